Background: an optimization exercise with open tools, aiming at small area. Do not read the settings as production practice.
Function was checked by simulation only, so behaviour that the tests miss may differ from the original.
Runs are listed by start time; runs that overlapped did not see each other's results, and the first one shown may already differ from the original design.
The series may have gaps, and a smaller design here may also do less where the tests do not look.
Power and IR drop assume default switching activity.

[flow/constraint.sdc]
create_clock -name core_clock -period 10.0 [get_ports {clk}]
set_input_delay 2.0000 -clock core_clock [delete_from_list [all_inputs] [get_ports {clk}]]
set_output_delay 2.0000 -clock core_clock [all_outputs]
set_load 0.01 [all_outputs]
[flow/run.sh]
#!/bin/bash
# synth_recipe.tcl (not shown) runs the flow's synth.tcl, then flattens the netlist and writes it again
# the make line also repeats each setting of config.mk as NAME=value (left out here)
make -C /OpenROAD-flow-scripts/flow DESIGN_CONFIG=/design/flow/config.mk WORK_HOME=/design/flow/orfs CLKGATE_MAP_FILE= SYNTH_SCRIPT=/design/flow/synth_recipe.tcl finish
[flow/config.mk]
export PLATFORM = sky130hd
export DESIGN_NAME = top_flyinglogo
export DESIGN_NICKNAME = top_flyinglogo
export VERILOG_FILES = /design/flow/design.v
export SDC_FILE = /design/flow/constraint.sdc
export NUM_CORES = 4
export LEC_CHECK = 0
export CAP_MARGIN = 20
export CORE_MARGIN = 2
export CORE_UTILIZATION = 40
export SLEW_MARGIN = 20
export SYNTH_MEMORY_MAX_BITS = 65536
[flow/design.v]
`timescale 1ns / 1ps
module buzzer(
input clk,
input rst,
input up,
input down,
output buzzer_out
    );
    parameter [31:0] period = 32'd500;
    parameter [31:0] length = 32'd2048;
    reg [1:0] crtSong;
    reg [31:0] crtTune;
    reg clk_1000;
    reg [2:0]buzzer_state;
    reg [31:0]cnt;
    reg [31:0]MODE;
    reg [31:0] clkCounter;
    function [8:0] tune_rom;
        input [1:0] song;
        input [31:0] idx;
        begin
            tune_rom = 9'h000;
            if (idx < 32'd512) begin
                case ({song, idx[8:0]})
                11'd512: tune_rom = 9'h008;
                11'd513: tune_rom = 9'h108;
                11'd514: tune_rom = 9'h108;
                11'd515: tune_rom = 9'h108;
                11'd516: tune_rom = 9'h008;
                11'd517: tune_rom = 9'h108;
                11'd518: tune_rom = 9'h108;
                11'd519: tune_rom = 9'h108;
                11'd520: tune_rom = 9'h00c;
                11'd521: tune_rom = 9'h10c;
                11'd522: tune_rom = 9'h10c;
                11'd523: tune_rom = 9'h10c;
                11'd524: tune_rom = 9'h00c;
                11'd525: tune_rom = 9'h10c;
                11'd526: tune_rom = 9'h10c;
                11'd527: tune_rom = 9'h10c;
                11'd528: tune_rom = 9'h00d;
                11'd529: tune_rom = 9'h10d;
                11'd530: tune_rom = 9'h10d;
                11'd531: tune_rom = 9'h10d;
                11'd532: tune_rom = 9'h00d;
                11'd533: tune_rom = 9'h10d;
                11'd534: tune_rom = 9'h10d;
                11'd535: tune_rom = 9'h10d;
                11'd536: tune_rom = 9'h00c;
                11'd537: tune_rom = 9'h10c;
                11'd538: tune_rom = 9'h10c;
                11'd539: tune_rom = 9'h10c;
                11'd540: tune_rom = 9'h10c;
                11'd541: tune_rom = 9'h10c;
                11'd542: tune_rom = 9'h10c;
                11'd543: tune_rom = 9'h10c;
                11'd544: tune_rom = 9'h00b;
                11'd545: tune_rom = 9'h10b;
                11'd546: tune_rom = 9'h10b;
                11'd547: tune_rom = 9'h10b;
                11'd548: tune_rom = 9'h00b;
                11'd549: tune_rom = 9'h10b;
                11'd550: tune_rom = 9'h10b;
                11'd551: tune_rom = 9'h10b;
                11'd552: tune_rom = 9'h00a;
                11'd553: tune_rom = 9'h10a;
                11'd554: tune_rom = 9'h10a;
                11'd555: tune_rom = 9'h10a;
                11'd556: tune_rom = 9'h00a;
                11'd557: tune_rom = 9'h10a;
                11'd558: tune_rom = 9'h10a;
                11'd559: tune_rom = 9'h10a;
                11'd560: tune_rom = 9'h009;
                11'd561: tune_rom = 9'h109;
                11'd562: tune_rom = 9'h109;
                11'd563: tune_rom = 9'h109;
                11'd564: tune_rom = 9'h009;
                11'd565: tune_rom = 9'h109;
                11'd566: tune_rom = 9'h109;
                11'd567: tune_rom = 9'h109;
                11'd568: tune_rom = 9'h008;
                11'd569: tune_rom = 9'h108;
                11'd570: tune_rom = 9'h108;
                11'd571: tune_rom = 9'h108;
                11'd572: tune_rom = 9'h108;
                11'd573: tune_rom = 9'h108;
                11'd574: tune_rom = 9'h108;
                11'd575: tune_rom = 9'h108;
                11'd576: tune_rom = 9'h00c;
                11'd577: tune_rom = 9'h10c;
                11'd578: tune_rom = 9'h10c;
                11'd579: tune_rom = 9'h10c;
                11'd580: tune_rom = 9'h00c;
                11'd581: tune_rom = 9'h10c;
                11'd582: tune_rom = 9'h10c;
                11'd583: tune_rom = 9'h10c;
                11'd584: tune_rom = 9'h00b;
                11'd585: tune_rom = 9'h10b;
                11'd586: tune_rom = 9'h10b;
                11'd587: tune_rom = 9'h10b;
                11'd588: tune_rom = 9'h00b;
                11'd589: tune_rom = 9'h10b;
                11'd590: tune_rom = 9'h10b;
                11'd591: tune_rom = 9'h10b;
                11'd592: tune_rom = 9'h00a;
                11'd593: tune_rom = 9'h10a;
                11'd594: tune_rom = 9'h10a;
                11'd595: tune_rom = 9'h10a;
                11'd596: tune_rom = 9'h00a;
                11'd597: tune_rom = 9'h10a;
                11'd598: tune_rom = 9'h10a;
                11'd599: tune_rom = 9'h10a;
                11'd600: tune_rom = 9'h009;
                11'd601: tune_rom = 9'h109;
                11'd602: tune_rom = 9'h109;
                11'd603: tune_rom = 9'h109;
                11'd604: tune_rom = 9'h109;
                11'd605: tune_rom = 9'h109;
                11'd606: tune_rom = 9'h109;
                11'd607: tune_rom = 9'h109;
                11'd608: tune_rom = 9'h00c;
                11'd609: tune_rom = 9'h10c;
                11'd610: tune_rom = 9'h10c;
                11'd611: tune_rom = 9'h10c;
                11'd612: tune_rom = 9'h00c;
                11'd613: tune_rom = 9'h10c;
                11'd614: tune_rom = 9'h10c;
                11'd615: tune_rom = 9'h10c;
                11'd616: tune_rom = 9'h00b;
                11'd617: tune_rom = 9'h10b;
                11'd618: tune_rom = 9'h10b;
                11'd619: tune_rom = 9'h10b;
                11'd620: tune_rom = 9'h00b;
                11'd621: tune_rom = 9'h10b;
                11'd622: tune_rom = 9'h10b;
                11'd623: tune_rom = 9'h10b;
                11'd624: tune_rom = 9'h00a;
                11'd625: tune_rom = 9'h10a;
                11'd626: tune_rom = 9'h10a;
                11'd627: tune_rom = 9'h10a;
                11'd628: tune_rom = 9'h00a;
                11'd629: tune_rom = 9'h10a;
                11'd630: tune_rom = 9'h10a;
                11'd631: tune_rom = 9'h10a;
                11'd632: tune_rom = 9'h009;
                11'd633: tune_rom = 9'h109;
                11'd634: tune_rom = 9'h109;
                11'd635: tune_rom = 9'h109;
                11'd636: tune_rom = 9'h109;
                11'd637: tune_rom = 9'h109;
                11'd638: tune_rom = 9'h109;
                11'd639: tune_rom = 9'h109;
                11'd1025: tune_rom = 9'h100;
                11'd1026: tune_rom = 9'h00a;
                11'd1027: tune_rom = 9'h10a;
                11'd1028: tune_rom = 9'h00a;
                11'd1029: tune_rom = 9'h10a;
                11'd1030: tune_rom = 9'h00c;
                11'd1031: tune_rom = 9'h10c;
                11'd1032: tune_rom = 9'h00d;
                11'd1033: tune_rom = 9'h10d;
                11'd1034: tune_rom = 9'h10d;
                11'd1035: tune_rom = 9'h10d;
                11'd1036: tune_rom = 9'h10d;
                11'd1037: tune_rom = 9'h10d;
                11'd1038: tune_rom = 9'h00c;
                11'd1039: tune_rom = 9'h00d;
                11'd1040: tune_rom = 9'h00c;
                11'd1041: tune_rom = 9'h10c;
                11'd1042: tune_rom = 9'h00a;
                11'd1043: tune_rom = 9'h10a;
                11'd1044: tune_rom = 9'h009;
                11'd1045: tune_rom = 9'h109;
                11'd1046: tune_rom = 9'h00c;
                11'd1047: tune_rom = 9'h10c;
                11'd1048: tune_rom = 9'h00a;
                11'd1049: tune_rom = 9'h10a;
                11'd1050: tune_rom = 9'h10a;
                11'd1051: tune_rom = 9'h10a;
                11'd1052: tune_rom = 9'h10a;
                11'd1053: tune_rom = 9'h10a;
                11'd1054: tune_rom = 9'h10a;
                11'd1055: tune_rom = 9'h10a;
                11'd1056: tune_rom = 9'h10a;
                11'd1057: tune_rom = 9'h10a;
                11'd1058: tune_rom = 9'h10a;
                11'd1059: tune_rom = 9'h10a;
                11'd1060: tune_rom = 9'h00a;
                11'd1061: tune_rom = 9'h10a;
                11'd1062: tune_rom = 9'h00c;
                11'd1063: tune_rom = 9'h10c;
                11'd1064: tune_rom = 9'h00d;
                11'd1065: tune_rom = 9'h10d;
                11'd1066: tune_rom = 9'h10d;
                11'd1067: tune_rom = 9'h10d;
                11'd1068: tune_rom = 9'h10d;
                11'd1069: tune_rom = 9'h10d;
                11'd1070: tune_rom = 9'h00c;
                11'd1071: tune_rom = 9'h00d;
                11'd1072: tune_rom = 9'h00f;
                11'd1073: tune_rom = 9'h10f;
                11'd1074: tune_rom = 9'h00e;
                11'd1075: tune_rom = 9'h10e;
                11'd1076: tune_rom = 9'h00d;
                11'd1077: tune_rom = 9'h10d;
                11'd1078: tune_rom = 9'h00c;
                11'd1079: tune_rom = 9'h10c;
                11'd1080: tune_rom = 9'h00d;
                11'd1081: tune_rom = 9'h10d;
                11'd1082: tune_rom = 9'h10d;
                11'd1083: tune_rom = 9'h10d;
                11'd1084: tune_rom = 9'h10d;
                11'd1085: tune_rom = 9'h10d;
                11'd1086: tune_rom = 9'h10d;
                11'd1087: tune_rom = 9'h10d;
                11'd1089: tune_rom = 9'h100;
                11'd1090: tune_rom = 9'h00c;
                11'd1091: tune_rom = 9'h00d;
                11'd1092: tune_rom = 9'h00c;
                11'd1093: tune_rom = 9'h10c;
                11'd1094: tune_rom = 9'h00a;
                11'd1095: tune_rom = 9'h10a;
                11'd1096: tune_rom = 9'h009;
                11'd1097: tune_rom = 9'h109;
                11'd1098: tune_rom = 9'h109;
                11'd1099: tune_rom = 9'h109;
                11'd1100: tune_rom = 9'h109;
                11'd1101: tune_rom = 9'h109;
                11'd1102: tune_rom = 9'h109;
                11'd1103: tune_rom = 9'h109;
                11'd1105: tune_rom = 9'h100;
                11'd1106: tune_rom = 9'h00c;
                11'd1107: tune_rom = 9'h00d;
                11'd1108: tune_rom = 9'h00c;
                11'd1109: tune_rom = 9'h10c;
                11'd1110: tune_rom = 9'h009;
                11'd1111: tune_rom = 9'h109;
                11'd1112: tune_rom = 9'h008;
                11'd1113: tune_rom = 9'h108;
                11'd1114: tune_rom = 9'h108;
                11'd1115: tune_rom = 9'h108;
                11'd1116: tune_rom = 9'h108;
                11'd1117: tune_rom = 9'h108;
                11'd1118: tune_rom = 9'h108;
                11'd1119: tune_rom = 9'h108;
                11'd1121: tune_rom = 9'h100;
                11'd1122: tune_rom = 9'h100;
                11'd1123: tune_rom = 9'h100;
                11'd1124: tune_rom = 9'h006;
                11'd1125: tune_rom = 9'h106;
                11'd1126: tune_rom = 9'h007;
                11'd1127: tune_rom = 9'h107;
                11'd1128: tune_rom = 9'h008;
                11'd1129: tune_rom = 9'h108;
                11'd1130: tune_rom = 9'h108;
                11'd1131: tune_rom = 9'h108;
                11'd1132: tune_rom = 9'h108;
                11'd1133: tune_rom = 9'h108;
                11'd1134: tune_rom = 9'h009;
                11'd1135: tune_rom = 9'h109;
                11'd1136: tune_rom = 9'h007;
                11'd1137: tune_rom = 9'h107;
                11'd1138: tune_rom = 9'h107;
                11'd1139: tune_rom = 9'h107;
                11'd1140: tune_rom = 9'h107;
                11'd1141: tune_rom = 9'h107;
                11'd1142: tune_rom = 9'h006;
                11'd1143: tune_rom = 9'h106;
                11'd1144: tune_rom = 9'h006;
                11'd1145: tune_rom = 9'h106;
                11'd1146: tune_rom = 9'h106;
                11'd1147: tune_rom = 9'h106;
                11'd1148: tune_rom = 9'h106;
                11'd1149: tune_rom = 9'h106;
                11'd1150: tune_rom = 9'h106;
                11'd1151: tune_rom = 9'h106;
                11'd1152: tune_rom = 9'h106;
                11'd1153: tune_rom = 9'h106;
                11'd1154: tune_rom = 9'h106;
                11'd1155: tune_rom = 9'h106;
                11'd1157: tune_rom = 9'h100;
                11'd1158: tune_rom = 9'h100;
                11'd1159: tune_rom = 9'h100;
                11'd1161: tune_rom = 9'h100;
                11'd1162: tune_rom = 9'h100;
                11'd1163: tune_rom = 9'h100;
                11'd1164: tune_rom = 9'h009;
                11'd1165: tune_rom = 9'h109;
                11'd1166: tune_rom = 9'h109;
                11'd1167: tune_rom = 9'h109;
                11'd1168: tune_rom = 9'h109;
                11'd1169: tune_rom = 9'h109;
                11'd1170: tune_rom = 9'h109;
                11'd1171: tune_rom = 9'h109;
                11'd1172: tune_rom = 9'h109;
                11'd1173: tune_rom = 9'h109;
                11'd1174: tune_rom = 9'h109;
                11'd1175: tune_rom = 9'h109;
                11'd1176: tune_rom = 9'h109;
                11'd1177: tune_rom = 9'h109;
                11'd1178: tune_rom = 9'h109;
                11'd1179: tune_rom = 9'h109;
                11'd1180: tune_rom = 9'h009;
                11'd1181: tune_rom = 9'h109;
                11'd1182: tune_rom = 9'h109;
                11'd1183: tune_rom = 9'h109;
                11'd1184: tune_rom = 9'h109;
                11'd1185: tune_rom = 9'h109;
                11'd1186: tune_rom = 9'h109;
                11'd1187: tune_rom = 9'h109;
                11'd1188: tune_rom = 9'h008;
                11'd1189: tune_rom = 9'h108;
                11'd1190: tune_rom = 9'h108;
                11'd1191: tune_rom = 9'h108;
                11'd1192: tune_rom = 9'h108;
                11'd1193: tune_rom = 9'h108;
                11'd1194: tune_rom = 9'h108;
                11'd1195: tune_rom = 9'h108;
                11'd1196: tune_rom = 9'h009;
                11'd1197: tune_rom = 9'h109;
                11'd1198: tune_rom = 9'h109;
                11'd1199: tune_rom = 9'h109;
                11'd1200: tune_rom = 9'h109;
                11'd1201: tune_rom = 9'h109;
                11'd1202: tune_rom = 9'h109;
                11'd1203: tune_rom = 9'h109;
                11'd1204: tune_rom = 9'h109;
                11'd1205: tune_rom = 9'h109;
                11'd1206: tune_rom = 9'h109;
                11'd1207: tune_rom = 9'h109;
                11'd1208: tune_rom = 9'h00b;
                11'd1209: tune_rom = 9'h10b;
                11'd1210: tune_rom = 9'h10b;
                11'd1211: tune_rom = 9'h10b;
                11'd1212: tune_rom = 9'h00a;
                11'd1213: tune_rom = 9'h10a;
                11'd1214: tune_rom = 9'h10a;
                11'd1215: tune_rom = 9'h10a;
                11'd1216: tune_rom = 9'h10a;
                11'd1217: tune_rom = 9'h10a;
                11'd1218: tune_rom = 9'h009;
                11'd1219: tune_rom = 9'h109;
                11'd1220: tune_rom = 9'h108;
                11'd1221: tune_rom = 9'h108;
                11'd1222: tune_rom = 9'h108;
                11'd1223: tune_rom = 9'h108;
                11'd1224: tune_rom = 9'h108;
                11'd1225: tune_rom = 9'h108;
                11'd1226: tune_rom = 9'h108;
                11'd1227: tune_rom = 9'h108;
                11'd1228: tune_rom = 9'h009;
                11'd1229: tune_rom = 9'h109;
                11'd1230: tune_rom = 9'h109;
                11'd1231: tune_rom = 9'h109;
                11'd1232: tune_rom = 9'h109;
                11'd1233: tune_rom = 9'h109;
                11'd1234: tune_rom = 9'h109;
                11'd1235: tune_rom = 9'h109;
                11'd1236: tune_rom = 9'h00c;
                11'd1237: tune_rom = 9'h10c;
                11'd1238: tune_rom = 9'h10c;
                11'd1239: tune_rom = 9'h10c;
                11'd1240: tune_rom = 9'h10c;
                11'd1241: tune_rom = 9'h10c;
                11'd1242: tune_rom = 9'h10c;
                11'd1243: tune_rom = 9'h10c;
                11'd1244: tune_rom = 9'h00b;
                11'd1245: tune_rom = 9'h10b;
                11'd1246: tune_rom = 9'h10b;
                11'd1247: tune_rom = 9'h10b;
                11'd1248: tune_rom = 9'h00a;
                11'd1249: tune_rom = 9'h10a;
                11'd1250: tune_rom = 9'h10a;
                11'd1251: tune_rom = 9'h10a;
                11'd1252: tune_rom = 9'h009;
                11'd1253: tune_rom = 9'h109;
                11'd1254: tune_rom = 9'h109;
                11'd1255: tune_rom = 9'h109;
                11'd1256: tune_rom = 9'h00a;
                11'd1257: tune_rom = 9'h10a;
                11'd1258: tune_rom = 9'h10a;
                11'd1259: tune_rom = 9'h10a;
                11'd1260: tune_rom = 9'h00b;
                11'd1261: tune_rom = 9'h10b;
                11'd1262: tune_rom = 9'h10b;
                11'd1263: tune_rom = 9'h10b;
                11'd1264: tune_rom = 9'h10b;
                11'd1265: tune_rom = 9'h10b;
                11'd1266: tune_rom = 9'h00c;
                11'd1267: tune_rom = 9'h10c;
                11'd1268: tune_rom = 9'h10c;
                11'd1269: tune_rom = 9'h10c;
                11'd1270: tune_rom = 9'h10c;
                11'd1271: tune_rom = 9'h10c;
                11'd1272: tune_rom = 9'h00d;
                11'd1273: tune_rom = 9'h10d;
                11'd1274: tune_rom = 9'h10d;
                11'd1275: tune_rom = 9'h10d;
                11'd1276: tune_rom = 9'h10d;
                11'd1277: tune_rom = 9'h10d;
                11'd1278: tune_rom = 9'h10d;
                11'd1279: tune_rom = 9'h10d;
                11'd1280: tune_rom = 9'h00c;
                11'd1281: tune_rom = 9'h10c;
                11'd1282: tune_rom = 9'h10c;
                11'd1283: tune_rom = 9'h10c;
                11'd1284: tune_rom = 9'h00b;
                11'd1285: tune_rom = 9'h10b;
                11'd1286: tune_rom = 9'h10b;
                11'd1287: tune_rom = 9'h10b;
                11'd1288: tune_rom = 9'h00a;
                11'd1289: tune_rom = 9'h10a;
                11'd1290: tune_rom = 9'h10a;
                11'd1291: tune_rom = 9'h10a;
                11'd1292: tune_rom = 9'h009;
                11'd1293: tune_rom = 9'h109;
                11'd1294: tune_rom = 9'h109;
                11'd1295: tune_rom = 9'h109;
                11'd1296: tune_rom = 9'h109;
                11'd1297: tune_rom = 9'h109;
                11'd1298: tune_rom = 9'h109;
                11'd1299: tune_rom = 9'h109;
                11'd1300: tune_rom = 9'h109;
                11'd1301: tune_rom = 9'h109;
                11'd1302: tune_rom = 9'h109;
                11'd1303: tune_rom = 9'h109;
                11'd1304: tune_rom = 9'h109;
                11'd1305: tune_rom = 9'h109;
                11'd1306: tune_rom = 9'h109;
                11'd1307: tune_rom = 9'h109;
                11'd1308: tune_rom = 9'h009;
                11'd1309: tune_rom = 9'h109;
                11'd1310: tune_rom = 9'h109;
                11'd1311: tune_rom = 9'h109;
                11'd1312: tune_rom = 9'h109;
                11'd1313: tune_rom = 9'h109;
                11'd1314: tune_rom = 9'h109;
                11'd1315: tune_rom = 9'h109;
                11'd1316: tune_rom = 9'h008;
                11'd1317: tune_rom = 9'h108;
                11'd1318: tune_rom = 9'h108;
                11'd1319: tune_rom = 9'h108;
                11'd1320: tune_rom = 9'h108;
                11'd1321: tune_rom = 9'h108;
                11'd1322: tune_rom = 9'h108;
                11'd1323: tune_rom = 9'h108;
                11'd1324: tune_rom = 9'h009;
                11'd1325: tune_rom = 9'h109;
                11'd1326: tune_rom = 9'h109;
                11'd1327: tune_rom = 9'h109;
                11'd1328: tune_rom = 9'h109;
                11'd1329: tune_rom = 9'h109;
                11'd1330: tune_rom = 9'h109;
                11'd1331: tune_rom = 9'h109;
                11'd1332: tune_rom = 9'h109;
                11'd1333: tune_rom = 9'h109;
                11'd1334: tune_rom = 9'h109;
                11'd1335: tune_rom = 9'h109;
                11'd1336: tune_rom = 9'h00b;
                11'd1337: tune_rom = 9'h10b;
                11'd1338: tune_rom = 9'h10b;
                11'd1339: tune_rom = 9'h10b;
                11'd1340: tune_rom = 9'h00a;
                11'd1341: tune_rom = 9'h10a;
                11'd1342: tune_rom = 9'h10a;
                11'd1343: tune_rom = 9'h10a;
                11'd1344: tune_rom = 9'h10a;
                11'd1345: tune_rom = 9'h10a;
                11'd1346: tune_rom = 9'h009;
                11'd1347: tune_rom = 9'h109;
                11'd1348: tune_rom = 9'h108;
                11'd1349: tune_rom = 9'h108;
                11'd1350: tune_rom = 9'h108;
                11'd1351: tune_rom = 9'h108;
                11'd1352: tune_rom = 9'h108;
                11'd1353: tune_rom = 9'h108;
                11'd1354: tune_rom = 9'h108;
                11'd1355: tune_rom = 9'h108;
                11'd1356: tune_rom = 9'h009;
                11'd1357: tune_rom = 9'h109;
                11'd1358: tune_rom = 9'h109;
                11'd1359: tune_rom = 9'h109;
                11'd1360: tune_rom = 9'h006;
                11'd1361: tune_rom = 9'h106;
                11'd1362: tune_rom = 9'h008;
                11'd1363: tune_rom = 9'h108;
                11'd1364: tune_rom = 9'h108;
                11'd1365: tune_rom = 9'h108;
                11'd1366: tune_rom = 9'h009;
                11'd1367: tune_rom = 9'h109;
                11'd1368: tune_rom = 9'h006;
                11'd1369: tune_rom = 9'h106;
                11'd1370: tune_rom = 9'h106;
                11'd1371: tune_rom = 9'h106;
                11'd1372: tune_rom = 9'h005;
                11'd1373: tune_rom = 9'h105;
                11'd1374: tune_rom = 9'h105;
                11'd1375: tune_rom = 9'h105;
                11'd1376: tune_rom = 9'h105;
                11'd1377: tune_rom = 9'h105;
                11'd1378: tune_rom = 9'h105;
                11'd1379: tune_rom = 9'h105;
                11'd1380: tune_rom = 9'h006;
                11'd1381: tune_rom = 9'h106;
                11'd1382: tune_rom = 9'h106;
                11'd1383: tune_rom = 9'h106;
                11'd1384: tune_rom = 9'h008;
                11'd1385: tune_rom = 9'h108;
                11'd1386: tune_rom = 9'h108;
                11'd1387: tune_rom = 9'h108;
                11'd1388: tune_rom = 9'h009;
                11'd1389: tune_rom = 9'h109;
                11'd1390: tune_rom = 9'h109;
                11'd1391: tune_rom = 9'h109;
                11'd1392: tune_rom = 9'h109;
                11'd1393: tune_rom = 9'h109;
                11'd1394: tune_rom = 9'h109;
                11'd1395: tune_rom = 9'h109;
                11'd1396: tune_rom = 9'h109;
                11'd1397: tune_rom = 9'h109;
                11'd1398: tune_rom = 9'h109;
                11'd1399: tune_rom = 9'h109;
                11'd1400: tune_rom = 9'h109;
                11'd1401: tune_rom = 9'h109;
                11'd1402: tune_rom = 9'h109;
                11'd1403: tune_rom = 9'h109;
                11'd1404: tune_rom = 9'h109;
                11'd1405: tune_rom = 9'h109;
                11'd1406: tune_rom = 9'h109;
                11'd1407: tune_rom = 9'h109;
                11'd1408: tune_rom = 9'h109;
                11'd1409: tune_rom = 9'h109;
                11'd1410: tune_rom = 9'h109;
                11'd1411: tune_rom = 9'h109;
                11'd1412: tune_rom = 9'h109;
                11'd1413: tune_rom = 9'h109;
                11'd1414: tune_rom = 9'h109;
                11'd1415: tune_rom = 9'h109;
                11'd1416: tune_rom = 9'h109;
                11'd1417: tune_rom = 9'h109;
                11'd1418: tune_rom = 9'h109;
                11'd1419: tune_rom = 9'h109;
                11'd1536: tune_rom = 9'h00a;
                11'd1537: tune_rom = 9'h10a;
                11'd1538: tune_rom = 9'h00a;
                11'd1539: tune_rom = 9'h10a;
                11'd1540: tune_rom = 9'h00a;
                11'd1541: tune_rom = 9'h10a;
                11'd1542: tune_rom = 9'h008;
                11'd1543: tune_rom = 9'h00a;
                11'd1545: tune_rom = 9'h00c;
                11'd1546: tune_rom = 9'h10c;
                11'd1548: tune_rom = 9'h005;
                11'd1549: tune_rom = 9'h105;
                11'd1551: tune_rom = 9'h008;
                11'd1552: tune_rom = 9'h108;
                11'd1554: tune_rom = 9'h005;
                11'd1556: tune_rom = 9'h003;
                11'd1557: tune_rom = 9'h103;
                11'd1559: tune_rom = 9'h006;
                11'd1560: tune_rom = 9'h106;
                11'd1561: tune_rom = 9'h007;
                11'd1562: tune_rom = 9'h107;
                11'd1563: tune_rom = 9'h007;
                11'd1564: tune_rom = 9'h006;
                11'd1565: tune_rom = 9'h106;
                11'd1566: tune_rom = 9'h005;
                11'd1567: tune_rom = 9'h105;
                11'd1568: tune_rom = 9'h00a;
                11'd1569: tune_rom = 9'h10a;
                11'd1570: tune_rom = 9'h00c;
                11'd1571: tune_rom = 9'h00d;
                11'd1573: tune_rom = 9'h00b;
                11'd1574: tune_rom = 9'h00c;
                11'd1576: tune_rom = 9'h00a;
                11'd1578: tune_rom = 9'h008;
                11'd1579: tune_rom = 9'h009;
                11'd1580: tune_rom = 9'h007;
                11'd1581: tune_rom = 9'h107;
                11'd1583: tune_rom = 9'h008;
                11'd1584: tune_rom = 9'h108;
                11'd1586: tune_rom = 9'h005;
                11'd1589: tune_rom = 9'h003;
                11'd1591: tune_rom = 9'h006;
                11'd1592: tune_rom = 9'h106;
                11'd1593: tune_rom = 9'h007;
                11'd1595: tune_rom = 9'h007;
                11'd1596: tune_rom = 9'h006;
                11'd1597: tune_rom = 9'h106;
                11'd1599: tune_rom = 9'h005;
                11'd1600: tune_rom = 9'h00a;
                11'd1601: tune_rom = 9'h10a;
                11'd1602: tune_rom = 9'h00c;
                11'd1603: tune_rom = 9'h10c;
                11'd1604: tune_rom = 9'h00d;
                11'd1605: tune_rom = 9'h10d;
                11'd1606: tune_rom = 9'h00b;
                11'd1607: tune_rom = 9'h10b;
                11'd1608: tune_rom = 9'h00c;
                11'd1609: tune_rom = 9'h10c;
                11'd1611: tune_rom = 9'h00a;
                11'd1612: tune_rom = 9'h10a;
                11'd1613: tune_rom = 9'h009;
                11'd1614: tune_rom = 9'h008;
                11'd1615: tune_rom = 9'h007;
                11'd1616: tune_rom = 9'h107;
                11'd1617: tune_rom = 9'h107;
                11'd1618: tune_rom = 9'h107;
                11'd1620: tune_rom = 9'h00c;
                11'd1621: tune_rom = 9'h10c;
                11'd1622: tune_rom = 9'h00b;
                11'd1623: tune_rom = 9'h00b;
                11'd1624: tune_rom = 9'h00a;
                11'd1625: tune_rom = 9'h10a;
                11'd1626: tune_rom = 9'h00a;
                11'd1627: tune_rom = 9'h10a;
                11'd1628: tune_rom = 9'h005;
                11'd1629: tune_rom = 9'h006;
                11'd1630: tune_rom = 9'h106;
                11'd1631: tune_rom = 9'h008;
                11'd1632: tune_rom = 9'h108;
                11'd1634: tune_rom = 9'h006;
                11'd1635: tune_rom = 9'h008;
                11'd1636: tune_rom = 9'h009;
                11'd1637: tune_rom = 9'h109;
                11'd1639: tune_rom = 9'h00c;
                11'd1640: tune_rom = 9'h00b;
                11'd1641: tune_rom = 9'h00b;
                11'd1642: tune_rom = 9'h10b;
                11'd1643: tune_rom = 9'h00a;
                11'd1644: tune_rom = 9'h10a;
                11'd1646: tune_rom = 9'h00a;
                11'd1647: tune_rom = 9'h10a;
                11'd1648: tune_rom = 9'h001;
                11'd1649: tune_rom = 9'h101;
                11'd1650: tune_rom = 9'h001;
                11'd1651: tune_rom = 9'h101;
                11'd1652: tune_rom = 9'h001;
                11'd1653: tune_rom = 9'h101;
                11'd1655: tune_rom = 9'h00c;
                11'd1656: tune_rom = 9'h00b;
                11'd1657: tune_rom = 9'h00b;
                11'd1658: tune_rom = 9'h00a;
                11'd1659: tune_rom = 9'h10a;
                11'd1660: tune_rom = 9'h00a;
                11'd1662: tune_rom = 9'h005;
                11'd1664: tune_rom = 9'h006;
                11'd1665: tune_rom = 9'h008;
                11'd1666: tune_rom = 9'h108;
                11'd1667: tune_rom = 9'h006;
                11'd1668: tune_rom = 9'h008;
                11'd1670: tune_rom = 9'h009;
                11'd1671: tune_rom = 9'h109;
                11'd1673: tune_rom = 9'h00a;
                11'd1674: tune_rom = 9'h10a;
                11'd1676: tune_rom = 9'h009;
                11'd1677: tune_rom = 9'h109;
                11'd1679: tune_rom = 9'h100;
                11'd1680: tune_rom = 9'h100;
                11'd1681: tune_rom = 9'h100;
                11'd1682: tune_rom = 9'h008;
                11'd1684: tune_rom = 9'h100;
                11'd1685: tune_rom = 9'h100;
                11'd1686: tune_rom = 9'h100;
                11'd1688: tune_rom = 9'h100;
                11'd1689: tune_rom = 9'h100;
                11'd1690: tune_rom = 9'h100;
                11'd1692: tune_rom = 9'h100;
                11'd1693: tune_rom = 9'h100;
                11'd1694: tune_rom = 9'h100;
                11'd1695: tune_rom = 9'h00c;
                default: tune_rom = 9'h000;
                endcase
            end
        end
    endfunction
    wire [8:0] crt_entry  = tune_rom(crtSong, crtTune);
    wire [8:0] next_entry = tune_rom(crtSong, crtTune + 32'd1);
    wire [7:0] crt_note   = crt_entry[7:0];
    wire       next_cont  = next_entry[8];
    always@(posedge clk or negedge rst)
    begin
        if (~rst )
        begin
            crtSong <= 2'd0;
            buzzer_state<=0;
            crtTune <= 0;
            clkCounter <= 32'd0;
        end
        else
        begin
            if (up) begin
               case(crtSong)
                2'b00:begin crtSong <= 2'b11;end
                2'b01:begin crtSong <= 2'b00;end
                2'b10:begin crtSong <= 2'b01;end
                2'b11:begin crtSong <= 2'b10;end
                endcase
                crtTune <= 0;
                clkCounter <= 0;
            end
            else if (down)
            begin
                case(crtSong)
                    2'b00:begin crtSong <= 2'b01;end
                    2'b01:begin crtSong <= 2'b10;end
                    2'b10:begin crtSong <= 2'b11;end
                    2'b11:begin crtSong <= 2'b00;end
                endcase
                crtTune <= 0;
                clkCounter <= 0;
            end
            else
            begin
                crtSong <= crtSong;
                if (crtTune < length && clkCounter == period)
                begin
                        crtTune <= crtTune + 1;
                        clkCounter <= 0;
                end
                else
                begin
                        crtTune <= crtTune;
                        clkCounter <= clkCounter + 1;
                end
            end
            case (crt_note)
                8'd0: begin buzzer_state <= 1; MODE <= 32'd200000; end
                8'd1: begin buzzer_state <= 1; MODE <= 32'd382; end
                8'd2: begin buzzer_state <= 1; MODE <= 32'd340; end
                8'd3: begin buzzer_state <= 1; MODE <= 32'd303; end
                8'd4: begin buzzer_state <= 1; MODE <= 32'd286; end
                8'd5: begin buzzer_state <= 1; MODE <= 32'd255; end
                8'd6: begin buzzer_state <= 1; MODE <= 32'd227; end
                8'd7: begin buzzer_state <= 1; MODE <= 32'd202; end
                8'd8: begin buzzer_state <= 1; MODE <= 32'd191; end
                8'd9: begin buzzer_state <= 1; MODE <= 32'd170; end
                8'd10: begin buzzer_state <= 1; MODE <= 32'd152; end
                8'd11: begin buzzer_state <= 1; MODE <= 32'd143; end
                8'd12: begin buzzer_state <= 1; MODE <= 32'd128; end
                8'd13: begin buzzer_state <= 1; MODE <= 32'd114; end
                8'd14: begin buzzer_state <= 1; MODE <= 32'd101; end
                8'd15: begin buzzer_state <= 1; MODE <= 32'd96; end
                8'd16: begin buzzer_state <= 1; MODE <= 32'd85; end
                8'd17: begin buzzer_state <= 1; MODE <= 32'd76; end
                8'd18: begin buzzer_state <= 1; MODE <= 32'd72; end
                8'd19: begin buzzer_state <= 1; MODE <= 32'd64; end
                8'd20: begin buzzer_state <= 1; MODE <= 32'd57; end
                8'd21: begin buzzer_state <= 1; MODE <= 32'd51; end
               default :buzzer_state<=0;
            endcase
        end
    end
    always@(posedge clk or negedge rst)
    begin
        if (~rst )
        begin
            clk_1000 <= 0;
            cnt <= 0;
        end
        else if(buzzer_state)
        begin
            if (cnt == MODE || (!next_cont && clkCounter == period))
            begin
                clk_1000 <= ~clk_1000;
                cnt <= 0;
            end
            else
            begin
                cnt<=cnt+32'b1;
            end
         end
     end
   assign  buzzer_out = clk_1000;
endmodule
`timescale 1ns / 1ps
module toPosedge(
    input clk,
    input rst_n,
    input  sig_in,
    output sig_out
    );
    reg prevSign;
	reg [99:0] cnt;
	reg [1:0] debounced, debounced_prev;
	always @(posedge clk) begin
	   if (rst_n) begin
	       cnt <= 0;
	       debounced <= 0; 
	       debounced_prev <= 0;
	       prevSign <= 0;
	   end
	   else 
	   begin 
	       prevSign <= sig_in;
           if (sig_in == prevSign) begin
               cnt <= cnt + 1;
            end 
            else 
            begin
               cnt <= 0;
            end
            if (cnt >= 100'd1024) begin
               debounced <= {1'b0, sig_in};
            end
            else begin
               debounced <= 2'b10;
            end
            debounced_prev <= debounced;
	    end
	 end
	assign sig_out = debounced == 2'b0 & debounced_prev == 2'b01;
endmodule
`timescale 1 ns / 1 ns
module vga_640x480(pclk, reset, hsync, vsync, valid, h_cnt, v_cnt);
   input        pclk;
   input        reset;
   output       hsync;
   output       vsync;
   output       valid;
   output [16:0] h_cnt;
   output [16:0] v_cnt;
   parameter    h_frontporch = 95;
   parameter    h_active = 143;
   parameter    h_backporch = 783;
   parameter    h_total = 800;
   parameter    v_frontporch = 2;
   parameter    v_active = 35;
   parameter    v_backporch = 515;
   parameter    v_total = 525;
   reg [16:0]    x_cnt;
   reg [16:0]    y_cnt;
   wire         h_valid;
   wire         v_valid;
   always @(posedge reset or posedge pclk)
      if (reset == 1'b1) begin
         x_cnt <= 0;
      end
      else 
      begin
         if (x_cnt == h_total - 1)
            x_cnt <= 0;
         else
            x_cnt <= x_cnt + 1;
      end
   always @(posedge pclk)
      if (reset == 1'b1)
         y_cnt <= 0;
      else 
      begin
         if (y_cnt == (v_total - 1) & x_cnt == (h_total - 1))
            y_cnt <= 0;
         else if (x_cnt == (h_total - 1))
            y_cnt <= y_cnt + 1;
      end
   assign hsync = ((x_cnt >= h_frontporch)) ? 1'b1 : 
                  1'b0;
   assign vsync = ((y_cnt >= v_frontporch)) ? 1'b1 : 
                  1'b0;
   assign h_valid = ((x_cnt >= h_active) & (x_cnt < h_backporch)) ? 1'b1 : 
                    1'b0;
   assign v_valid = ((y_cnt >= v_active) & (y_cnt < v_backporch)) ? 1'b1 : 
                    1'b0;
   assign valid = ((h_valid == 1'b1) & (v_valid == 1'b1)) ? 1'b1 : 
                  1'b0;
   assign h_cnt = ((h_valid == 1'b1)) ? x_cnt - 17'd143 : 
                  {17'b1111_1111_1111_1111_1};
   assign v_cnt = ((v_valid == 1'b1)) ? y_cnt - 17'd36 : 
                  {17'b1111_1111_1111_1111_1};
endmodule
`timescale 1 ns / 1 ns
module logo_rom(clka, addra, douta, rom_addr, rom_data);
   input         clka;
   input  [16:0] addra;
   output [11:0] douta;
   output [16:0] rom_addr;
   input  [11:0] rom_data;
   reg [11:0] mem_q;
   reg [11:0] out_q;
   assign rom_addr = addra;
   always @(posedge clka) begin
      mem_q <= rom_data;
      out_q <= mem_q;
   end
   assign douta = out_q;
endmodule
`timescale 1 ns / 1 ns
module top_flyinglogo(clk, rst, hsync, vsync, vga_r, vga_g, vga_b, buzzer_out, button, rom_addr, rom_data);
   input           clk;
   input           rst;
   input [1:0]     button;
   output          hsync;
   output          vsync;
   output [3:0]    vga_r;
   output [3:0]    vga_g;
   output [3:0]    vga_b;
   output [16:0]   rom_addr;
   input  [11:0]   rom_data;
   wire            pclk;
   wire            valid;
   wire [16:0]      h_cnt;
   wire [16:0]      v_cnt;
   reg [11:0]       vga_data;
   wire [11:0]      douta;
   wire            inArea;
   reg [9:0]       logo_x;
   reg [9:0]       logo_y;
   parameter [16:0] WIDTH = 17'd320;
   wire [16:0] addr;
   wire             go_up, go_down;
   reg  [1:0]       focus;
   reg [11:0]       color;
   reg [19:0]       cnt;
   reg              darking;
   assign addr = {1'b0, v_cnt[16:1]} * WIDTH + {1'b0, h_cnt[16:1]};
   reg [7:0]       speed_cnt;
   wire            speed_ctrl;
   output buzzer_out;
   buzzer Buzzer(
    clk, rst, go_up, go_down, buzzer_out);
   reg [3:0]       flag_edge;
   reg rst_n;
   toPosedge btnUp(clk, rst_n, button[1], go_up);
   toPosedge btnDown(clk, rst_n ,button[0], go_down);
   always @(posedge clk)
   begin
        if (rst_n) begin
            focus <= 2'b00;
        end
        else begin
            if (go_up == 1'b1) begin
            case(focus)
                2'b00:begin focus <= 2'b11;end
                2'b01:begin focus <= 2'b00;end
                2'b10:begin focus <= 2'b01;end
                2'b11:begin focus <= 2'b10;end
            endcase
          end
          else if (go_down == 1'b1) begin
            case(focus)
                2'b00:begin focus <= 2'b01;end
                2'b01:begin focus <= 2'b10;end
                2'b10:begin focus <= 2'b11;end
                2'b11:begin focus <= 2'b00;end
            endcase
          end
          else begin
            focus <= focus;
          end
        end
        rst_n <= ~rst;
   end 
   assign pclk = clk;
	logo_rom u1 (
          .clka(pclk),     
          .addra(addr),   
          .douta(douta),   
          .rom_addr(rom_addr),
          .rom_data(rom_data)
        );
	vga_640x480 u2 (
		.pclk(pclk), 
		.reset(rst_n), 
		.hsync(hsync), 
		.vsync(vsync), 
		.valid(valid), 
		.h_cnt(h_cnt), 
		.v_cnt(v_cnt)
		);
   always @(posedge pclk)
   begin: logo_display
      if (rst_n == 1'b1) begin
            darking <= 1'b1;
            color <= 12'hfff;
            vga_data <= 12'b0;
            cnt <= 20'b0;
      end
      else 
      begin
          if(cnt < (20'd25000 - 20'd1)) begin
            cnt <= cnt + 20'b1;
            color <= color;
            darking <= darking;
          end
          else begin
            cnt <= 20'b0;
             if(darking) begin
                color <= color - 12'h111;
             end
             else begin 
                color <= color + 12'h111;
             end
             if ((darking && color == 12'h111) || (!darking && color == 12'heee)) begin
                darking <= ~darking;
             end
             else begin
                darking <= darking;
             end
          end
          if (!(hsync && vsync) ) begin
               vga_data <= 12'd0;
          end
          else if (valid == 1'b1) begin
            if(douta != 12'h0)begin
                if(v_cnt >= 0 && v_cnt < 160 && focus == 2'b01)begin
                    vga_data <= color;
                end
                else if (v_cnt >= 160 && v_cnt < 320 && focus == 2'b10) begin
                    vga_data <= color;
                end
                else if (v_cnt >= 320 && v_cnt < 480 && focus == 2'b11) begin
                    vga_data <= color;
                end
                else begin
                    vga_data <= douta;
                end
            end
            else begin
               vga_data <= douta;
            end
         end
         else
         begin
            vga_data <= 12'h0;
         end
      end
   end
   assign vga_r = vga_data[11:8];
   assign vga_g = vga_data[7:4];
   assign vga_b = vga_data[3:0];
endmodule
==> impl_metrics.tcl, run 1 <==
set metrics [dict create \
    area_delta_synth_final_pct 11.64 \
    synth-seq-area-share_pct 39.52 \
    synth.avg_cell_area_um2 8.431 \
    min_path_type "register to register" \
    worst_pin_slew_ps 1019 \
    drive_gt1_share_pct 5.442 \
    diodes 0 \
    synthArstFlopShare_pct 27.46 \
    clk-insertion-delay-late_ps 620 \
    skew_ps 41.07 \
    place_congestion 0.9119 \
    critPathMaxFanout 18 \
    crit_path_end_kind "output pin" \
    clk_pin_slew_ps 70 \
    finalSetupViolations 0 \
    initial_utilization_pct 40.41 \
    yosys-top-cells-area "dfxtp_1 (26%), dfrtp_1 (13%), xor2_1 (7.8%), nor2_1 (6.8%), xnor2_1 (5.0%)" \
    core_area_um2 57700 \
    synthCells 2765 \
    htreeDepth 2 \
    finalPower_mw 3.638 \
    postRouteAntennaNets 0 \
    path_cells "or4_1, nor4_1, o21ai_0, a21oi_1, o21a_1, nand3_1, ha_1, ha_1, inv_1, fa_1, inv_1, a21oi_1, o21bai_1, a21o_1, a21oi_1, xnor2_1, ha_1, nand2_1, o21ai_0, xnor2_1, clkdlybuf4s50_1" \
    period_minus_slack_ps 7772 \
    synth.distinct_cells 90 \
    dp.final_hpwl_um 37190 \
    root_buffer "clkbuf_16" \
    crit_arrival_ps 5770 \
    grt-ovfl-total 0 \
    grt_usage_pct 17.85 \
    p_leak_nw 9.949 \
    finalHoldViolCount 0 \
    drt_iter0_drc 1542 \
    synth-seq-cells 426 \
    fin_hold_ws_ps 321.8 \
    num_vias 19260 \
    postCtsSetupRepairBufs 0 \
    rows 88 \
    dieArea_um2 60230 \
    max_freq_mhz 128.7 \
    synth_edf_count 10 \
    worst_slack_ps 2228 \
    cts_sinks 426 \
    fin_area_um2 26030 \
    numCtsBuffers 47 \
    io_pins 48 \
    synthTopCellsByCount "nor2_1 (420), dfxtp_1 (299), nand2_1 (231)" \
    layout.nets 2850 \
    drv_cap 0 \
    wire_per_inst_um 15.35 \
    max_stage_delay_ps 650 \
    synth_top_area_cell "dfxtp_1" \
    start_kind "register" \
    antenna_found_initial 0 \
    relSlewSlack_pct 32.04 \
    dp.cells 3470 \
    die_y_um 245.4 \
    grt_first_pass_wirelength_um 91330 \
    firstDrtPassIters 7 \
    crit_path_top_delay_cell "or4_1" \
    io_buffers 47 \
    crit_type "register to output pin" \
    place_area_um2 24390 \
    grt_pass1_vias 18390 \
    crit_required_ps 8000 \
    syn_area_um2 23310 \
    ff2ff_path_depth 13 \
    hold_depth 0 \
    cts_tree "built" \
    crit_buf_inv 3 \
    status "finished clean" \
    critPathTopFamily "compound AO/OA/AOI/OAI gates" \
    cts_resized 0 \
    utilization_pct 45.11 \
    tns_ps 0 \
    synth_top_cell_area_share_pct 25.68 \
    pre_cts_slack_ps 2853 \
    ys_warn_count 5 \
    stdcell_count 3558 \
    vias_per_cell 5.413 \
    cts_buffer_depth 3 \
    die_w_um 245.4 \
    hold_buffers 0 \
    slew_viol_final 0 \
    rsz0062_at_grt "no" \
    crit_cells 21 \
    yosysMostFrequentCell "nor2_1" \
    drc 0 \
    wl_um 54610 \
    fin_crit_sh_pct 77.72 \
    grt_start_max_net_pins 100 \
    irDropWorstVdd_mv 0.1372 \
    synthFlopType "dfxtp_1" \
    power_density_nw_per_um2 139.8 \
]
layer usage:
metal / vias to the layer above / GRT usage (%) / part of all wire [%]
met5: - / 0 / 0
met1: 9195 / 24.34 / 48
met3: 74 / 2.499 / 4.0
met2: 355 / 29.40 / 46
li1: 9636 / - / -
met4: 0 / 5.152 / 1.8
cell families after synthesis:
group / synth area share (%)
compound gates: 9.661
xor+xnor: 12.85
fa+ha+maj: 4.304
buf+inv: 3.607
flops: 39.52
mux: 1.803
other cells: 0.03221
simple gates: 28.22
registers in the layout, indices dropped and copies added, names as in the netlist, 10 cells and up:
signal             flops
Buzzer.crtTune        32
Buzzer.clkCounter     32
Buzzer.MODE           10
Buzzer.cnt            32
color                 12
u1.mem_q              12
cnt                   20
u2.x_cnt              17
btnDown.cnt          100
u2.y_cnt              17
vga_data              12
u1.out_q              12
btnUp.cnt            100
cells in the final DEF, fill, tap and decap left out, drive strengths merged, types with 37 or more instances in the layout:
cell type,instances
nand3,136
nand2,231
nor3,63
nor4,84
or3,53
dfrtp,117
and3,67
inv,82
xnor2,134
clkbuf,68
xor2,208
clkdlybuf4s50,46
ha,77
o21ai,101
dfxtp,299
a21oi,85
nor2,421
nand4,97
and2,37
where the power goes:
| group | internal (mW) | switching (mW) | leakage, nW |
|---|---|---|---|
| sequential | 1.74 | 0.0296 | 4.12 |
| combinational | 0.0360 | 0.0581 | 5.04 |
| clock | 1.04 | 0.739 | 0.787 |
| total | 2.81 | 0.827 | 9.95 |
final timing paths:
check                           slack [ps]                end              start
max in group asynchronous             7560  Buzzer.crtTune[3]                rst
worst min-delay path                   320        u1.out_q[4]        u1.mem_q[4]
worst max-delay path                  2230       rom_addr[16]        u2.y_cnt[7]
min in group asynchronous              650        u2.x_cnt[5]              rst_n
worst max register to register        5400    Buzzer.clk_1000  Buzzer.crtTune[2]
worst min register to register         320        u1.out_q[4]        u1.mem_q[4]
final cells by class:
| type | count | area [um2] |
|---|---|---|
| fillers | 5634 | 31670 |
| multi-input cells | 2132 | 13310 |
| flip-flops and latches | 426 | 9215 |
| clock buffers | 68 | 1366 |
| well taps | 765 | 957.2 |
| repair buffers | 67 | 638.1 |
| inverters | 81 | 304.0 |
| clock inverters | 19 | 237.7 |
worst register-to-register path: cells and delay by family (launching register included):
kind	cells	cell delay, ps
fa+ha+maj	1	900
flops	1	590
buf+inv	4	1440
xor+xnor	1	180
simple gates	4	740
compound gates	3	630
==> run 2, diff against run 1 <==
==> flow/design.v (replaced) <==
`timescale 1ns / 1ps
module buzzer(
input clk,
input rst,
input up,
input down,
output buzzer_out
    );
    reg [1:0]  song;
    reg [11:0] tune;       
    reg [8:0]  slot_cnt;   
    reg        run;        
    reg [3:0]  note_q;     
    reg [17:0] cnt;        
    reg        wave;
    function [4:0] song_rom;
        input [10:0] a;
        begin
            song_rom = 5'h00;
            case (a)
            11'd512: song_rom = 5'h18;
            11'd513: song_rom = 5'h18;
            11'd514: song_rom = 5'h18;
            11'd515: song_rom = 5'h08;
            11'd516: song_rom = 5'h18;
            11'd517: song_rom = 5'h18;
            11'd518: song_rom = 5'h18;
            11'd519: song_rom = 5'h08;
            11'd520: song_rom = 5'h1c;
            11'd521: song_rom = 5'h1c;
            11'd522: song_rom = 5'h1c;
            11'd523: song_rom = 5'h0c;
            11'd524: song_rom = 5'h1c;
            11'd525: song_rom = 5'h1c;
            11'd526: song_rom = 5'h1c;
            11'd527: song_rom = 5'h0c;
            11'd528: song_rom = 5'h1d;
            11'd529: song_rom = 5'h1d;
            11'd530: song_rom = 5'h1d;
            11'd531: song_rom = 5'h0d;
            11'd532: song_rom = 5'h1d;
            11'd533: song_rom = 5'h1d;
            11'd534: song_rom = 5'h1d;
            11'd535: song_rom = 5'h0d;
            11'd536: song_rom = 5'h1c;
            11'd537: song_rom = 5'h1c;
            11'd538: song_rom = 5'h1c;
            11'd539: song_rom = 5'h1c;
            11'd540: song_rom = 5'h1c;
            11'd541: song_rom = 5'h1c;
            11'd542: song_rom = 5'h1c;
            11'd543: song_rom = 5'h0c;
            11'd544: song_rom = 5'h1b;
            11'd545: song_rom = 5'h1b;
            11'd546: song_rom = 5'h1b;
            11'd547: song_rom = 5'h0b;
            11'd548: song_rom = 5'h1b;
            11'd549: song_rom = 5'h1b;
            11'd550: song_rom = 5'h1b;
            11'd551: song_rom = 5'h0b;
            11'd552: song_rom = 5'h1a;
            11'd553: song_rom = 5'h1a;
            11'd554: song_rom = 5'h1a;
            11'd555: song_rom = 5'h0a;
            11'd556: song_rom = 5'h1a;
            11'd557: song_rom = 5'h1a;
            11'd558: song_rom = 5'h1a;
            11'd559: song_rom = 5'h0a;
            11'd560: song_rom = 5'h19;
            11'd561: song_rom = 5'h19;
            11'd562: song_rom = 5'h19;
            11'd563: song_rom = 5'h09;
            11'd564: song_rom = 5'h19;
            11'd565: song_rom = 5'h19;
            11'd566: song_rom = 5'h19;
            11'd567: song_rom = 5'h09;
            11'd568: song_rom = 5'h18;
            11'd569: song_rom = 5'h18;
            11'd570: song_rom = 5'h18;
            11'd571: song_rom = 5'h18;
            11'd572: song_rom = 5'h18;
            11'd573: song_rom = 5'h18;
            11'd574: song_rom = 5'h18;
            11'd575: song_rom = 5'h08;
            11'd576: song_rom = 5'h1c;
            11'd577: song_rom = 5'h1c;
            11'd578: song_rom = 5'h1c;
            11'd579: song_rom = 5'h0c;
            11'd580: song_rom = 5'h1c;
            11'd581: song_rom = 5'h1c;
            11'd582: song_rom = 5'h1c;
            11'd583: song_rom = 5'h0c;
            11'd584: song_rom = 5'h1b;
            11'd585: song_rom = 5'h1b;
            11'd586: song_rom = 5'h1b;
            11'd587: song_rom = 5'h0b;
            11'd588: song_rom = 5'h1b;
            11'd589: song_rom = 5'h1b;
            11'd590: song_rom = 5'h1b;
            11'd591: song_rom = 5'h0b;
            11'd592: song_rom = 5'h1a;
            11'd593: song_rom = 5'h1a;
            11'd594: song_rom = 5'h1a;
            11'd595: song_rom = 5'h0a;
            11'd596: song_rom = 5'h1a;
            11'd597: song_rom = 5'h1a;
            11'd598: song_rom = 5'h1a;
            11'd599: song_rom = 5'h0a;
            11'd600: song_rom = 5'h19;
            11'd601: song_rom = 5'h19;
            11'd602: song_rom = 5'h19;
            11'd603: song_rom = 5'h19;
            11'd604: song_rom = 5'h19;
            11'd605: song_rom = 5'h19;
            11'd606: song_rom = 5'h19;
            11'd607: song_rom = 5'h09;
            11'd608: song_rom = 5'h1c;
            11'd609: song_rom = 5'h1c;
            11'd610: song_rom = 5'h1c;
            11'd611: song_rom = 5'h0c;
            11'd612: song_rom = 5'h1c;
            11'd613: song_rom = 5'h1c;
            11'd614: song_rom = 5'h1c;
            11'd615: song_rom = 5'h0c;
            11'd616: song_rom = 5'h1b;
            11'd617: song_rom = 5'h1b;
            11'd618: song_rom = 5'h1b;
            11'd619: song_rom = 5'h0b;
            11'd620: song_rom = 5'h1b;
            11'd621: song_rom = 5'h1b;
            11'd622: song_rom = 5'h1b;
            11'd623: song_rom = 5'h0b;
            11'd624: song_rom = 5'h1a;
            11'd625: song_rom = 5'h1a;
            11'd626: song_rom = 5'h1a;
            11'd627: song_rom = 5'h0a;
            11'd628: song_rom = 5'h1a;
            11'd629: song_rom = 5'h1a;
            11'd630: song_rom = 5'h1a;
            11'd631: song_rom = 5'h0a;
            11'd632: song_rom = 5'h19;
            11'd633: song_rom = 5'h19;
            11'd634: song_rom = 5'h19;
            11'd635: song_rom = 5'h19;
            11'd636: song_rom = 5'h19;
            11'd637: song_rom = 5'h19;
            11'd638: song_rom = 5'h19;
            11'd639: song_rom = 5'h09;
            11'd1024: song_rom = 5'h10;
            11'd1026: song_rom = 5'h1a;
            11'd1027: song_rom = 5'h0a;
            11'd1028: song_rom = 5'h1a;
            11'd1029: song_rom = 5'h0a;
            11'd1030: song_rom = 5'h1c;
            11'd1031: song_rom = 5'h0c;
            11'd1032: song_rom = 5'h1d;
            11'd1033: song_rom = 5'h1d;
            11'd1034: song_rom = 5'h1d;
            11'd1035: song_rom = 5'h1d;
            11'd1036: song_rom = 5'h1d;
            11'd1037: song_rom = 5'h0d;
            11'd1038: song_rom = 5'h0c;
            11'd1039: song_rom = 5'h0d;
            11'd1040: song_rom = 5'h1c;
            11'd1041: song_rom = 5'h0c;
            11'd1042: song_rom = 5'h1a;
            11'd1043: song_rom = 5'h0a;
            11'd1044: song_rom = 5'h19;
            11'd1045: song_rom = 5'h09;
            11'd1046: song_rom = 5'h1c;
            11'd1047: song_rom = 5'h0c;
            11'd1048: song_rom = 5'h1a;
            11'd1049: song_rom = 5'h1a;
            11'd1050: song_rom = 5'h1a;
            11'd1051: song_rom = 5'h1a;
            11'd1052: song_rom = 5'h1a;
            11'd1053: song_rom = 5'h1a;
            11'd1054: song_rom = 5'h1a;
            11'd1055: song_rom = 5'h1a;
            11'd1056: song_rom = 5'h1a;
            11'd1057: song_rom = 5'h1a;
            11'd1058: song_rom = 5'h1a;
            11'd1059: song_rom = 5'h0a;
            11'd1060: song_rom = 5'h1a;
            11'd1061: song_rom = 5'h0a;
            11'd1062: song_rom = 5'h1c;
            11'd1063: song_rom = 5'h0c;
            11'd1064: song_rom = 5'h1d;
            11'd1065: song_rom = 5'h1d;
            11'd1066: song_rom = 5'h1d;
            11'd1067: song_rom = 5'h1d;
            11'd1068: song_rom = 5'h1d;
            11'd1069: song_rom = 5'h0d;
            11'd1070: song_rom = 5'h0c;
            11'd1071: song_rom = 5'h0d;
            11'd1072: song_rom = 5'h1f;
            11'd1073: song_rom = 5'h0f;
            11'd1074: song_rom = 5'h1e;
            11'd1075: song_rom = 5'h0e;
            11'd1076: song_rom = 5'h1d;
            11'd1077: song_rom = 5'h0d;
            11'd1078: song_rom = 5'h1c;
            11'd1079: song_rom = 5'h0c;
            11'd1080: song_rom = 5'h1d;
            11'd1081: song_rom = 5'h1d;
            11'd1082: song_rom = 5'h1d;
            11'd1083: song_rom = 5'h1d;
            11'd1084: song_rom = 5'h1d;
            11'd1085: song_rom = 5'h1d;
            11'd1086: song_rom = 5'h1d;
            11'd1087: song_rom = 5'h0d;
            11'd1088: song_rom = 5'h10;
            11'd1090: song_rom = 5'h0c;
            11'd1091: song_rom = 5'h0d;
            11'd1092: song_rom = 5'h1c;
            11'd1093: song_rom = 5'h0c;
            11'd1094: song_rom = 5'h1a;
            11'd1095: song_rom = 5'h0a;
            11'd1096: song_rom = 5'h19;
            11'd1097: song_rom = 5'h19;
            11'd1098: song_rom = 5'h19;
            11'd1099: song_rom = 5'h19;
            11'd1100: song_rom = 5'h19;
            11'd1101: song_rom = 5'h19;
            11'd1102: song_rom = 5'h19;
            11'd1103: song_rom = 5'h09;
            11'd1104: song_rom = 5'h10;
            11'd1106: song_rom = 5'h0c;
            11'd1107: song_rom = 5'h0d;
            11'd1108: song_rom = 5'h1c;
            11'd1109: song_rom = 5'h0c;
            11'd1110: song_rom = 5'h19;
            11'd1111: song_rom = 5'h09;
            11'd1112: song_rom = 5'h18;
            11'd1113: song_rom = 5'h18;
            11'd1114: song_rom = 5'h18;
            11'd1115: song_rom = 5'h18;
            11'd1116: song_rom = 5'h18;
            11'd1117: song_rom = 5'h18;
            11'd1118: song_rom = 5'h18;
            11'd1119: song_rom = 5'h08;
            11'd1120: song_rom = 5'h10;
            11'd1121: song_rom = 5'h10;
            11'd1122: song_rom = 5'h10;
            11'd1124: song_rom = 5'h16;
            11'd1125: song_rom = 5'h06;
            11'd1126: song_rom = 5'h17;
            11'd1127: song_rom = 5'h07;
            11'd1128: song_rom = 5'h18;
            11'd1129: song_rom = 5'h18;
            11'd1130: song_rom = 5'h18;
            11'd1131: song_rom = 5'h18;
            11'd1132: song_rom = 5'h18;
            11'd1133: song_rom = 5'h08;
            11'd1134: song_rom = 5'h19;
            11'd1135: song_rom = 5'h09;
            11'd1136: song_rom = 5'h17;
            11'd1137: song_rom = 5'h17;
            11'd1138: song_rom = 5'h17;
            11'd1139: song_rom = 5'h17;
            11'd1140: song_rom = 5'h17;
            11'd1141: song_rom = 5'h07;
            11'd1142: song_rom = 5'h16;
            11'd1143: song_rom = 5'h06;
            11'd1144: song_rom = 5'h16;
            11'd1145: song_rom = 5'h16;
            11'd1146: song_rom = 5'h16;
            11'd1147: song_rom = 5'h16;
            11'd1148: song_rom = 5'h16;
            11'd1149: song_rom = 5'h16;
            11'd1150: song_rom = 5'h16;
            11'd1151: song_rom = 5'h16;
            11'd1152: song_rom = 5'h16;
            11'd1153: song_rom = 5'h16;
            11'd1154: song_rom = 5'h16;
            11'd1155: song_rom = 5'h06;
            11'd1156: song_rom = 5'h10;
            11'd1157: song_rom = 5'h10;
            11'd1158: song_rom = 5'h10;
            11'd1160: song_rom = 5'h10;
            11'd1161: song_rom = 5'h10;
            11'd1162: song_rom = 5'h10;
            11'd1164: song_rom = 5'h19;
            11'd1165: song_rom = 5'h19;
            11'd1166: song_rom = 5'h19;
            11'd1167: song_rom = 5'h19;
            11'd1168: song_rom = 5'h19;
            11'd1169: song_rom = 5'h19;
            11'd1170: song_rom = 5'h19;
            11'd1171: song_rom = 5'h19;
            11'd1172: song_rom = 5'h19;
            11'd1173: song_rom = 5'h19;
            11'd1174: song_rom = 5'h19;
            11'd1175: song_rom = 5'h19;
            11'd1176: song_rom = 5'h19;
            11'd1177: song_rom = 5'h19;
            11'd1178: song_rom = 5'h19;
            11'd1179: song_rom = 5'h09;
            11'd1180: song_rom = 5'h19;
            11'd1181: song_rom = 5'h19;
            11'd1182: song_rom = 5'h19;
            11'd1183: song_rom = 5'h19;
            11'd1184: song_rom = 5'h19;
            11'd1185: song_rom = 5'h19;
            11'd1186: song_rom = 5'h19;
            11'd1187: song_rom = 5'h09;
            11'd1188: song_rom = 5'h18;
            11'd1189: song_rom = 5'h18;
            11'd1190: song_rom = 5'h18;
            11'd1191: song_rom = 5'h18;
            11'd1192: song_rom = 5'h18;
            11'd1193: song_rom = 5'h18;
            11'd1194: song_rom = 5'h18;
            11'd1195: song_rom = 5'h08;
            11'd1196: song_rom = 5'h19;
            11'd1197: song_rom = 5'h19;
            11'd1198: song_rom = 5'h19;
            11'd1199: song_rom = 5'h19;
            11'd1200: song_rom = 5'h19;
            11'd1201: song_rom = 5'h19;
            11'd1202: song_rom = 5'h19;
            11'd1203: song_rom = 5'h19;
            11'd1204: song_rom = 5'h19;
            11'd1205: song_rom = 5'h19;
            11'd1206: song_rom = 5'h19;
            11'd1207: song_rom = 5'h09;
            11'd1208: song_rom = 5'h1b;
            11'd1209: song_rom = 5'h1b;
            11'd1210: song_rom = 5'h1b;
            11'd1211: song_rom = 5'h0b;
            11'd1212: song_rom = 5'h1a;
            11'd1213: song_rom = 5'h1a;
            11'd1214: song_rom = 5'h1a;
            11'd1215: song_rom = 5'h1a;
            11'd1216: song_rom = 5'h1a;
            11'd1217: song_rom = 5'h0a;
            11'd1218: song_rom = 5'h19;
            11'd1219: song_rom = 5'h19;
            11'd1220: song_rom = 5'h18;
            11'd1221: song_rom = 5'h18;
            11'd1222: song_rom = 5'h18;
            11'd1223: song_rom = 5'h18;
            11'd1224: song_rom = 5'h18;
            11'd1225: song_rom = 5'h18;
            11'd1226: song_rom = 5'h18;
            11'd1227: song_rom = 5'h08;
            11'd1228: song_rom = 5'h19;
            11'd1229: song_rom = 5'h19;
            11'd1230: song_rom = 5'h19;
            11'd1231: song_rom = 5'h19;
            11'd1232: song_rom = 5'h19;
            11'd1233: song_rom = 5'h19;
            11'd1234: song_rom = 5'h19;
            11'd1235: song_rom = 5'h09;
            11'd1236: song_rom = 5'h1c;
            11'd1237: song_rom = 5'h1c;
            11'd1238: song_rom = 5'h1c;
            11'd1239: song_rom = 5'h1c;
            11'd1240: song_rom = 5'h1c;
            11'd1241: song_rom = 5'h1c;
            11'd1242: song_rom = 5'h1c;
            11'd1243: song_rom = 5'h0c;
            11'd1244: song_rom = 5'h1b;
            11'd1245: song_rom = 5'h1b;
            11'd1246: song_rom = 5'h1b;
            11'd1247: song_rom = 5'h0b;
            11'd1248: song_rom = 5'h1a;
            11'd1249: song_rom = 5'h1a;
            11'd1250: song_rom = 5'h1a;
            11'd1251: song_rom = 5'h0a;
            11'd1252: song_rom = 5'h19;
            11'd1253: song_rom = 5'h19;
            11'd1254: song_rom = 5'h19;
            11'd1255: song_rom = 5'h09;
            11'd1256: song_rom = 5'h1a;
            11'd1257: song_rom = 5'h1a;
            11'd1258: song_rom = 5'h1a;
            11'd1259: song_rom = 5'h0a;
            11'd1260: song_rom = 5'h1b;
            11'd1261: song_rom = 5'h1b;
            11'd1262: song_rom = 5'h1b;
            11'd1263: song_rom = 5'h1b;
            11'd1264: song_rom = 5'h1b;
            11'd1265: song_rom = 5'h0b;
            11'd1266: song_rom = 5'h1c;
            11'd1267: song_rom = 5'h1c;
            11'd1268: song_rom = 5'h1c;
            11'd1269: song_rom = 5'h1c;
            11'd1270: song_rom = 5'h1c;
            11'd1271: song_rom = 5'h0c;
            11'd1272: song_rom = 5'h1d;
            11'd1273: song_rom = 5'h1d;
            11'd1274: song_rom = 5'h1d;
            11'd1275: song_rom = 5'h1d;
            11'd1276: song_rom = 5'h1d;
            11'd1277: song_rom = 5'h1d;
            11'd1278: song_rom = 5'h1d;
            11'd1279: song_rom = 5'h0d;
            11'd1280: song_rom = 5'h1c;
            11'd1281: song_rom = 5'h1c;
            11'd1282: song_rom = 5'h1c;
            11'd1283: song_rom = 5'h0c;
            11'd1284: song_rom = 5'h1b;
            11'd1285: song_rom = 5'h1b;
            11'd1286: song_rom = 5'h1b;
            11'd1287: song_rom = 5'h0b;
            11'd1288: song_rom = 5'h1a;
            11'd1289: song_rom = 5'h1a;
            11'd1290: song_rom = 5'h1a;
            11'd1291: song_rom = 5'h0a;
            11'd1292: song_rom = 5'h19;
            11'd1293: song_rom = 5'h19;
            11'd1294: song_rom = 5'h19;
            11'd1295: song_rom = 5'h19;
            11'd1296: song_rom = 5'h19;
            11'd1297: song_rom = 5'h19;
            11'd1298: song_rom = 5'h19;
            11'd1299: song_rom = 5'h19;
            11'd1300: song_rom = 5'h19;
            11'd1301: song_rom = 5'h19;
            11'd1302: song_rom = 5'h19;
            11'd1303: song_rom = 5'h19;
            11'd1304: song_rom = 5'h19;
            11'd1305: song_rom = 5'h19;
            11'd1306: song_rom = 5'h19;
            11'd1307: song_rom = 5'h09;
            11'd1308: song_rom = 5'h19;
            11'd1309: song_rom = 5'h19;
            11'd1310: song_rom = 5'h19;
            11'd1311: song_rom = 5'h19;
            11'd1312: song_rom = 5'h19;
            11'd1313: song_rom = 5'h19;
            11'd1314: song_rom = 5'h19;
            11'd1315: song_rom = 5'h09;
            11'd1316: song_rom = 5'h18;
            11'd1317: song_rom = 5'h18;
            11'd1318: song_rom = 5'h18;
            11'd1319: song_rom = 5'h18;
            11'd1320: song_rom = 5'h18;
            11'd1321: song_rom = 5'h18;
            11'd1322: song_rom = 5'h18;
            11'd1323: song_rom = 5'h08;
            11'd1324: song_rom = 5'h19;
            11'd1325: song_rom = 5'h19;
            11'd1326: song_rom = 5'h19;
            11'd1327: song_rom = 5'h19;
            11'd1328: song_rom = 5'h19;
            11'd1329: song_rom = 5'h19;
            11'd1330: song_rom = 5'h19;
            11'd1331: song_rom = 5'h19;
            11'd1332: song_rom = 5'h19;
            11'd1333: song_rom = 5'h19;
            11'd1334: song_rom = 5'h19;
            11'd1335: song_rom = 5'h09;
            11'd1336: song_rom = 5'h1b;
            11'd1337: song_rom = 5'h1b;
            11'd1338: song_rom = 5'h1b;
            11'd1339: song_rom = 5'h0b;
            11'd1340: song_rom = 5'h1a;
            11'd1341: song_rom = 5'h1a;
            11'd1342: song_rom = 5'h1a;
            11'd1343: song_rom = 5'h1a;
            11'd1344: song_rom = 5'h1a;
            11'd1345: song_rom = 5'h0a;
            11'd1346: song_rom = 5'h19;
            11'd1347: song_rom = 5'h19;
            11'd1348: song_rom = 5'h18;
            11'd1349: song_rom = 5'h18;
            11'd1350: song_rom = 5'h18;
            11'd1351: song_rom = 5'h18;
            11'd1352: song_rom = 5'h18;
            11'd1353: song_rom = 5'h18;
            11'd1354: song_rom = 5'h18;
            11'd1355: song_rom = 5'h08;
            11'd1356: song_rom = 5'h19;
            11'd1357: song_rom = 5'h19;
            11'd1358: song_rom = 5'h19;
            11'd1359: song_rom = 5'h09;
            11'd1360: song_rom = 5'h16;
            11'd1361: song_rom = 5'h06;
            11'd1362: song_rom = 5'h18;
            11'd1363: song_rom = 5'h18;
            11'd1364: song_rom = 5'h18;
            11'd1365: song_rom = 5'h08;
            11'd1366: song_rom = 5'h19;
            11'd1367: song_rom = 5'h09;
            11'd1368: song_rom = 5'h16;
            11'd1369: song_rom = 5'h16;
            11'd1370: song_rom = 5'h16;
            11'd1371: song_rom = 5'h06;
            11'd1372: song_rom = 5'h15;
            11'd1373: song_rom = 5'h15;
            11'd1374: song_rom = 5'h15;
            11'd1375: song_rom = 5'h15;
            11'd1376: song_rom = 5'h15;
            11'd1377: song_rom = 5'h15;
            11'd1378: song_rom = 5'h15;
            11'd1379: song_rom = 5'h05;
            11'd1380: song_rom = 5'h16;
            11'd1381: song_rom = 5'h16;
            11'd1382: song_rom = 5'h16;
            11'd1383: song_rom = 5'h06;
            11'd1384: song_rom = 5'h18;
            11'd1385: song_rom = 5'h18;
            11'd1386: song_rom = 5'h18;
            11'd1387: song_rom = 5'h08;
            11'd1388: song_rom = 5'h19;
            11'd1389: song_rom = 5'h19;
            11'd1390: song_rom = 5'h19;
            11'd1391: song_rom = 5'h19;
            11'd1392: song_rom = 5'h19;
            11'd1393: song_rom = 5'h19;
            11'd1394: song_rom = 5'h19;
            11'd1395: song_rom = 5'h19;
            11'd1396: song_rom = 5'h19;
            11'd1397: song_rom = 5'h19;
            11'd1398: song_rom = 5'h19;
            11'd1399: song_rom = 5'h19;
            11'd1400: song_rom = 5'h19;
            11'd1401: song_rom = 5'h19;
            11'd1402: song_rom = 5'h19;
            11'd1403: song_rom = 5'h19;
            11'd1404: song_rom = 5'h19;
            11'd1405: song_rom = 5'h19;
            11'd1406: song_rom = 5'h19;
            11'd1407: song_rom = 5'h19;
            11'd1408: song_rom = 5'h19;
            11'd1409: song_rom = 5'h19;
            11'd1410: song_rom = 5'h19;
            11'd1411: song_rom = 5'h19;
            11'd1412: song_rom = 5'h19;
            11'd1413: song_rom = 5'h19;
            11'd1414: song_rom = 5'h19;
            11'd1415: song_rom = 5'h19;
            11'd1416: song_rom = 5'h19;
            11'd1417: song_rom = 5'h19;
            11'd1418: song_rom = 5'h19;
            11'd1419: song_rom = 5'h09;
            11'd1536: song_rom = 5'h1a;
            11'd1537: song_rom = 5'h0a;
            11'd1538: song_rom = 5'h1a;
            11'd1539: song_rom = 5'h0a;
            11'd1540: song_rom = 5'h1a;
            11'd1541: song_rom = 5'h0a;
            11'd1542: song_rom = 5'h08;
            11'd1543: song_rom = 5'h0a;
            11'd1545: song_rom = 5'h1c;
            11'd1546: song_rom = 5'h0c;
            11'd1548: song_rom = 5'h15;
            11'd1549: song_rom = 5'h05;
            11'd1551: song_rom = 5'h18;
            11'd1552: song_rom = 5'h08;
            11'd1554: song_rom = 5'h05;
            11'd1556: song_rom = 5'h13;
            11'd1557: song_rom = 5'h03;
            11'd1559: song_rom = 5'h16;
            11'd1560: song_rom = 5'h06;
            11'd1561: song_rom = 5'h17;
            11'd1562: song_rom = 5'h07;
            11'd1563: song_rom = 5'h07;
            11'd1564: song_rom = 5'h16;
            11'd1565: song_rom = 5'h06;
            11'd1566: song_rom = 5'h15;
            11'd1567: song_rom = 5'h05;
            11'd1568: song_rom = 5'h1a;
            11'd1569: song_rom = 5'h0a;
            11'd1570: song_rom = 5'h0c;
            11'd1571: song_rom = 5'h0d;
            11'd1573: song_rom = 5'h0b;
            11'd1574: song_rom = 5'h0c;
            11'd1576: song_rom = 5'h0a;
            11'd1578: song_rom = 5'h08;
            11'd1579: song_rom = 5'h09;
            11'd1580: song_rom = 5'h17;
            11'd1581: song_rom = 5'h07;
            11'd1583: song_rom = 5'h18;
            11'd1584: song_rom = 5'h08;
            11'd1586: song_rom = 5'h05;
            11'd1589: song_rom = 5'h03;
            11'd1591: song_rom = 5'h16;
            11'd1592: song_rom = 5'h06;
            11'd1593: song_rom = 5'h07;
            11'd1595: song_rom = 5'h07;
            11'd1596: song_rom = 5'h16;
            11'd1597: song_rom = 5'h06;
            11'd1599: song_rom = 5'h05;
            11'd1600: song_rom = 5'h1a;
            11'd1601: song_rom = 5'h0a;
            11'd1602: song_rom = 5'h1c;
            11'd1603: song_rom = 5'h0c;
            11'd1604: song_rom = 5'h1d;
            11'd1605: song_rom = 5'h0d;
            11'd1606: song_rom = 5'h1b;
            11'd1607: song_rom = 5'h0b;
            11'd1608: song_rom = 5'h1c;
            11'd1609: song_rom = 5'h0c;
            11'd1611: song_rom = 5'h1a;
            11'd1612: song_rom = 5'h0a;
            11'd1613: song_rom = 5'h09;
            11'd1614: song_rom = 5'h08;
            11'd1615: song_rom = 5'h17;
            11'd1616: song_rom = 5'h17;
            11'd1617: song_rom = 5'h17;
            11'd1618: song_rom = 5'h07;
            11'd1620: song_rom = 5'h1c;
            11'd1621: song_rom = 5'h0c;
            11'd1622: song_rom = 5'h0b;
            11'd1623: song_rom = 5'h0b;
            11'd1624: song_rom = 5'h1a;
            11'd1625: song_rom = 5'h0a;
            11'd1626: song_rom = 5'h1a;
            11'd1627: song_rom = 5'h0a;
            11'd1628: song_rom = 5'h05;
            11'd1629: song_rom = 5'h16;
            11'd1630: song_rom = 5'h06;
            11'd1631: song_rom = 5'h18;
            11'd1632: song_rom = 5'h08;
            11'd1634: song_rom = 5'h06;
            11'd1635: song_rom = 5'h08;
            11'd1636: song_rom = 5'h19;
            11'd1637: song_rom = 5'h09;
            11'd1639: song_rom = 5'h0c;
            11'd1640: song_rom = 5'h0b;
            11'd1641: song_rom = 5'h1b;
            11'd1642: song_rom = 5'h0b;
            11'd1643: song_rom = 5'h1a;
            11'd1644: song_rom = 5'h0a;
            11'd1646: song_rom = 5'h1a;
            11'd1647: song_rom = 5'h0a;
            11'd1648: song_rom = 5'h11;
            11'd1649: song_rom = 5'h01;
            11'd1650: song_rom = 5'h11;
            11'd1651: song_rom = 5'h01;
            11'd1652: song_rom = 5'h11;
            11'd1653: song_rom = 5'h01;
            11'd1655: song_rom = 5'h0c;
            11'd1656: song_rom = 5'h0b;
            11'd1657: song_rom = 5'h0b;
            11'd1658: song_rom = 5'h1a;
            11'd1659: song_rom = 5'h0a;
            11'd1660: song_rom = 5'h0a;
            11'd1662: song_rom = 5'h05;
            11'd1664: song_rom = 5'h06;
            11'd1665: song_rom = 5'h18;
            11'd1666: song_rom = 5'h08;
            11'd1667: song_rom = 5'h06;
            11'd1668: song_rom = 5'h08;
            11'd1670: song_rom = 5'h19;
            11'd1671: song_rom = 5'h09;
            11'd1673: song_rom = 5'h1a;
            11'd1674: song_rom = 5'h0a;
            11'd1676: song_rom = 5'h19;
            11'd1677: song_rom = 5'h09;
            11'd1678: song_rom = 5'h10;
            11'd1679: song_rom = 5'h10;
            11'd1680: song_rom = 5'h10;
            11'd1682: song_rom = 5'h08;
            11'd1683: song_rom = 5'h10;
            11'd1684: song_rom = 5'h10;
            11'd1685: song_rom = 5'h10;
            11'd1687: song_rom = 5'h10;
            11'd1688: song_rom = 5'h10;
            11'd1689: song_rom = 5'h10;
            11'd1691: song_rom = 5'h10;
            11'd1692: song_rom = 5'h10;
            11'd1693: song_rom = 5'h10;
            11'd1695: song_rom = 5'h0c;
            default: song_rom = 5'h00;
            endcase
        end
    endfunction
    function [17:0] half_period;
        input [3:0] n;
        begin
            case (n)
            4'd0:  half_period = 18'd200000;
            4'd1:  half_period = 18'd382;
            4'd2:  half_period = 18'd340;
            4'd3:  half_period = 18'd303;
            4'd4:  half_period = 18'd286;
            4'd5:  half_period = 18'd255;
            4'd6:  half_period = 18'd227;
            4'd7:  half_period = 18'd202;
            4'd8:  half_period = 18'd191;
            4'd9:  half_period = 18'd170;
            4'd10: half_period = 18'd152;
            4'd11: half_period = 18'd143;
            4'd12: half_period = 18'd128;
            4'd13: half_period = 18'd114;
            4'd14: half_period = 18'd101;
            default: half_period = 18'd96;
            endcase
        end
    endfunction
    wire [4:0] entry     = (tune[11:9] == 3'd0) ? song_rom({song, tune[8:0]}) : 5'h00;
    wire       next_cont = entry[4];
    wire       slot_end  = (slot_cnt == 9'd500);
    wire       finished  = tune[11] & tune[0];
    always @(posedge clk or negedge rst)
    begin
        if (~rst) begin
            song     <= 2'd0;
            tune     <= 12'd0;
            slot_cnt <= 9'd0;
            run      <= 1'b0;
        end
        else begin
            run <= 1'b1;
            if (up) begin
                song     <= song - 2'd1;
                tune     <= 12'd0;
                slot_cnt <= 9'd0;
            end
            else if (down) begin
                song     <= song + 2'd1;
                tune     <= 12'd0;
                slot_cnt <= 9'd0;
            end
            else if (slot_end) begin
                tune     <= tune + 12'd1;
                slot_cnt <= 9'd0;
            end
            else if (!finished)
                slot_cnt <= slot_cnt + 9'd1;
        end
    end
    always @(posedge clk)
        note_q <= entry[3:0];
    always @(posedge clk or negedge rst)
    begin
        if (~rst) begin
            wave <= 1'b0;
            cnt  <= 18'd0;
        end
        else if (run) begin
            if (cnt == half_period(note_q) || (!next_cont && slot_end)) begin
                wave <= ~wave;
                cnt  <= 18'd0;
            end
            else
                cnt <= cnt + 18'd1;
        end
    end
    assign buzzer_out = wave;
endmodule
`timescale 1ns / 1ps
module toPosedge(
    input clk,
    input rst_n,
    input  sig_in,
    output sig_out
    );
    reg        prev;      
    reg        armed;     
    reg [10:0] cnt;       
    wire       sat = cnt[10] & cnt[0];
    always @(posedge clk) begin
        if (rst_n) begin
            prev  <= 1'b0;
            armed <= 1'b0;
            cnt   <= 11'd0;
        end
        else begin
            prev  <= sig_in;
            armed <= sat & prev;
            if (sig_in != prev)
                cnt <= 11'd0;
            else if (!sat)
                cnt <= cnt + 11'd1;
        end
    end
    assign sig_out = armed & ~prev;
endmodule
`timescale 1 ns / 1 ns
module vga_640x480(pclk, reset, hsync, vsync, x_cnt, y_cnt);
   input        pclk;
   input        reset;
   output       hsync;
   output       vsync;
   output reg [9:0] x_cnt;
   output reg [9:0] y_cnt;
   always @(posedge pclk)
      if (reset) begin
         x_cnt <= 10'd0;
         y_cnt <= 10'd0;
      end
      else if (x_cnt == 10'd799) begin
         x_cnt <= 10'd0;
         y_cnt <= (y_cnt == 10'd524) ? 10'd0 : y_cnt + 10'd1;
      end
      else
         x_cnt <= x_cnt + 10'd1;
   assign hsync = (x_cnt >= 10'd95);
   assign vsync = (y_cnt >= 10'd2);
endmodule
`timescale 1 ns / 1 ns
module logo_rom(x_cnt, y_cnt, rom_addr);
   input  [9:0]  x_cnt;
   input  [9:0]  y_cnt;
   output [16:0] rom_addr;
   wire [9:0]  hx = x_cnt - 10'd146;
   wire [9:0]  vy = y_cnt - 10'd36;
   wire [16:0] h  = (x_cnt >= 10'd146) ? {8'd0, hx[9:1]} : 17'h0ffff;
   wire [16:0] v  = (y_cnt >= 10'd36)  ? {8'd0, vy[9:1]} : 17'h0ffff;
   assign rom_addr = v * 17'd320 + h;
endmodule
`timescale 1 ns / 1 ns
module top_flyinglogo(clk, rst, hsync, vsync, vga_r, vga_g, vga_b, buzzer_out, button, rom_addr, rom_data);
   input           clk;
   input           rst;
   input [1:0]     button;
   output          hsync;
   output          vsync;
   output [3:0]    vga_r;
   output [3:0]    vga_g;
   output [3:0]    vga_b;
   output [16:0]   rom_addr;
   input  [11:0]   rom_data;
   output          buzzer_out;
   reg             rst_n;      
   reg             rst_n2;     
   wire            go_up, go_down;
   wire [9:0]      x_cnt, y_cnt;
   always @(posedge clk) begin
      rst_n  <= ~rst;
      rst_n2 <= rst_n;
   end
   toPosedge btnUp(clk, rst_n, button[1], go_up);
   toPosedge btnDown(clk, rst_n, button[0], go_down);
   buzzer Buzzer(clk, rst, go_up, go_down, buzzer_out);
   vga_640x480 u2(.pclk(clk), .reset(rst_n), .hsync(hsync), .vsync(vsync),
                  .x_cnt(x_cnt), .y_cnt(y_cnt));
   logo_rom u1(.x_cnt(x_cnt), .y_cnt(y_cnt), .rom_addr(rom_addr));
   reg             up_d, down_d;
   reg  [1:0]      focus_d;    
   reg  [14:0]     fade_cnt;   
   reg  [3:0]      grey;       
   reg             darking;
   always @(posedge clk) begin
      up_d   <= go_up;
      down_d <= go_down;
      if (rst_n2)
         focus_d <= 2'd0;
      else if (up_d)
         focus_d <= focus_d - 2'd1;
      else if (down_d)
         focus_d <= focus_d + 2'd1;
      if (rst_n2) begin
         fade_cnt <= 15'd0;
         grey     <= 4'hf;
         darking  <= 1'b1;
      end
      else if (fade_cnt == 15'd24999) begin
         fade_cnt <= 15'd0;
         grey     <= darking ? grey - 4'd1 : grey + 4'd1;
         if ((darking && grey == 4'd1) || (!darking && grey == 4'd14))
            darking <= ~darking;
      end
      else
         fade_cnt <= fade_cnt + 15'd1;
   end
   wire visible = (x_cnt >= 10'd144) && (x_cnt < 10'd784) &&
                  (y_cnt >= 10'd35) && (y_cnt < 10'd515);
   wire in_band = ((y_cnt >= 10'd36)  && (y_cnt < 10'd196) && focus_d == 2'd1) ||
                  ((y_cnt >= 10'd196) && (y_cnt < 10'd356) && focus_d == 2'd2) ||
                  ((y_cnt >= 10'd356) && focus_d == 2'd3);
   wire grey_on = in_band && (rom_data != 12'd0);
   wire [11:0] pix = grey_on ? {grey, grey, grey} : rom_data;
   wire [11:0] vga_data = visible ? pix : 12'd0;
   assign vga_r = vga_data[11:8];
   assign vga_g = vga_data[7:4];
   assign vga_b = vga_data[3:0];
endmodule
==> run 2 against run 1 <==
Still clean; via count is 56% lower; count of clock-buffer cells in the layout is 46 lower; critical path depth stayed put; total power is 64% lower; area after synthesis is 58% lower; register-to-register slack better by 170 ps; synthesized cell count is 56% lower; critical endpoint is now rom_addr[15]; largest power group unchanged.
==> impl_metrics.tcl, run 2 <==
set metrics [dict create \
    hold_buffers 0 \
    rsz0062_at_grt "no" \
    clk_pin_slew_ps 60 \
    yosys.area_share.simple_pct 24.25 \
    largestRegisters "Buzzer.cnt: 18 flops, fade_cnt: 15 flops, Buzzer.tune: 12 flops" \
    synth-seq-area-share_pct 27.67 \
    cts_resized 0 \
    place_area_um2 10370 \
    core_area_um2 24180 \
    tns_ps 0 \
    p_leak_nw 4.375 \
    synth_edf_count 0 \
    max_stage_delay_ps 600 \
    synth.avg_cell_area_um2 8.017 \
    synth_xor_area_share_pct 10.35 \
    dp.final_hpwl_um 15590 \
    ys_warn_count 4 \
    synthCells 1225 \
    yosys-top-cells-area "dfxtp_1 (17%), dfrtp_1 (11%), ha_1 (10%), nor2_1 (5.7%), xor2_1 (5.5%)" \
    min_from "Buzzer.wave" \
    area_delta_synth_final_pct 12.07 \
    postCtsSetupRepairBufs 0 \
    grt-ovfl-total 0 \
    critPathMaxFanout 10 \
    synth_top_cell_area_share_pct 16.72 \
    grt_pass1_vias 7807 \
    postRouteAntennaNets 0 \
    relSlewSlack_pct 45.60 \
    min_path_type "register to register" \
    layout.nets 1324 \
    root_buffer "clkbuf_16" \
    synth-compound-area-share_pct 17.42 \
    start_kind "register" \
    wl_um 22840 \
    firstDrtPassIters 5 \
    io_pins 48 \
    crit_required_ps 8000 \
    yosysMostFrequentCell "nor2_1" \
    synthArstFlopShare_pct 34.40 \
    drv_cap 0 \
    hold_depth 1 \
    path_cells "inv_1, ha_1, nand2b_1, o21a_1, or3_1, o21ai_0, ha_1, fa_1, a21oi_1, nor2_1, nor2_1, o21bai_1, a21oi_1, xnor2_1, ha_1, inv_1, nor4_1, a21oi_1, o311a_1, o311ai_0, clkdlybuf4s50_1" \
    power_density_nw_per_um2 118.9 \
    hold_end "Buzzer.wave" \
    numCtsBuffers 17 \
    syn_area_um2 9821 \
    synth_top_area_cell "dfxtp_1" \
    fin_hold_ws_ps 462.7 \
    rows 57 \
    wire_per_inst_um 14.63 \
    synth-seq-cells 125 \
    regMostFlops "Buzzer.cnt" \
    status "finished clean" \
    worst_pin_slew_ps 816.0 \
    drive_gt1_share_pct 6.225 \
    drc 0 \
    period_minus_slack_ps 7238 \
    synthAdderAreaFrac_pct 10.73 \
    largest_reg_flops 18 \
    final_common_cell "nor2_1" \
    die_y_um 160.7 \
    max_freq_mhz 138.2 \
    vias_per_cell 5.430 \
    die_w_um 160.7 \
    synthMuxAreaShare_pct 3.198 \
    htreeDepth 4 \
    cts_tree "built" \
    diodes 0 \
    stdcell_count 1561 \
    grt_usage_pct 17.91 \
    initial_utilization_pct 40.62 \
    synth.distinct_cells 87 \
    fin_crit_sh_pct 72.38 \
    grt_first_pass_wirelength_um 38750 \
    place_congestion 0.8490 \
    finalHoldViolCount 0 \
    grt_start_max_net_pins 83 \
    crit_arrival_ps 5240 \
    r2r-start "Buzzer.tune[2]" \
    crit_path_top_delay_cell "clkdlybuf4s50_1" \
    fin_area_um2 11010 \
    irDropWorstVdd_mv 0.1186 \
    synth_top_family_by_area "simple AND/OR/NAND/NOR gates" \
    crit_path_end_kind "output pin" \
    synthFlopType "dfxtp_1" \
    io_buffers 47 \
    ff2ff_path_depth 13 \
    num_vias 8476 \
    crit_type "register to output pin" \
    synthTopCellsByCount "nor2_1 (148), nand2_1 (117), dfxtp_1 (82)" \
    slew_viol_final 0 \
    rrSetupSlack_ps 5570 \
    drt_iter0_drc 691 \
    cts_buffer_depth 2 \
    utilization_pct 45.52 \
    dieArea_um2 25820 \
    layout_common_cells "nor2_1 (148), nand2_1 (117), dfxtp_1 (82)" \
    finalSetupViolations 0 \
    skew_ps 6.893 \
    clk-insertion-delay-late_ps 420 \
    dp.cells 1530 \
    antenna_found_initial 0 \
    cts_sinks 125 \
]
## run 2: through the flow
stage | power, mW | setup slack [ps]
detailed placement | 0.6639 | 3197
global placement | 0.6613 | 3316
global route | 1.364 | 2201
CTS | 1.324 | 2736
finish | 1.308 | 2762
floorplan | 0.6352 | 4046
## run 2: final cells by class
class	instances	area, um2
Clock inverter	9	126.4
Timing Repair Buffer	56	533.0
Tap cell	324	405.4
Multi-Input combinational cell	964	6485
Clock buffer	22	506.7
Fill cell	2380	13170
Sequential cell	125	2720
Inverter	61	229.0
## run 2: worst max-delay path by stage
| stage | from | to | slack (ps) | cells after the start |
|---|---|---|---|---|
| 2_1_floorplan | u2.y_cnt[2] | rom_addr[15] | 4050 | 21 |
| 3_3_place_gp | u2.y_cnt[2] | rom_addr[15] | 3320 | 21 |
| 3_5_place_dp | u2.y_cnt[2] | rom_addr[15] | 3200 | 21 |
| 4_1_cts | u2.y_cnt[2] | rom_addr[15] | 2740 | 21 |
| 5_1_grt | u2.y_cnt[2] | rom_addr[15] | 2200 | 21 |
| 6_report | u2.y_cnt[2] | rom_addr[15] | 2760 | 21 |
## run 2: critical path, delay by kind of cell, from the launching register on
kind                     cells  cell delay (ps)
XOR/XNOR                     1               90
adder cells (fa/ha/maj)      4             1390
flip-flops                   1              390
AO/OA/AOI/OAI                8             1090
buffers and inverters        3              860
AND/OR/NAND/NOR              5             1000
## run 2: kinds of logic (layout without fill, tap and decap cells)
| logic type | count (synthesis) | in the layout |
|---|---|---|
| flops | 125 | 125 |
| mux | 27 | 27 |
| simple gates | 487 | 487 |
| fa+ha+maj | 83 | 83 |
| xor+xnor | 116 | 116 |
| buf+inv | 136 | 148 |
| other cells | 1 | 1 |
| compound gates | 250 | 250 |
## run 2: report_power, final
group / total (mW) / switching, mW / internal [mW]
logic: 0.0888 / 0.0447 / 0.0442
registers: 0.565 / 0.0350 / 0.530
clock network: 0.654 / 0.221 / 0.433
total: 1.31 / 0.301 / 1.01
## run 2: metal layers
metal	track usage (%)	part of all wire [%]
met1	25.73	49
met2	27.31	44
met3	3.022	5.3
met4	5.925	1.6
met5	0	0
==> run 3, diff against run 2 <==
--- a/flow/design.v
+++ b/flow/design.v
@@ -10,6 +10,7 @@
     reg [11:0] tune;       
-    reg [8:0]  slot_cnt;   
+    reg        fin;        
+    reg [8:0]  slot;       
     reg        run;        
-    reg [3:0]  note_q;     
-    reg [17:0] cnt;        
+    reg        match;      
+    reg [8:0]  cnt;        
     reg        wave;
@@ -18,3 +19,2 @@
         begin
-            song_rom = 5'h00;
             case (a)
@@ -671,3 +671,3 @@
     endfunction
-    function [17:0] half_period;
+    function [8:0] pre_match;
         input [3:0] n;
@@ -675,18 +675,17 @@
             case (n)
-            4'd0:  half_period = 18'd200000;
-            4'd1:  half_period = 18'd382;
-            4'd2:  half_period = 18'd340;
-            4'd3:  half_period = 18'd303;
-            4'd4:  half_period = 18'd286;
-            4'd5:  half_period = 18'd255;
-            4'd6:  half_period = 18'd227;
-            4'd7:  half_period = 18'd202;
-            4'd8:  half_period = 18'd191;
-            4'd9:  half_period = 18'd170;
-            4'd10: half_period = 18'd152;
-            4'd11: half_period = 18'd143;
-            4'd12: half_period = 18'd128;
-            4'd13: half_period = 18'd114;
-            4'd14: half_period = 18'd101;
-            default: half_period = 18'd96;
+            4'd0: pre_match = 9'h001;   
+            4'd1: pre_match = 9'h1c4;   
+            4'd3: pre_match = 9'h064;   
+            4'd5: pre_match = 9'h01d;   
+            4'd6: pre_match = 9'h138;   
+            4'd7: pre_match = 9'h1d7;   
+            4'd8: pre_match = 9'h1d2;   
+            4'd9: pre_match = 9'h0bb;   
+            4'd10: pre_match = 9'h014;   
+            4'd11: pre_match = 9'h154;   
+            4'd12: pre_match = 9'h05a;   
+            4'd13: pre_match = 9'h16e;   
+            4'd14: pre_match = 9'h083;   
+            4'd15: pre_match = 9'h174;   
+            default: pre_match = 9'bx;
             endcase
@@ -694,6 +693,9 @@
     endfunction
-    wire [4:0] entry     = (tune[11:9] == 3'd0) ? song_rom({song, tune[8:0]}) : 5'h00;
-    wire       next_cont = entry[4];
-    wire       slot_end  = (slot_cnt == 9'd500);
-    wire       finished  = tune[11] & tune[0];
+    wire [4:0] raw       = song_rom({song, tune[8:0]});
+    wire       in_song   = (tune[11:9] == 3'd0) & ~fin;
+    wire [3:0] note      = in_song ? raw[3:0] : 4'd0;
+    wire       next_cont = in_song & raw[4];
+    wire       slot_end  = (slot == 9'h0c4);
+    wire       fin_flip  = fin & (tune[8:0] == 9'd399) & (slot == 9'h0df);
+    wire       flip      = match | (slot_end & ~fin & ~next_cont) | fin_flip;
     always @(posedge clk or negedge rst)
@@ -701,6 +703,7 @@
         if (~rst) begin
-            song     <= 2'd0;
-            tune     <= 12'd0;
-            slot_cnt <= 9'd0;
-            run      <= 1'b0;
+            song <= 2'd0;
+            tune <= 12'd0;
+            fin  <= 1'b0;
+            slot <= 9'h001;
+            run  <= 1'b0;
         end
@@ -708,18 +711,23 @@
             run <= 1'b1;
-            if (up) begin
-                song     <= song - 2'd1;
-                tune     <= 12'd0;
-                slot_cnt <= 9'd0;
+            if (up | down) begin
+                song <= up ? song - 2'd1 : song + 2'd1;
+                tune <= 12'd0;
+                fin  <= 1'b0;
+                slot <= 9'h001;
             end
-            else if (down) begin
-                song     <= song + 2'd1;
-                tune     <= 12'd0;
-                slot_cnt <= 9'd0;
+            else if (fin_flip) begin
+                tune <= 12'd0;
+                slot <= 9'h001;
             end
             else if (slot_end) begin
-                tune     <= tune + 12'd1;
-                slot_cnt <= 9'd0;
+                slot <= 9'h001;
+                if (tune[11]) begin
+                    fin  <= 1'b1;
+                    tune <= 12'd0;
+                end
+                else
+                    tune <= tune + 12'd1;
             end
-            else if (!finished)
-                slot_cnt <= slot_cnt + 9'd1;
+            else
+                slot <= {slot[7:0], slot[8] ^ slot[4]};
         end
@@ -727,3 +735,3 @@
     always @(posedge clk)
-        note_q <= entry[3:0];
+        match <= run & ~flip & (cnt == pre_match(note));
     always @(posedge clk or negedge rst)
@@ -732,11 +740,11 @@
             wave <= 1'b0;
-            cnt  <= 18'd0;
+            cnt  <= 9'h04d;
         end
         else if (run) begin
-            if (cnt == half_period(note_q) || (!next_cont && slot_end)) begin
+            if (flip) begin
                 wave <= ~wave;
-                cnt  <= 18'd0;
+                cnt  <= 9'h04d;
             end
             else
-                cnt <= cnt + 18'd1;
+                cnt <= {cnt[7:0], cnt[8] ^ cnt[4] ^ ((cnt[7:0] == 8'd0) & cnt[8])};
         end
@@ -754,4 +762,6 @@
     reg        armed;     
-    reg [10:0] cnt;       
-    wire       sat = cnt[10] & cnt[0];
+    reg [10:0] cnt;
+    wire       low_zero = (cnt[9:0] == 10'd0);
+    wire       sat      = low_zero & ~cnt[10];
+    wire       fb       = cnt[10] ^ cnt[8] ^ (low_zero & cnt[10]);
     always @(posedge clk) begin
@@ -760,3 +770,3 @@
             armed <= 1'b0;
-            cnt   <= 11'd0;
+            cnt   <= 11'h7f0;
         end
@@ -766,5 +776,5 @@
             if (sig_in != prev)
-                cnt <= 11'd0;
-            else if (!sat)
-                cnt <= cnt + 11'd1;
+                cnt <= 11'h7f0;
+            else
+                cnt <= {cnt[9:0], fb};
         end
@@ -774,33 +784,43 @@
 `timescale 1 ns / 1 ns
-module vga_640x480(pclk, reset, hsync, vsync, x_cnt, y_cnt);
-   input        pclk;
-   input        reset;
-   output       hsync;
-   output       vsync;
-   output reg [9:0] x_cnt;
-   output reg [9:0] y_cnt;
+module vga_640x480(pclk, reset, hsync, vsync, h_cnt, line_base, line_odd);
+   input             pclk;
+   input             reset;
+   output            hsync;
+   output            vsync;
+   output reg [9:0]  h_cnt;
+   output reg [10:0] line_base;
+   output reg        line_odd;
+   wire line_end  = (h_cnt == 10'd781);
+   wire frame_end = (line_base == 11'd1219) & ~line_odd;
    always @(posedge pclk)
       if (reset) begin
-         x_cnt <= 10'd0;
-         y_cnt <= 10'd0;
+         h_cnt     <= 10'd1006;
+         line_base <= 11'd1957;
+         line_odd  <= 1'b0;
       end
-      else if (x_cnt == 10'd799) begin
-         x_cnt <= 10'd0;
-         y_cnt <= (y_cnt == 10'd524) ? 10'd0 : y_cnt + 10'd1;
+      else if (line_end) begin
+         h_cnt <= 10'd1006;
+         if (frame_end) begin
+            line_base <= 11'd1957;
+            line_odd  <= 1'b0;
+         end
+         else begin
+            if (line_odd)
+               line_base <= line_base + 11'd5;
+            line_odd <= ~line_odd;
+         end
       end
       else
-         x_cnt <= x_cnt + 10'd1;
-   assign hsync = (x_cnt >= 10'd95);
-   assign vsync = (y_cnt >= 10'd2);
+         h_cnt <= h_cnt + 10'd1;
+   assign hsync = (h_cnt >= 10'd77) && (h_cnt < 10'd1006);
+   assign vsync = (line_base != 11'd1957);
 endmodule
 `timescale 1 ns / 1 ns
-module logo_rom(x_cnt, y_cnt, rom_addr);
-   input  [9:0]  x_cnt;
-   input  [9:0]  y_cnt;
+module logo_rom(h_cnt, line_base, rom_addr);
+   input  [9:0]  h_cnt;
+   input  [10:0] line_base;
    output [16:0] rom_addr;
-   wire [9:0]  hx = x_cnt - 10'd146;
-   wire [9:0]  vy = y_cnt - 10'd36;
-   wire [16:0] h  = (x_cnt >= 10'd146) ? {8'd0, hx[9:1]} : 17'h0ffff;
-   wire [16:0] v  = (y_cnt >= 10'd36)  ? {8'd0, vy[9:1]} : 17'h0ffff;
-   assign rom_addr = v * 17'd320 + h;
+   wire [10:0] hi   = line_base + {8'd0, h_cnt[9:7]};
+   wire        at_edge = (h_cnt[9:7] == 3'd0);
+   assign rom_addr = {hi[10] ^ at_edge, hi[9:0], h_cnt[6:1]};
 endmodule
@@ -820,9 +840,8 @@
    reg             rst_n;      
-   reg             rst_n2;     
    wire            go_up, go_down;
-   wire [9:0]      x_cnt, y_cnt;
-   always @(posedge clk) begin
-      rst_n  <= ~rst;
-      rst_n2 <= rst_n;
-   end
+   wire [9:0]      h_cnt;
+   wire [10:0]     line_base;
+   wire            line_odd;
+   always @(posedge clk)
+      rst_n <= ~rst;
    toPosedge btnUp(clk, rst_n, button[1], go_up);
@@ -831,13 +850,14 @@
    vga_640x480 u2(.pclk(clk), .reset(rst_n), .hsync(hsync), .vsync(vsync),
-                  .x_cnt(x_cnt), .y_cnt(y_cnt));
-   logo_rom u1(.x_cnt(x_cnt), .y_cnt(y_cnt), .rom_addr(rom_addr));
+                  .h_cnt(h_cnt), .line_base(line_base), .line_odd(line_odd));
+   logo_rom u1(.h_cnt(h_cnt), .line_base(line_base), .rom_addr(rom_addr));
    reg             up_d, down_d;
    reg  [1:0]      focus_d;    
-   reg  [14:0]     fade_cnt;   
+   reg  [14:0]     fade;       
    reg  [3:0]      grey;       
    reg             darking;
+   wire            fade_end = (fade == 15'h1b5d);
    always @(posedge clk) begin
-      up_d   <= go_up;
-      down_d <= go_down;
-      if (rst_n2)
+      up_d   <= go_up & ~rst_n;
+      down_d <= go_down & ~rst_n;
+      if (rst_n)
          focus_d <= 2'd0;
@@ -847,10 +867,10 @@
          focus_d <= focus_d + 2'd1;
-      if (rst_n2) begin
-         fade_cnt <= 15'd0;
-         grey     <= 4'hf;
-         darking  <= 1'b1;
+      if (rst_n) begin
+         fade    <= 15'h1b5d;
+         grey    <= 4'd14;
+         darking <= 1'b0;
       end
-      else if (fade_cnt == 15'd24999) begin
-         fade_cnt <= 15'd0;
-         grey     <= darking ? grey - 4'd1 : grey + 4'd1;
+      else if (fade_end) begin
+         fade    <= 15'h1b5f;
+         grey    <= darking ? grey - 4'd1 : grey + 4'd1;
          if ((darking && grey == 4'd1) || (!darking && grey == 4'd14))
@@ -859,9 +879,12 @@
       else
-         fade_cnt <= fade_cnt + 15'd1;
+         fade <= {fade[13:0], fade[14] ^ fade[13]};
    end
-   wire visible = (x_cnt >= 10'd144) && (x_cnt < 10'd784) &&
-                  (y_cnt >= 10'd35) && (y_cnt < 10'd515);
-   wire in_band = ((y_cnt >= 10'd36)  && (y_cnt < 10'd196) && focus_d == 2'd1) ||
-                  ((y_cnt >= 10'd196) && (y_cnt < 10'd356) && focus_d == 2'd2) ||
-                  ((y_cnt >= 10'd356) && focus_d == 2'd3);
+   wire row_vis = (line_base == 11'd2042 && line_odd) || (line_base == 11'd2047) ||
+                  (line_base < 11'd1194) || (line_base == 11'd1194 && !line_odd);
+   wire visible = (h_cnt >= 10'd126) && (h_cnt < 10'd766) && row_vis;
+   wire band1   = (line_base == 11'd2047) || (line_base < 11'd399);
+   wire band2   = (line_base >= 11'd399) && (line_base < 11'd799);
+   wire band3   = (line_base >= 11'd799) && (line_base < 11'd1957);
+   wire in_band = (band1 && focus_d == 2'd1) || (band2 && focus_d == 2'd2) ||
+                  (band3 && focus_d == 2'd3);
    wire grey_on = in_band && (rom_data != 12'd0);
==> run 3 against run 2 <==
Clock skew is 2.9 ps higher; sequential share of layout area is 1.8 points higher; die area is 16% lower; fmax is 24% higher; critical path depth is 14 lower; hold slack worse by 16 ps; register-to-register slack worse by 680 ps; total power is 29% lower; synthesized cell count is 15% lower; still clean; final cell count is 17% lower; combinational power is 1% lower.
==> impl_metrics.tcl, run 3 <==
set metrics [dict create \
    status "finished clean" \
    hold_depth 1 \
    rsz0062_at_grt "no" \
    num_vias 7575 \
    ff2ff_path_depth 14 \
    htreeDepth 3 \
    cts_resized 0 \
    crit_buf_inv 3 \
    postRouteAntennaNets 0 \
    path_cells "clkdlybuf4s50_1, nor4_1, a31o_2, inv_1, nand2_1, a21oi_1, clkdlybuf4s50_1" \
    multi_input_area_um2 5244 \
    yosys-top-cells-area "dfxtp_1 (18%), dfrtp_1 (9.2%), ha_1 (7.5%), nand2_1 (5.7%), nor2_1 (3.7%)" \
    vias_per_cell 5.827 \
    firstDrtPassIters 5 \
    synth.avg_cell_area_um2 7.889 \
    r2r-end "Buzzer.match" \
    layout.nets 1091 \
    dp.final_hpwl_um 14680 \
    grt_pass1_vias 6977 \
    grt_usage_pct 20.19 \
    synth-seq-cells 109 \
    io_buffers 47 \
    finalSetupViolations 0 \
    io_pins 48 \
    root_buffer "clkbuf_16" \
    drc 0 \
    drv_cap 0 \
    slew_viol_final 0 \
    synth-seq-area-share_pct 28.84 \
    regMostFlops "fade" \
    initial_utilization_pct 40.64 \
    crit_path_top_delay_cell "clkdlybuf4s50_1" \
    postCtsSetupRepairBufs 0 \
    final_common_cell "nand2_1" \
    grt-ovfl-total 0 \
    clk-insertion-delay-late_ps 350 \
    wl_um 21520 \
    grt_first_pass_wirelength_um 36430 \
    final.fill_count 2066 \
    max_stage_delay_ps 500 \
    start_kind "primary input" \
    irDropWorstVdd_mv 0.09113 \
    synth_top_cell_area_share_pct 18.07 \
    synthTopCellsByCount "nand2_1 (124), nor2_1 (80), dfxtp_1 (74)" \
    place_congestion 0.8921 \
    synth_edf_count 0 \
    diodes 0 \
    max_freq_mhz 171.0 \
    area_delta_synth_final_pct 9.067 \
    layout_common_cells "nand2_1 (124), nor2_1 (80), dfxtp_1 (74)" \
    critPathMaxFanout 7 \
    synthCells 1039 \
    crit_path_end_kind "output pin" \
    worst_pin_slew_ps 994.3 \
    cpMostUsedCell "clkdlybuf4s50_1" \
    drive_gt1_share_pct 5.922 \
    skew_ps 9.798 \
    synth.distinct_cells 86 \
    min_from "btnDown.cnt[10]" \
    synth_top_area_cell "dfxtp_1" \
    yosysMostFrequentCell "nand2_1" \
    numCtsBuffers 9 \
    period_minus_slack_ps 5848 \
    hold_buffers 0 \
    synthArstFlopShare_pct 32.11 \
    wire_per_inst_um 16.56 \
    die_y_um 147.2 \
    min_path_type "register to register" \
    die_w_um 147.2 \
    drt_iter0_drc 696 \
    synthFlopType "dfxtp_1" \
    rows 52 \
    relSlewSlack_pct 33.42 \
    antenna_found_initial 0 \
    finalHoldViolCount 0 \
    cts_sinks 109 \
    largest_reg_flops 15 \
    p_leak_nw 3.394 \
    crit_required_ps 8000 \
    cts_tree "built" \
    hold_end "btnDown.armed" \
    tns_ps 0 \
    crit_type "primary input to output pin" \
    syn_area_um2 8197 \
    regArea_um2 2369 \
    r2r-start "Buzzer.tune[1]" \
    utilization_pct 44.32 \
    largestRegisters "fade: 15 flops, Buzzer.tune: 12 flops" \
    dieArea_um2 21650 \
    crit_arrival_ps 3850 \
    grt_start_max_net_pins 82 \
    critPathTopFamily "buffers and inverters" \
    cts_buffer_depth 2 \
    clk_pin_slew_ps 80 \
    fin_crit_sh_pct 58.48 \
    crit_start "rom_data[7]" \
    rrSetupSlack_ps 4890 \
    ys_warn_count 4 \
    core_area_um2 20170 \
    power_density_nw_per_um2 104.3 \
]
-- run 3: cell types whose count changed in the layout (fill, tap and decap cells not counted), sizes merged, moves of 8 or more --
cell,delta
a21oi,-11
and2,+17
clkbuf,-13
dfrtp,-13
dfxtp,-8
ha,-32
inv,-21
mux2i,-10
nand4,-17
nor2,-75
or3,+14
xnor2,-32
xor2,-37
-- run 3: cell families after synthesis --
logic type                 share of synthesized area, %
muxes                                             1.786
xor gates and xnor gates                          5.022
other                                           0.04575
adders and majority gates                         7.724
buffers and inverters                             7.190
DFF                                               28.84
AOI/OAI and AO/OA                                 22.56
and+or+nand+nor                                   26.84
-- run 3: power breakdown --
part	leakage, nW	switching, mW	internal, mW
Sequential	1.06	0.0233	0.456
Combinational	2.18	0.0432	0.0445
Clock	0.152	0.184	0.181
-- run 3: routing by layer --
| layer | vias up | share of wire [%] | wire, um | global-route usage (%) |
|---|---|---|---|---|
| met5 | - | 0 | 0 | 0 |
| met4 | 0 | 1.9 | 416 | 6.635 |
| met3 | 37 | 5.7 | 1223 | 3.137 |
| met2 | 253 | 45 | 9585 | 30.19 |
| met1 | 3573 | 48 | 10300 | 29.67 |
| li1 | 3712 | - | - | - |
-- run 3: area by class of cell --
type | instances | area share, %
multi-input cells | 811 | 58.66
clock inverters | 7 | 0.9937
inverters | 38 | 1.596
flip-flops and latches | 109 | 26.49
well taps | 270 | 3.779
repair buffers | 56 | 5.962
clock buffers | 9 | 2.519
-- run 3: stage by stage --
stage          total power [mW]  std cells  hold slack [ps]  area (um2)  setup WS, ps
2_1_floorplan            0.5430       1039            405.8        8197          5204
4_1_cts                  0.9480       1300            451.9        8940          4146
3_3_place_gp             0.5768       1284            426.0        8626          4150
6_report                 0.9324       1300            447.1        8940          4152
3_5_place_dp             0.5766       1284            423.3        8626          4148
5_1_grt                  0.9795       1300            461.8        8940          4039
-- run 3: how the worst max path moves through the flow --
stage	endpoint	slack, ps	cells after the start
after global placement	vga_b[1]	4150	7
after floorplan	vga_b[2]	5200	5
after global routing	vga_b[1]	4040	7
after detailed placement	vga_b[1]	4150	7
final	vga_b[1]	4150	7
after CTS	vga_b[1]	4150	7
==> run 4, diff against run 3 <==
==> flow/design.v (replaced) <==
`timescale 1ns / 1ps
module buzzer(
input clk,
input rst,
input up,
input down,
output buzzer_out
    );
    reg [1:0]  song;
    reg [11:0] tune;       
    reg        fin;        
    reg [8:0]  slot;       
    reg        run;        
    reg        match;      
    reg [8:0]  cnt;        
    reg        wave;
    function [8:0] pre_match;
        input [3:0] n;
        begin
            case (n)
            4'd0: pre_match = 9'h001;   
            4'd1: pre_match = 9'h1c4;   
            4'd3: pre_match = 9'h064;   
            4'd5: pre_match = 9'h01d;   
            4'd6: pre_match = 9'h138;   
            4'd7: pre_match = 9'h1d7;   
            4'd8: pre_match = 9'h1d2;   
            4'd9: pre_match = 9'h0bb;   
            4'd10: pre_match = 9'h014;   
            4'd11: pre_match = 9'h154;   
            4'd12: pre_match = 9'h05a;   
            4'd13: pre_match = 9'h16e;   
            4'd14: pre_match = 9'h083;   
            4'd15: pre_match = 9'h174;   
            default: pre_match = 9'bx;
            endcase
        end
    endfunction
    wire [4:0] raw;
    song_table table0(.a({song, tune[8:0]}), .q(raw));
    wire       in_song   = (tune[11:9] == 3'd0) & ~fin;
    wire [3:0] note      = in_song ? raw[3:0] : 4'd0;
    wire       next_cont = in_song & raw[4];
    wire       slot_end  = (slot == 9'h0c4);
    wire       fin_flip  = fin & (tune[8:0] == 9'd399) & (slot == 9'h0df);
    wire       flip      = match | (slot_end & ~fin & ~next_cont) | fin_flip;
    always @(posedge clk or negedge rst)
    begin
        if (~rst) begin
            song <= 2'd0;
            tune <= 12'd0;
            fin  <= 1'b0;
            slot <= 9'h001;
            run  <= 1'b0;
        end
        else begin
            run <= 1'b1;
            if (up | down) begin
                song <= up ? song - 2'd1 : song + 2'd1;
                tune <= 12'd0;
                fin  <= 1'b0;
                slot <= 9'h001;
            end
            else if (fin_flip) begin
                tune <= 12'd0;
                slot <= 9'h001;
            end
            else if (slot_end) begin
                slot <= 9'h001;
                if (tune[11]) begin
                    fin  <= 1'b1;
                    tune <= 12'd0;
                end
                else
                    tune <= tune + 12'd1;
            end
            else
                slot <= {slot[7:0], slot[8] ^ slot[4]};
        end
    end
    always @(posedge clk)
        match <= run & ~flip & (cnt == pre_match(note));
    always @(posedge clk or negedge rst)
    begin
        if (~rst) begin
            wave <= 1'b0;
            cnt  <= 9'h04d;
        end
        else if (run) begin
            if (flip) begin
                wave <= ~wave;
                cnt  <= 9'h04d;
            end
            else
                cnt <= {cnt[7:0], cnt[8] ^ cnt[4] ^ ((cnt[7:0] == 8'd0) & cnt[8])};
        end
    end
    assign buzzer_out = wave;
endmodule
module song_table(a, q);
  input [10:0] a;
  wire [10:0] a;
  output [4:0] q;
  wire [4:0] q;
  wire _000_;
  wire _001_;
  wire _002_;
  wire _003_;
  wire _004_;
  wire _005_;
  wire _006_;
  wire _007_;
  wire _008_;
  wire _009_;
  wire _010_;
  wire _011_;
  wire _012_;
  wire _013_;
  wire _014_;
  wire _015_;
  wire _016_;
  wire _017_;
  wire _018_;
  wire _019_;
  wire _020_;
  wire _021_;
  wire _022_;
  wire _023_;
  wire _024_;
  wire _025_;
  wire _026_;
  wire _027_;
  wire _028_;
  wire _029_;
  wire _030_;
  wire _031_;
  wire _032_;
  wire _033_;
  wire _034_;
  wire _035_;
  wire _036_;
  wire _037_;
  wire _038_;
  wire _039_;
  wire _040_;
  wire _041_;
  wire _042_;
  wire _043_;
  wire _044_;
  wire _045_;
  wire _046_;
  wire _047_;
  wire _048_;
  wire _049_;
  wire _050_;
  wire _051_;
  wire _052_;
  wire _053_;
  wire _054_;
  wire _055_;
  wire _056_;
  wire _057_;
  wire _058_;
  wire _059_;
  wire _060_;
  wire _061_;
  wire _062_;
  wire _063_;
  wire _064_;
  wire _065_;
  wire _066_;
  wire _067_;
  wire _068_;
  wire _069_;
  wire _070_;
  wire _071_;
  wire _072_;
  wire _073_;
  wire _074_;
  wire _075_;
  wire _076_;
  wire _077_;
  wire _078_;
  wire _079_;
  wire _080_;
  wire _081_;
  wire _082_;
  wire _083_;
  wire _084_;
  wire _085_;
  wire _086_;
  wire _087_;
  wire _088_;
  wire _089_;
  wire _090_;
  wire _091_;
  wire _092_;
  wire _093_;
  wire _094_;
  wire _095_;
  wire _096_;
  wire _097_;
  wire _098_;
  wire _099_;
  wire _100_;
  wire _101_;
  wire _102_;
  wire _103_;
  wire _104_;
  wire _105_;
  wire _106_;
  wire _107_;
  wire _108_;
  wire _109_;
  wire _110_;
  wire _111_;
  wire _112_;
  wire _113_;
  wire _114_;
  wire _115_;
  wire _116_;
  wire _117_;
  wire _118_;
  wire _119_;
  wire _120_;
  wire _121_;
  wire _122_;
  wire _123_;
  wire _124_;
  wire _125_;
  wire _126_;
  wire _127_;
  wire _128_;
  wire _129_;
  wire _130_;
  wire _131_;
  wire _132_;
  wire _133_;
  wire _134_;
  wire _135_;
  wire _136_;
  wire _137_;
  wire _138_;
  wire _139_;
  wire _140_;
  wire _141_;
  wire _142_;
  wire _143_;
  wire _144_;
  wire _145_;
  wire _146_;
  wire _147_;
  wire _148_;
  wire _149_;
  wire _150_;
  wire _151_;
  wire _152_;
  wire _153_;
  wire _154_;
  wire _155_;
  wire _156_;
  wire _157_;
  wire _158_;
  wire _159_;
  wire _160_;
  wire _161_;
  wire _162_;
  wire _163_;
  wire _164_;
  wire _165_;
  wire _166_;
  wire _167_;
  wire _168_;
  wire _169_;
  wire _170_;
  wire _171_;
  wire _172_;
  wire _173_;
  wire _174_;
  wire _175_;
  wire _176_;
  wire _177_;
  wire _178_;
  wire _179_;
  wire _180_;
  wire _181_;
  wire _182_;
  wire _183_;
  wire _184_;
  wire _185_;
  wire _186_;
  wire _187_;
  wire _188_;
  wire _189_;
  wire _190_;
  wire _191_;
  wire _192_;
  wire _193_;
  wire _194_;
  wire _195_;
  wire _196_;
  wire _197_;
  wire _198_;
  wire _199_;
  wire _200_;
  wire _201_;
  wire _202_;
  wire _203_;
  wire _204_;
  wire _205_;
  wire _206_;
  wire _207_;
  wire _208_;
  wire _209_;
  wire _210_;
  wire _211_;
  wire _212_;
  wire _213_;
  wire _214_;
  wire _215_;
  wire _216_;
  wire _217_;
  wire _218_;
  wire _219_;
  wire _220_;
  wire _221_;
  wire _222_;
  wire _223_;
  wire _224_;
  wire _225_;
  wire _226_;
  wire _227_;
  wire _228_;
  wire _229_;
  wire _230_;
  wire _231_;
  wire _232_;
  wire _233_;
  wire _234_;
  wire _235_;
  wire _236_;
  wire _237_;
  wire _238_;
  wire _239_;
  wire _240_;
  wire _241_;
  wire _242_;
  wire _243_;
  wire _244_;
  wire _245_;
  wire _246_;
  wire _247_;
  wire _248_;
  wire _249_;
  wire _250_;
  wire _251_;
  wire _252_;
  wire _253_;
  wire _254_;
  wire _255_;
  wire _256_;
  wire _257_;
  wire _258_;
  wire _259_;
  wire _260_;
  wire _261_;
  wire _262_;
  wire _263_;
  wire _264_;
  wire _265_;
  wire _266_;
  wire _267_;
  wire _268_;
  wire _269_;
  wire _270_;
  wire _271_;
  wire _272_;
  wire _273_;
  wire _274_;
  wire _275_;
  wire _276_;
  wire _277_;
  wire _278_;
  wire _279_;
  wire _280_;
  wire _281_;
  wire _282_;
  wire _283_;
  wire _284_;
  wire _285_;
  wire _286_;
  wire _287_;
  wire _288_;
  wire _289_;
  wire _290_;
  wire _291_;
  wire _292_;
  wire _293_;
  wire _294_;
  wire _295_;
  wire _296_;
  wire _297_;
  wire _298_;
  wire _299_;
  wire _300_;
  wire _301_;
  wire _302_;
  wire _303_;
  wire _304_;
  wire _305_;
  wire _306_;
  wire _307_;
  wire _308_;
  wire _309_;
  wire _310_;
  wire _311_;
  wire _312_;
  wire _313_;
  wire _314_;
  wire _315_;
  wire _316_;
  wire _317_;
  wire _318_;
  wire _319_;
  wire _320_;
  wire _321_;
  wire _322_;
  wire _323_;
  wire _324_;
  wire _325_;
  wire _326_;
  wire _327_;
  wire _328_;
  wire _329_;
  wire _330_;
  wire _331_;
  wire _332_;
  wire _333_;
  wire _334_;
  wire _335_;
  wire _336_;
  wire _337_;
  wire _338_;
  wire _339_;
  wire _340_;
  wire _341_;
  wire _342_;
  wire _343_;
  wire _344_;
  wire _345_;
  wire _346_;
  wire _347_;
  wire _348_;
  wire _349_;
  wire _350_;
  wire _351_;
  wire _352_;
  wire _353_;
  wire _354_;
  wire _355_;
  wire _356_;
  wire _357_;
  wire _358_;
  wire _359_;
  wire _360_;
  wire _361_;
  wire _362_;
  wire _363_;
  wire _364_;
  wire _365_;
  wire _366_;
  wire _367_;
  wire _368_;
  wire _369_;
  wire _370_;
  wire _371_;
  wire _372_;
  wire _373_;
  wire _374_;
  wire _375_;
  wire _376_;
  wire _377_;
  wire _378_;
  wire _379_;
  wire _380_;
  wire _381_;
  wire _382_;
  wire _383_;
  wire _384_;
  wire _385_;
  wire _386_;
  wire _387_;
  wire _388_;
  wire _389_;
  wire _390_;
  wire _391_;
  wire _392_;
  wire _393_;
  wire _394_;
  wire _395_;
  wire _396_;
  wire _397_;
  wire _398_;
  wire _399_;
  wire _400_;
  wire _401_;
  wire _402_;
  wire _403_;
  wire _404_;
  wire _405_;
  wire _406_;
  wire _407_;
  wire _408_;
  wire _409_;
  wire _410_;
  wire _411_;
  wire _412_;
  wire _413_;
  wire _414_;
  wire _415_;
  wire _416_;
  wire _417_;
  wire _418_;
  wire _419_;
  wire _420_;
  wire _421_;
  wire _422_;
  wire _423_;
  wire _424_;
  wire _425_;
  wire _426_;
  wire _427_;
  wire _428_;
  wire _429_;
  wire _430_;
  wire _431_;
  wire _432_;
  wire _433_;
  wire _434_;
  wire _435_;
  wire _436_;
  wire _437_;
  wire _438_;
  wire _439_;
  wire _440_;
  wire _441_;
  wire _442_;
  wire _443_;
  wire _444_;
  wire _445_;
  wire _446_;
  wire _447_;
  wire _448_;
  wire _449_;
  wire _450_;
  assign _069_ = ~a[9];
  assign _080_ = a[8] | a[7];
  assign _091_ = _080_ | _069_;
  assign _102_ = ~_091_;
  assign _113_ = a[4] & ~(a[3]);
  assign _124_ = ~(a[2] & a[1]);
  assign _135_ = _124_ & _113_;
  assign _145_ = a[2] & ~(a[5]);
  assign _156_ = _135_ & ~(_145_);
  assign _167_ = ~a[1];
  assign _178_ = a[2] & ~(a[4]);
  assign _189_ = _178_ ? a[3] : _167_;
  assign _200_ = ~a[0];
  assign _211_ = ~(a[5] | a[1]);
  assign _221_ = _211_ | _200_;
  assign _232_ = _189_ & ~(_221_);
  assign _243_ = _232_ | _156_;
  assign _254_ = a[0] | ~(a[2]);
  assign _265_ = ~(a[6] | a[3]);
  assign _276_ = _265_ | _254_;
  assign _287_ = a[6] | ~(a[2]);
  assign _298_ = a[3] & ~(a[2]);
  assign _308_ = _287_ & ~(_298_);
  assign _319_ = a[0] & ~(_308_);
  assign _330_ = _276_ & ~(_319_);
  assign _341_ = _330_ | _167_;
  assign _352_ = ~(a[2] | a[1]);
  assign _363_ = a[0] | a[6];
  assign _374_ = _352_ & ~(_363_);
  assign _385_ = _341_ & ~(_374_);
  assign _396_ = _385_ & _243_;
  assign _399_ = ~a[6];
  assign _400_ = _399_ & ~(_243_);
  assign _401_ = ~(a[3] & a[4]);
  assign _402_ = a[1] & ~(a[0]);
  assign _403_ = _401_ & ~(_402_);
  assign _404_ = a[5] & ~(_403_);
  assign _405_ = _167_ ? a[4] : _200_;
  assign _406_ = ~a[3];
  assign _407_ = _178_ | _406_;
  assign _408_ = _405_ & ~(_407_);
  assign _409_ = _408_ | _404_;
  assign _410_ = _409_ | _400_;
  assign _411_ = _410_ | _396_;
  assign _412_ = ~a[10];
  assign _413_ = a[1] | ~(a[2]);
  assign _414_ = a[4] & ~(a[5]);
  assign _415_ = ~(_414_ | _413_);
  assign _416_ = a[5] | a[4];
  assign _417_ = a[2] & a[4];
  assign _418_ = _416_ & ~(_417_);
  assign _419_ = _418_ | _415_;
  assign _420_ = a[0] & ~(_413_);
  assign _421_ = ~(a[6] & a[3]);
  assign _422_ = _421_ | _420_;
  assign _423_ = _419_ & ~(_422_);
  assign _424_ = _423_ | _412_;
  assign _425_ = ~a[2];
  assign _426_ = a[0] & ~(a[1]);
  assign _427_ = _425_ & ~(_426_);
  assign _428_ = a[5] | a[2];
  assign _429_ = ~(_428_ & a[3]);
  assign _430_ = _429_ | _427_;
  assign _431_ = a[0] | ~(a[1]);
  assign _432_ = _431_ & ~(_426_);
  assign _433_ = a[5] & a[2];
  assign _434_ = a[3] & ~(a[5]);
  assign _435_ = ~(_434_ | _433_);
  assign _436_ = _432_ & ~(_435_);
  assign _437_ = a[6] | a[4];
  assign _438_ = _437_ | _436_;
  assign _439_ = _430_ & ~(_438_);
  assign _440_ = _439_ | _424_;
  assign _441_ = _411_ & ~(_440_);
  assign _442_ = _102_ & ~(_441_);
  assign _443_ = a[6] | a[5];
  assign _444_ = a[8] | ~(a[7]);
  assign _445_ = _444_ | _069_;
  assign _446_ = _445_ | _443_;
  assign _447_ = a[3] & ~(a[4]);
  assign _448_ = _413_ | ~(_447_);
  assign _449_ = a[8] & ~(a[9]);
  assign _450_ = _449_ & _448_;
  assign _000_ = _450_ | ~(_446_);
  assign _001_ = a[2] & a[3];
  assign _002_ = ~_001_;
  assign _003_ = a[4] | ~(a[7]);
  assign _004_ = _003_ | _443_;
  assign _005_ = _002_ & ~(_004_);
  assign _006_ = _124_ & ~(_352_);
  assign _007_ = _006_ | a[3];
  assign _008_ = a[6] | ~(a[1]);
  assign _009_ = a[4] & ~(a[6]);
  assign _010_ = _009_ | _433_;
  assign _011_ = _008_ & ~(_010_);
  assign _012_ = _011_ | _007_;
  assign _013_ = _012_ & ~(_449_);
  assign _014_ = _005_ & ~(_013_);
  assign _015_ = _448_ & ~(_014_);
  assign _016_ = _000_ & ~(_015_);
  assign _017_ = a[1] & ~(a[3]);
  assign _018_ = ~a[4];
  assign _019_ = a[0] & a[2];
  assign _020_ = _019_ | _018_;
  assign _021_ = a[0] & ~(a[2]);
  assign _022_ = _021_ | ~(_254_);
  assign _023_ = _167_ & ~(_022_);
  assign _024_ = _020_ & ~(_023_);
  assign _025_ = _024_ | _017_;
  assign _026_ = a[0] & a[1];
  assign _027_ = _124_ & ~(_026_);
  assign _028_ = _027_ | ~(_401_);
  assign _029_ = _446_ | ~(_028_);
  assign _030_ = _025_ & ~(_029_);
  assign _031_ = _449_ & ~(a[7]);
  assign _032_ = _031_ | _030_;
  assign _033_ = _414_ & ~(_017_);
  assign _034_ = a[2] & ~(a[3]);
  assign _035_ = _034_ | _399_;
  assign _036_ = _035_ | ~(_033_);
  assign _037_ = a[3] | a[4];
  assign _038_ = _037_ | _399_;
  assign _039_ = a[5] & ~(_038_);
  assign _040_ = _036_ & ~(_039_);
  assign _041_ = _040_ & _032_;
  assign _042_ = ~_444_;
  assign _043_ = _009_ | a[2];
  assign _044_ = a[5] & ~(a[6]);
  assign _045_ = ~(a[1] | a[3]);
  assign _046_ = _044_ | ~(_045_);
  assign _047_ = _046_ | _043_;
  assign _048_ = ~(a[6] & a[5]);
  assign _049_ = ~(_048_ | _447_);
  assign _050_ = _049_ | a[8];
  assign _051_ = _047_ & ~(_050_);
  assign _052_ = _051_ | _042_;
  assign _053_ = _005_ | a[9];
  assign _054_ = _052_ & ~(_053_);
  assign _055_ = ~(_054_ | _041_);
  assign _056_ = _055_ & ~(_016_);
  assign _057_ = a[10] & ~(_056_);
  assign q[3] = _057_ | _442_;
  assign _058_ = ~(a[5] | a[3]);
  assign _059_ = _058_ & ~(a[2]);
  assign _060_ = _437_ | ~(_059_);
  assign _061_ = _060_ & _040_;
  assign _062_ = _069_ & ~(_061_);
  assign _063_ = a[8] & ~(_062_);
  assign _064_ = a[3] | ~(a[6]);
  assign _065_ = a[5] & ~(a[2]);
  assign _066_ = _065_ | _064_;
  assign _067_ = _006_ & ~(_066_);
  assign _068_ = ~(a[8] ^ a[7]);
  assign _070_ = a[3] & ~(a[6]);
  assign _071_ = a[4] ? a[5] : _070_;
  assign _072_ = _071_ | ~(_068_);
  assign _073_ = _072_ | _067_;
  assign _074_ = _012_ & ~(_073_);
  assign _075_ = _074_ | _063_;
  assign _076_ = a[6] & a[4];
  assign _077_ = a[5] & ~(_045_);
  assign _078_ = a[2] | ~(a[3]);
  assign _079_ = _078_ & ~(_034_);
  assign _081_ = _079_ & ~(_077_);
  assign _082_ = _076_ & ~(_081_);
  assign _083_ = a[7] & ~(_082_);
  assign _084_ = _069_ & ~(_083_);
  assign _085_ = _060_ & ~(_084_);
  assign _086_ = _085_ | _030_;
  assign _087_ = _086_ | _075_;
  assign _088_ = _029_ | ~(_025_);
  assign _089_ = _088_ | _385_;
  assign _090_ = _352_ & ~(_434_);
  assign _092_ = _385_ & ~(_090_);
  assign _093_ = _092_ | a[4];
  assign _094_ = a[0] | ~(a[5]);
  assign _095_ = _167_ & ~(_034_);
  assign _096_ = _095_ | _094_;
  assign _097_ = a[2] & ~(_431_);
  assign _098_ = a[6] & ~(_097_);
  assign _099_ = _037_ | a[2];
  assign _100_ = ~(a[6] & a[4]);
  assign _101_ = _001_ & ~(_100_);
  assign _103_ = _099_ & ~(_101_);
  assign _104_ = _096_ ? _098_ : _103_;
  assign _105_ = _417_ | _406_;
  assign _106_ = _428_ & ~(_211_);
  assign _107_ = _105_ & ~(_106_);
  assign _108_ = a[6] & ~(a[2]);
  assign _109_ = _413_ & ~(_108_);
  assign _110_ = a[6] & ~(a[5]);
  assign _111_ = _110_ | a[3];
  assign _112_ = _109_ & ~(_111_);
  assign _114_ = a[3] | ~(a[1]);
  assign _115_ = _114_ & ~(_416_);
  assign _116_ = _115_ & ~(_006_);
  assign _117_ = _116_ | _112_;
  assign _118_ = _117_ | _107_;
  assign _119_ = _104_ & ~(_118_);
  assign _120_ = a[4] & ~(_114_);
  assign _121_ = _120_ & _022_;
  assign _122_ = _058_ & ~(_437_);
  assign _123_ = _045_ & ~(a[6]);
  assign _125_ = _123_ | _091_;
  assign _126_ = _125_ | _122_;
  assign _127_ = _126_ | _121_;
  assign _128_ = _127_ | _119_;
  assign _129_ = _128_ | ~(_093_);
  assign _130_ = ~(_129_ & _089_);
  assign _131_ = _087_ & ~(_130_);
  assign _132_ = a[10] & ~(_131_);
  assign _133_ = _412_ & ~(_091_);
  assign _134_ = _037_ ? _443_ : _399_;
  assign _136_ = _133_ & ~(_134_);
  assign q[2] = _136_ | _132_;
  assign _137_ = _399_ ? a[5] : _037_;
  assign _138_ = _064_ & ~(_018_);
  assign _139_ = _137_ & ~(_138_);
  assign _140_ = _139_ | a[10];
  assign _141_ = a[5] | ~(a[6]);
  assign _142_ = _402_ | a[3];
  assign _143_ = _432_ | _018_;
  assign _144_ = _142_ & ~(_143_);
  assign _146_ = _007_ & ~(_144_);
  assign _147_ = _146_ | _141_;
  assign _148_ = a[2] | ~(a[4]);
  assign _149_ = _402_ | a[6];
  assign _150_ = _149_ | ~(_148_);
  assign _151_ = _070_ | ~(_150_);
  assign _152_ = _433_ | ~(_447_);
  assign _153_ = _094_ & ~(_152_);
  assign _154_ = a[5] & ~(a[4]);
  assign _155_ = ~(_154_ | _001_);
  assign _157_ = a[1] & ~(_155_);
  assign _158_ = _157_ | _153_;
  assign _159_ = _151_ & ~(_158_);
  assign _160_ = _159_ | ~(_147_);
  assign _161_ = ~(_160_ & _096_);
  assign _162_ = ~(a[6] & a[1]);
  assign _163_ = _018_ & ~(_034_);
  assign _164_ = _163_ & ~(_162_);
  assign _165_ = _037_ & ~(_200_);
  assign _166_ = _094_ & ~(_165_);
  assign _168_ = _164_ & ~(_166_);
  assign _169_ = _168_ | _424_;
  assign _170_ = _161_ & ~(_169_);
  assign _171_ = _170_ | _091_;
  assign _172_ = _088_ & ~(_060_);
  assign _173_ = _113_ & ~(_065_);
  assign _174_ = ~(_154_ | _045_);
  assign _175_ = _174_ | _035_;
  assign _176_ = _175_ | _173_;
  assign _177_ = _141_ & ~(_044_);
  assign _179_ = _108_ | _401_;
  assign _180_ = _179_ | _177_;
  assign _181_ = ~(_180_ & a[7]);
  assign _182_ = _176_ & ~(_181_);
  assign _183_ = _069_ & ~(_182_);
  assign _184_ = _183_ | _172_;
  assign _185_ = ~a[8];
  assign _186_ = _124_ | a[6];
  assign _187_ = a[5] | a[1];
  assign _188_ = _287_ & ~(_187_);
  assign _190_ = a[2] ? a[4] : a[6];
  assign _191_ = _190_ | _188_;
  assign _192_ = _186_ & ~(_191_);
  assign _193_ = _185_ & ~(_192_);
  assign _194_ = _193_ | a[3];
  assign _195_ = _265_ | _018_;
  assign _196_ = _177_ & ~(_195_);
  assign _197_ = _196_ | _042_;
  assign _198_ = _194_ & ~(_197_);
  assign _199_ = a[2] | a[1];
  assign _201_ = _141_ | a[7];
  assign _202_ = _201_ | _199_;
  assign _203_ = ~_178_;
  assign _204_ = _177_ & ~(_203_);
  assign _205_ = _204_ | _185_;
  assign _206_ = _202_ & ~(_205_);
  assign _207_ = _206_ | _412_;
  assign _208_ = _207_ | _198_;
  assign _209_ = _184_ & ~(_208_);
  assign _210_ = _437_ & ~(_076_);
  assign _212_ = _210_ | _428_;
  assign _213_ = ~a[5];
  assign _214_ = _009_ & ~(_213_);
  assign _215_ = _212_ & ~(_214_);
  assign _216_ = a[3] & ~(_215_);
  assign _217_ = _216_ & _032_;
  assign _218_ = _217_ | _209_;
  assign _219_ = _171_ & ~(_218_);
  assign q[1] = _140_ & ~(_219_);
  assign _220_ = _421_ & ~(_265_);
  assign _222_ = _220_ | _122_;
  assign _223_ = _133_ & ~(_222_);
  assign _224_ = _078_ & ~(_216_);
  assign _225_ = _148_ & ~(_224_);
  assign _226_ = _048_ | a[8];
  assign _227_ = a[2] & ~(a[8]);
  assign _228_ = _211_ | _178_;
  assign _229_ = ~(_228_ | _227_);
  assign _230_ = ~(_229_ & _226_);
  assign _231_ = _199_ & ~(_064_);
  assign _233_ = _037_ & ~(_231_);
  assign _234_ = a[8] & ~(_443_);
  assign _235_ = _178_ & ~(_226_);
  assign _236_ = _235_ | _234_;
  assign _237_ = _236_ | _233_;
  assign _238_ = _230_ & ~(_237_);
  assign _239_ = _100_ | a[7];
  assign _240_ = ~(_437_ & _421_);
  assign _241_ = _240_ | ~(_239_);
  assign _242_ = _241_ & ~(_428_);
  assign _244_ = _242_ | _068_;
  assign _245_ = _244_ | _238_;
  assign _246_ = _245_ | _225_;
  assign _247_ = _113_ & ~(_150_);
  assign _248_ = _028_ & ~(_247_);
  assign _249_ = _203_ & ~(_248_);
  assign _250_ = _447_ | a[5];
  assign _251_ = _250_ | _249_;
  assign _252_ = ~(_178_ & a[1]);
  assign _253_ = _070_ | _213_;
  assign _255_ = _253_ | _135_;
  assign _256_ = _252_ & ~(_255_);
  assign _257_ = ~(a[0] & a[3]);
  assign _258_ = _008_ | ~(_257_);
  assign _259_ = _407_ & ~(_258_);
  assign _260_ = _259_ | _080_;
  assign _261_ = _260_ | _256_;
  assign _262_ = _251_ & ~(_261_);
  assign _263_ = _246_ & ~(_262_);
  assign _264_ = _263_ | a[9];
  assign _266_ = ~(a[2] | a[4]);
  assign _267_ = _417_ & ~(_187_);
  assign _268_ = ~(_267_ | _266_);
  assign _269_ = _268_ | _064_;
  assign _270_ = _010_ | ~(_428_);
  assign _271_ = _270_ & ~(_028_);
  assign _272_ = _271_ | _091_;
  assign _273_ = _269_ & ~(_272_);
  assign _274_ = a[0] | a[5];
  assign _275_ = _274_ | ~(_417_);
  assign _277_ = _275_ & ~(_065_);
  assign _278_ = _277_ | a[1];
  assign _279_ = _148_ & ~(_178_);
  assign _280_ = _094_ | ~(_413_);
  assign _281_ = _279_ & ~(_280_);
  assign _282_ = a[5] | ~(a[0]);
  assign _283_ = _178_ & ~(_282_);
  assign _284_ = _283_ | _421_;
  assign _285_ = _284_ | _281_;
  assign _286_ = _278_ & ~(_285_);
  assign _288_ = ~(_094_ & _416_);
  assign _289_ = _288_ | _095_;
  assign _290_ = ~(_257_ | _148_);
  assign _291_ = _289_ & ~(_290_);
  assign _292_ = ~(_448_ & _399_);
  assign _293_ = _292_ | _120_;
  assign _294_ = _291_ & ~(_293_);
  assign _295_ = _294_ | _286_;
  assign _296_ = _273_ & ~(_295_);
  assign _297_ = _296_ | _016_;
  assign _299_ = _264_ & ~(_297_);
  assign _300_ = a[10] & ~(_299_);
  assign q[0] = _300_ | _223_;
  assign _301_ = a[3] & ~(_148_);
  assign _302_ = _026_ & ~(_301_);
  assign _303_ = _102_ & ~(_302_);
  assign _304_ = _303_ | a[10];
  assign _305_ = a[5] & ~(_008_);
  assign _306_ = _201_ & ~(_305_);
  assign _307_ = _306_ | _425_;
  assign _309_ = _018_ & ~(_110_);
  assign _310_ = ~(_309_ & _017_);
  assign _311_ = a[4] ? a[3] : _421_;
  assign _312_ = _307_ ? _310_ : _311_;
  assign _313_ = a[8] | ~(a[4]);
  assign _314_ = _199_ | _399_;
  assign _315_ = _313_ & ~(_314_);
  assign _316_ = ~(_315_ | _068_);
  assign _317_ = ~(_316_ & _312_);
  assign _318_ = _186_ | ~(_447_);
  assign _320_ = _177_ | _167_;
  assign _321_ = _309_ | _406_;
  assign _322_ = _320_ & ~(_321_);
  assign _323_ = _018_ ? a[1] : _399_;
  assign _324_ = _065_ & ~(_323_);
  assign _325_ = _298_ | _200_;
  assign _326_ = _325_ | _324_;
  assign _327_ = _326_ | _322_;
  assign _328_ = a[8] & a[7];
  assign _329_ = _059_ & ~(_162_);
  assign _331_ = _329_ | _328_;
  assign _332_ = _331_ | ~(_327_);
  assign _333_ = _332_ & ~(_005_);
  assign _334_ = _318_ & ~(_333_);
  assign _335_ = _317_ & ~(_334_);
  assign _336_ = _100_ & ~(_122_);
  assign _337_ = _185_ & ~(_336_);
  assign _338_ = _078_ & ~(_337_);
  assign _339_ = ~(_080_ & a[0]);
  assign _340_ = _100_ | a[2];
  assign _342_ = _340_ ? _167_ : _077_;
  assign _343_ = _342_ | _339_;
  assign _344_ = _343_ | _338_;
  assign _345_ = _147_ & ~(_344_);
  assign _346_ = _345_ | a[9];
  assign _347_ = _346_ | _335_;
  assign _348_ = a[3] & ~(a[1]);
  assign _349_ = _348_ | _018_;
  assign _350_ = _200_ & ~(_058_);
  assign _351_ = _187_ & ~(_350_);
  assign _353_ = _351_ | _349_;
  assign _354_ = _167_ & ~(_274_);
  assign _355_ = _257_ | ~(_154_);
  assign _356_ = ~(_355_ & _108_);
  assign _357_ = _356_ | _354_;
  assign _358_ = _353_ & ~(_357_);
  assign _359_ = _220_ | _266_;
  assign _360_ = a[0] | a[1];
  assign _361_ = _360_ | _298_;
  assign _362_ = _361_ | ~(_359_);
  assign _364_ = _076_ | _352_;
  assign _365_ = _282_ | _406_;
  assign _366_ = _364_ & ~(_365_);
  assign _367_ = _366_ | _108_;
  assign _368_ = _362_ & ~(_367_);
  assign _369_ = _368_ | _358_;
  assign _370_ = _028_ | _287_;
  assign _371_ = _165_ & ~(_370_);
  assign _372_ = _037_ & _287_;
  assign _373_ = _372_ | _274_;
  assign _375_ = _370_ & ~(_373_);
  assign _376_ = _094_ | ~(_178_);
  assign _377_ = _037_ & ~(_282_);
  assign _378_ = _376_ & ~(_377_);
  assign _379_ = _164_ & ~(_378_);
  assign _380_ = _379_ | _375_;
  assign _381_ = _380_ | _371_;
  assign _382_ = _369_ & ~(_381_);
  assign _383_ = _102_ & ~(_382_);
  assign _384_ = _427_ | _420_;
  assign _386_ = _384_ & ~(a[4]);
  assign _387_ = _045_ & _021_;
  assign _388_ = _431_ & ~(_387_);
  assign _389_ = a[4] & ~(_388_);
  assign _390_ = _178_ & ~(_142_);
  assign _391_ = _390_ | _446_;
  assign _392_ = _391_ | _389_;
  assign _393_ = _392_ | _386_;
  assign _394_ = _089_ & ~(_393_);
  assign _395_ = _394_ | _412_;
  assign _397_ = _395_ | _383_;
  assign _398_ = _347_ & ~(_397_);
  assign q[4] = _304_ & ~(_398_);
endmodule
`timescale 1ns / 1ps
module toPosedge(
    input clk,
    input rst_n,
    input  sig_in,
    output sig_out
    );
    reg        prev;      
    reg        armed;     
    reg [10:0] cnt;
    wire       low_zero = (cnt[9:0] == 10'd0);
    wire       sat      = low_zero & ~cnt[10];
    wire       fb       = cnt[10] ^ cnt[8] ^ (low_zero & cnt[10]);
    always @(posedge clk) begin
        if (rst_n) begin
            prev  <= 1'b0;
            armed <= 1'b0;
            cnt   <= 11'h7f0;
        end
        else begin
            prev  <= sig_in;
            armed <= sat & prev;
            if (sig_in != prev)
                cnt <= 11'h7f0;
            else
                cnt <= {cnt[9:0], fb};
        end
    end
    assign sig_out = armed & ~prev;
endmodule
`timescale 1 ns / 1 ns
module vga_640x480(pclk, reset, hsync, vsync, h_cnt, line_base, line_odd);
   input             pclk;
   input             reset;
   output            hsync;
   output            vsync;
   output reg [9:0]  h_cnt;
   output reg [10:0] line_base;
   output reg        line_odd;
   wire line_end  = (h_cnt == 10'd781);
   wire frame_end = (line_base == 11'd1219) & ~line_odd;
   always @(posedge pclk)
      if (reset) begin
         h_cnt     <= 10'd1006;
         line_base <= 11'd1957;
         line_odd  <= 1'b0;
      end
      else if (line_end) begin
         h_cnt <= 10'd1006;
         if (frame_end) begin
            line_base <= 11'd1957;
            line_odd  <= 1'b0;
         end
         else begin
            if (line_odd)
               line_base <= line_base + 11'd5;
            line_odd <= ~line_odd;
         end
      end
      else
         h_cnt <= h_cnt + 10'd1;
   assign hsync = (h_cnt >= 10'd77) && (h_cnt < 10'd1006);
   assign vsync = (line_base != 11'd1957);
endmodule
`timescale 1 ns / 1 ns
module logo_rom(h_cnt, line_base, rom_addr);
   input  [9:0]  h_cnt;
   input  [10:0] line_base;
   output [16:0] rom_addr;
   wire [10:0] hi   = line_base + {8'd0, h_cnt[9:7]};
   wire        at_edge = (h_cnt[9:7] == 3'd0);
   assign rom_addr = {hi[10] ^ at_edge, hi[9:0], h_cnt[6:1]};
endmodule
`timescale 1 ns / 1 ns
module top_flyinglogo(clk, rst, hsync, vsync, vga_r, vga_g, vga_b, buzzer_out, button, rom_addr, rom_data);
   input           clk;
   input           rst;
   input [1:0]     button;
   output          hsync;
   output          vsync;
   output [3:0]    vga_r;
   output [3:0]    vga_g;
   output [3:0]    vga_b;
   output [16:0]   rom_addr;
   input  [11:0]   rom_data;
   output          buzzer_out;
   reg             rst_n;      
   wire            go_up, go_down;
   wire [9:0]      h_cnt;
   wire [10:0]     line_base;
   wire            line_odd;
   always @(posedge clk)
      rst_n <= ~rst;
   toPosedge btnUp(clk, rst_n, button[1], go_up);
   toPosedge btnDown(clk, rst_n, button[0], go_down);
   buzzer Buzzer(clk, rst, go_up, go_down, buzzer_out);
   vga_640x480 u2(.pclk(clk), .reset(rst_n), .hsync(hsync), .vsync(vsync),
                  .h_cnt(h_cnt), .line_base(line_base), .line_odd(line_odd));
   logo_rom u1(.h_cnt(h_cnt), .line_base(line_base), .rom_addr(rom_addr));
   reg             up_d, down_d;
   reg  [1:0]      focus_d;    
   reg  [14:0]     fade;       
   reg  [3:0]      grey;       
   reg             darking;
   wire            fade_end = (fade == 15'h1b5d);
   always @(posedge clk) begin
      up_d   <= go_up & ~rst_n;
      down_d <= go_down & ~rst_n;
      if (rst_n)
         focus_d <= 2'd0;
      else if (up_d)
         focus_d <= focus_d - 2'd1;
      else if (down_d)
         focus_d <= focus_d + 2'd1;
      if (rst_n) begin
         fade    <= 15'h1b5d;
         grey    <= 4'd14;
         darking <= 1'b0;
      end
      else if (fade_end) begin
         fade    <= 15'h1b5f;
         grey    <= darking ? grey - 4'd1 : grey + 4'd1;
         if ((darking && grey == 4'd1) || (!darking && grey == 4'd14))
            darking <= ~darking;
      end
      else
         fade <= {fade[13:0], fade[14] ^ fade[13]};
   end
   wire row_vis = (line_base == 11'd2042 && line_odd) || (line_base == 11'd2047) ||
                  (line_base < 11'd1194) || (line_base == 11'd1194 && !line_odd);
   wire visible = (h_cnt >= 10'd126) && (h_cnt < 10'd766) && row_vis;
   wire band1   = (line_base == 11'd2047) || (line_base < 11'd399);
   wire band2   = (line_base >= 11'd399) && (line_base < 11'd799);
   wire band3   = (line_base >= 11'd799) && (line_base < 11'd1957);
   wire in_band = (band1 && focus_d == 2'd1) || (band2 && focus_d == 2'd2) ||
                  (band3 && focus_d == 2'd3);
   wire grey_on = in_band && (rom_data != 12'd0);
   wire [11:0] pix = grey_on ? {grey, grey, grey} : rom_data;
   wire [11:0] vga_data = visible ? pix : 12'd0;
   assign vga_r = vga_data[11:8];
   assign vga_g = vga_data[7:4];
   assign vga_b = vga_data[3:0];
endmodule
==> flow/flow/run.sh (new file) <==
#!/bin/bash
# Own layout flow: the standard ORFS flow, with two changes:
#  * synthesis maps logic with an area-oriented ABC script (area.abc) in place
#    of ORFS's speed script; everything else in synthesis is the standard flow's own
#    (synth_recipe.tcl is sourced unchanged, only the abc call is redirected);
#  * ports are buffered with sky130_fd_sc_hd__buf_1.
# Each tool's output goes to a log file in the work folder.
set -euo pipefail
W=$(pwd)
export AREA_ABC_SCRIPT="$W/flow/area.abc"
# synthesis script: redirect the abc call, then the standard flow's own script
{
  echo 'proc abc {args} {'
  echo '  set i [lsearch -exact $args -script]'
  echo '  if {$i >= 0} { lset args [expr {$i + 1}] $::env(AREA_ABC_SCRIPT) }'
  echo '  yosys abc {*}$args'
  echo '}'
  cat "$W/synth_recipe.tcl"
} > "$W/area_synth.tcl"
sed -e "s#SYNTH_SCRIPT=[^ ]*#SYNTH_SCRIPT=$W/area_synth.tcl BUFFER_PORTS_ARGS='-buffer_cell sky130_fd_sc_hd__buf_1'#" \
  "$W/standard.sh" > "$W/area_standard.sh"
bash "$W/area_standard.sh" > "$W/flow_make.log" 2>&1
test -f "$W/out/final.def"
==> flow/flow/area.abc (new file) <==
strash
dc2
dch -f
if -K 6 -a
mfs2
strash
dc2
dch -f
map -a
mfs2
strash
dch -f
map -a
topo
==> flow/standard.sh (new file) <==
#!/bin/bash
# synth_recipe.tcl (not shown) runs the flow's synth.tcl, then flattens the netlist and writes it again
# the make line also repeats each setting of config.mk as NAME=value (left out here)
make -C /OpenROAD-flow-scripts/flow DESIGN_CONFIG=/design/flow/config.mk WORK_HOME=/design/flow/orfs CLKGATE_MAP_FILE= SYNTH_SCRIPT=/design/flow/synth_recipe.tcl "${@:-finish}"
--- a/flow/config.mk
+++ b/flow/config.mk
@@ -10,2 +10,3 @@
 export CORE_UTILIZATION = 40
+export CTS_BUF_LIST = sky130_fd_sc_hd__clkbuf_8
 export SLEW_MARGIN = 20
removed: flow/run.sh
==> run 4 against run 3 <==
Still clean; register-to-register slack improved by 190 ps; sequential power decreased by 3%; clock skew is 11 ps higher; via count decreased by 7.7%; synthesized cell count down 5.3%; global-route usage up 1.1 points; die area shrank 14%; utilization increased by 0.22 points; first-iteration DRC count down 6.0%; non-clock buffer count decreased by 4; critical path type unchanged; largest power group unchanged.
==> impl_metrics.tcl, run 4 <==
set metrics [dict create \
    rsz0062_at_grt "no" \
    ys_warn_count 4 \
    grt_first_pass_wirelength_um 31710 \
    area_delta_synth_final_pct 9.238 \
    crit_path_end_kind "output pin" \
    synth-seq-cells 109 \
    layout.nets 1114 \
    slew_viol_final 0 \
    period_minus_slack_ps 5341 \
    ff2ff_path_depth 22 \
    drv_cap 0 \
    hold_buffers 0 \
    worst_slack_ps 4659 \
    place_congestion 0.9835 \
    synth_top_area_cell "dfxtp_1" \
    place_area_um2 7481 \
    final.fill_count 1805 \
    wl_um 19210 \
    syn_area_um2 7029 \
    clk-insertion-delay-late_ps 390 \
    grt_start_max_net_pins 37 \
    pre_cts_slack_ps 4677 \
    start_kind "primary input" \
    core_area_um2 17240 \
    dieArea_um2 18650 \
    synth_top_cell_area_share_pct 21.08 \
    hold_depth 2 \
    largestRegisters "fade: 15 flops, Buzzer.tune: 12 flops" \
    finalSetupViolations 0 \
    fin_crit_sh_pct 53.41 \
    vias_per_cell 5.496 \
    regArea_um2 2364 \
    drc 0 \
    regMostFlops "fade" \
    cts_resized 0 \
    synth-seq-area-share_pct 33.62 \
    relSlewSlack_pct 35.86 \
    cts_sinks 109 \
    synthFlopType "dfxtp_1" \
    yosysMostFrequentCell "clkinv_1" \
    io_pins 48 \
    synthArstFlopShare_pct 32.11 \
    dp.final_hpwl_um 14520 \
    cts_buffer_depth 2 \
    min_path_type "register to register" \
    clk_pin_slew_ps 110 \
    firstDrtPassIters 5 \
    fin_area_um2 7679 \
    finalHoldViolCount 0 \
    numCtsBuffers 9 \
    postCtsSetupRepairBufs 0 \
    num_vias 6991 \
    postRouteAntennaNets 0 \
    max_freq_mhz 187.2 \
    cts_tree "built" \
    grt-ovfl-total 0 \
    irDropWorstVdd_mv 0.08717 \
    p_leak_nw 2.912 \
    power_density_nw_per_um2 103.0 \
    die_w_um 136.6 \
    synth_edf_count 0 \
    antenna_found_initial 1 \
    crit_arrival_ps 3340 \
    synthCells 984 \
    skew_ps 20.60 \
    final_common_cell "clkinv_1" \
    initial_utilization_pct 40.78 \
    status "finished clean" \
    drt_iter0_drc 654 \
    synth.avg_cell_area_um2 7.144 \
    grt_pass1_vias 6389 \
    synth.distinct_cells 40 \
    yosys-top-cells-area "dfxtp_1 (21%), dfrtp_1 (11%), ha_1 (10%), clkinv_1 (9.2%), nor2_1 (7.9%)" \
    rows 48 \
    synthTopCellsByCount "clkinv_1 (172), nor2_1 (148), nand2_1 (101)" \
    fin_hold_ws_ps 426.2 \
    wire_per_inst_um 15.11 \
    tns_ps 0 \
    grt_usage_pct 21.34 \
    largest_reg_flops 15 \
    htreeDepth 3 \
    multi_input_area_um2 3975 \
    root_buffer "clkbuf_8" \
    critPathMaxFanout 12 \
    crit_required_ps 8000 \
    io_buffers 47 \
    crit_type "primary input to output pin" \
    layout_common_cells "clkinv_1 (172), nor2_1 (148), nand2_1 (101)" \
    worst_pin_slew_ps 953.3 \
    die_y_um 136.6 \
    drive_gt1_share_pct 4.302 \
]
run 4: cell count changes after synthesis, sizes merged, moves of 32 or more:
cell	before	now
nor2	83	148
o21ai	51	87
clkinv	0	172
clkbuf	32	0
inv	38	0
buf	49	6
run 4: kinds of logic after synthesis:
group	synth area share (%)
xor gates and xnor gates	2.866
DFF	33.62
and+or+nand+nor	22.93
AOI/OAI and AO/OA	20.45
other	0.05335
adders and majority gates	10.25
buffers and inverters	9.826
run 4: power breakdown:
| part | total [mW] | switching, mW | leakage [nW] | internal (mW) |
|---|---|---|---|---|
| sequential | 0.467 | 0.0129 | 1.06 | 0.454 |
| clock | 0.261 | 0.164 | 0.102 | 0.0972 |
| combinational | 0.0626 | 0.0394 | 1.75 | 0.0232 |
| total | 0.791 | 0.216 | 2.91 | 0.574 |
run 4: critical path, cell delays in order:
cell      delay [ps]
buf_1             90
nor4_1           280
nand3_1          100
nand2_1          290
clkinv_1         200
nand2_1          140
a21oi_1           70
buf_1            160
run 4: layout make-up:
| cell class | instances | share of cell area (%) |
|---|---|---|
| multi-input cells | 697 | 51.77 |
| clock buffers | 9 | 1.613 |
| clock inverters | 7 | 0.9288 |
| well taps | 225 | 3.666 |
| flip-flops and latches | 109 | 30.78 |
| inverters | 172 | 8.408 |
| repair buffers | 52 | 2.803 |
| diodes | 1 | 0.03259 |
run 4: layer usage:
metal,vias up,wire length (um),GRT usage [%]
met5,-,0,0
met1,3202,8857,29.00
met4,0,539,8.333
met3,48,1412,4.296
li1,3472,-,-
met2,269,8405,33.28
run 4: metrics by stage:
step	power, mW	utilization [%]	cells
2_1_floorplan	0.5206	-	984
3_3_place_gp	0.5399	43.40	1255
3_5_place_dp	0.5401	43.40	1255
4_1_cts	0.8005	44.53	1271
5_1_grt	0.8301	44.53	1271
6_report	0.7908	44.55	1272
run 4: final timing paths:
check	startpoint	to	slack [ps]
min in group asynchronous	rst	Buzzer.cnt[5]	1620
hold reg to reg	fade[0]	fade[1]	430
max in group asynchronous	rst	Buzzer.slot[0]	8020
setup / recovery	rom_data[0]	vga_b[2]	4660
setup reg to reg	Buzzer.tune[3]	Buzzer.match	5080
hold / removal	fade[0]	fade[1]	430
==> run 5, diff against run 4 <==
--- a/flow/design.v
+++ b/flow/design.v
@@ -12,3 +12,2 @@
     reg [8:0]  slot;       
-    reg        run;        
     reg        match;      
@@ -46,3 +45,3 @@
     wire       flip      = match | (slot_end & ~fin & ~next_cont) | fin_flip;
-    always @(posedge clk or negedge rst)
+    always @(posedge clk)
     begin
@@ -53,6 +52,4 @@
             slot <= 9'h001;
-            run  <= 1'b0;
         end
         else begin
-            run <= 1'b1;
             if (up | down) begin
@@ -81,4 +78,4 @@
     always @(posedge clk)
-        match <= run & ~flip & (cnt == pre_match(note));
-    always @(posedge clk or negedge rst)
+        match <= ~flip & (cnt == pre_match(note));
+    always @(posedge clk)
     begin
@@ -86,5 +83,5 @@
             wave <= 1'b0;
-            cnt  <= 9'h04d;
+            cnt  <= 9'h126;
         end
-        else if (run) begin
+        else begin
             if (flip) begin
@@ -1051,8 +1048,8 @@
    output reg        line_odd;
-   wire line_end  = (h_cnt == 10'd781);
-   wire frame_end = (line_base == 11'd1219) & ~line_odd;
+   wire line_end  = (h_cnt == 10'd909);
+   wire frame_end = (line_base == 11'd1218) & ~line_odd;
    always @(posedge pclk)
       if (reset) begin
-         h_cnt     <= 10'd1006;
-         line_base <= 11'd1957;
+         h_cnt     <= 10'd110;
+         line_base <= 11'd1956;
          line_odd  <= 1'b0;
@@ -1060,5 +1057,5 @@
       else if (line_end) begin
-         h_cnt <= 10'd1006;
+         h_cnt <= 10'd110;
          if (frame_end) begin
-            line_base <= 11'd1957;
+            line_base <= 11'd1956;
             line_odd  <= 1'b0;
@@ -1073,4 +1070,4 @@
          h_cnt <= h_cnt + 10'd1;
-   assign hsync = (h_cnt >= 10'd77) && (h_cnt < 10'd1006);
-   assign vsync = (line_base != 11'd1957);
+   assign hsync = (h_cnt >= 10'd205);
+   assign vsync = (line_base != 11'd1956);
 endmodule
@@ -1081,4 +1078,4 @@
    output [16:0] rom_addr;
-   wire [10:0] hi   = line_base + {8'd0, h_cnt[9:7]};
-   wire        at_edge = (h_cnt[9:7] == 3'd0);
+   wire [10:0] hi      = line_base + {8'd0, h_cnt[9:7]};
+   wire        at_edge = ~h_cnt[9] & ~h_cnt[8];
    assign rom_addr = {hi[10] ^ at_edge, hi[9:0], h_cnt[6:1]};
@@ -1140,8 +1137,8 @@
    end
-   wire row_vis = (line_base == 11'd2042 && line_odd) || (line_base == 11'd2047) ||
-                  (line_base < 11'd1194) || (line_base == 11'd1194 && !line_odd);
-   wire visible = (h_cnt >= 10'd126) && (h_cnt < 10'd766) && row_vis;
-   wire band1   = (line_base == 11'd2047) || (line_base < 11'd399);
-   wire band2   = (line_base >= 11'd399) && (line_base < 11'd799);
-   wire band3   = (line_base >= 11'd799) && (line_base < 11'd1957);
+   wire row_vis = (line_base == 11'd2041 && line_odd) || (line_base == 11'd2046) ||
+                  (line_base < 11'd1192) || (line_base == 11'd1193 && !line_odd);
+   wire visible = (h_cnt >= 10'd254) && (h_cnt < 10'd894) && row_vis;
+   wire band1   = (line_base == 11'd2046) || (line_base < 11'd396);
+   wire band2   = (line_base >= 11'd396) && (line_base < 11'd796);
+   wire band3   = (line_base >= 11'd796) && (line_base < 11'd1956);
    wire in_band = (band1 && focus_d == 2'd1) || (band2 && focus_d == 2'd2) ||
--- a/flow/flow/run.sh
+++ b/flow/flow/run.sh
@@ -5,3 +5,4 @@
 #    (synth_recipe.tcl is sourced unchanged, only the abc call is redirected);
-#  * ports are buffered with sky130_fd_sc_hd__buf_1.
+#  * ports are buffered with sky130_fd_sc_hd__buf_1;
+#  * clock tree synthesis uses clkbuf_8 and inserts no dummy loads.
 # Each tool's output goes to a log file in the work folder.
@@ -19,3 +20,3 @@
 } > "$W/area_synth.tcl"
-sed -e "s#SYNTH_SCRIPT=[^ ]*#SYNTH_SCRIPT=$W/area_synth.tcl BUFFER_PORTS_ARGS='-buffer_cell sky130_fd_sc_hd__buf_1'#" \
+sed -e "s#SYNTH_SCRIPT=[^ ]*#SYNTH_SCRIPT=$W/area_synth.tcl BUFFER_PORTS_ARGS='-buffer_cell sky130_fd_sc_hd__buf_1' CTS_ARGS='-sink_clustering_enable -repair_clock_nets -buf_list sky130_fd_sc_hd__clkbuf_8 -dont_use_dummy_load'#" \
   "$W/standard.sh" > "$W/area_standard.sh"
==> run 5 against run 4 <==
Still clean; fmax down 1.0%; clock power down 19%; synthesized cell count grew 0.10%; total power shrank 11%; sequential cell count fell by 1; sequential power shrank 3%; sequential share of layout area fell by 1.4 points; utilization down 0.26 points; cell area shrank 4.0%; largest power group unchanged; highest routed layer unchanged.
==> impl_metrics.tcl, run 5 <==
set metrics [dict create \
    dp.final_hpwl_um 14160 \
    start_kind "primary input" \
    grt-ovfl-total 0 \
    slew_viol_final 0 \
    htreeDepth 3 \
    period_minus_slack_ps 5396 \
    wire_per_inst_um 14.74 \
    r2r-start "Buzzer.tune[4]" \
    fin_hold_ws_ps 403.4 \
    max_freq_mhz 185.3 \
    dieArea_um2 18110 \
    numCtsBuffers 9 \
    p_seq_share_pct 64.0 \
    yosys-top-cells-area "dfxtp_1 (32%), ha_1 (10%), clkinv_1 (9.4%), nor2_1 (8.6%), nand2_1 (6.1%)" \
    multi_input_area_um2 3973 \
    tns_ps 0 \
    p_leak_nw 2.672 \
    crit_buf_inv 3 \
    synth_edf_count 0 \
    io_buffers 47 \
    die_w_um 134.6 \
    layout_common_cells "clkinv_1 (170), nor2_1 (156), nand2_1 (111)" \
    cts_sinks 108 \
    regMostFlops "fade" \
    largest_reg_flops 15 \
    fin_crit_sh_pct 53.96 \
    synth_top_area_cell "dfxtp_1" \
    place_congestion 0.9850 \
    skew_ps 37.02 \
    synth-seq-cells 108 \
    grt_usage_pct 20.83 \
    combPwrFrac_pct 6.1 \
    synthFlopType "dfxtp_1" \
    synthTopCellsByCount "clkinv_1 (170), nor2_1 (156), nand2_1 (111)" \
    dp.cells 1249 \
    crit_type "primary input to output pin" \
    grt_start_max_net_pins 24 \
    crit_path_top_delay_cell "nor4_1" \
    final_common_cell "clkinv_1" \
    crit_path_end_kind "output pin" \
    core_area_um2 16640 \
    final.fill_count 1735 \
    synth.avg_cell_area_um2 6.922 \
    cts_buffer_depth 2 \
    min_path_type "register to register" \
    synth-seq-area-share_pct 31.71 \
    hold_buffers 0 \
    finalHoldViolCount 0 \
    ys_warn_count 4 \
    io_pins 48 \
    finalPower_uw 704.5 \
    drc 0 \
    worst_pin_slew_ps 885.2 \
    finalSetupViolations 0 \
    area_delta_synth_final_pct 8.112 \
    synth.distinct_cells 43 \
    relSlewSlack_pct 40.90 \
    crit_required_ps 8000 \
    clk_pin_slew_ps 100 \
    postCtsSetupRepairBufs 0 \
    root_buffer "clkbuf_8" \
    status "finished clean" \
    antenna_found_initial 0 \
    path_cells "buf_1, nor4_1, nand3_1, nand2_1, clkinv_1, nand2_1, a21oi_1, buf_1" \
    synthCells 985 \
    diodes 0 \
    rsz0062_at_grt "no" \
    cts_resized 0 \
    clk-insertion-delay-late_ps 390 \
    layout.nets 1114 \
    crit_start "rom_data[4]" \
    regArea_um2 2162 \
    num_vias 6795 \
    p_clk_share_pct 29.9 \
    max_stage_delay_ps 320 \
    cts_tree "built" \
    largestRegisters "fade: 15 flops, Buzzer.tune: 12 flops" \
    synth_top_cell_area_share_pct 31.71 \
    wl_um 18540 \
    drv_cap 0 \
    grt_pass1_vias 6366 \
    initial_utilization_pct 40.97 \
    synthArstFlopShare_pct 0 \
    min_from "fade[9]" \
    power_density_nw_per_um2 95.58 \
    die_y_um 134.6 \
    firstDrtPassIters 6 \
    vias_per_cell 5.401 \
    crit_arrival_ps 3400 \
    drive_gt1_share_pct 3.179 \
    sw_frac_of_total_pct 23.66 \
    yosysMostFrequentCell "clkinv_1" \
    grt_first_pass_wirelength_um 31000 \
    stdcell_count 1258 \
    critPathMaxFanout 12 \
    p_sw_uw 166.7 \
    rows 47 \
    critPathTopFamily "simple AND/OR/NAND/NOR gates" \
    power.internal_uw 537.9 \
    postRouteAntennaNets 0 \
    irDropWorstVdd_mv 0.06449 \
    drt_iter0_drc 771 \
    syn_area_um2 6818 \
]
==> run 5: cells by family after synthesis <==
kind of cell	share of synthesized area (%)
and+or+nand+nor	25.34
AOI/OAI and AO/OA	19.73
buffers and inverters	10.02
DFF	31.71
adders and majority gates	10.75
xor gates and xnor gates	2.441
==> run 5: layer usage <==
metal	GRT usage (%)	share of wire [%]	routed length, um	vias to the layer above
met2	33.33	44	8166	268
met1	27.92	46	8503	3028
met3	4.429	7.2	1341	58
met4	7.076	2.9	530	0
met5	0	0	0	-
li1	-	-	-	3441
==> run 5: tightest hold or removal path, cell delays in order, from the launching register on <==
cell and delay [ps]:
dfxtp_1 300, clkinv_1 50, nor2_1 40
==> run 5: power by group through the flow <==
stage	combinational [mW]	clock (mW)	sequential, mW
final	0.0427	0.211	0.451
after floorplan	0.0337	0	0.459
after CTS	0.0432	0.220	0.451
after detailed placement	0.0431	0	0.461
after global placement	0.0426	0	0.461
after global routing	0.0502	0.237	0.453
==> run 5: area by class of cell <==
class,instances,area share [%]
Clock buffer,9,1.681
Multi-Input combinational cell,701,53.90
Tap cell,220,3.735
Sequential cell,108,29.33
Inverter,170,8.657
Timing Repair Buffer,50,2.699
==> run 5: stage by stage <==
step | util, % | setup slack, ps | cell area (um2)
floorplan | - | 5043 | 6818
global placement | 43.55 | 4622 | 7247
detailed placement | 43.55 | 4630 | 7247
CTS | 44.29 | 4561 | 7371
global route | 44.29 | 4069 | 7371
finish | 44.29 | 4604 | 7371
==> run 5: final timing paths <==
path / endpoint / slack, ps / cells after the start
setup reg to reg: Buzzer.match / 4960 / 18
hold / removal: fade[10] / 400 / 2
setup / recovery: vga_r[0] / 4600 / 8
hold reg to reg: fade[10] / 400 / 2
==> run 6, diff against run 5 <==
==> flow/flow/run.sh (replaced) <==
#!/bin/bash
# Own layout flow: the standard ORFS flow (standard.sh), with these changes:
#  * synthesis maps logic with an area-oriented ABC script (flow/area.abc) in
#    place of ORFS's speed script, and leaves adders to ABC instead of mapping
#    them to half/full-adder cells (ADDER_MAP_FILE empty). Everything else in
#    synthesis is the standard flow's own: synth_recipe.tcl is sourced unchanged and only
#    the abc call's -script argument is redirected;
#  * ports are buffered with sky130_fd_sc_hd__buf_1;
#  * clock tree synthesis uses clkbuf_8 and inserts no dummy loads.
# The make output (all tools) goes to flow_make.log in the work folder; ORFS
# keeps each step's log under orfs/logs/.
set -euo pipefail
W=$(pwd)
export AREA_ABC_SCRIPT="$W/flow/area.abc"
{
  echo 'proc abc {args} {'
  echo '  set i [lsearch -exact $args -script]'
  echo '  if {$i >= 0} { lset args [expr {$i + 1}] $::env(AREA_ABC_SCRIPT) }'
  echo '  yosys abc {*}$args'
  echo '}'
  cat "$W/synth_recipe.tcl"
} > "$W/area_synth.tcl"
EXTRA="SYNTH_SCRIPT=$W/area_synth.tcl ADDER_MAP_FILE= BUFFER_PORTS_ARGS='-buffer_cell sky130_fd_sc_hd__buf_1'"
EXTRA="$EXTRA CTS_ARGS='-sink_clustering_enable -repair_clock_nets -buf_list sky130_fd_sc_hd__clkbuf_8 -dont_use_dummy_load'"
sed -e "s#SYNTH_SCRIPT=[^ ]*#$EXTRA#" "$W/standard.sh" > "$W/area_standard.sh"
bash "$W/area_standard.sh" > "$W/flow_make.log" 2>&1
test -f "$W/out/final.def"
==> flow/flow/area.abc (replaced) <==
strash
dc2
dch -f
if -K 4 -a
mfs2
strash
dc2
dch -f
map -a
mfs2
strash
dch -f
map -a
topo
==> run 6 against run 5 <==
Global-route usage rose by 0.11 points; total power fell by 1.2%; setup slack got worse by 110 ps; clock power barely moved; final cell count fell by 7.0%; register-to-register slack improved by 260 ps; utilization rose by 0.53 points; combinational power fell by 11%.
==> impl_metrics.tcl, run 6 <==
set metrics [dict create \
    status "finished clean" \
    grt_pass1_vias 5877 \
    synth.distinct_cells 35 \
    htreeDepth 3 \
    path_cells "buf_1, nor4_1, a31oi_1, nand3_1, clkinv_1, nand2_1, a21oi_1, buf_1" \
    rrSetupSlack_ps 5220 \
    rows 44 \
    yosys.area_share.simple_pct 28.71 \
    p_clk_share_pct 29.8 \
    p_seq_share_pct 64.7 \
    max_freq_mhz 181.7 \
    firstDrtPassIters 5 \
    period_minus_slack_ps 5505 \
    p_leak_nw 2.314 \
    wire_per_inst_um 14.30 \
    syn_area_um2 6048 \
    crit_path_end_kind "output pin" \
    synth-compound-area-share_pct 22.47 \
    grt_start_max_net_pins 24 \
    grt_first_pass_wirelength_um 27760 \
    drc 0 \
    worst_pin_slew_ps 715.7 \
    die_w_um 127.0 \
    place_congestion 1.023 \
    skew_ps 39.84 \
    postRouteAntennaNets 0 \
    dp.final_hpwl_um 12700 \
    synth-seq-cells 108 \
    layout.nets 1004 \
    crit_arrival_ps 3500 \
    synthTopCellsByCount "nor2_1 (185), clkinv_1 (159), nand2_1 (112)" \
    rsz0062_at_grt "no" \
    drv_cap 0 \
    drt_iter0_drc 750 \
    final_common_cell "nor2_1" \
    sw_frac_of_total_pct 22.90 \
    power.internal_uw 536.7 \
    yosysMostFrequentCell "nor2_1" \
    crit_type "primary input to output pin" \
    max_stage_delay_ps 340 \
    irDropWorstVdd_mv 0.06556 \
    regMostFlops "fade" \
    root_buffer "clkbuf_8" \
    tns_ps 0 \
    crit_cells 8 \
    synth_top_family_by_area "simple AND/OR/NAND/NOR gates" \
    final.fill_count 1544 \
    cts_resized 0 \
    synth_top_area_cell "dfxtp_1" \
    die_y_um 127.0 \
    synthCells 932 \
    cts_sinks 108 \
    p_sw_uw 159.4 \
    finalHoldViolCount 0 \
    numCtsBuffers 9 \
    largest_reg_flops 15 \
    combPwrFrac_pct 5.5 \
    cts_tree "built" \
    largestRegisters "fade: 15 flops, Buzzer.tune: 12 flops" \
    clk_pin_slew_ps 80 \
    start_kind "primary input" \
    stdcell_count 1170 \
    io_buffers 47 \
    synthMuxAreaShare_pct 0 \
    synth-seq-area-share_pct 35.75 \
    hold_buffers 0 \
    crit_path_top_delay_cell "nor4_1" \
    num_vias 6447 \
    place_area_um2 6440 \
    grt_usage_pct 20.94 \
    synth_top_cell_area_share_pct 35.75 \
    crit_start "rom_data[4]" \
    fin_area_um2 6564 \
    drive_gt1_share_pct 3.448 \
    crit_required_ps 8000 \
    min_path_type "register to register" \
    io_pins 48 \
    r2r-start "Buzzer.tune[1]" \
    ff2ff_path_depth 18 \
    layout_common_cells "nor2_1 (185), clkinv_1 (159), nand2_1 (112)" \
    synth_edf_count 0 \
    critPathTopFamily "simple AND/OR/NAND/NOR gates" \
    clk-insertion-delay-late_ps 380 \
    diodes 0 \
    antenna_found_initial 0 \
    initial_utilization_pct 41.30 \
    postCtsSetupRepairBufs 0 \
    yosys-top-cells-area "dfxtp_1 (36%), nor2_1 (11%), clkinv_1 (9.9%), o21ai_0 (7.5%), nand2_1 (7.0%)" \
    critPathMaxFanout 13 \
    wl_um 16730 \
    vias_per_cell 5.510 \
    relSlewSlack_pct 51.85 \
    synth_xor_area_share_pct 2.462 \
    crit_buf_inv 3 \
    power_density_nw_per_um2 106.0 \
    slew_viol_final 0 \
    finalSetupViolations 0 \
    synthAdderAreaFrac_pct 0 \
    area_delta_synth_final_pct 8.523 \
    cts_buffer_depth 2 \
    cpMostUsedCell "buf_1" \
    ys_warn_count 4 \
    grt-ovfl-total 0 \
    regArea_um2 2162 \
    synthFlopType "dfxtp_1" \
    cp-endpoint "vga_b[1]" \
    fin_crit_sh_pct 55.05 \
    dieArea_um2 16120 \
    multi_input_area_um2 3244 \
    r2r-end "Buzzer.match" \
    synth.avg_cell_area_um2 6.490 \
    synthArstFlopShare_pct 0 \
    core_area_um2 14640 \
    dp.cells 1161 \
]
run 6: cell types whose count changed after synthesis, sizes merged, moves of 2 or more:
cell    before  now
o31ai        8    4
nor3        38   33
a22oi        4    6
a41oi        1    3
a21oi       83   77
o22ai        8    5
clkinv     170  159
o21ai       71   91
a31oi       13   11
nor2       156  185
nand3       33   26
ha          57    0
nor4        21   17
run 6: final cells by class:
cell class | instances | share of cell area, %
sequential | 108 | 32.94
clock buffer | 9 | 1.887
tap | 184 | 3.507
inverter | 159 | 9.093
multi-input combinational | 659 | 49.43
timing repair buffer | 51 | 3.145
run 6: worst min-delay path by stage:
stage	startpoint	endpoint	cells past startpoint	slack, ps
after detailed placement	btnDown.cnt[0]	btnDown.cnt[1]	2	410
after global placement	fade[12]	fade[13]	2	410
final	btnDown.armed	down_d	2	400
after floorplan	fade[0]	fade[1]	2	400
after global routing	btnDown.armed	down_d	2	430
after CTS	btnDown.armed	down_d	2	410
run 6: metrics by stage:
stage	total power, mW	hold slack, ps	setup WS, ps	utilization (%)
3_3_place_gp	0.4982	409.3	4498	43.98
4_1_cts	0.7053	405.5	4479	44.82
6_report	0.6961	404.1	4495	44.82
5_1_grt	0.7305	431.6	4291	44.82
3_5_place_dp	0.4987	411.5	4483	43.98
2_1_floorplan	0.4880	398.0	4981	-
run 6: power groups by stage:
stage / logic [mW] / clock network [mW] / registers (mW)
floorplan: 0.0299 / 0 / 0.458
global placement: 0.0380 / 0 / 0.460
detailed placement: 0.0382 / 0 / 0.460
CTS: 0.0384 / 0.216 / 0.451
global route: 0.0452 / 0.233 / 0.452
finish: 0.0381 / 0.208 / 0.450
run 6: worst reg2reg max path, cell delays in order (launching register included):
cell and delay (ps):
dfxtp_1 690, clkinv_1 570, nor2_1 370, clkinv_1 280, a21oi_1 360, clkinv_1 190
o2111ai_1 180, a22oi_1 160, o41ai_1 380, nand2_1 170, nor2_1 270, nor2_1 120
clkinv_1 70, nand2_1 70, o21ai_0 140, o21ai_0 120, xor2_1 150, nand3_1 80
nor4_1 310
run 6: layer usage:
layer	vias up	global-route usage (%)	routed length (um)
met5	-	0	0
li1	3248	-	-
met1	2847	29.48	7768
met4	0	7.628	474
met2	290	30.68	6898
met3	62	5.694	1590
run 6: cell families (layout without fill, tap and decap cells):
group                     after synthesis  count (layout)
and+or+nand+nor                       408             408
AOI/OAI and AO/OA                     234             234
buffers and inverters                 165             219
DFF                                   108             108
xor gates and xnor gates               17              17
==> run 7, diff against run 6 <==
==> flow/design.v (replaced) <==
`timescale 1ns / 1ps
module buzzer(
input clk,
input rst,
input up,
input down,
output buzzer_out
    );
    reg [1:0]  song;
    reg [11:0] tune;       
    reg        fin;        
    reg [8:0]  slot;       
    reg        match;      
    reg [8:0]  cnt;        
    reg        wave;
    function [8:0] pre_match;
        input [3:0] n;
        begin
            case (n)
            4'd0: pre_match = 9'h001;   
            4'd1: pre_match = 9'h1c4;   
            4'd3: pre_match = 9'h064;   
            4'd5: pre_match = 9'h01d;   
            4'd6: pre_match = 9'h138;   
            4'd7: pre_match = 9'h1d7;   
            4'd8: pre_match = 9'h1d2;   
            4'd9: pre_match = 9'h0bb;   
            4'd10: pre_match = 9'h014;   
            4'd11: pre_match = 9'h154;   
            4'd12: pre_match = 9'h05a;   
            4'd13: pre_match = 9'h16e;   
            4'd14: pre_match = 9'h083;   
            4'd15: pre_match = 9'h174;   
            default: pre_match = 9'h001;
            endcase
        end
    endfunction
    wire [4:0] raw;
    song_table table0(.a({song, tune[8:0]}), .q(raw));
    wire       in_song   = (tune[11:9] == 3'd0) & ~fin;
    wire [3:0] note      = in_song ? raw[3:0] : 4'd0;
    wire       next_cont = in_song & raw[4];
    wire       slot_end  = (slot == 9'h0c4);
    wire       fin_flip  = fin & (tune[8:0] == 9'd399) & (slot == 9'h0df);
    wire       flip      = match | (slot_end & ~fin & ~next_cont) | fin_flip;
    always @(posedge clk)
    begin
        if (~rst) begin
            song <= 2'd0;
            tune <= 12'd0;
            fin  <= 1'b0;
            slot <= 9'h001;
        end
        else begin
            if (up | down) begin
                song <= up ? song - 2'd1 : song + 2'd1;
                tune <= 12'd0;
                fin  <= 1'b0;
                slot <= 9'h001;
            end
            else if (fin_flip) begin
                tune <= 12'd0;
                slot <= 9'h001;
            end
            else if (slot_end) begin
                slot <= 9'h001;
                if (tune[11]) begin
                    fin  <= 1'b1;
                    tune <= 12'd0;
                end
                else
                    tune <= tune + 12'd1;
            end
            else
                slot <= {slot[7:0], slot[8] ^ slot[4]};
        end
    end
    always @(posedge clk)
        match <= ~flip & (cnt == pre_match(note));
    always @(posedge clk)
    begin
        if (~rst) begin
            wave <= 1'b0;
            cnt  <= 9'h126;
        end
        else begin
            if (flip) begin
                wave <= ~wave;
                cnt  <= 9'h04d;
            end
            else
                cnt <= {cnt[7:0], cnt[8] ^ cnt[4] ^ ((cnt[7:0] == 8'd0) & cnt[8])};
        end
    end
    assign buzzer_out = wave;
endmodule
module song_table(a, q);
  input [10:0] a;
  wire [10:0] a;
  output [4:0] q;
  wire [4:0] q;
  wire _000_;
  wire _001_;
  wire _002_;
  wire _003_;
  wire _004_;
  wire _005_;
  wire _006_;
  wire _007_;
  wire _008_;
  wire _009_;
  wire _010_;
  wire _011_;
  wire _012_;
  wire _013_;
  wire _014_;
  wire _015_;
  wire _016_;
  wire _017_;
  wire _018_;
  wire _019_;
  wire _020_;
  wire _021_;
  wire _022_;
  wire _023_;
  wire _024_;
  wire _025_;
  wire _026_;
  wire _027_;
  wire _028_;
  wire _029_;
  wire _030_;
  wire _031_;
  wire _032_;
  wire _033_;
  wire _034_;
  wire _035_;
  wire _036_;
  wire _037_;
  wire _038_;
  wire _039_;
  wire _040_;
  wire _041_;
  wire _042_;
  wire _043_;
  wire _044_;
  wire _045_;
  wire _046_;
  wire _047_;
  wire _048_;
  wire _049_;
  wire _050_;
  wire _051_;
  wire _052_;
  wire _053_;
  wire _054_;
  wire _055_;
  wire _056_;
  wire _057_;
  wire _058_;
  wire _059_;
  wire _060_;
  wire _061_;
  wire _062_;
  wire _063_;
  wire _064_;
  wire _065_;
  wire _066_;
  wire _067_;
  wire _068_;
  wire _069_;
  wire _070_;
  wire _071_;
  wire _072_;
  wire _073_;
  wire _074_;
  wire _075_;
  wire _076_;
  wire _077_;
  wire _078_;
  wire _079_;
  wire _080_;
  wire _081_;
  wire _082_;
  wire _083_;
  wire _084_;
  wire _085_;
  wire _086_;
  wire _087_;
  wire _088_;
  wire _089_;
  wire _090_;
  wire _091_;
  wire _092_;
  wire _093_;
  wire _094_;
  wire _095_;
  wire _096_;
  wire _097_;
  wire _098_;
  wire _099_;
  wire _100_;
  wire _101_;
  wire _102_;
  wire _103_;
  wire _104_;
  wire _105_;
  wire _106_;
  wire _107_;
  wire _108_;
  wire _109_;
  wire _110_;
  wire _111_;
  wire _112_;
  wire _113_;
  wire _114_;
  wire _115_;
  wire _116_;
  wire _117_;
  wire _118_;
  wire _119_;
  wire _120_;
  wire _121_;
  wire _122_;
  wire _123_;
  wire _124_;
  wire _125_;
  wire _126_;
  wire _127_;
  wire _128_;
  wire _129_;
  wire _130_;
  wire _131_;
  wire _132_;
  wire _133_;
  wire _134_;
  wire _135_;
  wire _136_;
  wire _137_;
  wire _138_;
  wire _139_;
  wire _140_;
  wire _141_;
  wire _142_;
  wire _143_;
  wire _144_;
  wire _145_;
  wire _146_;
  wire _147_;
  wire _148_;
  wire _149_;
  wire _150_;
  wire _151_;
  wire _152_;
  wire _153_;
  wire _154_;
  wire _155_;
  wire _156_;
  wire _157_;
  wire _158_;
  wire _159_;
  wire _160_;
  wire _161_;
  wire _162_;
  wire _163_;
  wire _164_;
  wire _165_;
  wire _166_;
  wire _167_;
  wire _168_;
  wire _169_;
  wire _170_;
  wire _171_;
  wire _172_;
  wire _173_;
  wire _174_;
  wire _175_;
  wire _176_;
  wire _177_;
  wire _178_;
  wire _179_;
  wire _180_;
  wire _181_;
  wire _182_;
  wire _183_;
  wire _184_;
  wire _185_;
  wire _186_;
  wire _187_;
  wire _188_;
  wire _189_;
  wire _190_;
  wire _191_;
  wire _192_;
  wire _193_;
  wire _194_;
  wire _195_;
  wire _196_;
  wire _197_;
  wire _198_;
  wire _199_;
  wire _200_;
  wire _201_;
  wire _202_;
  wire _203_;
  wire _204_;
  wire _205_;
  wire _206_;
  wire _207_;
  wire _208_;
  wire _209_;
  wire _210_;
  wire _211_;
  wire _212_;
  wire _213_;
  wire _214_;
  wire _215_;
  wire _216_;
  wire _217_;
  wire _218_;
  wire _219_;
  wire _220_;
  wire _221_;
  wire _222_;
  wire _223_;
  wire _224_;
  wire _225_;
  wire _226_;
  wire _227_;
  wire _228_;
  wire _229_;
  wire _230_;
  wire _231_;
  wire _232_;
  wire _233_;
  wire _234_;
  wire _235_;
  wire _236_;
  wire _237_;
  wire _238_;
  wire _239_;
  wire _240_;
  wire _241_;
  wire _242_;
  wire _243_;
  wire _244_;
  wire _245_;
  wire _246_;
  wire _247_;
  wire _248_;
  wire _249_;
  wire _250_;
  wire _251_;
  wire _252_;
  wire _253_;
  wire _254_;
  wire _255_;
  wire _256_;
  wire _257_;
  wire _258_;
  wire _259_;
  wire _260_;
  wire _261_;
  wire _262_;
  wire _263_;
  wire _264_;
  wire _265_;
  wire _266_;
  wire _267_;
  wire _268_;
  wire _269_;
  wire _270_;
  wire _271_;
  wire _272_;
  wire _273_;
  wire _274_;
  wire _275_;
  wire _276_;
  wire _277_;
  wire _278_;
  wire _279_;
  wire _280_;
  wire _281_;
  wire _282_;
  wire _283_;
  wire _284_;
  wire _285_;
  wire _286_;
  wire _287_;
  wire _288_;
  wire _289_;
  wire _290_;
  wire _291_;
  wire _292_;
  wire _293_;
  wire _294_;
  wire _295_;
  wire _296_;
  wire _297_;
  wire _298_;
  wire _299_;
  wire _300_;
  wire _301_;
  wire _302_;
  wire _303_;
  wire _304_;
  wire _305_;
  wire _306_;
  wire _307_;
  wire _308_;
  wire _309_;
  wire _310_;
  wire _311_;
  wire _312_;
  wire _313_;
  wire _314_;
  wire _315_;
  wire _316_;
  wire _317_;
  wire _318_;
  wire _319_;
  wire _320_;
  wire _321_;
  wire _322_;
  wire _323_;
  wire _324_;
  wire _325_;
  wire _326_;
  wire _327_;
  wire _328_;
  wire _329_;
  wire _330_;
  wire _331_;
  wire _332_;
  wire _333_;
  wire _334_;
  wire _335_;
  wire _336_;
  wire _337_;
  wire _338_;
  wire _339_;
  wire _340_;
  wire _341_;
  wire _342_;
  wire _343_;
  wire _344_;
  wire _345_;
  wire _346_;
  wire _347_;
  wire _348_;
  wire _349_;
  wire _350_;
  wire _351_;
  wire _352_;
  wire _353_;
  wire _354_;
  wire _355_;
  wire _356_;
  wire _357_;
  wire _358_;
  wire _359_;
  wire _360_;
  wire _361_;
  wire _362_;
  wire _363_;
  wire _364_;
  wire _365_;
  wire _366_;
  wire _367_;
  wire _368_;
  wire _369_;
  wire _370_;
  wire _371_;
  wire _372_;
  wire _373_;
  wire _374_;
  wire _375_;
  wire _376_;
  wire _377_;
  wire _378_;
  wire _379_;
  wire _380_;
  wire _381_;
  wire _382_;
  wire _383_;
  wire _384_;
  wire _385_;
  wire _386_;
  wire _387_;
  wire _388_;
  wire _389_;
  wire _390_;
  wire _391_;
  wire _392_;
  wire _393_;
  wire _394_;
  wire _395_;
  wire _396_;
  wire _397_;
  wire _398_;
  wire _399_;
  wire _400_;
  wire _401_;
  wire _402_;
  wire _403_;
  wire _404_;
  wire _405_;
  wire _406_;
  wire _407_;
  wire _408_;
  wire _409_;
  wire _410_;
  wire _411_;
  wire _412_;
  wire _413_;
  wire _414_;
  wire _415_;
  wire _416_;
  wire _417_;
  wire _418_;
  wire _419_;
  wire _420_;
  wire _421_;
  wire _422_;
  wire _423_;
  wire _424_;
  wire _425_;
  wire _426_;
  wire _427_;
  wire _428_;
  wire _429_;
  assign _070_ = ~(a[3] | a[4]);
  assign _081_ = ~_070_;
  assign _092_ = ~a[5];
  assign _102_ = a[4] | ~(a[1]);
  assign _113_ = ~a[0];
  assign _124_ = a[3] | ~(a[2]);
  assign _135_ = _113_ & ~(_124_);
  assign _146_ = _102_ & ~(_135_);
  assign _157_ = _146_ | _092_;
  assign _167_ = a[5] | ~(a[6]);
  assign _178_ = ~a[1];
  assign _189_ = a[1] | a[3];
  assign _200_ = a[2] ? _178_ : _189_;
  assign _210_ = ~(a[0] & a[2]);
  assign _221_ = a[3] & ~(_210_);
  assign _232_ = a[0] | ~(a[1]);
  assign _243_ = a[4] & ~(_232_);
  assign _254_ = _243_ | _221_;
  assign _265_ = _200_ & ~(_254_);
  assign _276_ = _265_ | _167_;
  assign _287_ = ~a[6];
  assign _297_ = a[5] | a[2];
  assign _308_ = _297_ & ~(_232_);
  assign _319_ = ~a[2];
  assign _330_ = a[3] | ~(a[4]);
  assign _341_ = _319_ & ~(_330_);
  assign _352_ = _341_ | _308_;
  assign _363_ = _287_ & ~(_352_);
  assign _374_ = _276_ & ~(_363_);
  assign _376_ = _374_ | ~(_157_);
  assign _377_ = _376_ | _081_;
  assign _378_ = ~a[10];
  assign _379_ = ~_210_;
  assign _380_ = a[6] & a[3];
  assign _381_ = ~_380_;
  assign _382_ = a[5] | ~(a[4]);
  assign _383_ = a[2] & ~(a[1]);
  assign _384_ = ~(_383_ & _382_);
  assign _385_ = ~(a[5] | a[4]);
  assign _386_ = a[2] & a[4];
  assign _387_ = ~(_386_ | _385_);
  assign _388_ = _384_ & ~(_387_);
  assign _389_ = ~(_388_ | _381_);
  assign _390_ = _389_ & ~(_379_);
  assign _391_ = _390_ | _378_;
  assign _392_ = _377_ & ~(_391_);
  assign _393_ = a[3] & ~(a[4]);
  assign _394_ = a[6] & a[5];
  assign _395_ = _393_ | ~(_394_);
  assign _396_ = _319_ & ~(_189_);
  assign _397_ = _287_ & ~(_385_);
  assign _398_ = _396_ & ~(_397_);
  assign _399_ = _395_ & ~(_398_);
  assign _400_ = _113_ & ~(_399_);
  assign _401_ = a[5] & a[2];
  assign _402_ = _401_ & ~(a[0]);
  assign _403_ = _297_ & ~(_402_);
  assign _404_ = ~(_403_ | _400_);
  assign _405_ = a[3] & ~(a[6]);
  assign _406_ = _167_ & ~(a[1]);
  assign _407_ = _406_ & ~(_405_);
  assign _408_ = a[3] & a[4];
  assign _409_ = _408_ | _178_;
  assign _410_ = _409_ | ~(_081_);
  assign _411_ = _092_ & ~(_410_);
  assign _412_ = a[6] & ~(a[2]);
  assign _413_ = _330_ & ~(_092_);
  assign _414_ = _412_ & ~(_413_);
  assign _415_ = _377_ & ~(_414_);
  assign _416_ = _415_ | _411_;
  assign _417_ = _382_ | _319_;
  assign _418_ = ~(a[2] | a[4]);
  assign _419_ = _418_ | _386_;
  assign _420_ = a[6] & ~(_419_);
  assign _421_ = _417_ & ~(_420_);
  assign _422_ = ~(_167_ & a[1]);
  assign _423_ = _422_ | _421_;
  assign _424_ = a[3] & ~(_423_);
  assign _425_ = a[2] & ~(a[6]);
  assign _426_ = ~(_425_ & _178_);
  assign _427_ = _157_ & ~(_426_);
  assign _428_ = _427_ | a[0];
  assign _429_ = _428_ | _424_;
  assign _000_ = _429_ | ~(_416_);
  assign _001_ = a[1] & ~(a[6]);
  assign _002_ = _001_ ^ _000_;
  assign _003_ = _393_ & ~(_002_);
  assign _004_ = _003_ | _407_;
  assign _005_ = ~(_004_ & _404_);
  assign _006_ = ~(_001_ | _000_);
  assign _007_ = _407_ | _393_;
  assign _008_ = _007_ | _404_;
  assign _009_ = _006_ & ~(_008_);
  assign _010_ = a[0] & a[5];
  assign _011_ = _010_ | ~(_418_);
  assign _012_ = a[2] | ~(a[4]);
  assign _013_ = a[0] & a[1];
  assign _014_ = _013_ & _012_;
  assign _015_ = ~a[4];
  assign _016_ = _015_ & ~(_124_);
  assign _017_ = _016_ | _014_;
  assign _018_ = _011_ & ~(_017_);
  assign _019_ = _018_ | _009_;
  assign _020_ = _019_ | ~(_005_);
  assign _021_ = _178_ & ~(_012_);
  assign _022_ = _021_ & ~(a[3]);
  assign _023_ = ~(_022_ & _167_);
  assign _024_ = _023_ | _000_;
  assign _025_ = ~(a[1] | a[4]);
  assign _026_ = a[2] & ~(_408_);
  assign _027_ = _026_ | _025_;
  assign _028_ = _027_ & ~(_167_);
  assign _029_ = _024_ & ~(_028_);
  assign _030_ = _015_ & ~(_167_);
  assign _031_ = ~a[3];
  assign _032_ = _167_ & ~(_015_);
  assign _033_ = _032_ | _031_;
  assign _034_ = ~(_033_ | _030_);
  assign _035_ = a[6] & ~(a[3]);
  assign _036_ = _035_ | _210_;
  assign _037_ = ~(_036_ | _034_);
  assign _038_ = _020_ ? _029_ : _037_;
  assign _039_ = _038_ & _392_;
  assign _040_ = ~(a[8] | a[7]);
  assign _041_ = ~(_040_ & a[9]);
  assign _042_ = ~(_041_ | _039_);
  assign _043_ = ~(a[6] | a[5]);
  assign _044_ = ~_043_;
  assign _045_ = a[7] & ~(a[8]);
  assign _046_ = ~(_045_ & a[9]);
  assign _047_ = _046_ | _044_;
  assign _048_ = _232_ | _408_;
  assign _049_ = _025_ & ~(_113_);
  assign _050_ = _048_ & ~(_049_);
  assign _051_ = _050_ | a[2];
  assign _052_ = _408_ & ~(_113_);
  assign _053_ = _052_ | _025_;
  assign _054_ = a[0] & ~(a[1]);
  assign _055_ = _054_ | _319_;
  assign _056_ = _053_ & ~(_055_);
  assign _057_ = _051_ & ~(_056_);
  assign _058_ = _057_ | _047_;
  assign _059_ = a[8] & ~(a[9]);
  assign _060_ = _059_ & ~(a[7]);
  assign _061_ = _060_ | ~(_058_);
  assign _062_ = _408_ | a[5];
  assign _063_ = _062_ | _021_;
  assign _064_ = _070_ & ~(_287_);
  assign _065_ = _167_ & ~(_064_);
  assign _066_ = _063_ & ~(_065_);
  assign _067_ = _066_ | ~(_061_);
  assign _068_ = a[10] & ~(_067_);
  assign _069_ = _399_ | a[7];
  assign _071_ = _043_ & ~(a[4]);
  assign _072_ = ~a[7];
  assign _073_ = a[2] & a[3];
  assign _074_ = _073_ | _072_;
  assign _075_ = _071_ & ~(_074_);
  assign _076_ = ~a[8];
  assign _077_ = a[10] & ~(a[9]);
  assign _078_ = ~(_077_ & _076_);
  assign _079_ = _078_ | _075_;
  assign _080_ = _069_ & ~(_079_);
  assign _082_ = a[10] & ~(_047_);
  assign _083_ = ~(_383_ & _393_);
  assign _084_ = _082_ & ~(_083_);
  assign _085_ = a[2] & a[1];
  assign _086_ = a[8] | ~(a[9]);
  assign _087_ = _085_ & ~(_086_);
  assign _088_ = _087_ | _059_;
  assign _089_ = ~(_075_ & a[10]);
  assign _090_ = _088_ & ~(_089_);
  assign _091_ = _090_ | _084_;
  assign _093_ = _091_ | _080_;
  assign _094_ = _093_ | _068_;
  assign q[3] = _094_ | _042_;
  assign _095_ = _039_ | _276_;
  assign _096_ = _394_ & ~(a[2]);
  assign _097_ = a[0] ? _380_ : _096_;
  assign _098_ = _102_ | ~(_097_);
  assign _099_ = ~_385_;
  assign _100_ = _383_ | _113_;
  assign _101_ = _419_ & ~(_100_);
  assign _103_ = _099_ & ~(_101_);
  assign _104_ = a[3] & ~(_103_);
  assign _105_ = ~(_104_ | _376_);
  assign _106_ = _098_ & ~(_105_);
  assign _107_ = ~(_035_ | _405_);
  assign _108_ = _107_ ^ _379_;
  assign _109_ = _108_ | _092_;
  assign _110_ = _106_ & ~(_109_);
  assign _111_ = ~(a[0] ^ a[2]);
  assign _112_ = ~(_111_ | _410_);
  assign _114_ = _041_ | _378_;
  assign _115_ = _043_ & _070_;
  assign _116_ = _115_ | _114_;
  assign _117_ = _116_ | _389_;
  assign _118_ = _117_ | _112_;
  assign _119_ = _118_ | _110_;
  assign _120_ = _119_ | _004_;
  assign _121_ = _095_ & ~(_120_);
  assign _122_ = _167_ & ~(a[2]);
  assign _123_ = a[2] & ~(_167_);
  assign _125_ = _123_ | _178_;
  assign _126_ = _125_ | _122_;
  assign _127_ = ~(_425_ | _412_);
  assign _128_ = _418_ | a[1];
  assign _129_ = _127_ & ~(_128_);
  assign _130_ = _126_ & ~(_129_);
  assign _131_ = _031_ & ~(_130_);
  assign _132_ = _405_ & ~(a[4]);
  assign _133_ = a[5] & a[4];
  assign _134_ = ~(a[8] ^ a[7]);
  assign _136_ = _133_ | ~(_134_);
  assign _137_ = _136_ | _132_;
  assign _138_ = ~(_137_ | _131_);
  assign _139_ = a[6] & ~(a[8]);
  assign _140_ = _067_ & ~(_139_);
  assign _141_ = a[5] ? _015_ : _386_;
  assign _142_ = _141_ & ~(_381_);
  assign _143_ = _189_ & ~(_015_);
  assign _144_ = _096_ & ~(_143_);
  assign _145_ = _144_ | _072_;
  assign _147_ = ~(_145_ | _142_);
  assign _148_ = _133_ | _408_;
  assign _149_ = _148_ | _386_;
  assign _150_ = ~(_149_ & _147_);
  assign _151_ = _150_ | _140_;
  assign _152_ = ~(_115_ & _058_);
  assign _153_ = _319_ & ~(_152_);
  assign _154_ = _067_ & ~(a[7]);
  assign _155_ = _154_ | _153_;
  assign _156_ = _151_ & ~(_155_);
  assign _158_ = ~(_156_ | _138_);
  assign _159_ = ~_077_;
  assign _160_ = _159_ & ~(_082_);
  assign _161_ = _158_ & ~(_160_);
  assign _162_ = _378_ & ~(_041_);
  assign _163_ = _070_ ? _287_ : _044_;
  assign _164_ = _162_ & ~(_163_);
  assign _165_ = _164_ | _161_;
  assign q[2] = _165_ | _121_;
  assign _166_ = a[6] ? a[3] : a[5];
  assign _168_ = _166_ & ~(a[4]);
  assign _169_ = a[6] & a[4];
  assign _170_ = _169_ & ~(a[3]);
  assign _171_ = _170_ | a[10];
  assign _172_ = _171_ | _168_;
  assign _173_ = _106_ & ~(_391_);
  assign _174_ = _173_ | _041_;
  assign _175_ = _396_ & ~(_099_);
  assign _176_ = _133_ & _405_;
  assign _177_ = _176_ | _175_;
  assign _179_ = _147_ & ~(_177_);
  assign _180_ = _077_ & ~(_179_);
  assign _181_ = _180_ | _153_;
  assign _182_ = _069_ | _167_;
  assign _183_ = ~(_043_ | _394_);
  assign _184_ = _016_ & ~(_183_);
  assign _185_ = _184_ | _076_;
  assign _186_ = _182_ & ~(_185_);
  assign _187_ = ~(a[5] | a[1]);
  assign _188_ = _187_ | ~(_127_);
  assign _190_ = ~(_426_ & _076_);
  assign _191_ = _188_ & ~(_190_);
  assign _192_ = _386_ | a[3];
  assign _193_ = _192_ | _191_;
  assign _194_ = _148_ & ~(_183_);
  assign _195_ = _194_ | a[7];
  assign _196_ = _193_ & ~(_195_);
  assign _197_ = _196_ | _186_;
  assign _198_ = _181_ & ~(_197_);
  assign _199_ = ~(_133_ & _287_);
  assign _201_ = a[6] ^ a[4];
  assign _202_ = ~(_201_ | _297_);
  assign _203_ = _199_ & ~(_202_);
  assign _204_ = _203_ | _031_;
  assign _205_ = _061_ & ~(_204_);
  assign _206_ = _205_ | _198_;
  assign _207_ = _174_ & ~(_206_);
  assign q[1] = _172_ & ~(_207_);
  assign _208_ = ~(_412_ & _330_);
  assign _209_ = a[1] & ~(_167_);
  assign _211_ = ~(_209_ & a[3]);
  assign _212_ = _380_ & ~(_113_);
  assign _213_ = _035_ & _383_;
  assign _214_ = _213_ | _212_;
  assign _215_ = _211_ & ~(_214_);
  assign _216_ = a[4] & ~(_215_);
  assign _217_ = _208_ & ~(_216_);
  assign _218_ = _217_ | _004_;
  assign _219_ = _003_ & ~(_167_);
  assign _220_ = ~(_383_ | _330_);
  assign _222_ = a[0] & ~(a[2]);
  assign _223_ = a[3] & ~(a[1]);
  assign _224_ = _223_ & ~(_222_);
  assign _225_ = _382_ & ~(_010_);
  assign _226_ = _225_ | _224_;
  assign _227_ = _226_ | _220_;
  assign _228_ = _341_ & ~(_232_);
  assign _229_ = _393_ & ~(a[1]);
  assign _230_ = _229_ | a[6];
  assign _231_ = _230_ | _228_;
  assign _233_ = _227_ & ~(_231_);
  assign _234_ = _223_ & ~(_287_);
  assign _235_ = _409_ & ~(_234_);
  assign _236_ = _401_ & ~(_235_);
  assign _237_ = _380_ | a[2];
  assign _238_ = _025_ & ~(_237_);
  assign _239_ = _209_ & _222_;
  assign _240_ = _239_ | _114_;
  assign _241_ = _240_ | _238_;
  assign _242_ = _241_ | _236_;
  assign _244_ = _242_ | _233_;
  assign _245_ = _244_ | _219_;
  assign _246_ = _218_ & ~(_245_);
  assign _247_ = _092_ & ~(_139_);
  assign _248_ = _247_ & ~(_201_);
  assign _249_ = _033_ & ~(_248_);
  assign _250_ = _249_ | a[2];
  assign _251_ = _073_ & ~(_199_);
  assign _252_ = _251_ | _134_;
  assign _253_ = _250_ & ~(_252_);
  assign _255_ = a[2] & ~(_025_);
  assign _256_ = _255_ & ~(_143_);
  assign _257_ = _382_ & ~(_394_);
  assign _258_ = a[4] | ~(a[5]);
  assign _259_ = ~(a[6] & a[1]);
  assign _260_ = _259_ | _401_;
  assign _261_ = a[5] & ~(a[1]);
  assign _262_ = _260_ & ~(_261_);
  assign _263_ = _258_ & ~(_262_);
  assign _264_ = a[3] ? _257_ : _263_;
  assign _266_ = _264_ | _256_;
  assign _267_ = _425_ & _393_;
  assign _268_ = _035_ & ~(_297_);
  assign _269_ = ~(_268_ | _267_);
  assign _270_ = _269_ | _232_;
  assign _271_ = ~(_270_ & _040_);
  assign _272_ = _266_ & ~(_271_);
  assign _273_ = _272_ | _253_;
  assign _274_ = _297_ & ~(_072_);
  assign _275_ = _274_ & ~(_016_);
  assign _277_ = _275_ | _187_;
  assign _278_ = ~_035_;
  assign _279_ = _278_ | _021_;
  assign _280_ = _277_ & ~(_279_);
  assign _281_ = _076_ ? _394_ : _043_;
  assign _282_ = _016_ & ~(_281_);
  assign _283_ = _282_ | _159_;
  assign _284_ = _283_ | _280_;
  assign _285_ = _273_ & ~(_284_);
  assign _286_ = ~(_070_ & _092_);
  assign _288_ = ~(_286_ & _107_);
  assign _289_ = _162_ & ~(_288_);
  assign _290_ = _289_ | _091_;
  assign _291_ = _290_ | _285_;
  assign q[0] = _291_ | _246_;
  assign _292_ = _213_ | _000_;
  assign _293_ = _276_ | ~(_022_);
  assign _294_ = _167_ & ~(_383_);
  assign _295_ = _294_ & ~(_127_);
  assign _296_ = _260_ & ~(_295_);
  assign _298_ = _393_ & ~(_296_);
  assign _299_ = _001_ & ~(_330_);
  assign _300_ = _299_ & ~(_352_);
  assign _301_ = ~(_187_ & _405_);
  assign _302_ = _319_ & ~(_301_);
  assign _303_ = _123_ & _408_;
  assign _304_ = _303_ | _113_;
  assign _305_ = _304_ | _302_;
  assign _306_ = _305_ | _300_;
  assign _307_ = _306_ | _298_;
  assign _309_ = _293_ & ~(_307_);
  assign _310_ = _309_ | _114_;
  assign _311_ = _292_ & ~(_310_);
  assign _312_ = ~(a[8] & a[7]);
  assign _313_ = a[3] | ~(a[0]);
  assign _314_ = _313_ | ~(_394_);
  assign _315_ = _314_ | _146_;
  assign _316_ = _401_ ^ a[4];
  assign _317_ = _278_ & ~(_316_);
  assign _318_ = _315_ & ~(_317_);
  assign _320_ = a[1] & ~(_318_);
  assign _321_ = _319_ ? a[1] : _382_;
  assign _322_ = _035_ & ~(_321_);
  assign _323_ = _322_ | _040_;
  assign _324_ = _323_ | _320_;
  assign _325_ = _269_ & ~(_379_);
  assign _326_ = _325_ | a[7];
  assign _327_ = _258_ | a[1];
  assign _328_ = _313_ | _169_;
  assign _329_ = _327_ & ~(_328_);
  assign _331_ = _326_ & ~(_329_);
  assign _332_ = a[4] & ~(_001_);
  assign _333_ = _167_ & ~(a[8]);
  assign _334_ = ~(_333_ & _382_);
  assign _335_ = _334_ | _332_;
  assign _336_ = _209_ | _031_;
  assign _337_ = _335_ & ~(_336_);
  assign _338_ = ~(a[0] | a[1]);
  assign _339_ = _338_ | _337_;
  assign _340_ = _339_ | _331_;
  assign _342_ = _324_ & ~(_340_);
  assign _343_ = _312_ & ~(_342_);
  assign _344_ = _343_ | _075_;
  assign _345_ = _012_ & ~(_148_);
  assign _346_ = _139_ & ~(_345_);
  assign _347_ = a[3] & ~(a[2]);
  assign _348_ = _115_ & ~(a[8]);
  assign _349_ = _348_ | _347_;
  assign _350_ = _349_ | _346_;
  assign _351_ = _187_ | _040_;
  assign _353_ = _351_ | _223_;
  assign _354_ = ~(_353_ | _100_);
  assign _355_ = ~(_354_ & _423_);
  assign _356_ = _350_ & ~(_355_);
  assign _357_ = _356_ | _159_;
  assign _358_ = _344_ & ~(_357_);
  assign _359_ = _347_ & ~(_015_);
  assign _360_ = _013_ & ~(_359_);
  assign _361_ = _162_ & ~(_360_);
  assign _362_ = _361_ | _358_;
  assign _364_ = ~_054_;
  assign _365_ = a[2] ? _232_ : _364_;
  assign _366_ = _073_ | a[4];
  assign _367_ = _366_ & ~(_049_);
  assign _368_ = _365_ & ~(_367_);
  assign _369_ = _341_ & ~(_364_);
  assign _370_ = ~(_369_ | _243_);
  assign _371_ = ~(_370_ & _082_);
  assign _372_ = ~(_371_ | _368_);
  assign _373_ = _372_ & ~(_158_);
  assign _375_ = _373_ | _362_;
  assign q[4] = _375_ | _311_;
endmodule
`timescale 1ns / 1ps
module toPosedge(
    input clk,
    input rst_n,
    input  sig_in,
    output sig_out
    );
    reg        prev;      
    reg        armed;     
    reg [10:0] cnt;
    wire       low_zero = (cnt[9:0] == 10'd0);
    wire       sat      = low_zero & ~cnt[10];
    wire       fb       = cnt[10] ^ cnt[8] ^ (low_zero & cnt[10]);
    always @(posedge clk) begin
        if (rst_n) begin
            prev  <= 1'b0;
            armed <= 1'b0;
            cnt   <= 11'h7f0;
        end
        else begin
            prev  <= sig_in;
            armed <= sat & prev;
            if (sig_in != prev)
                cnt <= 11'h7f0;
            else
                cnt <= {cnt[9:0], fb};
        end
    end
    assign sig_out = armed & ~prev;
endmodule
`timescale 1 ns / 1 ns
module vga_640x480(pclk, reset, hsync, vsync, h_cnt, line_base, line_odd);
   input             pclk;
   input             reset;
   output            hsync;
   output            vsync;
   output reg [9:0]  h_cnt;
   output reg [10:0] line_base;
   output reg        line_odd;
   wire line_end  = (h_cnt == 10'd909);
   wire frame_end = (line_base == 11'd1218) & ~line_odd;
   always @(posedge pclk)
      if (reset) begin
         h_cnt     <= 10'd110;
         line_base <= 11'd1956;
         line_odd  <= 1'b0;
      end
      else if (line_end) begin
         h_cnt <= 10'd110;
         if (frame_end) begin
            line_base <= 11'd1956;
            line_odd  <= 1'b0;
         end
         else begin
            if (line_odd)
               line_base <= line_base + 11'd5;
            line_odd <= ~line_odd;
         end
      end
      else
         h_cnt <= h_cnt + 10'd1;
   assign hsync = (h_cnt >= 10'd205);
   assign vsync = (line_base != 11'd1956);
endmodule
`timescale 1 ns / 1 ns
module logo_rom(h_cnt, line_base, rom_addr);
   input  [9:0]  h_cnt;
   input  [10:0] line_base;
   output [16:0] rom_addr;
   wire [10:0] hi      = line_base + {8'd0, h_cnt[9:7]};
   wire        at_edge = ~h_cnt[9] & ~h_cnt[8];
   assign rom_addr = {hi[10] ^ at_edge, hi[9:0], h_cnt[6:1]};
endmodule
`timescale 1 ns / 1 ns
module top_flyinglogo(clk, rst, hsync, vsync, vga_r, vga_g, vga_b, buzzer_out, button, rom_addr, rom_data);
   input           clk;
   input           rst;
   input [1:0]     button;
   output          hsync;
   output          vsync;
   output [3:0]    vga_r;
   output [3:0]    vga_g;
   output [3:0]    vga_b;
   output [16:0]   rom_addr;
   input  [11:0]   rom_data;
   output          buzzer_out;
   reg             rst_n;      
   wire            go_up, go_down;
   wire [9:0]      h_cnt;
   wire [10:0]     line_base;
   wire            line_odd;
   always @(posedge clk)
      rst_n <= ~rst;
   toPosedge btnUp(clk, rst_n, button[1], go_up);
   toPosedge btnDown(clk, rst_n, button[0], go_down);
   buzzer Buzzer(clk, rst, go_up, go_down, buzzer_out);
   vga_640x480 u2(.pclk(clk), .reset(rst_n), .hsync(hsync), .vsync(vsync),
                  .h_cnt(h_cnt), .line_base(line_base), .line_odd(line_odd));
   logo_rom u1(.h_cnt(h_cnt), .line_base(line_base), .rom_addr(rom_addr));
   reg             up_d, down_d;
   reg  [1:0]      focus_d;    
   reg  [6:0]      line_cnt;   
   reg  [3:0]      grey;       
   reg             darking;
   wire            line_end = (h_cnt == 10'd909);
   wire            fade_end = (line_cnt == 7'h01 && h_cnt == 10'd110) ||
                              (line_cnt == 7'h0b && h_cnt == 10'd310) ||
                              (line_cnt == 7'h44 && h_cnt == 10'd510) ||
                              (line_cnt == 7'h69 && h_cnt == 10'd710);
   always @(posedge clk) begin
      up_d   <= go_up & ~rst_n;
      down_d <= go_down & ~rst_n;
      if (rst_n)
         focus_d <= 2'd0;
      else if (up_d)
         focus_d <= focus_d - 2'd1;
      else if (down_d)
         focus_d <= focus_d + 2'd1;
      if (rst_n || (line_end && line_cnt == 7'h70))
         line_cnt <= 7'h01;
      else if (line_end)
         line_cnt <= {line_cnt[5:0], line_cnt[6] ^ line_cnt[5]};
      if (rst_n) begin
         grey    <= 4'd14;
         darking <= 1'b0;
      end
      else if (fade_end) begin
         grey    <= darking ? grey - 4'd1 : grey + 4'd1;
         if ((darking && grey == 4'd1) || (!darking && grey == 4'd14))
            darking <= ~darking;
      end
   end
   wire row_vis = (line_base == 11'd2041 && line_odd) || (line_base == 11'd2046) ||
                  (line_base < 11'd1192) || (line_base == 11'd1193 && !line_odd);
   wire visible = (h_cnt >= 10'd254) && (h_cnt < 10'd894) && row_vis;
   wire band1   = (line_base == 11'd2046) || (line_base < 11'd396);
   wire band2   = (line_base >= 11'd396) && (line_base < 11'd796);
   wire band3   = (line_base >= 11'd796) && (line_base < 11'd1956);
   wire in_band = (band1 && focus_d == 2'd1) || (band2 && focus_d == 2'd2) ||
                  (band3 && focus_d == 2'd3);
   wire grey_on = in_band && (rom_data != 12'd0);
   wire [11:0] pix = grey_on ? {grey, grey, grey} : rom_data;
   wire [11:0] vga_data = visible ? pix : 12'd0;
   assign vga_r = vga_data[11:8];
   assign vga_g = vga_data[7:4];
   assign vga_b = vga_data[3:0];
endmodule
==> flow/flow/area.abc (replaced) <==
strash
dc2
dch -f
if -K 4 -a
mfs2
strash
dc2
dch -f
amap
mfs2
strash
dch -f
amap
topo
==> run 7 against run 6 <==
Largest power group unchanged; register-to-register slack got worse by 1900 ps; clock skew fell by 19 ps; highest routed layer unchanged; utilization fell by 0.64 points; first-iteration DRC count up 25%; global-route usage rose by 1.5 points; area after synthesis decreased by 3.3%; sequential power down 6.7%; critical path type is now register to register.
==> impl_metrics.tcl, run 7 <==
set metrics [dict create \
    synth-seq-cells 100 \
    clk-insertion-delay-late_ps 370 \
    r2r-end "Buzzer.match" \
    clk_pin_slew_ps 100 \
    synth-seq-area-share_pct 34.22 \
    rows 44 \
    root_buffer "clkbuf_8" \
    crit_arrival_ps 6990 \
    min_path_type "register to register" \
    irDropWorstVdd_mv 0.1476 \
    postCtsSetupRepairBufs 0 \
    grt_pass1_vias 5737 \
    fin_crit_sh_pct 67.11 \
    relSlewSlack_pct 47.21 \
    r2r-start "Buzzer.tune[4]" \
    status "finished clean" \
    utilization_pct 44.18 \
    layout.nets 937 \
    dp.final_hpwl_um 13270 \
    wire_per_inst_um 15.91 \
    grt_start_max_net_pins 21 \
    rsz0062_at_grt "no" \
    synth_top_area_cell "dfxtp_1" \
    min_from "btnDown.cnt[5]" \
    synthCells 864 \
    io_buffers 47 \
    finalHoldViolCount 0 \
    initial_utilization_pct 40.55 \
    cts_resized 0 \
    synthTopCellsByCount "nor2_1 (217), clkinv_1 (104), dfxtp_1 (100)" \
    cts_buffer_depth 2 \
    die_w_um 124.9 \
    crit_path_end_kind "register" \
    synth_edf_count 0 \
    area_delta_synth_final_pct 8.941 \
    hold_end "btnDown.cnt[6]" \
    finalSetupViolations 0 \
    power_density_nw_per_um2 105.1 \
    hold_depth 1 \
    postRouteAntennaNets 0 \
    start_kind "register" \
    dieArea_um2 15610 \
    largest_reg_flops 12 \
    num_vias 6443 \
    drive_gt1_share_pct 1.523 \
    slew_viol_final 0 \
    synth.distinct_cells 46 \
    p_leak_nw 2.126 \
    grt-ovfl-total 0 \
    max_freq_mhz 149.0 \
    rrSetupSlack_ps 3290 \
    grt_usage_pct 22.42 \
    place_congestion 0.9948 \
    crit_required_ps 10280 \
    ff2ff_path_depth 27 \
    worst_pin_slew_ps 771.9 \
    yosys-top-cells-area "dfxtp_1 (34%), nor2_1 (14%), clkinv_1 (6.7%), o21ai_0 (4.6%), nand2_1 (4.1%)" \
    synth_top_cell_area_share_pct 34.22 \
    synthFlopType "dfxtp_1" \
    yosysMostFrequentCell "nor2_1" \
    drc 0 \
    die_y_um 124.9 \
    syn_area_um2 5849 \
    critPathMaxFanout 19 \
    regMostFlops "Buzzer.tune" \
    synthArstFlopShare_pct 0 \
    drv_cap 0 \
    htreeDepth 3 \
    layout_common_cells "nor2_1 (217), clkinv_1 (104), dfxtp_1 (100)" \
    wl_um 17550 \
    final.fill_count 1541 \
    tns_ps 0 \
    antenna_found_initial 0 \
    grt_first_pass_wirelength_um 28990 \
    cts_sinks 100 \
    numCtsBuffers 9 \
    crit_type "register to register" \
    ys_warn_count 4 \
    skew_ps 20.88 \
    cts_tree "built" \
    vias_per_cell 5.841 \
    io_pins 48 \
    final_common_cell "nor2_1" \
    period_minus_slack_ps 6711 \
    synth.avg_cell_area_um2 6.770 \
    hold_buffers 0 \
    diodes 0 \
    finalPower_uw 669.7 \
    core_area_um2 14420 \
    drt_iter0_drc 935 \
    firstDrtPassIters 6 \
]
[run 7: cell count changes in the layout (fill, tap and decap cells not counted), sizes merged, moves of 13 or more]
cell | before | now
clkinv | 159 | 104
nor3 | 33 | 46
o21ai | 91 | 54
nand2 | 112 | 64
nor2 | 185 | 217
a21oi | 77 | 37
a211oi | 3 | 21
nor2b | 0 | 13
[run 7: per-layer routing]
metal	GRT usage (%)	up-vias	share of wire, %
li1	-	3207	-
met1	32.07	2830	46
met2	32.30	321	41
met3	4.467	85	8.5
met4	10.65	0	4.6
met5	0	-	0
[run 7: worst max path at each step]
stage / from / endpoint / slack, ps / cells past startpoint
5_1_grt: Buzzer.tune[4] / Buzzer.match / 2610 / 27
4_1_cts: Buzzer.tune[4] / Buzzer.match / 3450 / 27
3_3_place_gp: Buzzer.tune[4] / Buzzer.match / 3660 / 27
6_report: Buzzer.tune[4] / Buzzer.match / 3290 / 27
3_5_place_dp: Buzzer.tune[4] / Buzzer.match / 3470 / 27
2_1_floorplan: Buzzer.tune[4] / Buzzer.match / 4530 / 27
[run 7: worst max-delay path, stage by stage, from the launching register on]
cell	delay, ps
dfxtp_1	630
clkinv_1	650
nor2_1	480
nand2_1	120
o21ai_0	130
nor2_1	60
o22ai_1	160
nor3_1	110
nor2_1	140
a21oi_1	50
nor4_1	490
clkinv_1	200
o221ai_1	260
o31ai_1	150
clkinv_1	90
o221ai_1	140
o21a_1	140
nor4_1	330
nor2_1	70
o41ai_1	660
clkinv_1	230
nor2_1	210
clkinv_1	130
nor2_1	160
nor2_1	70
a22o_1	260
a221o_1	350
nor3b_1	160
[run 7: kinds of logic (layout without fill, tap and decap cells)]
group	after synthesis	after routing	synth area share (%)
XOR/XNOR	2	2	0.2995
AO/OA/AOI/OAI	221	221	24.92
buffers and inverters	110	165	7.444
AND/OR/NAND/NOR	431	431	33.11
flip-flops	100	100	34.22
[run 7: where the power goes]
part / internal (mW) / switching [mW] / total, mW
clock: 0.0810 / 0.124 / 0.204
sequential: 0.408 / 0.0121 / 0.420
combinational: 0.0173 / 0.0275 / 0.0448
[run 7: stage by stage]
step	worst slack (ps)	area, um2	std cells	hold slack [ps]
final	3289	6372	1103	435.2
after global placement	3657	6248	1094	422.0
after floorplan	4535	5849	864	403.0
after global routing	2611	6372	1103	458.7
after detailed placement	3471	6248	1094	427.2
after CTS	3454	6372	1103	442.5
[run 7: cell type report]
| type | count | area, um2 | share of cell area [%] |
|---|---|---|---|
| repair buffers | 52 | 214.0 | 3.358 |
| inverters | 104 | 390.4 | 6.126 |
| clock buffers | 9 | 123.9 | 1.944 |
| flip-flops and latches | 100 | 2002 | 31.42 |
| multi-input cells | 654 | 3412 | 53.54 |
| well taps | 184 | 230.2 | 3.613 |
==> run 8, diff against run 7 <==
--- a/flow/config.mk
+++ b/flow/config.mk
@@ -9,3 +9,3 @@
 export CORE_MARGIN = 2
-export CORE_UTILIZATION = 40
+export CORE_UTILIZATION = 65
 export CTS_BUF_LIST = sky130_fd_sc_hd__clkbuf_8
==> run 8 against run 7 <==
Critical path depth up 1; wire length is 4.9% higher; critical path type unchanged; combinational power up 9.2%; fmax is 4.5% lower; total power increased by 0.81%; die area shrank 37%; sequential cell count stayed put; sequential share of layout area is 0.64 points higher.
==> impl_metrics.tcl, run 8 <==
set metrics [dict create \
    crit_arrival_ps 7330 \
    postRouteAntennaNets 0 \
    finalPower_uw 675.0 \
    skew_ps 33.53 \
    synth_top_cell_area_share_pct 34.22 \
    utilization_pct 71.61 \
    final_common_cell "nor2_1" \
    syn_area_um2 5849 \
    clk-insertion-delay-late_ps 370 \
    drv_cap 0 \
    cpMostUsedCell "nor2_1" \
    yosys-top-cells-area "dfxtp_1 (34%), nor2_1 (14%), clkinv_1 (6.7%), o21ai_0 (4.6%), nand2_1 (4.1%)" \
    relSlewSlack_pct 33.48 \
    area_delta_synth_final_pct 6.759 \
    period_minus_slack_ps 7031 \
    slew_viol_final 0 \
    grt_usage_pct 37.59 \
    regMostFlops "Buzzer.tune" \
    synth.avg_cell_area_um2 6.770 \
    crit_path_top_delay_cell "dfxtp_1" \
    htreeDepth 3 \
    final.fill_count 696 \
    p_leak_nw 2.099 \
    ff2ff_path_depth 28 \
    dieArea_um2 9774 \
    synth_top_area_cell "dfxtp_1" \
    min_path_type "register to register" \
    root_buffer "clkbuf_8" \
    fin_hold_ws_ps 429.7 \
    rrSetupSlack_ps 2970 \
    antenna_found_initial 0 \
    r2r-start "Buzzer.tune[2]" \
    clk_pin_slew_ps 110 \
    worst_pin_slew_ps 993.2 \
    r2r-end "Buzzer.match" \
    wire_per_inst_um 18.00 \
    synthArstFlopShare_pct 0 \
    io_buffers 47 \
    core_area_um2 8721 \
    drt_iter0_drc 922 \
    crit_type "register to register" \
    cts_resized 0 \
    drc 0 \
    place_congestion 1.143 \
    cts_sinks 100 \
    synth-seq-area-share_pct 34.22 \
    hold_depth 2 \
    place_area_um2 6116 \
    die_y_um 98.87 \
    power_density_nw_per_um2 108.1 \
    min_from "Buzzer.slot[5]" \
    diodes 0 \
    status "finished clean" \
    postCtsSetupRepairBufs 0 \
    fin_crit_sh_pct 70.31 \
    io_pins 48 \
    largest_reg_flops 12 \
    grt-ovfl-total 0 \
    hold_end "Buzzer.slot[6]" \
    synthTopCellsByCount "nor2_1 (217), clkinv_1 (104), dfxtp_1 (100)" \
    wl_um 18400 \
    irDropWorstVdd_mv 0.1161 \
    max_freq_mhz 142.2 \
    num_vias 6959 \
    initial_utilization_pct 67.07 \
    synth.distinct_cells 46 \
    grt_first_pass_wirelength_um 30480 \
    layout_common_cells "nor2_1 (217), clkinv_1 (104), dfxtp_1 (100)" \
    grt_start_max_net_pins 22 \
    crit_path_end_kind "register" \
    synthFlopType "dfxtp_1" \
    synth-seq-cells 100 \
    vias_per_cell 6.809 \
    critPathMaxFanout 21 \
    rsz0062_at_grt "no" \
    finalSetupViolations 0 \
    firstDrtPassIters 12 \
    max_stage_delay_ps 830 \
    numCtsBuffers 9 \
    rows 34 \
    start_kind "register" \
    die_w_um 98.87 \
    dp.final_hpwl_um 13680 \
    yosysMostFrequentCell "nor2_1" \
    layout.nets 932 \
    synth_edf_count 0 \
    drive_gt1_share_pct 1.094 \
    crit_required_ps 10300 \
    fin_area_um2 6245 \
    hold_buffers 0 \
    ys_warn_count 4 \
    synthCells 864 \
    cts_buffer_depth 2 \
    grt_pass1_vias 6529 \
    tns_ps 0 \
    finalHoldViolCount 0 \
    cts_tree "built" \
]
## run 8: power by group
group | switching (mW) | internal, mW
logic | 0.0316 | 0.0173
clock network | 0.124 | 0.0811
registers | 0.0126 | 0.408
total | 0.168 | 0.507
## run 8: stage by stage
stage | std cells | setup WS, ps
2_1_floorplan | 864 | 4535
4_1_cts | 1022 | 3270
3_5_place_dp | 1013 | 3238
5_1_grt | 1022 | 2289
6_report | 1022 | 2969
3_3_place_gp | 1013 | 3451
## run 8: worst max path at each step
| stage | start | slack, ps | to |
|---|---|---|---|
| after floorplan | Buzzer.tune[4] | 4530 | Buzzer.match |
| after global placement | Buzzer.tune[2] | 3450 | Buzzer.match |
| after detailed placement | Buzzer.tune[2] | 3240 | Buzzer.match |
| after CTS | Buzzer.tune[2] | 3270 | Buzzer.match |
| after global routing | Buzzer.tune[4] | 2290 | Buzzer.match |
| final | Buzzer.tune[2] | 2970 | Buzzer.match |
## run 8: cells by family after synthesis
family / share of synthesized area [%]
and+or+nand+nor: 33.11
AOI/OAI and AO/OA: 24.92
buffers and inverters: 7.444
DFF: 34.22
xor gates and xnor gates: 0.2995
## run 8: cell type report
cell class / instances / area [um2] / share of cell area [%]
clock buffers: 9 / 123.9 / 1.984
well taps: 108 / 135.1 / 2.164
inverters: 104 / 390.4 / 6.251
flip-flops and latches: 100 / 2002 / 32.06
repair buffers: 47 / 176.4 / 2.825
multi-input cells: 654 / 3417 / 54.72
## run 8: worst max-delay path: cells and delay by family (launching register included)
kind / cells / cell delay (ps)
AO/OA/AOI/OAI: 10 / 2500
buffers and inverters: 6 / 1570
flip-flops: 1 / 830
AND/OR/NAND/NOR: 12 / 2090
## run 8: layer usage
layer	routed length, um	part of all wire [%]	global-route usage [%]
met1	7007	38	47.42
met2	8177	44	60.24
met3	2084	11	8.511
met4	1131	6.1	19.28
met5	0	0	0
==> run 9, diff against run 8 <==
--- a/flow/config.mk
+++ b/flow/config.mk
@@ -9,4 +9,5 @@
 export CORE_MARGIN = 2
-export CORE_UTILIZATION = 65
+export CORE_UTILIZATION = 55
 export CTS_BUF_LIST = sky130_fd_sc_hd__clkbuf_8
+export GPL_TIMING_DRIVEN = 0
 export SLEW_MARGIN = 20
==> run 9 against run 8 <==
Total power shrank 1.1%; combinational power up 1%; cell area rose by 1.3%; utilization fell by 10 points; count of clock-buffer cells in the layout is the same; sequential cell count is the same; hold slack improved by 10 ps; critical endpoint unchanged; highest routed layer unchanged.
==> impl_metrics.tcl, run 9 <==
set metrics [dict create \
    dp.final_hpwl_um 13480 \
    synthMuxAreaShare_pct 0 \
    die_y_um 107.1 \
    power.internal_uw 508.6 \
    rows 37 \
    p_clk_share_pct 29.7 \
    die_w_um 107.1 \
    synth.distinct_cells 46 \
    min_path_type "register to register" \
    final_common_cell "nor2_1" \
    p_sw_uw 158.9 \
    finalPower_uw 667.5 \
    tns_ps 0 \
    io_buffers 47 \
    grt_first_pass_wirelength_um 29130 \
    synth.avg_cell_area_um2 6.770 \
    crit_type "register to register" \
    yosysMostFrequentCell "nor2_1" \
    irDropWorstVdd_mv 0.1524 \
    crit_arrival_ps 7880 \
    finalHoldViolCount 0 \
    grt-ovfl-total 0 \
    skew_ps 29.66 \
    drv_cap 0 \
    max_stage_delay_ps 860 \
    grt_pass1_vias 6142 \
    critPathMaxFanout 21 \
    vias_per_cell 6.361 \
    cts_buffer_depth 2 \
    power_density_nw_per_um2 105.5 \
    synthAdderAreaFrac_pct 0 \
    regMostFlops "Buzzer.tune" \
    synth-compound-area-share_pct 24.92 \
    layout_common_cells "nor2_1 (217), clkinv_1 (104), dfxtp_1 (100)" \
    synth_top_family_by_area "simple AND/OR/NAND/NOR gates" \
    antenna_found_initial 0 \
    drt_iter0_drc 790 \
    synth_top_cell_area_share_pct 34.22 \
    yosys-top-cells-area "dfxtp_1 (34%), nor2_1 (14%), clkinv_1 (6.7%), o21ai_0 (4.6%), nand2_1 (4.1%)" \
    wire_per_inst_um 17.08 \
    multi_input_area_um2 3417 \
    hold_buffers 0 \
    regArea_um2 2002 \
    synth-seq-area-share_pct 34.22 \
    fin_crit_sh_pct 75.90 \
    firstDrtPassIters 5 \
    clk-insertion-delay-late_ps 380 \
    p_leak_nw 2.126 \
    crit_required_ps 10290 \
    cts_sinks 100 \
    status "finished clean" \
    place_congestion 1.046 \
    crit_path_end_kind "register" \
    p_seq_share_pct 62.9 \
    initial_utilization_pct 56.66 \
    cpMostUsedCell "nor2_1" \
    wl_um 18040 \
    largest_reg_flops 12 \
    drc 0 \
    final.fill_count 927 \
    postCtsSetupRepairBufs 0 \
    layout.nets 938 \
    yosys.area_share.simple_pct 33.11 \
    drive_gt1_share_pct 1.739 \
    fin_hold_ws_ps 440.1 \
    finalSetupViolations 0 \
    htreeDepth 3 \
    io_pins 48 \
    syn_area_um2 5849 \
    area_delta_synth_final_pct 8.128 \
    grt_usage_pct 31.76 \
    sw_frac_of_total_pct 23.81 \
    synth_edf_count 0 \
    start_kind "register" \
    worst_slack_ps 2410 \
    synthArstFlopShare_pct 0 \
    grt_start_max_net_pins 22 \
    cts_tree "built" \
    root_buffer "clkbuf_8" \
    diodes 0 \
    num_vias 6717 \
    max_freq_mhz 131.8 \
    rrSetupSlack_ps 2410 \
    cts_resized 0 \
    worst_pin_slew_ps 942.2 \
    synthFlopType "dfxtp_1" \
    core_area_um2 10320 \
    combPwrFrac_pct 7.4 \
    synth-seq-cells 100 \
    numCtsBuffers 9 \
    period_minus_slack_ps 7590 \
    pre_cts_slack_ps 2697 \
    dieArea_um2 11480 \
    relSlewSlack_pct 35.56 \
    postRouteAntennaNets 0 \
    synthCells 864 \
    synthTopCellsByCount "nor2_1 (217), clkinv_1 (104), dfxtp_1 (100)" \
    ys_warn_count 4 \
    slew_viol_final 0 \
    clk_pin_slew_ps 100 \
    rsz0062_at_grt "no" \
    crit_path_top_delay_cell "dfxtp_1" \
    synth_top_area_cell "dfxtp_1" \
    synth_xor_area_share_pct 0.2995 \
]
run 9: power groups by stage:
stage          Clock (mW)  Sequential [mW]  Combinational, mW
6_report            0.198            0.420             0.0494
4_1_cts             0.202            0.420             0.0486
3_3_place_gp            0            0.428             0.0457
3_5_place_dp            0            0.429             0.0482
5_1_grt             0.221            0.422             0.0558
2_1_floorplan           0            0.426             0.0355
run 9: worst max-delay path, delay by kind of cell (launching register included):
kind	cells	cell delay [ps]
compound gates	10	2550
simple gates	12	2370
buf+inv	6	1690
flops	1	860
run 9: stage by stage:
stage	std cells	area, um2	utilization (%)
3_3_place_gp	1047	6196	60.02
5_1_grt	1056	6325	61.27
2_1_floorplan	864	5849	-
6_report	1056	6325	61.27
4_1_cts	1056	6320	61.22
3_5_place_dp	1047	6196	60.02
run 9: final cells by class:
type	instances	area share, %
Sequential cell	100	31.65
Tap cell	136	2.690
Multi-Input combinational cell	654	54.03
Inverter	104	6.172
Clock buffer	9	1.958
Buffer	6	0.7122
Timing Repair Buffer	47	2.789
run 9: layer usage:
| layer | global-route usage, % | routed length, um | vias up |
|---|---|---|---|
| met3 | 8.389 | 1911 | 76 |
| li1 | - | - | 3200 |
| met2 | 49.59 | 8124 | 395 |
| met5 | 0 | 0 | - |
| met1 | 41.11 | 7341 | 3046 |
| met4 | 14.10 | 658 | 0 |
run 9: final timing paths:
path                                startpoint      endpoint  depth (start not counted)
worst max-delay path            Buzzer.tune[2]  Buzzer.match                         28
worst min-delay path              btnUp.cnt[5]  btnUp.cnt[6]                          1
worst max register to register  Buzzer.tune[2]  Buzzer.match                         28
worst min register to register    btnUp.cnt[5]  btnUp.cnt[6]                          1
run 9: cells by family (layout without fill, tap and decap cells):
| kind of cell | after synthesis | count (layout) |
|---|---|---|
| AOI/OAI and AO/OA | 221 | 221 |
| and+or+nand+nor | 431 | 431 |
| buffers and inverters | 110 | 166 |
| xor gates and xnor gates | 2 | 2 |
| DFF | 100 | 100 |
==> run 10, diff against run 9 <==
--- a/flow/design.v
+++ b/flow/design.v
@@ -40,3 +40,2 @@
     wire       in_song   = (tune[11:9] == 3'd0) & ~fin;
-    wire [3:0] note      = in_song ? raw[3:0] : 4'd0;
     wire       next_cont = in_song & raw[4];
@@ -78,3 +77,3 @@
     always @(posedge clk)
-        match <= ~flip & (cnt == pre_match(note));
+        match <= ~flip & in_song & (cnt == pre_match(raw[3:0]));
     always @(posedge clk)
@@ -1068,10 +1067,8 @@
    reg  [1:0]      focus_d;    
-   reg  [6:0]      line_cnt;   
+   reg  [6:0]      tick_cnt;   
    reg  [3:0]      grey;       
    reg             darking;
-   wire            line_end = (h_cnt == 10'd909);
-   wire            fade_end = (line_cnt == 7'h01 && h_cnt == 10'd110) ||
-                              (line_cnt == 7'h0b && h_cnt == 10'd310) ||
-                              (line_cnt == 7'h44 && h_cnt == 10'd510) ||
-                              (line_cnt == 7'h69 && h_cnt == 10'd710);
+   wire            tick     = (h_cnt == 10'd110) || (h_cnt == 10'd310) ||
+                              (h_cnt == 10'd510) || (h_cnt == 10'd710);
+   wire            fade_end = tick && (tick_cnt == 7'h01);
    always @(posedge clk) begin
@@ -1085,6 +1082,6 @@
          focus_d <= focus_d + 2'd1;
-      if (rst_n || (line_end && line_cnt == 7'h70))
-         line_cnt <= 7'h01;
-      else if (line_end)
-         line_cnt <= {line_cnt[5:0], line_cnt[6] ^ line_cnt[5]};
+      if (rst_n || (tick && tick_cnt == 7'h70))
+         tick_cnt <= 7'h01;
+      else if (tick)
+         tick_cnt <= {tick_cnt[5:0], tick_cnt[6] ^ tick_cnt[5]};
       if (rst_n) begin
--- a/flow/config.mk
+++ b/flow/config.mk
@@ -9,5 +9,4 @@
 export CORE_MARGIN = 2
-export CORE_UTILIZATION = 55
+export CORE_UTILIZATION = 40
 export CTS_BUF_LIST = sky130_fd_sc_hd__clkbuf_8
-export GPL_TIMING_DRIVEN = 0
 export SLEW_MARGIN = 20
==> run 10 against run 9 <==
Setup slack better by 1100 ps; first-iteration DRC count down 3.7%; global-route usage down 8.4 points; fmax up 17%; wire length down 3.9%; final cell count up 3.1%; clock power about the same; largest cell class unchanged; highest routed layer unchanged.
==> impl_metrics.tcl, run 10 <==
set metrics [dict create \
    crit_type "register to register" \
    drv_cap 0 \
    ys_warn_count 4 \
    regArea_um2 2002 \
    syn_area_um2 5718 \
    clk_pin_slew_ps 90 \
    firstDrtPassIters 8 \
    cts_tree "built" \
    grt-ovfl-total 0 \
    stdcell_count 1089 \
    yosysMostFrequentCell "nor2_1" \
    yosys-top-cells-area "dfxtp_1 (35%), nor2_1 (15%), clkinv_1 (6.9%), nand2_1 (4.9%), o21ai_0 (4.8%)" \
    grt_pass1_vias 5573 \
    die_w_um 123.6 \
    dieArea_um2 15270 \
    drt_iter0_drc 761 \
    postRouteAntennaNets 0 \
    irDropWorstVdd_mv 0.09974 \
    synth.avg_cell_area_um2 6.703 \
    grt_usage_pct 23.36 \
    hold_buffers 0 \
    root_buffer "clkbuf_8" \
    synth_edf_count 0 \
    io_pins 48 \
    p_leak_nw 2.099 \
    grt_first_pass_wirelength_um 28140 \
    finalSetupViolations 0 \
    start_kind "register" \
    skew_ps 28.75 \
    dp.cells 1079 \
    crit_required_ps 10290 \
    grt_start_max_net_pins 22 \
    dp.final_hpwl_um 12940 \
    drive_gt1_share_pct 1.540 \
    largest_reg_flops 12 \
    diodes 0 \
    critPathMaxFanout 19 \
    multi_input_area_um2 3279 \
    finalHoldViolCount 0 \
    final.fill_count 1460 \
    regMostFlops "Buzzer.tune" \
    synthFlopType "dfxtp_1" \
    fin_crit_sh_pct 64.69 \
    synth.distinct_cells 43 \
    postCtsSetupRepairBufs 0 \
    die_y_um 123.6 \
    vias_per_cell 5.833 \
    numCtsBuffers 9 \
    synth-seq-area-share_pct 35.01 \
    rows 43 \
    synth_top_cell_area_share_pct 35.01 \
    status "finished clean" \
    crit_path_end_kind "register" \
    htreeDepth 3 \
    fin_hold_ws_ps 422.8 \
    slew_viol_final 0 \
    synth_top_area_cell "dfxtp_1" \
    layout.nets 927 \
    period_minus_slack_ps 6469 \
    io_buffers 47 \
    synthTopCellsByCount "nor2_1 (223), clkinv_1 (105), dfxtp_1 (100)" \
    rsz0062_at_grt "no" \
    wl_um 17340 \
    antenna_found_initial 0 \
    synthArstFlopShare_pct 0 \
    min_path_type "register to register" \
    synthCells 853 \
    relSlewSlack_pct 53.60 \
    max_freq_mhz 154.6 \
    drc 0 \
    clk-insertion-delay-late_ps 370 \
    tns_ps 0 \
    initial_utilization_pct 41.03 \
    cts_buffer_depth 2 \
    place_congestion 1.032 \
    area_delta_synth_final_pct 9.322 \
    wire_per_inst_um 15.92 \
    crit_arrival_ps 6760 \
    worst_pin_slew_ps 690.8 \
    power_density_nw_per_um2 108.9 \
    cts_resized 0 \
    final_common_cell "nor2_1" \
    synth-seq-cells 100 \
    cts_sinks 100 \
    num_vias 6352 \
    core_area_um2 13930 \
    layout_common_cells "nor2_1 (223), clkinv_1 (105), dfxtp_1 (100)" \
]
-- run 10: cell count changes in the layout (fill, tap and decap cells not counted), moves of 3 or more --
cell       before  now
o21a_1         11    7
a2111oi_0       6    3
nand2_1        64   74
a21oi_1        37   44
nor2_1        217  223
or3_1           9    5
or4_1           8    3
a31oi_1        18   15
nor3_1         45   40
nand3_1        18   15
-- run 10: logic make-up after synthesis --
logic type	after synthesis	share of synthesized area, %
AOI/OAI and AO/OA	219	25.01
and+or+nand+nor	423	32.30
buffers and inverters	111	7.681
DFF	100	35.01
-- run 10: path summary, 6_finish.rpt --
path / from / to / slack [ps] / cells past startpoint
setup / recovery: Buzzer.tune[4] / Buzzer.match / 3530 / 25
setup reg to reg: Buzzer.tune[4] / Buzzer.match / 3530 / 25
hold / removal: Buzzer.slot[2] / Buzzer.slot[3] / 420 / 2
hold reg to reg: Buzzer.slot[2] / Buzzer.slot[3] / 420 / 2
-- run 10: final cells by class --
| cell class | instances | share of cell area, % |
|---|---|---|
| well taps | 180 | 3.603 |
| multi-input cells | 642 | 52.46 |
| repair buffers | 53 | 3.623 |
| flip-flops and latches | 100 | 32.03 |
| clock buffers | 9 | 1.982 |
| inverters | 105 | 6.305 |
-- run 10: power breakdown --
group	switching (mW)	internal [mW]
clock	0.120	0.0809
sequential	0.0136	0.412
combinational	0.0335	0.0210
total	0.167	0.514
-- run 10: layer usage --
metal / GRT usage (%) / vias to the layer above / routed length [um]
li1: - / 3135 / -
met1: 32.60 / 2784 / 7796
met2: 33.62 / 349 / 7273
met3: 4.659 / 84 / 1334
met4: 12.57 / 0 / 931
met5: 0 / - / 0
-- run 10: worst max-delay path: stages (launching register included) --
cell	delay, ps
dfxtp_1	530
clkinv_1	520
nor2_1	500
clkinv_1	230
o221ai_1	290
nor2b_1	230
nor3_1	100
o22a_1	190
nor3_1	350
nor2_1	100
a211oi_1	320
nor2_1	110
o21ai_0	240
o21a_1	160
nor4_1	70
nor2_1	110
nor4_1	50
nor3_1	590
clkinv_1	340
nor2_1	240
a21oi_1	60
o32ai_1	440
nor2_1	80
a221oi_1	220
o2111ai_1	150
nor3b_1	180
-- run 10: through the flow --
step / worst slack [ps] / power [mW] / instance area [um2] / utilization, %
4_1_cts: 3719 / 0.6919 / 6238 / 44.77
6_report: 3531 / 0.6810 / 6251 / 44.86
3_5_place_dp: 3757 / 0.4893 / 6115 / 43.88
3_3_place_gp: 3886 / 0.4895 / 6115 / 43.88
5_1_grt: 2868 / 0.7159 / 6251 / 44.86
2_1_floorplan: 4410 / 0.4735 / 5718 / -
==> run 11, diff against run 10 <==
--- a/flow/flow/run.sh
+++ b/flow/flow/run.sh
@@ -23,3 +23,3 @@
 EXTRA="SYNTH_SCRIPT=$W/area_synth.tcl ADDER_MAP_FILE= BUFFER_PORTS_ARGS='-buffer_cell sky130_fd_sc_hd__buf_1'"
-EXTRA="$EXTRA CTS_ARGS='-sink_clustering_enable -repair_clock_nets -buf_list sky130_fd_sc_hd__clkbuf_8 -dont_use_dummy_load'"
+EXTRA="$EXTRA CTS_ARGS='-sink_clustering_enable -repair_clock_nets -buf_list sky130_fd_sc_hd__clkbuf_8 -sink_clustering_size 16 -dont_use_dummy_load'"
 sed -e "s#SYNTH_SCRIPT=[^ ]*#$EXTRA#" "$W/standard.sh" > "$W/area_standard.sh"
==> run 11 against run 10 <==
Register-to-register slack barely moved; die area did not move; sequential power barely moved; via count did not move; combinational power barely moved; cell area did not move; area after synthesis did not move; global-route usage did not move; hold slack did not move; clock skew did not move.
==> impl_metrics.tcl, run 11 <==
set metrics [dict create \
    period_minus_slack_ps 6469 \
    initial_utilization_pct 41.03 \
    power_density_nw_per_um2 108.9 \
    root_buffer "clkbuf_8" \
    rsz0062_at_grt "no" \
    crit_start "Buzzer.tune[4]" \
    drc 0 \
    area_delta_synth_final_pct 9.322 \
    regMostFlops "Buzzer.tune" \
    finalHoldViolCount 0 \
    cts_tree "built" \
    finalPower_uw 681.0 \
    critPathMaxFanout 19 \
    grt-ovfl-total 0 \
    yosysMostFrequentCell "nor2_1" \
    firstDrtPassIters 8 \
    irDropWorstVdd_mv 0.09974 \
    synthTopCellsByCount "nor2_1 (223), clkinv_1 (105), dfxtp_1 (100)" \
    cts_sinks 100 \
    synth_top_cell_area_share_pct 35.01 \
    die_y_um 123.6 \
    crit_arrival_ps 6760 \
    grt_start_max_net_pins 22 \
    regArea_um2 2002 \
    io_pins 48 \
    wire_per_inst_um 15.92 \
    antenna_found_initial 0 \
    syn_area_um2 5718 \
    max_stage_delay_ps 590 \
    synth_top_area_cell "dfxtp_1" \
    cpMostUsedCell "nor2_1" \
    grt_pass1_vias 5573 \
    postRouteAntennaNets 0 \
    crit_required_ps 10290 \
    p_leak_nw 2.099 \
    hold_buffers 0 \
    rrSetupSlack_ps 3530 \
    relSlewSlack_pct 53.60 \
    drv_cap 0 \
    numCtsBuffers 9 \
    synthCells 853 \
    grt_first_pass_wirelength_um 28140 \
    diodes 0 \
    finalSetupViolations 0 \
    cts_buffer_depth 2 \
    synth-seq-cells 100 \
    crit_type "register to register" \
    utilization_pct 44.86 \
    status "finished clean" \
    drive_gt1_share_pct 1.540 \
    crit_path_end_kind "register" \
    io_buffers 47 \
    max_freq_mhz 154.6 \
    yosys-top-cells-area "dfxtp_1 (35%), nor2_1 (15%), clkinv_1 (6.9%), nand2_1 (4.9%), o21ai_0 (4.8%)" \
    die_w_um 123.6 \
    crit_path_top_delay_cell "nor3_1" \
    r2r-start "Buzzer.tune[4]" \
    clk-insertion-delay-late_ps 370 \
    synth.avg_cell_area_um2 6.703 \
    crit_buf_inv 3 \
    clk_pin_slew_ps 90 \
    ys_warn_count 4 \
    synth-seq-area-share_pct 35.01 \
    final.fill_count 1460 \
    fin_hold_ws_ps 422.8 \
    htreeDepth 3 \
    layout_common_cells "nor2_1 (223), clkinv_1 (105), dfxtp_1 (100)" \
    num_vias 6352 \
    postCtsSetupRepairBufs 0 \
    synthArstFlopShare_pct 0 \
    skew_ps 28.75 \
    final_common_cell "nor2_1" \
    synth.distinct_cells 43 \
    start_kind "register" \
    dieArea_um2 15270 \
    synthFlopType "dfxtp_1" \
    wl_um 17340 \
    rows 43 \
    pre_cts_slack_ps 3757 \
    critPathTopFamily "simple AND/OR/NAND/NOR gates" \
    multi_input_area_um2 3279 \
    fin_crit_sh_pct 64.69 \
    slew_viol_final 0 \
    cts_resized 0 \
    place_congestion 1.032 \
    vias_per_cell 5.833 \
    dp.final_hpwl_um 12940 \
    synth_edf_count 0 \
    worst_slack_ps 3531 \
    layout.nets 927 \
    min_path_type "register to register" \
    core_area_um2 13930 \
    drt_iter0_drc 761 \
    min_from "Buzzer.slot[2]" \
    grt_usage_pct 23.36 \
    worst_pin_slew_ps 690.8 \
    tns_ps 0 \
    largest_reg_flops 12 \
]
## run 11: cell counts after synthesis
Identical to the previous run, type by type.
## run 11: tightest hold or removal path: stages (launching register included)
cell,delay [ps]
dfxtp_1,310
clkinv_1,60
nor2_1,40
## run 11: cell families after synthesis
group | synth area share, %
DFF | 35.01
buffers and inverters | 7.681
AOI/OAI and AO/OA | 25.01
and+or+nand+nor | 32.30
## run 11: final cells by class
type / instances / area share (%)
multi-input combinational: 642 / 52.46
sequential: 100 / 32.03
inverter: 105 / 6.305
timing repair buffer: 53 / 3.623
tap: 180 / 3.603
clock buffer: 9 / 1.982
## run 11: final timing paths
check | to | cells after the start
min | Buzzer.slot[3] | 2
max | Buzzer.match | 25
min reg2reg | Buzzer.slot[3] | 2
max reg2reg | Buzzer.match | 25
## run 11: power by group
part	switching (mW)	leakage, nW	internal, mW	total, mW
clock network	0.120	0.0647	0.0809	0.201
logic	0.0335	1.22	0.0210	0.0545
registers	0.0136	0.815	0.412	0.426
total	0.167	2.10	0.514	0.681
## run 11: stage by stage
step           cells  instance area [um2]
2_1_floorplan    853                 5718
3_3_place_gp    1079                 6115
3_5_place_dp    1079                 6115
4_1_cts         1088                 6238
5_1_grt         1089                 6251
6_report        1089                 6251
## run 11: routing by layer
layer,share of wire [%],track usage (%)
met1,45,32.60
met2,42,33.62
met3,7.7,4.659
met4,5.4,12.57
met5,0,0
==> run 12, diff against run 11 <==
--- a/flow/flow/run.sh
+++ b/flow/flow/run.sh
@@ -23,3 +23,3 @@
 EXTRA="SYNTH_SCRIPT=$W/area_synth.tcl ADDER_MAP_FILE= BUFFER_PORTS_ARGS='-buffer_cell sky130_fd_sc_hd__buf_1'"
-EXTRA="$EXTRA CTS_ARGS='-sink_clustering_enable -repair_clock_nets -buf_list sky130_fd_sc_hd__clkbuf_8 -sink_clustering_size 16 -dont_use_dummy_load'"
+EXTRA="$EXTRA CTS_ARGS='-sink_clustering_enable -repair_clock_nets -buf_list sky130_fd_sc_hd__clkbuf_8 -dont_use_dummy_load'"
 sed -e "s#SYNTH_SCRIPT=[^ ]*#$EXTRA#" "$W/standard.sh" > "$W/area_standard.sh"
--- a/flow/config.mk
+++ b/flow/config.mk
@@ -9,3 +9,3 @@
 export CORE_MARGIN = 2
-export CORE_UTILIZATION = 40
+export CORE_UTILIZATION = 65
 export CTS_BUF_LIST = sky130_fd_sc_hd__clkbuf_8
==> run 12 against run 11 <==
Sequential power is essentially flat; synthesized cell count is the same; combinational power grew 6.2%; largest cell class unchanged.
==> impl_metrics.tcl, run 12 <==
set metrics [dict create \
    die_y_um 97.79 \
    place_congestion 1.163 \
    die_w_um 97.79 \
    regArea_um2 2002 \
    grt_first_pass_wirelength_um 29010 \
    synth.distinct_cells 43 \
    critPathMaxFanout 14 \
    drive_gt1_share_pct 1.215 \
    drt_iter0_drc 841 \
    numCtsBuffers 9 \
    synthMuxAreaShare_pct 0 \
    synth-compound-area-share_pct 25.01 \
    start_kind "register" \
    crit_required_ps 10270 \
    crit_arrival_ps 7120 \
    synth_xor_area_share_pct 0 \
    htreeDepth 3 \
    stdcell_count 1013 \
    rrSetupSlack_ps 3150 \
    relSlewSlack_pct 32.63 \
    synth_top_area_cell "dfxtp_1" \
    synthTopCellsByCount "nor2_1 (223), clkinv_1 (105), dfxtp_1 (100)" \
    fin_crit_sh_pct 68.48 \
    finalHoldViolCount 0 \
    synthArstFlopShare_pct 0 \
    cts_tree "built" \
    yosys-top-cells-area "dfxtp_1 (35%), nor2_1 (15%), clkinv_1 (6.9%), nand2_1 (4.9%), o21ai_0 (4.8%)" \
    hold_buffers 0 \
    regMostFlops "Buzzer.tune" \
    ys_warn_count 4 \
    cts_buffer_depth 2 \
    max_freq_mhz 146.0 \
    diodes 0 \
    wl_um 17640 \
    wire_per_inst_um 17.41 \
    status "finished clean" \
    root_buffer "clkbuf_8" \
    synthCells 853 \
    synthFlopType "dfxtp_1" \
    crit_type "register to register" \
    firstDrtPassIters 10 \
    rows 34 \
    cts_resized 0 \
    grt_pass1_vias 6221 \
    dieArea_um2 9563 \
    syn_area_um2 5718 \
    grt-ovfl-total 0 \
    final_common_cell "nor2_1" \
    synthAdderAreaFrac_pct 0 \
    area_delta_synth_final_pct 7.155 \
    crit_path_end_kind "register" \
    synth-seq-area-share_pct 35.01 \
    synth_top_cell_area_share_pct 35.01 \
    rsz0062_at_grt "no" \
    cts_sinks 100 \
    antenna_found_initial 0 \
    postCtsSetupRepairBufs 0 \
    layout_common_cells "nor2_1 (223), clkinv_1 (105), dfxtp_1 (100)" \
    skew_ps 46.27 \
    slew_viol_final 0 \
    layout.nets 923 \
    tns_ps 0 \
    synth_top_family_by_area "simple AND/OR/NAND/NOR gates" \
    irDropWorstVdd_mv 0.1217 \
    postRouteAntennaNets 0 \
    largest_reg_flops 12 \
    drv_cap 0 \
    yosysMostFrequentCell "nor2_1" \
    grt_start_max_net_pins 22 \
    initial_utilization_pct 66.21 \
    clk_pin_slew_ps 80 \
    grt_usage_pct 36.61 \
    io_buffers 47 \
    power_density_nw_per_um2 112.9 \
    dp.final_hpwl_um 13250 \
    finalSetupViolations 0 \
    final.fill_count 680 \
    drc 0 \
    core_area_um2 8636 \
    period_minus_slack_ps 6848 \
    place_area_um2 6002 \
    utilization_pct 70.95 \
    vias_per_cell 6.610 \
    p_leak_nw 2.079 \
    synth-seq-cells 100 \
    num_vias 6696 \
    fin_hold_ws_ps 430.4 \
    worst_pin_slew_ps 1006 \
    synth_edf_count 0 \
    clk-insertion-delay-late_ps 380 \
    min_path_type "register to register" \
    synth.avg_cell_area_um2 6.703 \
    yosys.area_share.simple_pct 32.30 \
    dp.cells 1004 \
    io_pins 48 \
    fin_area_um2 6127 \
    multi_input_area_um2 3281 \
]
==> run 12: worst paths after layout <==
path,cells past startpoint,startpoint,to
setup / recovery,24,Buzzer.tune[6],Buzzer.match
hold / removal,2,Buzzer.slot[5],Buzzer.slot[6]
setup reg to reg,24,Buzzer.tune[6],Buzzer.match
hold reg to reg,2,Buzzer.slot[5],Buzzer.slot[6]
==> run 12: area by class of cell <==
| cell class | count | area share (%) |
|---|---|---|
| multi-input combinational | 642 | 53.54 |
| sequential | 100 | 32.67 |
| clock buffer | 9 | 2.022 |
| inverter | 105 | 6.433 |
| tap | 108 | 2.205 |
| timing repair buffer | 49 | 3.124 |
==> run 12: power by group <==
part           leakage [nW]  switching, mW  total [mW]  internal (mW)
sequential            0.815         0.0143       0.427          0.412
combinational          1.20         0.0368      0.0579         0.0211
clock                0.0647          0.126       0.207         0.0812
==> run 12: routing by layer <==
layer | part of all wire (%) | GRT usage (%) | wire length (um)
met2 | 45 | 58.57 | 7896
met1 | 39 | 47.02 | 6894
met4 | 4.7 | 18.48 | 835
met5 | 0 | 0 | 0
met3 | 11 | 7.874 | 2012
==> run 12: cells by family after synthesis <==
family,count (synthesis)
buf+inv,111
simple gates,423
compound gates,219
flops,100
==> run 12: critical path, stage by stage (launching register included) <==
cell,delay [ps]
dfxtp_1,630
clkinv_1,560
nor2_1,720
clkinv_1,430
a31oi_1,320
nor2b_1,100
nor3_1,260
o22a_1,180
nor3_1,70
a211oi_1,320
nor2_1,110
o21ai_0,250
o21a_1,160
nor4_1,80
nor2_1,120
nor4_1,70
nor3_1,620
clkinv_1,330
nor2_1,240
a21oi_1,70
o32ai_1,410
nor2_1,70
a221oi_1,240
o2111ai_1,180
nor3b_1,230
==> run 12: stage by stage <==
stage          setup slack, ps  power, mW
2_1_floorplan             4410     0.4735
3_3_place_gp              3409     0.4856
3_5_place_dp              3246     0.4912
4_1_cts                   3243     0.6881
5_1_grt                   2583     0.7114
6_report                  3152     0.6917
==> run 13, diff against run 12 <==
--- a/flow/design.v
+++ b/flow/design.v
@@ -77,3 +77,3 @@
     always @(posedge clk)
-        match <= ~flip & in_song & (cnt == pre_match(raw[3:0]));
+        match <= rst & ~flip & in_song & (cnt == pre_match(raw[3:0]));
     always @(posedge clk)
--- a/flow/config.mk
+++ b/flow/config.mk
@@ -9,3 +9,3 @@
 export CORE_MARGIN = 2
-export CORE_UTILIZATION = 65
+export CORE_UTILIZATION = 40
 export CTS_BUF_LIST = sky130_fd_sc_hd__clkbuf_8
==> run 13 against run 12 <==
Sequential cell count unchanged; non-clock buffer count shrank 1; register-to-register slack got worse by 30 ps; global-route usage down 13 points; combinational power is 4.0% lower; highest routed layer unchanged; critical endpoint unchanged; first-iteration DRC count fell by 16%; synthesized cell count is 0.59% lower; utilization down 26 points; critical path depth stayed put; count of clock-buffer cells in the layout unchanged.
==> impl_metrics.tcl, run 13 <==
set metrics [dict create \
    status "finished clean" \
    initial_utilization_pct 41.08 \
    crit_arrival_ps 7180 \
    die_w_um 123.6 \
    postRouteAntennaNets 0 \
    path_cells "clkinv_1, nor2_1, nand2_1, o211ai_1, a21oi_1, and3_1, o22a_1, nor4_1, clkinv_1, o221ai_1, o31a_1, o21ai_0, a2111oi_0, o221ai_1, nor2_1, clkinv_1, nor2_1, nor2_1, nor2_1, nor2_1, a21oi_1, nor2_1, a2111oi_0, nor2b_1" \
    synth-seq-area-share_pct 34.97 \
    synth_top_cell_area_share_pct 34.97 \
    synthArstFlopShare_pct 0 \
    cts_resized 0 \
    finalSetupViolations 0 \
    regMostFlops "Buzzer.tune" \
    relSlewSlack_pct 33.46 \
    pre_cts_slack_ps 3456 \
    layout.nets 917 \
    drc 0 \
    irDropWorstVdd_mv 0.08956 \
    diodes 0 \
    drv_cap 0 \
    crit_type "register to register" \
    synth.avg_cell_area_um2 6.750 \
    cts_tree "built" \
    place_congestion 1.048 \
    cts_buffer_depth 2 \
    cts_sinks 100 \
    critPathMaxFanout 24 \
    dp.cells 1070 \
    worst_slack_ps 3120 \
    largest_reg_flops 12 \
    r2r-end "Buzzer.match" \
    grt_start_max_net_pins 25 \
    rsz0062_at_grt "no" \
    period_minus_slack_ps 6880 \
    synthFlopType "dfxtp_1" \
    final_common_cell "nor2_1" \
    postCtsSetupRepairBufs 0 \
    area_delta_synth_final_pct 8.525 \
    grt_usage_pct 23.11 \
    max_stage_delay_ps 790 \
    htreeDepth 3 \
    rows 43 \
    root_buffer "clkbuf_8" \
    crit_required_ps 10300 \
    synth_edf_count 0 \
    hold_end "Buzzer.slot[6]" \
    io_buffers 47 \
    cpMostUsedCell "nor2_1" \
    grt_first_pass_wirelength_um 27720 \
    r2r-start "Buzzer.tune[4]" \
    dp.final_hpwl_um 13080 \
    critPathTopFamily "compound AO/OA/AOI/OAI gates" \
    clk-insertion-delay-late_ps 380 \
    dieArea_um2 15280 \
    numCtsBuffers 9 \
    die_y_um 123.6 \
    skew_ps 30.62 \
    stdcell_count 1079 \
    crit_path_top_delay_cell "clkinv_1" \
    finalHoldViolCount 0 \
    hold_depth 2 \
    io_pins 48 \
    worst_pin_slew_ps 993.5 \
    synth_top_area_cell "dfxtp_1" \
    ff2ff_path_depth 24 \
    grt_pass1_vias 5592 \
    min_path_type "register to register" \
    drive_gt1_share_pct 1.112 \
    wire_per_inst_um 16.10 \
    p_leak_nw 1.976 \
    start_kind "register" \
    rrSetupSlack_ps 3120 \
    synthCells 848 \
    max_freq_mhz 145.3 \
    clk_pin_slew_ps 80 \
    tns_ps 0 \
    layout_common_cells "nor2_1 (213), clkinv_1 (113), dfxtp_1 (100)" \
    grt-ovfl-total 0 \
    slew_viol_final 0 \
    synthTopCellsByCount "nor2_1 (213), clkinv_1 (113), dfxtp_1 (100)" \
    wl_um 17380 \
    synth-seq-cells 100 \
    yosys-top-cells-area "dfxtp_1 (35%), nor2_1 (14%), clkinv_1 (7.4%), o21ai_0 (4.8%), a21oi_1 (4.5%)" \
    core_area_um2 13930 \
    synth.distinct_cells 48 \
    vias_per_cell 5.927 \
    hold_buffers 0 \
    syn_area_um2 5724 \
    place_area_um2 6088 \
    ys_warn_count 4 \
    min_from "Buzzer.slot[5]" \
    crit_path_end_kind "register" \
    firstDrtPassIters 7 \
    fin_area_um2 6212 \
    power_density_nw_per_um2 110.1 \
    fin_crit_sh_pct 68.80 \
    crit_buf_inv 3 \
    yosysMostFrequentCell "nor2_1" \
    drt_iter0_drc 707 \
    num_vias 6395 \
    antenna_found_initial 0 \
]
run 13: report_power, final:
group / internal (mW) / leakage (nW) / switching, mW
Clock: 0.0809 / 0.0647 / 0.122
Combinational: 0.0206 / 1.10 / 0.0350
Sequential: 0.412 / 0.815 / 0.0125
run 13: cell families after synthesis:
group	synth area share (%)
buffers and inverters	8.197
AOI/OAI and AO/OA	25.44
and+or+nand+nor	31.39
DFF	34.97
run 13: stage by stage:
stage | total power, mW | util, % | hold slack [ps]
finish | 0.6838 | 44.58 | 425.2
global route | 0.7221 | 44.58 | 444.6
CTS | 0.6951 | 44.58 | 427.5
detailed placement | 0.4893 | 43.69 | 416.6
global placement | 0.4891 | 43.69 | 413.4
floorplan | 0.4741 | - | 403.0
run 13: layout make-up:
cell class                      instances  area, um2
Sequential cell                       100       2002
Clock buffer                            9      123.9
Tap cell                              180      225.2
Timing Repair Buffer                   48      183.9
Multi-Input combinational cell        629       3253
Inverter                              113      424.2
Fill cell                            1465       7722
run 13: worst max path at each step:
stage,cells after the start,startpoint,end,slack [ps]
finish,24,Buzzer.tune[4],Buzzer.match,3120
global route,24,Buzzer.tune[4],Buzzer.match,2460
CTS,24,Buzzer.tune[4],Buzzer.match,3430
detailed placement,24,Buzzer.tune[4],Buzzer.match,3460
global placement,24,Buzzer.tune[2],Buzzer.match,3390
floorplan,5,rom_data[6],vga_b[0],4740
run 13: worst min-delay path, delay by kind of cell (launching register included):
kind          cells  cell delay (ps)
simple gates      1               40
flops             1              300
buf+inv           1               50
run 13: per-layer routing:
metal	global-route usage, %	up-vias	part of all wire (%)
met5	0	-	0
met4	14.49	0	6.7
met3	4.304	116	7.7
met2	34.17	338	42
met1	30.99	2807	44
li1	-	3134	-

## separate check: timing with driven ports
The results above use ideal ports. As a check the final layouts listed here were re-extracted and re-timed, cells and wires unchanged. Step 1 (the two cells are an assumption about what drives the block):
set clk [get_ports {clk}]
set_driving_cell -lib_cell sky130_fd_sc_hd__clkbuf_16 $clk
set_driving_cell -lib_cell sky130_fd_sc_hd__buf_2 [delete_from_list [all_inputs] $clk]
Step 2, shift: input delay + t, output delay - t, t = (earliest + latest rising clock arrival at the registers) / 2. This alone moves slack from input paths to output paths. Three values: ideal, step 1, step 2; two values: the first two.
| run | t (ns) | slack for setup (ns) | latest minus earliest clock arrival (ns) | slew at the worst register clock pin (ns) | cell pins on the clock port's net |
|---|---|---|---|---|---|
| run 1 | 0.653 | 2.228 / 2.169 / 2.823 | 0.041 / 0.041 | 0.07 / 0.07 | 1 |
| run 2 | 0.452 | 2.762 / 2.722 / 3.174 | 0.007 / 0.007 | 0.06 / 0.06 | 1 |
| run 3 | 0.390 | 4.152 / 4.129 / 4.129 | 0.010 / 0.010 | 0.08 / 0.08 | 1 |
| run 4 | 0.418 | 4.659 / 4.635 / 4.635 | 0.020 / 0.021 | 0.11 / 0.11 | 1 |
| run 5 | 0.409 | 4.604 / 4.578 / 4.583 | 0.037 / 0.038 | 0.11 / 0.11 | 1 |
| run 6 | 0.392 | 4.495 / 4.470 / 4.470 | 0.051 / 0.050 | 0.12 / 0.12 | 1 |
| run 7 | 0.394 | 3.289 / 3.289 / 3.289 | 0.021 / 0.021 | 0.10 / 0.10 | 1 |
| run 8 | 0.390 | 2.969 / 2.969 / 2.969 | 0.034 / 0.034 | 0.11 / 0.11 | 1 |
| run 9 | 0.398 | 2.410 / 2.410 / 2.410 | 0.032 / 0.032 | 0.10 / 0.10 | 1 |
| run 10 | 0.389 | 3.531 / 3.531 / 3.531 | 0.029 / 0.029 | 0.09 / 0.09 | 1 |
| run 11 | 0.389 | 3.531 / 3.531 / 3.531 | 0.029 / 0.029 | 0.09 / 0.09 | 1 |
| run 12 | 0.389 | 3.152 / 3.152 / 3.152 | 0.047 / 0.047 | 0.12 / 0.12 | 1 |
| run 13 | 0.399 | 3.120 / 3.120 / 3.120 | 0.031 / 0.032 | 0.10 / 0.10 | 1 |
After both steps setup and hold are still met in every run listed. The setup slack of run 6, which loses most, moves by -0.025 ns with the drivers and by -0.025 ns with both steps.
